What follows belongs to an exercise in optimizing a design on an open flow for small area; a production flow would make more cautious choices.
Function was checked by simulation only, so behaviour that the tests miss may differ from the original.
Order is by start time. A run may have started before the one above it ended, and the first run may already hold edits.
Not every run is shown, and edits may drop behaviour that the tests do not exercise.

===== design.v =====
`timescale 1ns / 1ps
module mul_2bit(clk,reset,A,B,result);
input clk,reset;
input [1:0] A,B;
output [3:0] result;
reg [3:0] result;
always@(posedge clk or negedge reset)
begin
  if(reset == 1'b0)
    result <= 4'b0;
  else
   begin
      result[3] <= A[1] & A[0] & B[1] & B[0];
      result[2] <= A[1] & (~A[0]) & B[1] | A[1] & B[1] & (~B[0]);
      result[1] <= A[1] & (~B[1]) & B[0] | A[1] & (~A[0]) & B[0] | (~A[1]) & A[0] & B[1] | A[0] & B[1] & (~B[0]);
      result[0] <= A[0] & B[0];
   end
end
endmodule
`timescale 1ns / 1ps
module mul_3bit(clk,reset,A,B,result);
input clk,reset;
input [2:0] A,B;
output [5:0] result;
reg [5:0] result;
always@(posedge clk or negedge reset) 
begin
  if(reset==0)
    result <= 6'b0;
  else
   begin
        case(A)
          3'b000: result <= 6'b0;
          3'b001: result <= B;
          3'b010: result <= {B,1'b0};
          3'b011: result <= {B,1'b0}+B;
          3'b100: result <= {B,2'b0};
          3'b101: result <= {B,2'b0}+B;
          3'b110: result <= {B,2'b0}+{B,1'b0}; 
          default:  result <= {B,3'b0} + (~B + 1);
        endcase
   end
end
endmodule
`timescale 1ns / 1ps
module mul(clk,reset,filterWeight2,filterWeight3,filterOut2,filterOut3,computeOut2,computeOut3);
input clk,reset;
input [179:0] filterWeight2;      
input [59:0] filterWeight3;      
input [215:0] filterOut2;         
input [71:0] filterOut3;         
output [143:0] computeOut2;         
output [71:0] computeOut3;         
genvar i;
generate
    for (i = 0; i < 36; i=i+1)
       mul_2bit mul_2bit1(clk,reset,filterOut2[i*6+:2],filterOut2[(i*6+3)+:2],computeOut2[i*4+:4]);
    for (i = 0; i < 12; i=i+1)
       mul_3bit mul_3bit1(clk,reset,filterOut3[i*6+:3],filterOut3[(i*6+3)+:3],computeOut3[i*6+:6]);
endgenerate
endmodule
`timescale 1ns / 1ps
module shifter4bit(clk,reset,a,shift_bits,shiftOut);
input clk,reset;
input [3:0] a;
input [4:0] shift_bits;
output [23:0] shiftOut;
reg [23:0] shiftOut;
always@(posedge clk or negedge reset)
begin
    if(reset==1'b0)
    begin
        shiftOut<=24'b0;
    end
    else
    begin
        case(shift_bits)
            5'b00000:  shiftOut<={20'b0,a};
            5'b00001:  shiftOut<={19'b0,a,1'b0};
            5'b00010:  shiftOut<={18'b0,a,2'b0};
            5'b00011:  shiftOut<={17'b0,a,3'b0};
            5'b00100:  shiftOut<={16'b0,a,4'b0};
            5'b00101:  shiftOut<={15'b0,a,5'b0};
            5'b00110:  shiftOut<={14'b0,a,6'b0};
            5'b00111:  shiftOut<={13'b0,a,7'b0};
            5'b01000:  shiftOut<={12'b0,a,8'b0};
            5'b01001:  shiftOut<={11'b0,a,9'b0};
            5'b01010:  shiftOut<={10'b0,a,10'b0};
            5'b01011:  shiftOut<={9'b0,a,11'b0};
            5'b01100:  shiftOut<={8'b0,a,12'b0};
            5'b01101:  shiftOut<={7'b0,a,13'b0};
            5'b01110:  shiftOut<={6'b0,a,14'b0};
            5'b01111:  shiftOut<={5'b0,a,15'b0};
            5'b10000:  shiftOut<={4'b0,a,16'b0};
            5'b10001:  shiftOut<={3'b0,a,17'b0};
            5'b10010:  shiftOut<={2'b0,a,18'b0};
            5'b10011:  shiftOut<={1'b0,a,19'b0};
            5'b10100:  shiftOut<={a,20'b0};
            default:   shiftOut<=24'b0;
        endcase
    end
end
endmodule
`timescale 1ns / 1ps
module shifter6bit(clk,reset,a,shift_bits,shiftOut);
input clk,reset;
input [5:0] a;
input [4:0] shift_bits;
output [23:0] shiftOut;
reg [23:0] shiftOut;
always@(posedge clk or negedge reset)
begin
    if(reset==1'b0)
    begin
        shiftOut<=24'b0;
    end
    else
    begin
        case(shift_bits)
            5'b00000:  shiftOut<={20'b0,a};
            5'b00001:  shiftOut<={17'b0,a,1'b0};
            5'b00010:  shiftOut<={16'b0,a,2'b0};
            5'b00011:  shiftOut<={15'b0,a,3'b0};
            5'b00100:  shiftOut<={14'b0,a,4'b0};
            5'b00101:  shiftOut<={13'b0,a,5'b0};
            5'b00110:  shiftOut<={12'b0,a,6'b0};
            5'b00111:  shiftOut<={11'b0,a,7'b0};
            5'b01000:  shiftOut<={10'b0,a,8'b0};
            5'b01001:  shiftOut<={9'b0,a,9'b0};
            5'b01010:  shiftOut<={8'b0,a,10'b0};
            5'b01011:  shiftOut<={7'b0,a,11'b0};
            5'b01100:  shiftOut<={6'b0,a,12'b0};
            5'b01101:  shiftOut<={5'b0,a,13'b0};
            5'b01110:  shiftOut<={4'b0,a,14'b0};
            5'b01111:  shiftOut<={3'b0,a,15'b0};
            5'b10000:  shiftOut<={2'b0,a,16'b0};
            5'b10001:  shiftOut<={1'b0,a,17'b0};
            5'b10010:  shiftOut<={a,18'b0};
            default:   shiftOut<=24'b0;
        endcase
    end
end
endmodule
`timescale 1ns / 1ps
module concat(clk,reset,computeOut2,computeOut3,filterWeight2,filterWeight3,concatOut,nonconcatOut);
input clk,reset;
input [143:0] computeOut2;         
input [71:0] computeOut3;         
input [179:0] filterWeight2;      
input [59:0] filterWeight3;      
output [383:0] concatOut;
output [383:0] nonconcatOut;
reg [383:0] concatOut;
reg [383:0] nonconcatOut;    
wire [863:0] shiftOut2;      
wire [287:0] shiftOut3;      
genvar i;
generate
    for (i = 0 ; i < 36; i=i+1)
       shifter4bit shifter4bit1(clk,reset,computeOut2[i*4+:4],filterWeight2[i*5+:5],shiftOut2[i*24+:24]);
    for (i = 0; i < 12; i=i+1)
       shifter6bit shifter6bit1(clk,reset,computeOut3[i*6+:6],filterWeight3[i*5+:5],shiftOut3[i*24+:24]);
endgenerate
always@(*)
begin
  if(reset==1'b0)
  begin
    concatOut<=384'b0;
    nonconcatOut<=384'b0;
  end
  else
  begin
    nonconcatOut[23:0]<=shiftOut2[23:0];
    nonconcatOut[47:24]<=shiftOut2[47:24];
    concatOut[23:0]<=shiftOut2[71:48] | shiftOut3[23:0];
    concatOut[47:24]<=shiftOut2[95:72] | shiftOut3[47:24];
    concatOut[71:48]<=shiftOut2[143:120] | shiftOut2[119:96];
    concatOut[95:72]<=shiftOut2[167:144] | shiftOut3[71:48];
    concatOut[119:96]<=shiftOut2[191:168] | shiftOut3[95:72];
    nonconcatOut[71:48]<=shiftOut2[215:192];
    nonconcatOut[95:72]<=shiftOut2[239:216];
    nonconcatOut[119:96]<=shiftOut2[263:240];
    nonconcatOut[143:120]<=shiftOut2[287:264];
    concatOut[143:120]<=shiftOut2[311:288] | shiftOut3[119:96];
    concatOut[167:144]<=shiftOut2[335:312] | shiftOut3[143:120];
    concatOut[191:168]<=shiftOut2[383:360] | shiftOut2[359:336];
    concatOut[215:192]<=shiftOut2[407:384] | shiftOut3[167:144];
    concatOut[239:216]<=shiftOut2[431:408] | shiftOut3[191:168];
    nonconcatOut[167:144]<=shiftOut2[455:432];
    nonconcatOut[191:168]<=shiftOut2[479:456];
    nonconcatOut[215:192]<=shiftOut2[503:480];
    nonconcatOut[239:216]<=shiftOut2[527:504];
    concatOut[263:240]<=shiftOut2[551:528] | shiftOut3[215:192];
    concatOut[287:264]<=shiftOut2[575:552] | shiftOut3[239:216];
    concatOut[311:288]<=shiftOut2[623:600] | shiftOut2[599:576];
    concatOut[335:312]<=shiftOut2[647:624] | shiftOut3[263:240];
    concatOut[359:336]<=shiftOut2[671:648] | shiftOut3[287:264];
    nonconcatOut[263:240]<=shiftOut2[695:672];
    nonconcatOut[287:264]<=shiftOut2[719:696];
    nonconcatOut[311:288]<=shiftOut2[743:720];
    nonconcatOut[335:312]<=shiftOut2[767:744];
    concatOut[383:360]<=shiftOut2[815:792] | shiftOut2[791:768];
    nonconcatOut[359:336]<=shiftOut2[839:816];
    nonconcatOut[383:360]<=shiftOut2[863:840];
  end
end
endmodule
`timescale 1ns / 1ps
module add(clk,reset,concatOut,nonconcatOut,addOut);
input clk,reset;
input [383:0] concatOut;          
input [383:0] nonconcatOut;       
output [29:0] addOut;
reg [29:0] addOut;
always@(posedge clk or negedge reset)
begin
   if(reset==1'b0)
      addOut<=30'b0;
   else
   begin
      addOut<=concatOut[383:360]+concatOut[359:336]+concatOut[335:312]+concatOut[311:288]+concatOut[287:264]+concatOut[263:240]+concatOut[239:216]+concatOut[215:192]+concatOut[191:168]+concatOut[167:144]+concatOut[143:120]+concatOut[119:96]+concatOut[95:72]+concatOut[71:48]+concatOut[47:24] + concatOut[23:0]+nonconcatOut[383:360]+nonconcatOut[359:336]+nonconcatOut[335:312]+nonconcatOut[311:288]+nonconcatOut[287:264]+nonconcatOut[263:240]+nonconcatOut[239:216]+nonconcatOut[215:192]+nonconcatOut[191:168]+nonconcatOut[167:144]+nonconcatOut[143:120]+nonconcatOut[119:96]+nonconcatOut[95:72]+nonconcatOut[71:48]+nonconcatOut[47:24]+nonconcatOut[23:0];
   end
end
endmodule
`timescale 1ns / 1ps
module maxpooling(clk,reset,operands,maxOut);
input clk,reset;
input [107:0] operands;        
output [11:0] maxOut;
reg [11:0] maxOut;
reg [11:0] maxreg;
reg [3:0] i;
always@(*)
begin 
   maxreg = 12'b0;
   for (i=0; i<9; i=i+1)
   begin
       if(operands[i*12+:12] > maxreg) 
          maxreg = operands[i*12+:12]; 
   end
   if(reset==1'b0)
      maxOut = 12'b0;
   else
      maxOut = maxreg;
end 
endmodule
`timescale 1ns / 1ps
module avg_sum(clk,reset,operands,sumreg);
input clk,reset;
input [107:0] operands;        
output [15:0] sumreg;
reg [15:0] sumreg;
always@(*)
begin
    if(reset==1'b0)
      sumreg<=16'b0;
   else
      sumreg<=(({4'b0,operands[11:0]}+operands[23:12])+(operands[35:24]+operands[47:36]))+((operands[59:48]+operands[71:60])+(operands[83:72]+operands[95:84]))+operands[107:96];
end
endmodule
`timescale 1ns / 1ps
module avgpooling(clk,reset,operands,avgOut);
input clk,reset;
input [107:0] operands;        
output [11:0] avgOut;
reg [11:0] avgOut;
wire [15:0] sumreg;
reg [3:0] i;
avg_sum avg_sum1(clk,reset,operands,sumreg);
always@(*)
begin 
   if(reset==1'b0)
      avgOut<=12'b0;
   else
      avgOut<=sumreg/9;
end 
endmodule
`timescale 1ns / 1ps
module sgap_conv(clk,reset,ops,filterWeight2,filterWeight3,filterOut2,filterOut3,operands,data,sum);
input clk,reset;
input [1:0] ops;
input [179:0] filterWeight2;      
input [59:0] filterWeight3;       
input [215:0] filterOut2;         
input [71:0] filterOut3;          
input [107:0] operands;           
input [63:0] data;      
output [29:0] sum;
reg [29:0] sum;
wire [143:0] computeOut2;         
wire [71:0] computeOut3;         
wire [383:0] concatOut;          
wire [383:0] nonconcatOut;       
wire [29:0] addOut;
wire [11:0] maxOut;
wire [11:0] avgOut;
mul mul1(clk,reset,filterWeight2,filterWeight3,filterOut2,filterOut3,computeOut2,computeOut3);
concat concat1(clk,reset,computeOut2,computeOut3,filterWeight2,filterWeight3,concatOut,nonconcatOut);
add  add1(clk,reset,concatOut,nonconcatOut,addOut);
maxpooling maxpooling1(clk,reset,operands,maxOut);
avgpooling avgpooling1(clk,reset,operands,avgOut);
always@(*)
begin
   case(ops)
      2'b00:  sum<=addOut;
      2'b01:  sum<=maxOut;
      2'b10:  sum<=avgOut;
      default:  sum<=data;
   endcase
end
endmodule

===== run.sh =====
#!/bin/bash
# synth_recipe.tcl (not shown) runs the flow's synth.tcl, then flattens the netlist and writes it again
# the make line also repeats each setting of config.mk as NAME=value (left out here)
make -C /OpenROAD-flow-scripts/flow DESIGN_CONFIG=/design/flow/config.mk WORK_HOME=/design/flow/orfs CLKGATE_MAP_FILE= SYNTH_SCRIPT=/design/flow/synth_recipe.tcl finish

===== config.mk =====
export PLATFORM = sky130hd
export DESIGN_NAME = sgap_conv
export DESIGN_NICKNAME = sgap_conv
export VERILOG_FILES = /design/flow/design.v
export SDC_FILE = /design/flow/constraint.sdc
export NUM_CORES = 4
export LEC_CHECK = 0
export CAP_MARGIN = 20
export CORE_MARGIN = 2
export CORE_UTILIZATION = 40
export SLEW_MARGIN = 20

===== constraint.sdc =====
create_clock -name core_clock -period 35.0 [get_ports {clk}]
set_input_delay 7.0000 -clock core_clock [delete_from_list [all_inputs] [get_ports {clk}]]
set_output_delay 7.0000 -clock core_clock [all_outputs]
set_load 0.01 [all_outputs]

==> results of run 1 <==
[layout by cell type, fill, tap and decap left out, types with 37 or more instances in the layout]
cell type                         netlist  layout
sky130_fd_sc_hd__a221o_1               56      56
sky130_fd_sc_hd__fa_1                 786     786
sky130_fd_sc_hd__nand2b_1             179     179
sky130_fd_sc_hd__clkbuf_16              0     167
sky130_fd_sc_hd__nor3b_1               48      47
sky130_fd_sc_hd__inv_1                887     887
sky130_fd_sc_hd__nor4_1                68      68
sky130_fd_sc_hd__mux2_2                73      73
sky130_fd_sc_hd__o22ai_1              146     146
sky130_fd_sc_hd__or2_2                 62      62
sky130_fd_sc_hd__o21ai_0              767     767
sky130_fd_sc_hd__and3_1                77      77
sky130_fd_sc_hd__a22o_1                80      80
sky130_fd_sc_hd__xnor2_1               92      92
sky130_fd_sc_hd__a211oi_1              38      37
sky130_fd_sc_hd__a31oi_1               74      74
sky130_fd_sc_hd__or3_1                 42      42
sky130_fd_sc_hd__a21oi_1              422     422
sky130_fd_sc_hd__xor2_1                69      69
sky130_fd_sc_hd__and2_1               214     213
sky130_fd_sc_hd__nor2_1              1004    1003
sky130_fd_sc_hd__nor3_1               250     250
sky130_fd_sc_hd__nand3b_1              51      51
sky130_fd_sc_hd__nand3_1              199     199
sky130_fd_sc_hd__a32oi_1               50      50
sky130_fd_sc_hd__nand2_1             1246    1246
sky130_fd_sc_hd__a21o_1                65      65
sky130_fd_sc_hd__a22oi_1              273     273
sky130_fd_sc_hd__ha_1                 286     286
sky130_fd_sc_hd__buf_4                  1      37
sky130_fd_sc_hd__o31ai_1               50      50
sky130_fd_sc_hd__nor2b_1              193     193
sky130_fd_sc_hd__clkdlybuf4s50_1        0     625
sky130_fd_sc_hd__dfrtp_1             1398    1398
sky130_fd_sc_hd__mux2i_1              181     181
[per-stage QoR]
stage                     utilization, %  cells  instance area (um^2)
after detailed placement           43.70  13852                106300
final                              46.22  14186                112400
after floorplan                        -  10552                 97770
after global placement             43.70  13852                106300
after CTS                          46.19  14160                112300
after global routing               46.21  14176                112400
[state kept, by name (all words and copies together) (netlist names)]
| register | cells |
|---|---|
| concat1.genblk1.shifter4bit1.shiftOut | 864 |
| concat1.genblk2.shifter6bit1.shiftOut | 288 |
| mul1.genblk1.mul_2bit1.result | 144 |
| mul1.genblk2.mul_3bit1.result | 72 |
| add1.addOut | 30 |
[worst max-delay path by stage]
stage	slack (ns)	to	cells after the start
CTS	3.38	sum[0]	94
global route	1.61	sum[0]	92
floorplan	6.27	sum[0]	94
finish	3.36	sum[0]	94
detailed placement	3.41	sum[0]	94
global placement	3.47	sum[0]	94
[final cells by class]
cell class	count	area, um^2	share of cell area [%]
clock inverters	96	1419	1.262
flip-flops and latches	1398	34980	31.12
clock buffers	212	4638	4.126
repair buffers	670	6678	5.940
inverters	892	3348	2.978
diodes	26	65.06	0.05788
multi-input cells	7690	57270	50.95
well taps	3202	4006	3.564
[worst register-to-register path: cells and delay by family (launching register included)]
family	cells	cell delay, ns
compound gates	27	4.99
simple gates	6	0.92
fa+ha+maj	10	5.17
flops	1	0.36
buf+inv	2	0.12
[logic make-up (layout without fill, tap and decap cells)]
| kind of cell | count (synthesis) | count (layout) | synth area share, % |
|---|---|---|---|
| flops | 1398 | 1398 | 35.78 |
| other cells | 0 | 26 | 0 |
| compound gates | 2418 | 2418 | 16.15 |
| buf+inv | 1464 | 1870 | 5.655 |
| mux | 261 | 261 | 2.846 |
| fa+ha+maj | 1078 | 1078 | 19.82 |
| xor+xnor | 164 | 164 | 1.510 |
| simple gates | 3769 | 3769 | 18.23 |
[layer usage]
| layer | GRT usage (%) | up-vias | wire, um |
|---|---|---|---|
| met2 | 42.33 | 3077 | 154200 |
| met4 | 9.855 | 40 | 13850 |
| met5 | 0 | - | 255 |
| met3 | 5.287 | 554 | 25220 |
| met1 | 36.84 | 39269 | 143400 |
| li1 | - | 36589 | - |
==> metrics list, run 1 <==
* Run status: complete, no violations
* Sequential element share of the synthesized area: 35.78%
* Max cap viols: 0
- Clock tree synthesis found a total of 1398 sinks.
* Top cell type's share of synthesized area: a little over a third
- Post-CTS repair changed the size of 0 cells.
- Worst EP arrival: 24.64 ns
- The critical path is of the input port to output port type.
* Insertion delay to the later sink of the worst-skew pair: 0.86 ns
- CTS placed an instance of sky130_fd_sc_hd__clkbuf_16 at the clock tree root.
* Number of buffers and inverters on the critical path: 11
- Drt pass-1 iters: 6
- In this design, the critical path's most frequently occurring cell is sky130_fd_sc_hd__a21oi_1.
* Setup repair after global routing missed its margin: false
- Critical Path Start Type: input port
- The worst register-to-register path begins at concat1.genblk2[11].shifter6bit1.shiftOut[1].
* Number of antenna-violating nets in the routed design: 0
- Worst slack at placement: 3.412 ns
- After clock tree synthesis, the clock-pin slew on the worst setup and hold paths is 0.06 ns.
- Across every metal layer, demand over resource in global routing totals 26.90%.
* Final clock period utilization by the worst path: 90.39%
* Hold Crit Depth: 2
* Number of setup buffers added after CTS: 0
* Mapped Nets: around 12000
* Pin count of the biggest net entering global routing: 179
- Count of flip-flops with a built-in enable after synthesis: 0
- Die X: around 500 um
- Via count: a little under 80000
* Top flip-flop cell by instance count after synthesis: sky130_fd_sc_hd__dfrtp_1
- Derived from the worst setup path, the maximum achievable clock frequency is around 32 MHz.
- Site Rows: 181
- Maximum buffer depth of the clock tree: 3
- Average cell area after synthesis: approximately 9 um^2
- Endpoints failing hold: 0
- Starting density of the core: between 40% and 50%
* Data required time at the worst endpoint: 28.00 ns
- Setup slack on the worst reg-to-reg path comes out at ~23 ns.
- Dominant delay contributor by cell family on the critical path: compound AO/OA/AOI/OAI gates
* Post-synth cell types: 124
- Post-synthesis sequential element count: 1398
- Setup violations remaining at the end of the flow were counted as 0.
- Setup total negative slack on the finished layout was measured at 0 ns.
- Relative max-transition margin: 30.53%
* DRC violation count after routing: 0
- From synthesis to final layout, the design area changed by 14.98%.
* Core ar.: 243200 um^2
- Most instantiated library cell after synthesis: sky130_fd_sc_hd__dfrtp_1
- Height of the die: ~500 um
- Total detailed-routing wirelength: 336.8 mm
- Launch point of the worst hold path: mul1.genblk1[14].mul_2bit1.result[1]
- Routability-driven placement finished with a final weighted congestion of 1.003.
- CP Launch Point: operands[5]
- Dividing the detail-routed via count by the number of cells gives between 5 and 6.
* Setup slack of the critical path after layout: approximately 3.4 ns
- The die covers 248400 um^2.
- Final Critical Period: about 32 ns
* Slew Viols, Final: 0
* Net count of the finished layout: 12594
* Worst r2r path cells: 45
* Worst-path maximum fanout: 24
* Number of warning messages in the yosys log: 10
* Hold buffers post-CTS: 0
- Gr ovfl total: 0
* Worst clock skew: 0.04761 ns
- H-tree Lvls: 4
- Fill cells: 23162
- STA classifies the critical path endpoint as an output port.
* Longest individual stage delay on the worst path: between 0.7 and 0.8 ns
- For the pin with the worst max-slew slack, the measured transition is 1.031 ns.
* Terminus of the critical flop-to-flop path: add1.addOut[29]
* Slowest cell on the critical path: sky130_fd_sc_hd__a22oi_1
* Class of the tightest hold or removal check: flip-flop to flip-flop
- After synthesis, the most frequently instantiated cells are 1398 x sky130_fd_sc_hd__dfrtp_1, 1246 x sky130_fd_sc_hd__nand2_1, 1004 x sky130_fd_sc_hd__nor2_1, 887 x sky130_fd_sc_hd__inv_1, 786 x sky130_fd_sc_hd__fa_1.
* Hold slack final: 0.5464 ns
- Clock tree from TritonCTS: done
- Counting flops with an async set or reset pin after synthesis yields a share of 100.0%.
* Number of antenna violations at the first check in global routing: 59
* Number of global-route vias before repair: 79070
- After the first detailed-routing iteration, the DRC count stood at approximately 8600.
- # IOs: 734
- The post-route netlist has 5.156% of its cells at a drive strength greater than 1.
* Worst hold path endpoint: concat1.genblk1[14].shifter4bit1.shiftOut[21]
- Synthesis produced a netlist whose cell count is 10552.
- Dividing the detail-routed wire length by the instance count gives 23.74 um.
* Count of input and output buffers: 627
- First-pass GRT wire length: 506.1 mm
- The biggest area contributor in the post-synthesis netlist is sky130_fd_sc_hd__dfrtp_1.
- After synthesis, the cell types taking the most area are sky130_fd_sc_hd__dfrtp_1 36%, sky130_fd_sc_hd__fa_1 16%, sky130_fd_sc_hd__nand2_1 4.8%.
- Detailed placer's ending HPWL: 272.2 mm
- CTS buffer count: 166
* Mapped cell area: around 100000 um^2
Power of run 1 is left out: the tool's default activity adds up to more than one toggle a clock period on the data nets, which glitch-free logic cannot reach.
==> inputs of run 2 (changes only) <==
==> design.v (replaced) <==
`timescale 1ns / 1ps
module sgap_conv(clk,reset,ops,filterWeight2,filterWeight3,filterOut2,filterOut3,operands,data,sum);
input clk,reset;
input [1:0] ops;
input [179:0] filterWeight2;
input [59:0] filterWeight3;
input [215:0] filterOut2;
input [71:0] filterOut3;
input [107:0] operands;
input [63:0] data;
output reg [29:0] sum;
reg [143:0] p2;
reg [71:0] p3;
reg [28:0] acc;
reg [28:0] r;
integer i;
always @(posedge clk or negedge reset)
  if (!reset) begin
    p2 <= 0; p3 <= 0;
  end else begin
    for (i = 0; i < 36; i = i + 1)
      p2[i*4+:4] <= filterOut2[i*6+:2] * filterOut2[i*6+3+:2];
    for (i = 0; i < 12; i = i + 1)
      p3[i*6+:6] <= filterOut3[i*6+:3] * filterOut3[i*6+3+:3];
  end
reg [23:0] s2 [0:35];
reg [23:0] s3 [0:11];
reg [28:0] tot;
always @(*) begin
  for (i = 0; i < 36; i = i + 1)
    s2[i] = (filterWeight2[i*5+:5] <= 20) ? ({20'b0, p2[i*4+:4]} << filterWeight2[i*5+:5]) : 24'b0;
  for (i = 0; i < 12; i = i + 1)
    s3[i] = (filterWeight3[i*5+:5] <= 18) ? ({18'b0, p3[i*6+:6]} << filterWeight3[i*5+:5]) : 24'b0;
  tot = s2[0] + s2[1] + s2[8] + s2[9] + s2[10] + s2[11] + s2[18] + s2[19]
      + s2[20] + s2[21] + s2[28] + s2[29] + s2[30] + s2[31] + s2[34] + s2[35]
      + (s2[2] | s3[0]) + (s2[3] | s3[1]) + (s2[5] | s2[4]) + (s2[6] | s3[2])
      + (s2[7] | s3[3]) + (s2[12] | s3[4]) + (s2[13] | s3[5]) + (s2[15] | s2[14])
      + (s2[16] | s3[6]) + (s2[17] | s3[7]) + (s2[22] | s3[8]) + (s2[23] | s3[9])
      + (s2[25] | s2[24]) + (s2[26] | s3[10]) + (s2[27] | s3[11]) + (s2[33] | s2[32]);
end
always @(posedge clk or negedge reset)
  if (!reset) begin
    acc <= 0; r <= 0;
  end else begin
    acc <= tot; r <= acc;
  end
reg [11:0] mx;
reg [15:0] asum;
always @(*) begin
  mx = 12'b0;
  asum = 16'b0;
  for (i = 0; i < 9; i = i + 1) begin
    if (operands[i*12+:12] > mx) mx = operands[i*12+:12];
    asum = asum + operands[i*12+:12];
  end
end
wire [11:0] avg = asum / 9;
always @(*)
  case (ops)
    2'b00: sum = {1'b0, r};
    2'b01: sum = reset ? {18'b0, mx} : 30'b0;
    2'b10: sum = reset ? {18'b0, avg} : 30'b0;
    default: sum = data[29:0];
  endcase
endmodule
==> metrics list, run 2 <==
- Number of gates resized after CTS: 0 (unchanged)
- The insertion delay of the later-clocked pin in the worst-skew pair came to 0.64 ns (-0.22 ns).
- Gate count after technology mapping: 6852 (-35%)
- The wire length of the first global-routing pass was 320.1 mm (-37%).
* Launch point of the worst hold path: acc[14]
- All-layer global routing usage: 28.77% (+1.9 points)
- Total clock sinks: 274 (-80%)
- Class of the tightest hold or removal check: flip-flop to flip-flop
- Height of the die: 382.2 um (-23%)
- Post-synth cell types: 113 (-8.9%)
- Root buf cell: sky130_fd_sc_hd__clkbuf_16
- The clock transition time at the flip-flop clock pins of the worst setup and hold paths was 0.05 ns (about the same).
- Basic-gate share of the synthesized area counting and, or, nand and nor cells: 19.36% (+1.1 points)
- The clock buffer count from CTS is 38 (-77%).
* Sequential element share of the synthesized area: 11.98% (-24 points)
* Avg Vias per Cell: 5.636 (+0.53%)
- By count the netlist is led by 943 x sky130_fd_sc_hd__inv_1, 820 x sky130_fd_sc_hd__fa_1, 721 x sky130_fd_sc_hd__nand2_1, 480 x sky130_fd_sc_hd__nor2_1, 358 x sky130_fd_sc_hd__a21oi_1.
- Final routed wire length divided by cell count: 23.11 um (-2.7%)
- The total routed wire length on the met1 layer was 89.90 mm (-37%).
- The horizontal extent of the die is 382.2 um (-23%).
* Path type of the worst setup path: input port to output port
* Worst-path maximum fanout: 24 (unchanged)
- Post-synth top area cell: sky130_fd_sc_hd__fa_1
- The most used flip-flop cell after synthesis is sky130_fd_sc_hd__dfrtp_1.
* Number of antenna-violating nets in the routed design: 0 (unchanged)
- The highest clock rate is 30.41 MHz (-3.8%).
- The core area came to 141800 um^2 (-42%).
- The largest registers in the layout are p2: 144 flops, p3: 72 flops.
* # IOs: 734 (unchanged)
- Slew Viols, Final: 0 (unchanged)
- Area growth syn-to-layout: 15.90%
- Worst flop-to-flop path startpoint: p2[91]
- H-tree Lvls: 2 (-2)
- Most frequent standard cell in the layout excluding fill and tap cells: sky130_fd_sc_hd__inv_1
* Number of setup buffers added after CTS: 0 (unchanged)
* RD Place Congestion: 1.032 (+2.9%)
- Fraction of registers with async set or reset after synthesis: 100.0% (unchanged)
- The slew at the pin closest to its max-slew limit was 1.001 ns (-0.02997 ns).
- CP Launch Point: operands[1]
- Slowest cell on the critical path: sky130_fd_sc_hd__nor2_1
- Wire length on met2: 97.79 mm (-37%)
- The multiplexer share of the synthesized area came to 6.144% (+3.3 points).
- Count of flip-flops with a built-in enable after synthesis: 0 (unchanged)
- Number of global-route vias before repair: 51912 (-34%)
- Critical Path Start Type: input port
* Worst EP arrival: 25.88 ns (+1.24 ns)
- The max capacitance violation total was 0 (unchanged).
* Mapped cell area: 57230 um^2 (-41%)
* Site Rows: 138 (-24%)
* Post-synthesis sequential element count: 274 (-80%)
- Starting DRC count in detailed routing: 4839 (-44%)
- The top cell types in the final layout, fill and taps aside, are 943 x sky130_fd_sc_hd__inv_1, 820 x sky130_fd_sc_hd__fa_1, 721 x sky130_fd_sc_hd__nand2_1.
* Xor and xnor area share after synthesis: 1.176% (-0.33 points)
- Run status: complete, no violations
* Maximum buffer depth of the clock tree: 3 (unchanged)
- Drt pass-1 iters: 8 (+2)
* Complex-gate fraction of the synthesized area: 17.87% (+1.7 points)
- The required time of the critical path is 28.00 ns (about the same).
* Starting density of the core: 40.37% (+0.17 points)
* Number of antenna violations at the first check in global routing: 19 (-68%)
* Final Critical Period: 32.88 ns (+1.244 ns)
* Pin count of the biggest net entering global routing: 67 (-63%)
- Gr ovfl total: 0 (unchanged)
* Final clock period utilization by the worst path: 93.95% (+3.6 points)
- The setup-violating endpoint count in the final report came to 0 (unchanged).
- Fraction of final layout cells with drive strength greater than 1: 3.965% (-1.2 points)
- The number of warning messages in the yosys log is 3 (-7).
- Relative max-transition margin: 32.55% (+2.0 points)
* Top cell type's share of synthesized area: 28.69% (-7.1 points)
* Post-route setup TNS: 0 ns (unchanged)
- DRC violation count after routing: 0 (unchanged)
- Detailed placer's ending HPWL: 185.6 mm (-32%)
- Hold buffers post-CTS: 0 (unchanged)
- Detailed route wirelength on metal3: 16.07 mm (-36%)
* Share of synthesized cell area in full adder, half adder and majority cells: 35.37% (+16 points)
- The floorplan die area came to 146100 um^2 (-41%).
- The maximum cell stage delay along the critical path was 0.74 ns (+0.02 ns).
* Mapped Nets: 8677 (-30%)
- Clock tree from TritonCTS: done
- Combinational family with the most area after synthesis: adder cells
- Count of input and output buffers: 627 (unchanged)
* Critical Path Most Common Cell: sky130_fd_sc_hd__a21oi_1
* Endpoints failing hold: 0 (unchanged)
* Total detailed-routing wirelength: 212.3 mm (-37%)
- The net total in the final layout came to 9085 (-28%).
- The number of flip-flops under the largest register name is 144 (-83%).
* Setup repair after global routing missed its margin: false
- Most instantiated library cell after synthesis: sky130_fd_sc_hd__inv_1
- Highest routed metal layer: met5
- The worst setup path is captured at an output port.
- The setup skew after layout is 0.05090 ns (+0.003290 ns).
- The total number of vias is 51771 (-35%).
- Top register by number of flip-flops: p2
- The average cell area after synthesis is 8.352 um^2 (-9.9%).
- Largest cells by area after synthesis: sky130_fd_sc_hd__fa_1 29%, sky130_fd_sc_hd__dfrtp_1 12%, sky130_fd_sc_hd__ha_1 6.6%
## run 2: path summary, 6_finish.rpt
kind / endpoint / slack [ns] / cells past startpoint
min in group asynchronous: acc[6] / 6.31 / 1
max in group asynchronous: p2[44] / 26.42 / 4
worst max register to register: acc[28] / 23.77 / 44
worst min-delay path: r[14] / 0.35 / 0
worst min register to register: r[14] / 0.35 / 0
worst max-delay path: sum[0] / 2.12 / 92
## run 2: critical path, delay by kind of cell
kind	cells	cell delay, ns
compound gates	40	8.25
buf+inv	12	3.16
fa+ha+maj	8	2.34
simple gates	27	3.89
mux	5	1.17
## run 2: logic make-up (layout without fill, tap and decap cells)
family	Yosys count	count (layout)
other	0	7
AO/OA/AOI/OAI	1548	1548
buffers and inverters	1227	1664
AND/OR/NAND/NOR	2263	2263
flip-flops	274	274
adder cells (fa/ha/maj)	1127	1127
multiplexers	337	337
XOR/XNOR	76	76
## run 2: routing by layer
metal,GRT usage [%],vias to the layer above
met1,38.10,25395
li1,-,24051
met4,9.981,20
met2,46.83,1984
met5,0,-
met3,5.637,321
## run 2: final cells by class
| cell class | instances | area, um^2 |
|---|---|---|
| Tap cell | 1890 | 2365 |
| Fill cell | 13942 | 75430 |
| Inverter | 947 | 3555 |
| Multi-Input combinational cell | 5351 | 45760 |
| Sequential cell | 274 | 6857 |
| Timing Repair Buffer | 648 | 6451 |
| Clock buffer | 46 | 1031 |
| Clock inverter | 23 | 289.0 |
| Antenna cell | 7 | 17.52 |
## run 2: metrics by stage
stage               hold WS, ns  std cells  utilization, %  cell area (um^2)  setup slack (ns)
floorplan                0.3312       6852               -             57230             5.437
global placement         0.3334       9109           45.83             64970             2.392
detailed placement       0.3379       9109           45.83             64970             2.357
CTS                      0.3534       9178           46.76             66290             2.282
global route             0.3607       9184           46.78             66320            0.3960
finish                   0.3520       9186           46.79             66330             2.119
Power of run 2 is left out for the same reason.
## Run 3: large edit since run 2, in outline
design.v: 65 -> 4013 lines; modules unchanged: 0
  sgap_conv: edited, 64 -> 4006 lines, shown in part
  fa_cell: new, 3 lines
  ha_cell: new, 3 lines
==> module sgap_conv, changes in run 3, first 45 of 4025 lines <==
@@ -8,52 +8,3994 @@
 input [107:0] operands;
 input [63:0] data;
 output reg [29:0] sum;
-reg [143:0] p2;
+reg [107:0] c2;
 reg [71:0] p3;
+reg v1;
 reg [28:0] acc;
 reg [28:0] r;
 integer i;
-always @(posedge clk or negedge reset)
-  if (!reset) begin
-    p2 <= 0; p3 <= 0;
-  end else begin
-    for (i = 0; i < 36; i = i + 1)
-      p2[i*4+:4] <= filterOut2[i*6+:2] * filterOut2[i*6+3+:2];
-    for (i = 0; i < 12; i = i + 1)
-      p3[i*6+:6] <= filterOut3[i*6+:3] * filterOut3[i*6+3+:3];
-  end
-reg [23:0] s2 [0:35];
-reg [23:0] s3 [0:11];
-reg [28:0] tot;
-always @(*) begin
+always @(posedge clk) begin
   for (i = 0; i < 36; i = i + 1)
-    s2[i] = (filterWeight2[i*5+:5] <= 20) ? ({20'b0, p2[i*4+:4]} << filterWeight2[i*5+:5]) : 24'b0;
+    c2[i*3+:3] <= {filterOut2[i*6+1] & filterOut2[i*6+4],
+                   (filterOut2[i*6+1] & filterOut2[i*6+3]) ^ (filterOut2[i*6] & filterOut2[i*6+4]),
+                   filterOut2[i*6] & filterOut2[i*6+3]};
   for (i = 0; i < 12; i = i + 1)
-    s3[i] = (filterWeight3[i*5+:5] <= 18) ? ({18'b0, p3[i*6+:6]} << filterWeight3[i*5+:5]) : 24'b0;
-  tot = s2[0] + s2[1] + s2[8] + s2[9] + s2[10] + s2[11] + s2[18] + s2[19]
-      + s2[20] + s2[21] + s2[28] + s2[29] + s2[30] + s2[31] + s2[34] + s2[35]
-      + (s2[2] | s3[0]) + (s2[3] | s3[1]) + (s2[5] | s2[4]) + (s2[6] | s3[2])
-      + (s2[7] | s3[3]) + (s2[12] | s3[4]) + (s2[13] | s3[5]) + (s2[15] | s2[14])
-      + (s2[16] | s3[6]) + (s2[17] | s3[7]) + (s2[22] | s3[8]) + (s2[23] | s3[9])
-      + (s2[25] | s2[24]) + (s2[26] | s3[10]) + (s2[27] | s3[11]) + (s2[33] | s2[32]);
+    p3[i*6+:6] <= filterOut3[i*6+:3] * filterOut3[i*6+3+:3];
 end
 always @(posedge clk or negedge reset)
+  if (!reset) v1 <= 1'b0;
+  else v1 <= 1'b1;
+wire [143:0] p2;
+genvar g;
==> module fa_cell as of run 3 <==
module fa_cell(input a, input b, input c, output s, output co);
assign {co, s} = a + b + c;
endmodule
==> module ha_cell as of run 3 <==
module ha_cell(input a, input b, output s, output co);
assign {co, s} = a + b;
endmodule
--- a/config.mk
+++ b/config.mk
@@ -5,7 +5,9 @@
 export SDC_FILE = /design/flow/constraint.sdc
 export NUM_CORES = 4
 export LEC_CHECK = 0
+export ABC_AREA = 1
 export CAP_MARGIN = 20
 export CORE_MARGIN = 2
 export CORE_UTILIZATION = 40
 export SLEW_MARGIN = 20
+export SYNTH_HIERARCHICAL = 1
==> metrics list, run 3 <==
- The count of buffers inserted at the top-level ports is 627 (unchanged).
- The total number of vias was 44977 (-13%).
- First-pass GRT wire length: 287.0 mm (-10%)
- Launch point of the worst hold path: acc[5]
- Detailed placer's ending HPWL: 175.6 mm (-5.4%)
- Fraction of registers with async set or reset after synthesis: 24.69% (-75 points)
- On the critical path, the stage with the largest delay is an instance of sky130_fd_sc_hd__fa_1.
- Tightest Pin Transition: 1.052 ns (+0.05131 ns)
- The setup-violating endpoint count in the final report is 0 (unchanged).
* Most instantiated library cell after synthesis: sky130_fd_sc_hd__nand2_1
- The average cell area after synthesis was 7.801 um^2 (-6.6%).
- Post-synth top cells: 1518 x sky130_fd_sc_hd__nand2_1, 915 x sky130_fd_sc_hd__inv_1, 855 x sky130_fd_sc_hd__fa_1, 391 x sky130_fd_sc_hd__nor2_1, 382 x sky130_fd_sc_hd__o22ai_1
* Fill cells: 11159 (-20%)
* Die X: 341.1 um (-11%)
* Critical Path Start Type: input port
- Worst EP arrival: 23.54 ns (-2.34 ns)
- The maximum cell stage delay along the critical path is 0.59 ns (-0.15 ns).
* Starting DRC count in detailed routing: 4460 (-7.8%)
- Total detailed-routing wirelength: 198.3 mm (-6.6%)
- H-tree Lvls: 1 (-1)
* Gate count after technology mapping: 5828 (-15%)
* Mapped cell area: 45460 um^2 (-21%)
* Number of setup buffers added after CTS: 0 (unchanged)
* Count of flip-flops with a built-in enable after synthesis: 0 (unchanged)
- CP endpoint kind: output port
- The number of standard-cell rows in the floorplan is 123 (-11%).
* Top cell type's share of synthesized area: 37.65% (+9.0 points)
- The number of warning messages in the yosys log was 7 (+4).
* Dominant delay contributor by cell family on the critical path: adder cells
* Final clock period utilization by the worst path: 87.25% (-6.7 points)
* Top register by number of flip-flops: c2
- Drt pass-1 iters: 6 (-2)
- Among the stages of the critical path, the cell type that occurs most often is sky130_fd_sc_hd__nand2_2.
- Relative max-transition margin: 29.19% (-3.4 points)
- CP Launch Point: operands[96]
- Leading cell types in the layout, fill and taps excluded: 1518 x sky130_fd_sc_hd__nand2_1, 915 x sky130_fd_sc_hd__inv_1, 855 x sky130_fd_sc_hd__fa_1
- Final Critical Period: 30.54 ns (-2.344 ns)
- Path type of the worst setup path: input port to output port
* Max frequency: 32.75 MHz (+7.7%)
- Sequential element share of the synthesized area: 11.17% (-0.81 points)
- Number of antenna-violating nets in the routed design: 0 (unchanged)
* Number of buffers and inverters on the critical path: 13 (+1)
- In the synthesized netlist the dominant register cell turns out to be sky130_fd_sc_hd__dfxtp_1.
- The number of buffers between clock root and the deepest sink is 3 (unchanged).
- Max FFs per register: 108 (-25%)
- After synthesis, the cell types taking the most area are sky130_fd_sc_hd__fa_1 38%, sky130_fd_sc_hd__nand2_1 13%, sky130_fd_sc_hd__dfxtp_1 7.9%.
- The global placer's final weighted congestion came to 1.059 (+2.5%).
- The clock transition time at the flip-flop clock pins of the worst setup and hold paths is 0.07 ns (+0.02 ns).
- The setup skew after layout was 0.02981 ns (-0.02109 ns).
* Root buf cell: sky130_fd_sc_hd__clkbuf_16
- Post-route setup TNS: 0 ns (unchanged)
- Relative to the synthesized area, the layout overhead comes to 20.77%.
- Hold buffers post-CTS: 0 (unchanged)
- Setup repair after global routing missed its margin: false
* Run status: complete, no violations
- The post-synthesis register bit count came to 239 (-13%).
- Data required time at the worst endpoint: 28.00 ns (about the same)
- The fraction of final layout cells with drive strength greater than 1 is 3.433% (-0.53 points).
- Slew Viols, Final: 0 (unchanged)
* Insertion delay to the later sink of the worst-skew pair: 0.64 ns (about the same)
- Total clock sinks: 239 (-13%)
* Registers with the most flip-flops: c2: 108 flops, p3: 72 flops
- Worst flop-to-flop path startpoint: c2[81]
- Number of antenna violations at the first check in global routing: 11 (-8)
* Core ar.: 112700 um^2 (-21%)
* CTS buffer count: 31 (-18%)
- The library cell used most frequently in the layout, excluding fill and tap cells, is sky130_fd_sc_hd__nand2_1.
* Hold slack final: 0.3309 ns (-0.02114 ns)
* Die Footprint: 116400 um^2 (-20%)
- The per-cell via count in the routed design came to 5.600 (-0.63%).
- The global-route congestion overflow total was 0 (unchanged).
- All-layer global routing usage: 33.54% (+4.8 points)
- Starting density of the core: 40.36% (about the same)
- The final count of hold timing violations came to 0 (unchanged).
- Final routed wire length divided by cell count: 24.69 um (+6.8%)
* Pin count of the biggest net entering global routing: 62 (-7.5%)
- Number of global-route vias before repair: 44064 (-15%)
- # IOs: 734 (unchanged)
* Mapped Nets: 7490 (-14%)
- The tightest min-delay check is of the flip-flop to flip-flop type.
- The chip height came to 341.1 um (-11%).
* Worst-path maximum fanout: 5 (-79%)
- The distinct cell type count of the synthesized netlist is 51 (-55%).
- The number of remaining DRC errors is 0 (unchanged).
- Net count of the finished layout: 8163 (-10%)
- TritonCTS built the clock tree.
- Post-synth top area cell: sky130_fd_sc_hd__fa_1
- Number of gates resized after CTS: 0 (unchanged)
* Max cap viols: 0 (unchanged)
run 3: cell count changes after synthesis, moves of 198 or more:
cell,delta
sky130_fd_sc_hd__mux2i_1,-217
sky130_fd_sc_hd__a21oi_1,-265
sky130_fd_sc_hd__ha_1,-198
sky130_fd_sc_hd__clkbuf_1,-204
sky130_fd_sc_hd__dfrtp_1,-215
sky130_fd_sc_hd__nand3_1,+200
sky130_fd_sc_hd__and2_1,-288
sky130_fd_sc_hd__nand2_1,+797
run 3: area by class of cell:
type,instances,area (um^2),share of cell area (%)
diodes,6,15.01,0.02735
clock buffers,39,825.8,1.504
clock inverters,18,197.7,0.3600
inverters,923,3465,6.310
multi-input cells,4622,36750,66.93
flip-flops and latches,239,5080,9.252
well taps,1500,1877,3.418
repair buffers,684,6699,12.20
run 3: worst register-to-register path, delay by kind of cell (launching register included):
kind	cells	cell delay (ns)
DFF	1	0.35
and+or+nand+nor	3	0.46
adders and majority gates	35	15.55
AOI/OAI and AO/OA	1	0.45
buffers and inverters	2	0.17
run 3: per-module statistics from Yosys (local to each module, per instance):
module | cell area (um^2) | cells inside | copies in the design
sgap_conv | 28560 | 4976 | 1
fa_cell | 20.02 | 1 | 831
ha_cell | 12.51 | 1 | 21
run 3: routing by layer:
layer	vias to the layer above	track usage [%]	share of wire [%]
li1	20758	-	-
met1	21889	44.20	41
met2	1980	52.92	45
met3	340	7.548	9.0
met4	10	14.67	5.2
met5	-	0	0.033
run 3: path summary, 6_finish.rpt:
path / endpoint / slack [ns] / cells after the start
worst min-delay path: r[5] / 0.33 / 0
worst max-delay path: sum[0] / 4.46 / 101
max in group asynchronous: r[15] / 27.97 / 2
min in group asynchronous: acc[4] / 6.53 / 2
worst min register to register: r[5] / 0.33 / 0
worst max register to register: acc[27] / 17.94 / 41
run 3: per-stage QoR:
step	utilization (%)	std cells	area, um^2	worst slack, ns
after floorplan	-	5828	45460	6.714
after global placement	47.82	7968	53870	4.756
after detailed placement	47.82	7968	53870	4.409
after CTS	48.73	8025	54890	4.448
after global routing	48.74	8031	54910	3.280
final	48.74	8031	54910	4.464
run 3: cell families after synthesis:
group,share of synthesized area (%)
mux,0.2642
simple gates,23.22
xor+xnor,1.137
compound gates,15.71
fa+ha+maj,40.48
other cells,0.008249
buf+inv,8.001
flops,11.17
Power of run 3 is left out for the same reason.
==> inputs of run 4 (changes only) <==
--- a/config.mk
+++ b/config.mk
@@ -8,6 +8,8 @@
 export ABC_AREA = 1
 export CAP_MARGIN = 20
 export CORE_MARGIN = 2
-export CORE_UTILIZATION = 40
+export CORE_UTILIZATION = 60
+export CTS_BUF_LIST = sky130_fd_sc_hd__clkbuf_8
+export PLACE_DENSITY = 0.72
 export SLEW_MARGIN = 20
 export SYNTH_HIERARCHICAL = 1
==> metrics list, run 4 <==
- The number of flip-flops under the largest register name is 108 (unchanged).
- STA classifies the critical path startpoint as an input port.
* Total detailed-routing wirelength: 184.9 mm (-6.7%)
- The setup-violating endpoint count in the final report came to 0 (unchanged).
* Number of warning messages in the yosys log: 7 (unchanged)
- The relative max-transition margin is 27.36% (-1.8 points).
- The quantity of hold-fixing buffers added after cts was 0 (unchanged).
- Final Critical Period: 30.81 ns (+0.2718 ns)
- Dominant delay contributor by cell family on the critical path: adder cells
* Leading cell types in the layout, fill and taps excluded: 1518 x sky130_fd_sc_hd__nand2_1, 922 x sky130_fd_sc_hd__inv_1, 855 x sky130_fd_sc_hd__fa_1
- The effective utilization at floorplan is 60.86% (+21 points).
- The flow ran to the end and the layout has no timing, DRC or antenna violations.
- The worst hold path belongs to the class flip-flop to flip-flop.
* Setup repair after global routing missed its margin: false
* Number of setup buffers added after CTS: 0 (unchanged)
- The count of pins on the block boundary came to 734 (unchanged).
- Gr ovfl total: 0 (unchanged)
- RD Place Congestion: 1.218 (+15%)
- The wire length of the first global-routing pass was 274.0 mm (-4.5%).
- The final non-filler cell total came to 7527 (-6.3%).
- The cell total after placement was 7410 (-7.0%).
- The via count of the first global-routing pass was 46673 (+5.9%).
- By instance count, the leading cell after synthesis is sky130_fd_sc_hd__nand2_1.
* Worst EP arrival: 23.81 ns (+0.27 ns)
- Maximum buffer depth of the clock tree: 3 (unchanged)
- The root buffer cell chosen for the clock tree is sky130_fd_sc_hd__clkbuf_8.
* Post-synth top cells: 1518 x sky130_fd_sc_hd__nand2_1, 915 x sky130_fd_sc_hd__inv_1, 855 x sky130_fd_sc_hd__fa_1, 391 x sky130_fd_sc_hd__nor2_1, 382 x sky130_fd_sc_hd__o22ai_1
* Post-route setup TNS: 0 ns (unchanged)
- Drt pass-1 iters: 11 (+5)
- Data required time at the worst endpoint: 28.00 ns (about the same)
* Longest individual stage delay on the worst path: 0.57 ns (-0.02 ns)
* Worst-path maximum fanout: 5 (unchanged)
* Post-synth cell types: 51 (unchanged)
- Largest cells by area after synthesis: sky130_fd_sc_hd__fa_1 38%, sky130_fd_sc_hd__nand2_1 13%, sky130_fd_sc_hd__dfxtp_1 7.9%
- Endpoints failing hold: 0 (unchanged)
* Mapped cell area: 45460 um^2 (unchanged)
* DRC violation count after routing: 0 (unchanged)
* Detailed placer's ending HPWL: 159.7 mm (-9.1%)
- CTS buffer count: 45 (+45%)
- Clock tree from TritonCTS: done
- The all-layer global routing usage is 47.19% (+14 points).
- Total clock sinks: 239 (unchanged)
- The share of flip-flops with an asynchronous set or reset was 24.69% (unchanged).
- The worst setup path is of the input port to output port kind.
- Area growth syn-to-layout: 18.87%
- The number of standard-cell rows in the floorplan was 100 (-19%).
* Registers with the most flip-flops: c2: 108 flops, p3: 72 flops
- The horizontal extent of the die was 279.3 um (-18%).
- The insertion delay of the later-clocked pin in the worst-skew pair was 0.65 ns (about the same).
* Mapped Nets: 7490 (unchanged)
* Setup slack of the critical path after layout: 4.192 ns (-0.2717 ns)
* Slew Viols, Final: 0 (unchanged)
- The number of antenna violations at the first check in global routing was 39 (+28).
- The number of nets still failing antenna checks after routing is 0 (unchanged).
- The floorplan die area came to 77990 um^2 (-33%).
* Max frequency: 32.46 MHz (-0.88%)
* Worst clock skew: 0.03898 ns (+0.009172 ns)
* Number of gates resized after CTS: 0 (unchanged)
- The slew at the pin closest to its max-slew limit is 1.078 ns (+0.02582 ns).
- Top cell type's share of synthesized area: 37.65% (unchanged)
* Starting DRC count in detailed routing: 6323 (+42%)
* Fraction of final layout cells with drive strength greater than 1: 3.328% (-0.10 points)
- The sequential-to-total area share from yosys stat was 11.17% (unchanged).
* Worst slack at placement: 4.236 ns (-0.1727 ns)
- Top flip-flop cell by instance count after synthesis: sky130_fd_sc_hd__dfxtp_1
- The average cell area after synthesis is 7.801 um^2 (unchanged).
* Net count of the finished layout: 8150 (-0.16%)
- Finished Core Util: 72.35% (+24 points)
- Pin count of the biggest net entering global routing: 62 (unchanged)
- The number of buffers and inverters on the critical path came to 13 (unchanged).
- Fill cells: 5859 (-47%)
- Core ar.: 74700 um^2 (-34%)
- The post-synthesis register bit count is 239 (unchanged).
- The total number of vias was 47903 (+6.5%).
- The per-cell via count in the routed design was 6.364 (+14%).
- CP endpoint kind: output port
- Post-synth top area cell: sky130_fd_sc_hd__fa_1
- The post-detailed-route wirelength per cell was 24.57 um (-0.48%).
- Leaving out fill and tap cells, the most frequent cell in the layout is sky130_fd_sc_hd__nand2_1.
* Critical Path Most Common Cell: sky130_fd_sc_hd__nand2_2
- Slowest cell on the critical path: sky130_fd_sc_hd__fa_1
- Height of the die: 279.3 um (-18%)
- The part of the cycle the worst path needs was 88.02% (+0.78 points).
- Count of input and output buffers: 627 (unchanged)
* Max cap viols: 0 (unchanged)
- Top register by number of flip-flops: c2
- Clock transition time at the flip-flop clock pins of the worst setup and hold paths: 0.06 ns (about the same)
* H-tree Lvls: 2 (+1)
- Count of flip-flops with a built-in enable after synthesis: 0 (unchanged)
- Gate count after technology mapping: 5828 (unchanged)
run 4: changes by cell type in the layout (fill, tap and decap cells not counted), sizes merged:
| cell | delta |
|---|---|
| diode | +32 |
| buf | -27 |
| clkbuf | +16 |
| inv | +6 |
| bufinv | -1 |
| clkinv | +1 |
run 4: stage by stage:
| step | instance area (um^2) | hold WS, ns |
|---|---|---|
| floorplan | 45460 | 0.3312 |
| global placement | 53000 | 0.3341 |
| detailed placement | 53000 | 0.3347 |
| CTS | 53940 | 0.3517 |
| global route | 54010 | 0.3526 |
| finish | 54040 | 0.3476 |
run 4: area by class of cell:
type | count | area (um^2) | area share [%]
clock inverter | 24 | 182.7 | 0.3380
timing repair buffer | 657 | 6496 | 12.02
inverter | 923 | 3465 | 6.411
tap | 969 | 1212 | 2.244
sequential | 239 | 5080 | 9.400
multi-input combinational | 4622 | 36750 | 68.01
clock buffer | 55 | 757.0 | 1.401
antenna | 38 | 95.09 | 0.1760
run 4: final timing paths:
kind                              start      end  slack (ns)  cells after the start
min in group asynchronous         reset     r[0]        6.52                      2
max in group asynchronous         reset  acc[18]       27.99                      2
setup / recovery           operands[96]   sum[0]        4.19                    101
setup reg to reg                 c2[69]  acc[27]       17.84                     41
hold reg to reg                 acc[11]    r[11]        0.35                      0
hold / removal                  acc[11]    r[11]        0.35                      0
run 4: Yosys stat by module (local to each module, per instance):
module | cells inside | flops+latches | times used
fa_cell | 1 | 0 | 831
ha_cell | 1 | 0 | 21
sgap_conv | 4976 | 239 | 1
run 4: layer usage:
| metal | wire length (um) | track usage (%) |
|---|---|---|
| met1 | 61300 | 54.61 |
| met2 | 78170 | 70.27 |
| met3 | 29250 | 21.76 |
| met4 | 15970 | 31.17 |
| met5 | 257 | 0.8130 |
run 4: kinds of logic (layout without fill, tap and decap cells):
kind of cell	count (synthesis)	after routing	share of synthesized area [%]
AO/OA/AOI/OAI	1071	1071	15.71
XOR/XNOR	59	59	1.137
adder cells (fa/ha/maj)	958	958	40.48
buffers and inverters	967	1659	8.001
flip-flops	239	239	11.17
multiplexers	12	12	0.2642
other	1	39	0.008249
AND/OR/NAND/NOR	2521	2521	23.22
Power of run 4 is left out for the same reason.
==> inputs of run 5 (changes only) <==
==> flow/run.sh (new file) <==
#!/bin/bash
set -euo pipefail
W=$(pwd)
sed 's#^  log_cmd abc {\*}$abc_args#  set abc_args [lreplace $abc_args 0 1 -script '"$W"'/flow/area.abc]\n  log_cmd abc {*}$abc_args#' \
  "$FLOW_HOME/scripts/synth.tcl" > "$W/own_synth_body.tcl"
grep -q "flow/area.abc" "$W/own_synth_body.tcl"
sed 's#source $::env(SCRIPTS_DIR)/synth.tcl#source '"$W"'/own_synth_body.tcl#' synth_recipe.tcl > "$W/own_synth.tcl"
grep -q own_synth_body "$W/own_synth.tcl"
sed 's#SYNTH_SCRIPT=[^ ]*synth_recipe.tcl#SYNTH_SCRIPT='"$W"'/own_synth.tcl '"'"'BUFFER_PORTS_ARGS=-buffer_cell sky130_fd_sc_hd__buf_1'"'"'#' \
  standard.sh > "$W/own_standard.sh"
grep -q own_synth.tcl "$W/own_standard.sh"
bash "$W/own_standard.sh" finish > "$W/flow.log" 2>&1
==> flow/area.abc (new file) <==
strash
dch -f
amap -F 1000
==> standard.sh (new file) <==
#!/bin/bash
# synth_recipe.tcl (not shown) runs the flow's synth.tcl, then flattens the netlist and writes it again
# the make line also repeats each setting of config.mk as NAME=value (left out here)
make -C /OpenROAD-flow-scripts/flow DESIGN_CONFIG=/design/flow/config.mk WORK_HOME=/design/flow/orfs CLKGATE_MAP_FILE= SYNTH_SCRIPT=/design/flow/synth_recipe.tcl "${@:-finish}"
--- a/config.mk
+++ b/config.mk
@@ -8,8 +8,6 @@
 export ABC_AREA = 1
 export CAP_MARGIN = 20
 export CORE_MARGIN = 2
-export CORE_UTILIZATION = 60
-export CTS_BUF_LIST = sky130_fd_sc_hd__clkbuf_8
-export PLACE_DENSITY = 0.72
+export CORE_UTILIZATION = 40
 export SLEW_MARGIN = 20
 export SYNTH_HIERARCHICAL = 1
removed: run.sh
==> metrics list, run 5 <==
- The logic depth of the worst path, buffers included is 90 (-11%).
* Via count: 43278 (-9.7%)
- Max cap viols: 0 (unchanged)
- Among the stages of the critical path, the cell type that occurs most often is sky130_fd_sc_hd__fa_1.
- The count of clock tree sinks is 239 (unchanged).
- Registers with the most flip-flops: c2: 108 flops, p3: 72 flops
* Site Rows: 120 (+20%)
- The chip height is 331.8 um (+19%).
- Drt pass-1 iters: 14 (+3)
- Grouping stages by cell kind, the critical path spends the most delay in adder cells.
- Summed over all instances, the cell type with the most area after synthesis is sky130_fd_sc_hd__fa_1.
* Hold buffers post-CTS: 0 (unchanged)
- Detailed placer's ending HPWL: 161.6 mm (+1.2%)
* Clock tree from TritonCTS: done
- The multiplexer share of the synthesized area is 0% (-0.26 points).
* Top cell type's share of synthesized area: 39.82% (+2.2 points)
- The maximum cell stage delay along the critical path came to 0.59 ns (+0.02 ns).
- The count of pins on the block boundary was 734 (unchanged).
- Slew Viols, Final: 0 (unchanged)
* Fraction of registers with async set or reset after synthesis: 24.69% (unchanged)
- Slowest cell on the critical path: sky130_fd_sc_hd__fa_1
* Area growth syn-to-layout: 13.96%
- In the layout the commonest cells are 871 x sky130_fd_sc_hd__clkinv_1, 855 x sky130_fd_sc_hd__fa_1, 626 x sky130_fd_sc_hd__buf_1.
* Starting density of the core: 40.26% (-21 points)
- Post-synthesis sequential element count: 239 (unchanged)
* Count of input and output buffers: 627 (unchanged)
- The insertion delay of the later-clocked pin in the worst-skew pair was 0.65 ns (about the same).
- The global placer's final weighted congestion is 1.068 (-12%).
- Leaving out fill and tap cells, the most frequent cell in the layout is sky130_fd_sc_hd__clkinv_1.
- Worst r2r path cells: 40 (-2.4%)
- The number of design-rule violations left by the first detailed-router iteration is 6045 (-4.4%).
* Setup violation total in the final timing report: 0 (unchanged)
- The fraction of final layout cells with drive strength greater than 1 is 3.088% (-0.24 points).
- Clock transition time at the flip-flop clock pins of the worst setup and hold paths: 0.08 ns (+0.02 ns)
- The share of the synthesized area in compound gates (AO/OA/AOI/OAI) is 25.48% (+9.8 points).
- Number of global-route vias before repair: 42174 (-9.6%)
- Area of the multi-input gates: 34730 um^2 (-5.5%)
- The number of flip-flops under the largest register name is 108 (unchanged).
- The relative max-transition margin came to 26.55% (-0.81 points).
- The highest clock rate is 29.44 MHz (-9.3%).
- By count the netlist is led by 879 x sky130_fd_sc_hd__clkinv_1, 855 x sky130_fd_sc_hd__fa_1, 543 x sky130_fd_sc_hd__nor2_1, 387 x sky130_fd_sc_hd__o22ai_1, 362 x sky130_fd_sc_hd__o21ai_0.
* Basic-gate share of the synthesized area counting and, or, nand and nor cells: 12.18% (-11 points)
- Gr ovfl total: 0 (unchanged)
- CTS buffer count: 31 (-31%)
* Run status: complete, no violations
* Mapped Nets: 6492 (-13%)
* DRC violation count after routing: 0 (unchanged)
- The highest fanout seen on the critical path was 5 (unchanged).
- The synthesized area came to 42980 um^2 (-5.5%).
- The final count of hold timing violations came to 0 (unchanged).
- Post-synth cell types: 39 (-24%)
- The xor/xnor cell area share of the yosys netlist was 0.02038% (-1.1 points).
- Root buf cell: sky130_fd_sc_hd__clkbuf_16
* Top flip-flop cell by instance count after synthesis: sky130_fd_sc_hd__dfxtp_1
- Most instantiated library cell after synthesis: sky130_fd_sc_hd__clkinv_1
- By area the synthesized netlist is led by sky130_fd_sc_hd__fa_1 40%, sky130_fd_sc_hd__dfxtp_1 8.4%, sky130_fd_sc_hd__clkinv_1 7.7%.
- First-pass GRT wire length: 267.6 mm (-2.3%)
- Share of synthesized cell area in full adder, half adder and majority cells: 42.82% (+2.3 points)
- The net total in the final layout was 7240 (-11%).
- The number of nets still failing antenna checks after routing was 0 (unchanged).
- Class of the tightest hold or removal check: flip-flop to flip-flop
- The slew at the pin closest to its max-slew limit is 1.093 ns (+0.01508 ns).
* Post-route setup TNS: 0 ns (unchanged)
- Critical Path Start Type: input port
* Path type of the worst setup path: input port to output port
- The all-layer global routing usage is 32.59% (-15 points).
- The per-cell via count in the routed design is 6.155 (-3.3%).
* Combinational family with the most area after synthesis: adder cells
- The post-synthesis instance total came to 4830 (-17%).
- Number of antenna violations at the first check in global routing: 26 (-33%)
- Core ar.: 106800 um^2 (+43%)
- The part of the cycle the worst path needs was 97.06% (+9.0 points).
- The arrival time of the worst setup path came to 26.97 ns (+3.16 ns).
- Hold Crit Depth: 0 (unchanged)
- Fill cells: 10603 (+81%)
- Finished Core Util: 45.88% (-26 points)
- Worst clock skew: 0.04754 ns (+0.008551 ns)
- The sequential standard cell area was 5080 um^2 (unchanged).
* Average cell area after synthesis: 8.899 um^2 (+14%)
- Final routed wire length divided by cell count: 26.16 um (+6.5%)
* Count of flip-flops with a built-in enable after synthesis: 0 (unchanged)
- The floorplan die area is 110100 um^2 (+41%).
* Sequential element share of the synthesized area: 11.82% (+0.64 points)
* Number of buffers and inverters on the critical path: 24 (+11)
- The number of buffers between clock root and the deepest sink came to 3 (unchanged).
- The number of warning messages in the yosys log was 7 (unchanged).
- Final Critical Period: 33.97 ns (+3.164 ns)
- CP endpoint kind: output port
- Top register by number of flip-flops: c2
- The horizontal extent of the die was 331.8 um (+19%).
- Total detailed-routing wirelength: 184.0 mm (-0.54%)
* H-tree Lvls: 1 (-1)
* Data required time at the worst endpoint: 28.00 ns (about the same)
* Pin count of the biggest net entering global routing: 62 (unchanged)
run 5: cell count changes after synthesis, moves of 44 or more:
cell                        delta
sky130_fd_sc_hd__clkinv_1    +879
sky130_fd_sc_hd__a222oi_1    +245
sky130_fd_sc_hd__inv_1       -915
sky130_fd_sc_hd__nor2_1      +152
sky130_fd_sc_hd__a221o_1      -52
sky130_fd_sc_hd__nand2_1    -1338
sky130_fd_sc_hd__o21a_1       +67
sky130_fd_sc_hd__o2111ai_1    -99
sky130_fd_sc_hd__nor3_1       +66
sky130_fd_sc_hd__o21ai_0     +154
sky130_fd_sc_hd__o32ai_1      +44
sky130_fd_sc_hd__nand3_1     -105
run 5: metrics by stage:
stage          hold slack, ns  instance area [um^2]  instances  setup WS [ns]
3_5_place_dp           0.3347                 47670       6936        -0.8438
5_1_grt                0.3533                 48980       7031        -0.3078
3_3_place_gp           0.3317                 47670       6936        -0.2894
4_1_cts                0.3452                 48750       6997        0.09478
2_1_floorplan          0.3312                 42980       4830         0.5710
6_report               0.3406                 48980       7031          1.028
run 5: cell families after synthesis:
family,Yosys count
adder cells (fa/ha/maj),958
other,1
AND/OR/NAND/NOR,1206
XOR/XNOR,1
AO/OA/AOI/OAI,1546
buffers and inverters,879
flip-flops,239
run 5: final cells by class:
| class | count | area share (%) |
|---|---|---|
| antenna | 26 | 0.1328 |
| clock buffer | 37 | 1.711 |
| clock inverter | 20 | 0.3908 |
| inverter | 879 | 6.743 |
| multi-input combinational | 3712 | 70.91 |
| sequential | 239 | 10.37 |
| tap | 1403 | 3.584 |
| timing repair buffer | 715 | 6.156 |
run 5: worst paths after layout:
check / startpoint / endpoint / slack (ns)
worst max-delay path: operands[96] / sum[0] / 1.03
worst max register to register: c2[66] / acc[27] / 17.48
worst min register to register: acc[23] / r[23] / 0.34
max in group asynchronous: reset / acc[25] / 27.97
min in group asynchronous: reset / r[0] / 6.53
worst min-delay path: acc[23] / r[23] / 0.34
run 5: timing repair:
action / CTS / global route
hold endpoints to repair: 0 / 0
buffers inserted: 4 / 8
endpoints found under the setup margin: 2 / 3
pin swaps: 3 / 9
gates resized for setup: 3 / 30
run 5: per-module statistics from Yosys, one instance, submodules excluded:
module / cells / flip-flops and latches / copies in the design
fa_cell: 1 / 0 / 831
ha_cell: 1 / 0 / 21
sgap_conv: 3978 / 239 / 1
run 5: layer usage:
metal  vias to the layer above  track usage (%)  share of wire (%)
met5                         -                0                  0
met4                         0            16.09                5.9
met3                       430            6.983                9.4
met2                      2447            52.54                 46
met1                     21183            41.59                 39
li1                      19218                -                  -
Power of run 5 is left out for the same reason.
==> inputs of run 6 (changes only) <==
--- a/design.v
+++ b/design.v
@@ -3941,52 +3941,9 @@
 wire pa_171;
 wire pa_172;
 ha_cell pa_ha86 (pa_144, pa_118, pa_171, pa_172);
-wire pa_173;
-wire pa_174;
-ha_cell pa_ha87 (operands[0], pa_145, pa_173, pa_174);
-wire pa_175;
-wire pa_176;
-fa_cell pa_fa88 (pa_147, pa_146, pa_174, pa_175, pa_176);
-wire pa_177;
-wire pa_178;
-fa_cell pa_fa89 (pa_149, pa_148, pa_176, pa_177, pa_178);
-wire pa_179;
-wire pa_180;
-fa_cell pa_fa90 (pa_151, pa_150, pa_178, pa_179, pa_180);
-wire pa_181;
-wire pa_182;
-fa_cell pa_fa91 (pa_153, pa_152, pa_180, pa_181, pa_182);
-wire pa_183;
-wire pa_184;
-fa_cell pa_fa92 (pa_155, pa_154, pa_182, pa_183, pa_184);
-wire pa_185;
-wire pa_186;
-fa_cell pa_fa93 (pa_157, pa_156, pa_184, pa_185, pa_186);
-wire pa_187;
-wire pa_188;
-fa_cell pa_fa94 (pa_159, pa_158, pa_186, pa_187, pa_188);
-wire pa_189;
-wire pa_190;
-fa_cell pa_fa95 (pa_161, pa_160, pa_188, pa_189, pa_190);
-wire pa_191;
-wire pa_192;
-fa_cell pa_fa96 (pa_163, pa_162, pa_190, pa_191, pa_192);
-wire pa_193;
-wire pa_194;
-fa_cell pa_fa97 (pa_165, pa_164, pa_192, pa_193, pa_194);
-wire pa_195;
-wire pa_196;
-fa_cell pa_fa98 (pa_167, pa_166, pa_194, pa_195, pa_196);
-wire pa_197;
-wire pa_198;
-fa_cell pa_fa99 (pa_169, pa_168, pa_196, pa_197, pa_198);
-wire pa_199;
-wire pa_200;
-fa_cell pa_fa100 (pa_171, pa_170, pa_198, pa_199, pa_200);
-wire pa_201;
-wire pa_202;
-ha_cell pa_ha101 (pa_172, pa_200, pa_201, pa_202);
-wire [15:0] asum = {pa_202,pa_201,pa_199,pa_197,pa_195,pa_193,pa_191,pa_189,pa_187,pa_185,pa_183,pa_181,pa_179,pa_177,pa_175,pa_173};
+wire [15:0] asum_a = {1'b0,pa_172,pa_171,pa_169,pa_167,pa_165,pa_163,pa_161,pa_159,pa_157,pa_155,pa_153,pa_151,pa_149,pa_147,operands[0]};
+wire [15:0] asum_b = {1'b0,1'b0,pa_170,pa_168,pa_166,pa_164,pa_162,pa_160,pa_158,pa_156,pa_154,pa_152,pa_150,pa_148,pa_146,pa_145};
+wire [15:0] asum = asum_a + asum_b;
 reg [11:0] avg;
 reg [4:0] rem;
 always @(*) begin
==> metrics list, run 6 <==
- Among the stages of the critical path, the cell type that occurs most often is sky130_fd_sc_hd__clkinv_1.
- Post-synth top cells: 887 x sky130_fd_sc_hd__clkinv_1, 843 x sky130_fd_sc_hd__fa_1, 549 x sky130_fd_sc_hd__nor2_1, 387 x sky130_fd_sc_hd__o22ai_1, 363 x sky130_fd_sc_hd__o21ai_0
- The final count of hold timing violations is 0 (unchanged).
- The per-cell via count in the routed design is 6.143 (-0.20%).
* Slew Viols, Final: 0 (unchanged)
- The chip height is 332.7 um (+0.27%).
* Worst-path maximum fanout: 6 (+1)
* Path type of the worst setup path: input port to output port
* DRC violation count after routing: 0 (unchanged)
- Class of the tightest hold or removal check: flip-flop to flip-flop
- The number of warning messages in the yosys log came to 7 (unchanged).
- The fraction of final layout cells with drive strength greater than 1 came to 2.410% (-0.68 points).
- The arrival time of the worst setup path is 26.04 ns (-0.93 ns).
* All-layer global routing usage: 33.03% (+0.43 points)
* Root buf cell: sky130_fd_sc_hd__clkbuf_16
- Final routed wire length divided by cell count: 26.37 um (+0.80%)
- CP endpoint kind: output port
* Total clock sinks: 239 (unchanged)
* Total detailed-routing wirelength: 186.3 mm (+1.3%)
- The post-detailed-placement cell area came to 47820 um^2 (+0.32%).
- Die X: 332.7 um (+0.27%)
- By area the synthesized netlist is led by sky130_fd_sc_hd__fa_1 39%, sky130_fd_sc_hd__dfxtp_1 8.3%, sky130_fd_sc_hd__clkinv_1 7.7%.
* Number of global-route vias before repair: 42311 (+0.32%)
* Max frequency: 30.27 MHz (+2.8%)
* Final clock period utilization by the worst path: 94.39% (-2.7 points)
- Detailed placer's ending HPWL: 164.2 mm (+1.6%)
* Run status: complete, no violations
* Clock tree from TritonCTS: done
- The count of pins on the block boundary is 734 (unchanged).
- Drt pass-1 iters: 15 (+1)
- Among all stages on the critical path, the largest delay is contributed by sky130_fd_sc_hd__fa_1.
- Mapped Nets: 6543 (+0.79%)
- Number of antenna violations at the first check in global routing: 27 (+3.8%)
* Fin area: 49130 um^2 (+0.30%)
- Final Critical Period: 33.04 ns (-0.9347 ns)
- Core ar.: 107100 um^2 (+0.28%)
- The number of design-rule violations left by the first detailed-router iteration is 5796 (-4.1%).
- Count of flip-flops with a built-in enable after synthesis: 0 (unchanged)
* Critical Path Start Type: input port
- Max FFs per register: 108 (unchanged)
- Top register by number of flip-flops: c2
- The total number of vias was 43394 (+0.27%).
- The effective utilization at floorplan came to 40.37% (+0.11 points).
- The post-placement worst setup slack came to 0.1796 ns (+1.023 ns).
- The relative max-transition margin is 26.45% (-0.10 points).
* Max cap viols: 0 (unchanged)
* Top cell type's share of synthesized area: 39.05% (-0.77 points)
- Mapped cell area: 43220 um^2 (+0.55%)
* First-pass GRT wire length: 270.4 mm (+1.0%)
- The setup-violating endpoint count in the final report came to 0 (unchanged).
* Worst clock skew: 0.03079 ns (-0.01675 ns)
- The global placer's final weighted congestion came to 1.052 (-1.4%).
- In the layout the commonest cells are 886 x sky130_fd_sc_hd__clkinv_1, 843 x sky130_fd_sc_hd__fa_1, 626 x sky130_fd_sc_hd__buf_1.
- Number of antenna-violating nets in the routed design: 0 (unchanged)
- The net total in the final layout came to 7282 (+0.58%).
- The final setup slack of the worst path is 1.962 ns (+0.9347 ns).
- The required time of the critical path was 28.00 ns (about the same).
* CTS buffer count: 34 (+9.7%)
- Count of input and output buffers: 627 (unchanged)
- The maximum cell stage delay along the critical path came to 0.55 ns (-0.04 ns).
- From synthesis to final layout, the design area changed by 13.67%.
- The number of buffers and inverters on the critical path was 21 (-13%).
* Hold buffers post-CTS: 0 (unchanged)
- Finished Core Util: 45.89% (about the same)
- H-tree Lvls: 2 (+1)
- The sequential-to-total area share from yosys stat is 11.75% (-0.065 points).
- Average cell area after synthesis: 8.855 um^2 (-0.50%)
* Post-synthesis sequential element count: 239 (unchanged)
- Pin count of the biggest net entering global routing: 62 (unchanged)
- Top flip-flop cell by instance count after synthesis: sky130_fd_sc_hd__dfxtp_1
* Gr ovfl total: 0 (unchanged)
- The largest registers in the layout are c2: 108 flops, p3: 72 flops.
* Most frequent standard cell in the layout excluding fill and tap cells: sky130_fd_sc_hd__clkinv_1
- Post-synth cell types: 41 (+5.1%)
- Insertion delay to the later sink of the worst-skew pair: 0.59 ns (-0.06 ns)
- Die Footprint: 110700 um^2 (+0.54%)
* Fraction of registers with async set or reset after synthesis: 24.69% (unchanged)
* Maximum buffer depth of the clock tree: 3 (unchanged)
* Tightest Pin Transition: 1.103 ns (+0.009963 ns)
- Site Rows: 120 (unchanged)
* Dominant delay contributor by cell family on the critical path: compound AO/OA/AOI/OAI gates
- In the post-synthesis netlist, the cell with the most instances is sky130_fd_sc_hd__clkinv_1.
- The post-synthesis instance total is 4881 (+1.1%).
- Of all cell types, the one taking the most synthesized area is sky130_fd_sc_hd__fa_1.
* Clock transition time at the flip-flop clock pins of the worst setup and hold paths: 0.06 ns (-0.02 ns)
[run 6: cell count changes in the layout (fill, tap and decap cells not counted), sizes merged, moves of 7 or more]
cell    before  now
a222oi     245  267
nand4        9    1
fa         855  843
a22oi      105   81
ha         103  115
o21a        67   88
clkinv     881  891
nand3      171  186
diode       26   19
buf        714  702
a21oi       94  103
[run 6: final timing paths]
kind,start,end,slack [ns],cells past startpoint
worst max register to register,c2[69],acc[27],17.63,40
min in group asynchronous,reset,r[0],6.57,2
worst min register to register,acc[5],r[5],0.34,0
worst max-delay path,operands[96],sum[0],1.96,85
max in group asynchronous,reset,acc[22],27.93,2
worst min-delay path,acc[5],r[5],0.34,0
[run 6: modules after synthesis, one instance, submodules excluded]
module,flops+latches,area (um^2),cells,copies in the design
fa_cell,0,20.02,1,818
sgap_conv,239,26610,4044,1
ha_cell,0,12.51,1,19
[run 6: cells by family (layout without fill, tap and decap cells)]
logic type               after synthesis  count (layout)  synth area share (%)
other                                  1              20              0.008676
AO/OA/AOI/OAI                       1570            1570                 25.85
buffers and inverters                887            1648                 7.703
adder cells (fa/ha/maj)              958             958                 42.38
flip-flops                           239             239                 11.75
AND/OR/NAND/NOR                     1226            1226                 12.30
[run 6: repair_timing]
item | CTS | global route
gates resized for setup | 0 | 8
endpoints found under the setup margin | 0 | 3
buffers inserted | 0 | 11
[run 6: layout make-up]
cell class / count / area (um^2)
antenna: 19 / 47.55
multi-input combinational: 3755 / 34840
timing repair buffer: 703 / 2925
clock buffer: 41 / 908.4
sequential: 239 / 5080
inverter: 887 / 3329
fill: 10712 / 57920
clock inverter: 17 / 247.7
tap: 1403 / 1755
[run 6: layer usage]
| metal | global-route usage (%) | up-vias | wire length (um) |
|---|---|---|---|
| met5 | 0 | - | 81 |
| met4 | 14.91 | 14 | 9876 |
| met3 | 8.075 | 401 | 19330 |
| met2 | 53.19 | 2344 | 86090 |
| met1 | 42.00 | 21252 | 70920 |
| li1 | - | 19383 | - |
[run 6: metrics by stage]
step / hold slack (ns) / instances / setup TNS [ns]
6_report: 0.3417 / 7064 / 0
5_1_grt: 0.3458 / 7062 / -0.01428
4_1_cts: 0.3450 / 7034 / 0
3_5_place_dp: 0.3365 / 6976 / 0
3_3_place_gp: 0.3334 / 6976 / 0
2_1_floorplan: 0.3312 / 4881 / 0
Power of run 6 is left out for the same reason.
==> inputs of run 7 (changes only) <==
--- a/config.mk
+++ b/config.mk
@@ -9,5 +9,8 @@
 export CAP_MARGIN = 20
 export CORE_MARGIN = 2
 export CORE_UTILIZATION = 40
+export CTS_BUF_LIST = sky130_fd_sc_hd__clkbuf_8
+export CTS_CLUSTER_DIAMETER = 100
+export CTS_CLUSTER_SIZE = 20
 export SLEW_MARGIN = 20
 export SYNTH_HIERARCHICAL = 1
==> metrics list, run 7 <==
- Clock transition time at the flip-flop clock pins of the worst setup and hold paths: 0.10 ns (+0.04 ns)
* # IOs: 734 (unchanged)
- Post-synth top area cell: sky130_fd_sc_hd__fa_1
- The global placer's final weighted congestion came to 1.052 (unchanged).
- The count of clock tree sinks came to 239 (unchanged).
- The final design utilization came to 45.27% (-0.62 points).
- Max FFs per register: 108 (unchanged)
- The clock buffer count from CTS is 22 (-35%).
- The arrival time of the worst setup path is 25.97 ns (-0.07 ns).
* Max cap viols: 0 (unchanged)
* Most frequent standard cell in the layout excluding fill and tap cells: sky130_fd_sc_hd__clkinv_1
* Registers with the most flip-flops: c2: 108 flops, p3: 72 flops
- Root buf cell: sky130_fd_sc_hd__clkbuf_8
- Drt pass-1 iters: 13 (-2)
* Fraction of registers with async set or reset after synthesis: 24.69% (unchanged)
- The post-detailed-route wirelength per cell came to 26.39 um (about the same).
* DRC violation count after routing: 0 (unchanged)
- Broken down by cell family, the worst path's largest delay share belongs to compound AO/OA/AOI/OAI gates.
- Final clock period utilization by the worst path: 94.19% (-0.21 points)
- Class of the tightest hold or removal check: flip-flop to flip-flop
* Slew Viols, Final: 0 (unchanged)
- The flow ran to the end and the layout has no timing, DRC or antenna violations.
- The synthesized area was 43220 um^2 (unchanged).
- The average cell area after synthesis is 8.855 um^2 (unchanged).
* Most instantiated library cell after synthesis: sky130_fd_sc_hd__clkinv_1
- The fraction of final layout cells with drive strength greater than 1 came to 2.152% (-0.26 points).
- Number of antenna-violating nets in the routed design: 0 (unchanged)
- The quantity of hold-fixing buffers added after cts was 0 (unchanged).
- Sequential element share of the synthesized area: 11.75% (unchanged)
* Register-to-register setup slack: 17.55 ns (-0.08 ns)
* Path type of the worst setup path: input port to output port
- Maximum buffer depth of the clock tree: 3 (unchanged)
- The insertion delay of the later-clocked pin in the worst-skew pair is 0.70 ns (+0.11 ns).
- The number of antenna violations at the first check in global routing came to 28 (+3.7%).
* Number of global-route vias before repair: 42152 (-0.38%)
- The HPWL after detailed placement came to 164.2 mm (unchanged).
- Critical path depth: 85 (unchanged)
- The required time of the critical path is 28.00 ns (about the same).
- Core ar.: 107100 um^2 (unchanged)
* Number of buffers and inverters on the critical path: 21 (unchanged)
- The highest clock rate was 30.33 MHz (+0.22%).
* Area growth syn-to-layout: 12.14%
- All-layer global routing usage: 32.88% (-0.15 points)
- The distinct cell type count of the synthesized netlist is 41 (unchanged).
- The net total in the final layout was 7270 (-0.16%).
- Among the stages of the critical path, the cell type that occurs most often is sky130_fd_sc_hd__clkinv_1.
* Worst r2r path cells: 40 (unchanged)
- The largest individual stage delay along the critical path comes from the cell sky130_fd_sc_hd__fa_1.
* Post-synth top cells: 887 x sky130_fd_sc_hd__clkinv_1, 843 x sky130_fd_sc_hd__fa_1, 549 x sky130_fd_sc_hd__nor2_1, 387 x sky130_fd_sc_hd__o22ai_1, 363 x sky130_fd_sc_hd__o21ai_0
- The post-synthesis net count came to 6543 (unchanged).
- The top-area cell type share of the netlist area was 39.05% (unchanged).
- CP endpoint kind: output port
* H-tree Lvls: 1 (-1)
- Clock tree from TritonCTS: done
- Post-synthesis sequential element count: 239 (unchanged)
* Endpoints failing hold: 0 (unchanged)
- Largest cells by area after synthesis: sky130_fd_sc_hd__fa_1 39%, sky130_fd_sc_hd__dfxtp_1 8.3%, sky130_fd_sc_hd__clkinv_1 7.7%
- The worst hold path begins at acc[2].
* Count of input and output buffers: 627 (unchanged)
- Starting DRC count in detailed routing: 5555 (-4.2%)
- Top register by number of flip-flops: c2
- Site Rows: 120 (unchanged)
- Leaving out fill and tap cells, the most frequent cells in the layout are 886 x sky130_fd_sc_hd__clkinv_1, 843 x sky130_fd_sc_hd__fa_1, 626 x sky130_fd_sc_hd__buf_1.
- The setup-violating endpoint count in the final report came to 0 (unchanged).
- Longest individual stage delay on the worst path: 0.57 ns (+0.02 ns)
- The global-route congestion overflow total came to 0 (unchanged).
- Tightest Pin Transition: 1.113 ns (+0.009996 ns)
- The total number of vias is 43379 (-0.035%).
- The post-synthesis instance total came to 4881 (unchanged).
- Worst-path maximum fanout: 6 (unchanged)
* Worst clock skew: 0.03584 ns (+0.005048 ns)
* Top flip-flop cell by instance count after synthesis: sky130_fd_sc_hd__dfxtp_1
* Terminus of the critical flop-to-flop path: acc[27]
* Critical Path Start Type: input port
* Pin count of the biggest net entering global routing: 62 (unchanged)
- Die Footprint: 110700 um^2 (unchanged)
- Avg Vias per Cell: 6.157 (+0.24%)
- Number of warning messages in the yosys log: 7 (unchanged)
- Relative max-transition margin: 25.78% (-0.67 points)
- Final Critical Period: 32.97 ns (-0.07202 ns)
* Die X: 332.7 um (unchanged)
- Total detailed-routing wirelength: 185.9 mm (-0.20%)
- The chip height came to 332.7 um (unchanged).
* Starting density of the core: 40.37% (unchanged)
- Worst flop-to-flop path startpoint: c2[69]
- The count of cells along the worst hold path was 0 (unchanged).
* Worst hold path endpoint: r[2]
- The wire length of the first global-routing pass is 269.9 mm (-0.17%).
- The count of flip-flops with a built-in enable after synthesis is 0 (unchanged).
==> run 7: cell types whose count changed in the layout (fill, tap and decap cells not counted), sizes merged <==
cell / delta
bufinv: -5
inv: +7
clkinv: -2
clkbuf: -18
clkinvlp: -1
==> run 7: cells by family (layout without fill, tap and decap cells) <==
| family | after synthesis | count (layout) | synth area share, % |
|---|---|---|---|
| compound gates | 1570 | 1570 | 25.85 |
| fa+ha+maj | 958 | 958 | 42.38 |
| buf+inv | 887 | 1629 | 7.703 |
| flops | 239 | 239 | 11.75 |
| other cells | 1 | 20 | 0.008676 |
| simple gates | 1226 | 1226 | 12.30 |
==> run 7: modules after synthesis (local to each module, per instance) <==
module / cell area [um^2] / times used / cells inside / flip-flops and latches
sgap_conv: 26610 / 1 / 4044 / 239
fa_cell: 20.02 / 818 / 1 / 0
ha_cell: 12.51 / 19 / 1 / 0
==> run 7: what timing repair did <==
item | in CTS | in global routing
setup endpoints to repair | 0 | 3
resized for setup | 0 | 8
buffers inserted | 0 | 11
==> run 7: how the worst max path moves through the flow <==
| stage | from | to | slack (ns) |
|---|---|---|---|
| 2_1_floorplan | operands[96] | sum[0] | 3.05 |
| 3_3_place_gp | operands[96] | sum[0] | 0.50 |
| 3_5_place_dp | operands[96] | sum[0] | 0.18 |
| 4_1_cts | operands[96] | sum[0] | 0.04 |
| 5_1_grt | operands[96] | sum[0] | -0.01 |
| 6_report | operands[96] | sum[0] | 2.03 |
==> run 7: cell type report <==
type / instances / area [um^2]
multi-input cells: 3755 / 34840
well taps: 1403 / 1755
clock buffers: 23 / 316.6
repair buffers: 703 / 2925
flip-flops and latches: 239 / 5080
inverters: 887 / 3329
diodes: 19 / 47.55
clock inverters: 16 / 175.2
fillers: 10775 / 58590
==> run 7: per-stage QoR <==
step	instances	hold WS [ns]	setup WS, ns	TNS (ns)	area (um^2)
3_5_place_dp	6976	0.3365	0.1796	0	47820
2_1_floorplan	4881	0.3312	3.047	0	43220
5_1_grt	7044	0.3612	-0.01428	-0.01428	48460
4_1_cts	7015	0.3497	0.03510	0	48310
3_3_place_gp	6976	0.3334	0.5021	0	47820
6_report	7045	0.3471	2.034	0	48470
==> run 7: worst reg2reg max path: cells and delay by family, from the launching register on <==
kind,cells,cell delay [ns]
adders and majority gates,35,15.62
and+or+nand+nor,2,0.74
DFF,1,0.39
AOI/OAI and AO/OA,1,0.33
buffers and inverters,2,0.30
==> run 7: metal layers <==
layer | routed length (um) | up-vias | track usage [%] | share of wire [%]
met2 | 86190 | 2317 | 53.12 | 46
met3 | 18730 | 370 | 7.824 | 10
met1 | 71390 | 21340 | 42.13 | 38
met4 | 9539 | 12 | 14.01 | 5.1
met5 | 80 | - | 0 | 0.043
li1 | - | 19340 | - | -
Power of run 7 is left out for the same reason.
==> inputs of run 8 (changes only) <==
--- a/config.mk
+++ b/config.mk
@@ -12,5 +12,6 @@
 export CTS_BUF_LIST = sky130_fd_sc_hd__clkbuf_8
 export CTS_CLUSTER_DIAMETER = 100
 export CTS_CLUSTER_SIZE = 20
+export GPL_TIMING_DRIVEN = 0
 export SLEW_MARGIN = 20
 export SYNTH_HIERARCHICAL = 1
==> metrics list, run 8 <==
- The flow ran to the end and the layout has no timing, DRC or antenna violations.
- The sequential-to-total area share from yosys stat is 11.75% (unchanged).
- The average cell area after synthesis came to 8.855 um^2 (unchanged).
- Fraction of registers with async set or reset after synthesis: 24.69% (unchanged)
- The number of nets still failing antenna checks after routing came to 0 (unchanged).
- The count of pins on the block boundary was 734 (unchanged).
- The max capacitance violation total was 0 (unchanged).
- Endpoints failing hold: 0 (unchanged)
- Yosys attributes the largest share of cell area to sky130_fd_sc_hd__fa_1 39%, sky130_fd_sc_hd__dfxtp_1 8.3%, sky130_fd_sc_hd__clkinv_1 7.7%.
- CTS buffer count: 21 (-4.5%)
* Critical Path Start Type: input port
* Die Footprint: 110700 um^2 (unchanged)
* Via count: 43247 (-0.30%)
- Mapped Nets: 6543 (unchanged)
* Class of the tightest hold or removal check: flip-flop to flip-flop
* Site Rows: 120 (unchanged)
- Leading cell types in the layout, fill and taps excluded: 886 x sky130_fd_sc_hd__clkinv_1, 843 x sky130_fd_sc_hd__fa_1, 624 x sky130_fd_sc_hd__buf_1
- Top cell type's share of synthesized area: 39.05% (unchanged)
- Path type of the worst setup path: input port to output port
- Final clock period utilization by the worst path: 95.21% (+1.0 points)
- Post-synth top area cell: sky130_fd_sc_hd__fa_1
- The post-synthesis register bit count is 239 (unchanged).
* Max frequency: 30.01 MHz (-1.1%)
- Top register by number of flip-flops: c2
- The core area is 107100 um^2 (unchanged).
* Max FFs per register: 108 (unchanged)
- The relative max-transition margin is 21.75% (-4.0 points).
* Net count of the finished layout: 7207 (-0.87%)
* Gate count after technology mapping: 4881 (unchanged)
- H-tree Lvls: 1 (unchanged)
* Final routed wire length divided by cell count: 26.89 um (+1.9%)
- First-pass GRT wire length: 271.7 mm (+0.66%)
- The routed wire length came to 187.5 mm (+0.86%).
- Among all cell types in the netlist, the one instantiated most often is sky130_fd_sc_hd__clkinv_1.
* Gr ovfl total: 0 (unchanged)
- In the final layout, the registers with the most flip-flops are c2: 108 flops, p3: 72 flops.
- The count of clock tree sinks came to 239 (unchanged).
* Maximum buffer depth of the clock tree: 3 (unchanged)
- Most frequent standard cell in the layout excluding fill and tap cells: sky130_fd_sc_hd__clkinv_1
* Setup violation total in the final timing report: 0 (unchanged)
* Finished Core Util: 44.80% (-0.48 points)
* Root buf cell: sky130_fd_sc_hd__clkbuf_8
* CP endpoint kind: output port
- The chip height came to 332.7 um (unchanged).
* Hold buffers post-CTS: 0 (unchanged)
- The maximum cell stage delay along the critical path was 0.57 ns (about the same).
- The most numerous cell type found on the critical path is sky130_fd_sc_hd__clkinv_1.
* Count of input and output buffers: 627 (unchanged)
- Hold slack final: 0.3490 ns (+0.001872 ns)
- The effective utilization at floorplan came to 40.37% (unchanged).
- Clock transition time at the flip-flop clock pins of the worst setup and hold paths: 0.12 ns (+0.02 ns)
- Worst EP arrival: 26.32 ns (+0.35 ns)
- The slew at the pin closest to its max-slew limit was 1.165 ns (+0.05145 ns).
* Mapped cell area: 43220 um^2 (unchanged)
- Data required time at the worst endpoint: 28.00 ns (about the same)
* Die X: 332.7 um (unchanged)
- The sequential standard cell area was 5080 um^2 (unchanged).
* Number of global-route vias before repair: 42064 (-0.21%)
- Top flip-flop cell by instance count after synthesis: sky130_fd_sc_hd__dfxtp_1
* Worst clock skew: 0.05539 ns (+0.01955 ns)
* Clock tree from TritonCTS: done
* Number of warning messages in the yosys log: 7 (unchanged)
- The final critical-path required period came to 33.32 ns (+0.3591 ns).
- The highest fanout seen on the critical path came to 6 (unchanged).
- The number of buffers and inverters on the critical path is 23 (+9.5%).
- The detailed-routing iteration count for the pre-antenna-repair pass was 13 (unchanged).
* Slew Viols, Final: 0 (unchanged)
- The number of antenna violations at the first check in global routing was 18 (-36%).
* Pin count of the biggest net entering global routing: 36 (-42%)
* Dominant delay contributor by cell family on the critical path: compound AO/OA/AOI/OAI gates
- The fill cell total of the finished layout came to 10755 (-0.19%).
- Post-synth top cells: 887 x sky130_fd_sc_hd__clkinv_1, 843 x sky130_fd_sc_hd__fa_1, 549 x sky130_fd_sc_hd__nor2_1, 387 x sky130_fd_sc_hd__o22ai_1, 363 x sky130_fd_sc_hd__o21ai_0
* DRC violation count after routing: 0 (unchanged)
- The number of design-rule violations left by the first detailed-router iteration came to 5950 (+7.1%).
- Slowest cell on the critical path: sky130_fd_sc_hd__fa_1
- Relative to the synthesized area, the layout overhead comes to 10.96%.
- The area taken by multi-input logic gates is 34840 um^2 (about the same).
- Detailed placer's ending HPWL: 165.5 mm (+0.79%)
* Count of flip-flops with a built-in enable after synthesis: 0 (unchanged)
- The register-to-register setup slack came to 17.56 ns (about the same).
* Avg Vias per Cell: 6.202 (+0.73%)
- Insertion delay to the later sink of the worst-skew pair: 0.70 ns (about the same)
- The fraction of final layout cells with drive strength greater than 1 was 1.008% (-1.1 points).
- The distinct cell type count of the synthesized netlist is 41 (unchanged).
- The all-layer global routing usage came to 33.23% (+0.35 points).
- The global placer's final weighted congestion came to 1.065 (+1.2%).
[run 8: changes by cell type in the layout (fill, tap and decap cells not counted), moves of 2 or more]
| cell | delta |
|---|---|
| sky130_fd_sc_hd__buf_4 | -64 |
| sky130_fd_sc_hd__clkinv_2 | -2 |
| sky130_fd_sc_hd__buf_1 | -2 |
| sky130_fd_sc_hd__inv_12 | -2 |
| sky130_fd_sc_hd__diode_2 | -6 |
| sky130_fd_sc_hd__clkbuf_8 | -2 |
| sky130_fd_sc_hd__clkbuf_2 | +2 |
| sky130_fd_sc_hd__clkinv_8 | +2 |
[run 8: worst paths after layout]
| path | cells after the start | start | to |
|---|---|---|---|
| max reg2reg | 40 | c2[69] | acc[27] |
| max | 85 | operands[96] | sum[0] |
| min | 0 | acc[28] | r[28] |
| min in group asynchronous | 1 | reset | r[7] |
| max in group asynchronous | 2 | reset | acc[27] |
| min reg2reg | 0 | acc[28] | r[28] |
[run 8: through the flow]
step           instance area [um^2]  setup TNS, ns  setup WS [ns]  instances
2_1_floorplan                 43220              0          3.047       4881
3_3_place_gp                  47330              0         0.1892       6911
3_5_place_dp                  47360        -0.1898        -0.1898       6912
4_1_cts                       47820              0         0.1850       6949
5_1_grt                       47950        -0.1135        -0.1135       6970
6_report                      47960              0          1.675       6973
[run 8: repair_timing]
item / in CTS / in global routing
endpoints found under the setup margin: 1 / 3
pin swaps: 1 / 7
setup buffers: 2 / 10
gates cloned: 0 / 0
resized for setup: 1 / 5
[run 8: Yosys stat by module (local to each module, per instance)]
module	cells	flops+latches	times used
sgap_conv	4044	239	1
fa_cell	1	0	818
ha_cell	1	0	19
[run 8: layout make-up]
type / instances / share of cell area (%)
antenna: 13 / 0.06784
timing repair buffer: 641 / 5.155
clock buffer: 21 / 0.6027
tap: 1403 / 3.661
multi-input combinational: 3755 / 72.65
sequential: 239 / 10.59
inverter: 887 / 6.943
clock inverter: 14 / 0.3287
[run 8: kinds of logic (layout without fill, tap and decap cells)]
logic type                 Yosys count  after routing  share of synthesized area, %
DFF                                239            239                         11.75
adders and majority gates          958            958                         42.38
buffers and inverters              887           1563                         7.703
other                                1             14                      0.008676
AOI/OAI and AO/OA                 1570           1570                         25.85
and+or+nand+nor                   1226           1226                         12.30
[run 8: worst reg2reg max path: cells and delay by family (launching register included)]
family                   cells  cell delay [ns]
adder cells (fa/ha/maj)     35            15.46
buffers and inverters        2             0.32
flip-flops                   1             0.39
AND/OR/NAND/NOR              2             0.83
AO/OA/AOI/OAI                1             0.29
[run 8: layer usage]
metal  up-vias  share of wire (%)  GRT usage [%]
met5         -             0.0048              0
met4         2                5.1          14.27
met3       341                9.7          7.031
met2      2388                 46          53.88
met1     21290                 39          42.92
li1      19226                  -              -
Power of run 8 is left out for the same reason.
==> inputs of run 9 (changes only) <==
--- a/flow/run.sh
+++ b/flow/run.sh
@@ -6,7 +6,7 @@
 grep -q "flow/area.abc" "$W/own_synth_body.tcl"
 sed 's#source $::env(SCRIPTS_DIR)/synth.tcl#source '"$W"'/own_synth_body.tcl#' synth_recipe.tcl > "$W/own_synth.tcl"
 grep -q own_synth_body "$W/own_synth.tcl"
-sed 's#SYNTH_SCRIPT=[^ ]*synth_recipe.tcl#SYNTH_SCRIPT='"$W"'/own_synth.tcl '"'"'BUFFER_PORTS_ARGS=-buffer_cell sky130_fd_sc_hd__buf_1'"'"'#' \
+sed 's#SYNTH_SCRIPT=[^ ]*synth_recipe.tcl#SYNTH_SCRIPT='"$W"'/own_synth.tcl '"'"'BUFFER_PORTS_ARGS=-buffer_cell sky130_fd_sc_hd__buf_1'"'"' '"'"'CTS_ARGS=-sink_clustering_enable -repair_clock_nets -sink_clustering_size 16 -sink_clustering_max_diameter 100 -buf_list sky130_fd_sc_hd__clkbuf_8 -dont_use_dummy_load'"'"'#' \
   standard.sh > "$W/own_standard.sh"
 grep -q own_synth.tcl "$W/own_standard.sh"
 bash "$W/own_standard.sh" finish > "$W/flow.log" 2>&1
--- a/config.mk
+++ b/config.mk
@@ -11,7 +11,6 @@
 export CORE_UTILIZATION = 40
 export CTS_BUF_LIST = sky130_fd_sc_hd__clkbuf_8
 export CTS_CLUSTER_DIAMETER = 100
-export CTS_CLUSTER_SIZE = 20
-export GPL_TIMING_DRIVEN = 0
+export CTS_CLUSTER_SIZE = 16
 export SLEW_MARGIN = 20
 export SYNTH_HIERARCHICAL = 1
==> metrics list, run 9 <==
- In the synthesized netlist, the cells that appear most often are 887 x sky130_fd_sc_hd__clkinv_1, 843 x sky130_fd_sc_hd__fa_1, 549 x sky130_fd_sc_hd__nor2_1, 387 x sky130_fd_sc_hd__o22ai_1, 363 x sky130_fd_sc_hd__o21ai_0.
- By area, the combinational part of the netlist is dominated by adder cells.
- Fraction of final layout cells with drive strength greater than 1: 1.890% (+0.88 points)
- The via count of the first global-routing pass is 42082 (+0.043%).
- Area growth syn-to-layout: 11.74%
* CP Launch Point: operands[96]
- The final cell area excluding filler cells was 48290 um^2 (+0.70%).
- The largest individual stage delay along the critical path comes from the cell sky130_fd_sc_hd__fa_1.
- Endpoints failing hold: 0 (unchanged)
* Max FFs per register: 108 (unchanged)
* Run status: complete, no violations
- Total detailed-routing wirelength: 186.0 mm (-0.84%)
- Leaving out fill and tap cells, the most frequent cell in the layout is sky130_fd_sc_hd__clkinv_1.
- Register-to-register setup slack: 17.55 ns (about the same)
- Core ar.: 107100 um^2 (unchanged)
- In this run the critical register-to-register path is captured at acc[27].
* Via count: 43456 (+0.48%)
- The distinct cell type count of the synthesized netlist is 41 (unchanged).
- The relative max-transition margin is 27.71% (+6.0 points).
- The insertion delay of the later-clocked pin in the worst-skew pair is 0.72 ns (+0.02 ns).
* Final clock period utilization by the worst path: 94.37% (-0.85 points)
- Leading cell types in the layout, fill and taps excluded: 886 x sky130_fd_sc_hd__clkinv_1, 843 x sky130_fd_sc_hd__fa_1, 626 x sky130_fd_sc_hd__buf_1
* Max frequency: 30.28 MHz (+0.90%)
- The synthesized area came to 43220 um^2 (unchanged).
- In the synthesized netlist the dominant register cell turns out to be sky130_fd_sc_hd__dfxtp_1.
- Fill cells: 10784 (+0.27%)
* Detailed placer's ending HPWL: 164.2 mm (-0.78%)
* Clock transition time at the flip-flop clock pins of the worst setup and hold paths: 0.10 ns (-0.02 ns)
- The chip height was 332.7 um (unchanged).
- Finished Core Util: 45.11% (+0.31 points)
- The arrival time of the worst setup path came to 26.03 ns (-0.29 ns).
- The count of buffers inserted at the top-level ports was 627 (unchanged).
- The floorplan die area is 110700 um^2 (unchanged).
- The largest registers in the layout are c2: 108 flops, p3: 72 flops.
- The number of remaining DRC errors is 0 (unchanged).
- Worst clock skew: 0.07837 ns (+0.02298 ns)
- The wire length of the first global-routing pass is 269.9 mm (-0.65%).
- Gr ovfl total: 0 (unchanged)
- Number of warning messages in the yosys log: 7 (unchanged)
- TritonCTS built the clock tree.
- The net total in the final layout is 7271 (+0.89%).
* Top register by number of flip-flops: c2
* Complex-gate fraction of the synthesized area: 25.85% (unchanged)
* Worst hold path endpoint: r[22]
- Count of flip-flops with a built-in enable after synthesis: 0 (unchanged)
- Non-filler instance count after layout: 7030 (+0.82%)
* Top cell type's share of synthesized area: 39.05% (unchanged)
- Starting DRC count in detailed routing: 5933 (-0.29%)
* Number of antenna-violating nets in the routed design: 0 (unchanged)
* Critical Path Start Type: input port
- The horizontal extent of the die was 332.7 um (unchanged).
- The post-detailed-route wirelength per cell came to 26.45 um (-1.6%).
- The synthesized-area fraction occupied by and/or/nand/nor cells came to 12.30% (unchanged).
* Max cap viols: 0 (unchanged)
- Path type of the worst setup path: input port to output port
- Avg Vias per Cell: 6.182 (-0.33%)
* Total clock sinks: 239 (unchanged)
* H-tree Lvls: 1 (unchanged)
- CP endpoint kind: output port
- The slew at the pin closest to its max-slew limit is 1.084 ns (-0.08038 ns).
* Number of antenna violations at the first check in global routing: 29 (+11)
- Root buf cell: sky130_fd_sc_hd__clkbuf_8
* Post-synth top area cell: sky130_fd_sc_hd__fa_1
* Slew Viols, Final: 0 (unchanged)
- Starting density of the core: 40.37% (unchanged)
* Share of synthesized cell area in full adder, half adder and majority cells: 42.38% (unchanged)
- The startpoint identified for the worst register-to-register timing path is c2[78].
- The setup-violating endpoint count in the final report came to 0 (unchanged).
- Hold slack final: 0.3106 ns (-0.03841 ns)
- Hold buffers post-CTS: 0 (unchanged)
- RD Place Congestion: 1.052 (-1.2%)
- The post-synthesis net count is 6543 (unchanged).
* Critical Path Most Common Cell: sky130_fd_sc_hd__clkinv_1
* Cell area after placement: 47820 um^2 (+0.97%)
- The largest net degree at the start of global routing is 62 (+72%).
- The multiplexer share of the synthesized area is 0% (unchanged).
- The final critical-path required period was 33.03 ns (-0.2970 ns).
* # IOs: 734 (unchanged)
- The all-layer global routing usage is 32.88% (-0.34 points).
- The required time of the critical path was 28.00 ns (about the same).
- Class of the tightest hold or removal check: flip-flop to flip-flop
- The share of flip-flops with an asynchronous set or reset came to 24.69% (unchanged).
* Launch point of the worst hold path: acc[22]
- Site Rows: 120 (unchanged)
- Maximum buffer depth of the clock tree: 3 (unchanged)
- Gate count after technology mapping: 4881 (unchanged)
- The xor/xnor cell area share of the yosys netlist was 0% (unchanged).
* Hold Crit Depth: 0 (unchanged)
* Post-placement cell count: 6976 (+0.93%)
- The highest fanout seen on the critical path is 6 (unchanged).
- Most instantiated library cell after synthesis: sky130_fd_sc_hd__clkinv_1
- Longest individual stage delay on the worst path: 0.55 ns (-0.02 ns)
- Average cell area after synthesis: 8.855 um^2 (unchanged)
* Drt pass-1 iters: 13 (unchanged)
- The depth of the worst register-to-register path was 40 (unchanged).
* Sequential element share of the synthesized area: 11.75% (unchanged)
- Largest cells by area after synthesis: sky130_fd_sc_hd__fa_1 39%, sky130_fd_sc_hd__dfxtp_1 8.3%, sky130_fd_sc_hd__clkinv_1 7.7%
- Post-synthesis sequential element count: 239 (unchanged)
* CTS buffer count: 23 (+9.5%)
[run 9: cell counts after synthesis]
Identical to the previous run, type by type.
[run 9: how the worst max path moves through the flow]
stage          cells past startpoint     end
2_1_floorplan                     80  sum[0]
3_3_place_gp                      82  sum[0]
3_5_place_dp                      82  sum[0]
4_1_cts                           82  sum[0]
5_1_grt                           85  sum[0]
6_report                          85  sum[0]
[run 9: area by class of cell]
type                       count  area, um^2  area share, %
sequential                   239        5080          10.52
multi-input combinational   3755       34840          72.14
inverter                     887        3329          6.894
tap                         1403        1755          3.635
timing repair buffer         703        2925          6.057
antenna                       20       50.05         0.1036
clock buffer                  23       316.6         0.6555
[run 9: modules after synthesis (local to each module, per instance)]
| module | cell area (um^2) | flops+latches | times used | cells |
|---|---|---|---|---|
| fa_cell | 20.02 | 0 | 818 | 1 |
| ha_cell | 12.51 | 0 | 19 | 1 |
| sgap_conv | 26610 | 239 | 1 | 4044 |
[run 9: stage by stage]
stage | setup slack (ns) | TNS, ns
6_report | 1.972 | 0
5_1_grt | -0.01428 | -0.01428
4_1_cts | 0.03510 | 0
3_5_place_dp | 0.1796 | 0
3_3_place_gp | 0.5021 | 0
2_1_floorplan | 3.047 | 0
[run 9: cell families after synthesis]
family,count (synthesis)
compound gates,1570
flops,239
buf+inv,887
simple gates,1226
other cells,1
fa+ha+maj,958
[run 9: worst max-delay path, delay by kind of cell]
kind	cells	cell delay, ns
adders and majority gates	11	3.71
buffers and inverters	21	3.59
and+or+nand+nor	20	2.91
AOI/OAI and AO/OA	33	8.84
[run 9: timing repair]
action	in CTS	in global routing
buffers inserted	0	11
endpoints found under the setup margin	0	3
gates resized for setup	0	8
[run 9: routing by layer]
metal	GRT usage, %	part of all wire [%]	vias up
met2	53.24	46	2312
li1	-	-	19337
met1	42.04	38	21423
met3	7.853	10	372
met5	0	0.042	-
met4	13.95	5.2	12
Power of run 9 is left out for the same reason.
==> inputs of run 10 (changes only) <==
--- a/design.v
+++ b/design.v
@@ -15,13 +15,461 @@
 reg [28:0] acc;
 reg [28:0] r;
 integer i;
+wire [107:0] c2e;
+genvar ge;
+generate for (ge = 0; ge < 36; ge = ge + 1) begin : enc
+  g_and2 e0 (filterOut2[ge*6], filterOut2[ge*6+3], c2e[ge*3]);
+  g_xa e1 (filterOut2[ge*6+1], filterOut2[ge*6+3], filterOut2[ge*6], filterOut2[ge*6+4], c2e[ge*3+1]);
+  g_and2 e2 (filterOut2[ge*6+1], filterOut2[ge*6+4], c2e[ge*3+2]);
+end endgenerate
+wire [71:0] p3e;
+wire pp0_00;
+g_and2 a0_00 (filterOut3[0], filterOut3[3], pp0_00);
+wire pp0_01;
+g_and2 a0_01 (filterOut3[0], filterOut3[4], pp0_01);
+wire pp0_02;
+g_and2 a0_02 (filterOut3[0], filterOut3[5], pp0_02);
+wire pp0_10;
+g_and2 a0_10 (filterOut3[1], filterOut3[3], pp0_10);
+wire pp0_11;
+g_and2 a0_11 (filterOut3[1], filterOut3[4], pp0_11);
+wire pp0_12;
+g_and2 a0_12 (filterOut3[1], filterOut3[5], pp0_12);
+wire pp0_20;
+g_and2 a0_20 (filterOut3[2], filterOut3[3], pp0_20);
+wire pp0_21;
+g_and2 a0_21 (filterOut3[2], filterOut3[4], pp0_21);
+wire pp0_22;
+g_and2 a0_22 (filterOut3[2], filterOut3[5], pp0_22);
+wire m0_1;
+wire m0_2;
+ha_cell m0_ha1 (pp0_20, pp0_11, m0_1, m0_2);
+wire m0_3;
+wire m0_4;
+ha_cell m0_ha2 (pp0_21, pp0_12, m0_3, m0_4);
+wire m0_5;
+wire m0_6;
+ha_cell m0_ha3 (pp0_01, pp0_10, m0_5, m0_6);
+wire m0_7;
+wire m0_8;
+fa_cell m0_fa4 (pp0_02, m0_1, m0_6, m0_7, m0_8);
+wire m0_9;
+wire m0_10;
+fa_cell m0_fa5 (m0_3, m0_2, m0_8, m0_9, m0_10);
+wire m0_11;
+wire m0_12;
+fa_cell m0_fa6 (pp0_22, m0_4, m0_10, m0_11, m0_12);
+assign p3e[0+:6] = {m0_12,m0_11,m0_9,m0_7,m0_5,pp0_00};
+wire pp1_00;
+g_and2 a1_00 (filterOut3[6], filterOut3[9], pp1_00);
+wire pp1_01;
+g_and2 a1_01 (filterOut3[6], filterOut3[10], pp1_01);
+wire pp1_02;
+g_and2 a1_02 (filterOut3[6], filterOut3[11], pp1_02);
+wire pp1_10;
+g_and2 a1_10 (filterOut3[7], filterOut3[9], pp1_10);
+wire pp1_11;
+g_and2 a1_11 (filterOut3[7], filterOut3[10], pp1_11);
+wire pp1_12;
+g_and2 a1_12 (filterOut3[7], filterOut3[11], pp1_12);
+wire pp1_20;
+g_and2 a1_20 (filterOut3[8], filterOut3[9], pp1_20);
+wire pp1_21;
+g_and2 a1_21 (filterOut3[8], filterOut3[10], pp1_21);
+wire pp1_22;
+g_and2 a1_22 (filterOut3[8], filterOut3[11], pp1_22);
+wire m1_1;
+wire m1_2;
+ha_cell m1_ha1 (pp1_20, pp1_11, m1_1, m1_2);
+wire m1_3;
+wire m1_4;
+ha_cell m1_ha2 (pp1_21, pp1_12, m1_3, m1_4);
+wire m1_5;
+wire m1_6;
+ha_cell m1_ha3 (pp1_01, pp1_10, m1_5, m1_6);
+wire m1_7;
+wire m1_8;
+fa_cell m1_fa4 (pp1_02, m1_1, m1_6, m1_7, m1_8);
+wire m1_9;
+wire m1_10;
+fa_cell m1_fa5 (m1_3, m1_2, m1_8, m1_9, m1_10);
+wire m1_11;
+wire m1_12;
+fa_cell m1_fa6 (pp1_22, m1_4, m1_10, m1_11, m1_12);
+assign p3e[6+:6] = {m1_12,m1_11,m1_9,m1_7,m1_5,pp1_00};
+wire pp2_00;
+g_and2 a2_00 (filterOut3[12], filterOut3[15], pp2_00);
+wire pp2_01;
+g_and2 a2_01 (filterOut3[12], filterOut3[16], pp2_01);
+wire pp2_02;
+g_and2 a2_02 (filterOut3[12], filterOut3[17], pp2_02);
+wire pp2_10;
+g_and2 a2_10 (filterOut3[13], filterOut3[15], pp2_10);
+wire pp2_11;
+g_and2 a2_11 (filterOut3[13], filterOut3[16], pp2_11);
+wire pp2_12;
+g_and2 a2_12 (filterOut3[13], filterOut3[17], pp2_12);
+wire pp2_20;
+g_and2 a2_20 (filterOut3[14], filterOut3[15], pp2_20);
+wire pp2_21;
+g_and2 a2_21 (filterOut3[14], filterOut3[16], pp2_21);
+wire pp2_22;
+g_and2 a2_22 (filterOut3[14], filterOut3[17], pp2_22);
+wire m2_1;
+wire m2_2;
+ha_cell m2_ha1 (pp2_20, pp2_11, m2_1, m2_2);
+wire m2_3;
+wire m2_4;
+ha_cell m2_ha2 (pp2_21, pp2_12, m2_3, m2_4);
+wire m2_5;
+wire m2_6;
+ha_cell m2_ha3 (pp2_01, pp2_10, m2_5, m2_6);
+wire m2_7;
+wire m2_8;
+fa_cell m2_fa4 (pp2_02, m2_1, m2_6, m2_7, m2_8);
+wire m2_9;
+wire m2_10;
+fa_cell m2_fa5 (m2_3, m2_2, m2_8, m2_9, m2_10);
+wire m2_11;
+wire m2_12;
+fa_cell m2_fa6 (pp2_22, m2_4, m2_10, m2_11, m2_12);
+assign p3e[12+:6] = {m2_12,m2_11,m2_9,m2_7,m2_5,pp2_00};
+wire pp3_00;
+g_and2 a3_00 (filterOut3[18], filterOut3[21], pp3_00);
+wire pp3_01;
+g_and2 a3_01 (filterOut3[18], filterOut3[22], pp3_01);
+wire pp3_02;
+g_and2 a3_02 (filterOut3[18], filterOut3[23], pp3_02);
+wire pp3_10;
+g_and2 a3_10 (filterOut3[19], filterOut3[21], pp3_10);
+wire pp3_11;
+g_and2 a3_11 (filterOut3[19], filterOut3[22], pp3_11);
+wire pp3_12;
+g_and2 a3_12 (filterOut3[19], filterOut3[23], pp3_12);
+wire pp3_20;
+g_and2 a3_20 (filterOut3[20], filterOut3[21], pp3_20);
+wire pp3_21;
+g_and2 a3_21 (filterOut3[20], filterOut3[22], pp3_21);
+wire pp3_22;
+g_and2 a3_22 (filterOut3[20], filterOut3[23], pp3_22);
+wire m3_1;
+wire m3_2;
+ha_cell m3_ha1 (pp3_20, pp3_11, m3_1, m3_2);
+wire m3_3;
+wire m3_4;
+ha_cell m3_ha2 (pp3_21, pp3_12, m3_3, m3_4);
+wire m3_5;
+wire m3_6;
+ha_cell m3_ha3 (pp3_01, pp3_10, m3_5, m3_6);
+wire m3_7;
+wire m3_8;
+fa_cell m3_fa4 (pp3_02, m3_1, m3_6, m3_7, m3_8);
+wire m3_9;
+wire m3_10;
+fa_cell m3_fa5 (m3_3, m3_2, m3_8, m3_9, m3_10);
+wire m3_11;
+wire m3_12;
+fa_cell m3_fa6 (pp3_22, m3_4, m3_10, m3_11, m3_12);
+assign p3e[18+:6] = {m3_12,m3_11,m3_9,m3_7,m3_5,pp3_00};
+wire pp4_00;
+g_and2 a4_00 (filterOut3[24], filterOut3[27], pp4_00);
+wire pp4_01;
+g_and2 a4_01 (filterOut3[24], filterOut3[28], pp4_01);
+wire pp4_02;
+g_and2 a4_02 (filterOut3[24], filterOut3[29], pp4_02);
+wire pp4_10;
+g_and2 a4_10 (filterOut3[25], filterOut3[27], pp4_10);
+wire pp4_11;
+g_and2 a4_11 (filterOut3[25], filterOut3[28], pp4_11);
+wire pp4_12;
+g_and2 a4_12 (filterOut3[25], filterOut3[29], pp4_12);
+wire pp4_20;
+g_and2 a4_20 (filterOut3[26], filterOut3[27], pp4_20);
+wire pp4_21;
+g_and2 a4_21 (filterOut3[26], filterOut3[28], pp4_21);
+wire pp4_22;
+g_and2 a4_22 (filterOut3[26], filterOut3[29], pp4_22);
+wire m4_1;
+wire m4_2;
+ha_cell m4_ha1 (pp4_20, pp4_11, m4_1, m4_2);
+wire m4_3;
+wire m4_4;
+ha_cell m4_ha2 (pp4_21, pp4_12, m4_3, m4_4);
+wire m4_5;
+wire m4_6;
+ha_cell m4_ha3 (pp4_01, pp4_10, m4_5, m4_6);
+wire m4_7;
+wire m4_8;
+fa_cell m4_fa4 (pp4_02, m4_1, m4_6, m4_7, m4_8);
+wire m4_9;
+wire m4_10;
+fa_cell m4_fa5 (m4_3, m4_2, m4_8, m4_9, m4_10);
+wire m4_11;
+wire m4_12;
+fa_cell m4_fa6 (pp4_22, m4_4, m4_10, m4_11, m4_12);
+assign p3e[24+:6] = {m4_12,m4_11,m4_9,m4_7,m4_5,pp4_00};
+wire pp5_00;
+g_and2 a5_00 (filterOut3[30], filterOut3[33], pp5_00);
+wire pp5_01;
+g_and2 a5_01 (filterOut3[30], filterOut3[34], pp5_01);
+wire pp5_02;
+g_and2 a5_02 (filterOut3[30], filterOut3[35], pp5_02);
+wire pp5_10;
+g_and2 a5_10 (filterOut3[31], filterOut3[33], pp5_10);
+wire pp5_11;
+g_and2 a5_11 (filterOut3[31], filterOut3[34], pp5_11);
+wire pp5_12;
+g_and2 a5_12 (filterOut3[31], filterOut3[35], pp5_12);
+wire pp5_20;
+g_and2 a5_20 (filterOut3[32], filterOut3[33], pp5_20);
+wire pp5_21;
+g_and2 a5_21 (filterOut3[32], filterOut3[34], pp5_21);
+wire pp5_22;
+g_and2 a5_22 (filterOut3[32], filterOut3[35], pp5_22);
+wire m5_1;
+wire m5_2;
+ha_cell m5_ha1 (pp5_20, pp5_11, m5_1, m5_2);
+wire m5_3;
+wire m5_4;
+ha_cell m5_ha2 (pp5_21, pp5_12, m5_3, m5_4);
+wire m5_5;
+wire m5_6;
+ha_cell m5_ha3 (pp5_01, pp5_10, m5_5, m5_6);
+wire m5_7;
+wire m5_8;
+fa_cell m5_fa4 (pp5_02, m5_1, m5_6, m5_7, m5_8);
+wire m5_9;
+wire m5_10;
+fa_cell m5_fa5 (m5_3, m5_2, m5_8, m5_9, m5_10);
+wire m5_11;
+wire m5_12;
+fa_cell m5_fa6 (pp5_22, m5_4, m5_10, m5_11, m5_12);
+assign p3e[30+:6] = {m5_12,m5_11,m5_9,m5_7,m5_5,pp5_00};
+wire pp6_00;
+g_and2 a6_00 (filterOut3[36], filterOut3[39], pp6_00);
+wire pp6_01;
+g_and2 a6_01 (filterOut3[36], filterOut3[40], pp6_01);
+wire pp6_02;
+g_and2 a6_02 (filterOut3[36], filterOut3[41], pp6_02);
+wire pp6_10;
+g_and2 a6_10 (filterOut3[37], filterOut3[39], pp6_10);
+wire pp6_11;
+g_and2 a6_11 (filterOut3[37], filterOut3[40], pp6_11);
+wire pp6_12;
+g_and2 a6_12 (filterOut3[37], filterOut3[41], pp6_12);
+wire pp6_20;
+g_and2 a6_20 (filterOut3[38], filterOut3[39], pp6_20);
+wire pp6_21;
+g_and2 a6_21 (filterOut3[38], filterOut3[40], pp6_21);
+wire pp6_22;
+g_and2 a6_22 (filterOut3[38], filterOut3[41], pp6_22);
+wire m6_1;
+wire m6_2;
+ha_cell m6_ha1 (pp6_20, pp6_11, m6_1, m6_2);
+wire m6_3;
+wire m6_4;
+ha_cell m6_ha2 (pp6_21, pp6_12, m6_3, m6_4);
+wire m6_5;
+wire m6_6;
+ha_cell m6_ha3 (pp6_01, pp6_10, m6_5, m6_6);
+wire m6_7;
+wire m6_8;
+fa_cell m6_fa4 (pp6_02, m6_1, m6_6, m6_7, m6_8);
+wire m6_9;
+wire m6_10;
+fa_cell m6_fa5 (m6_3, m6_2, m6_8, m6_9, m6_10);
+wire m6_11;
+wire m6_12;
+fa_cell m6_fa6 (pp6_22, m6_4, m6_10, m6_11, m6_12);
+assign p3e[36+:6] = {m6_12,m6_11,m6_9,m6_7,m6_5,pp6_00};
+wire pp7_00;
+g_and2 a7_00 (filterOut3[42], filterOut3[45], pp7_00);
+wire pp7_01;
+g_and2 a7_01 (filterOut3[42], filterOut3[46], pp7_01);
+wire pp7_02;
+g_and2 a7_02 (filterOut3[42], filterOut3[47], pp7_02);
+wire pp7_10;
+g_and2 a7_10 (filterOut3[43], filterOut3[45], pp7_10);
+wire pp7_11;
+g_and2 a7_11 (filterOut3[43], filterOut3[46], pp7_11);
+wire pp7_12;
+g_and2 a7_12 (filterOut3[43], filterOut3[47], pp7_12);
+wire pp7_20;
+g_and2 a7_20 (filterOut3[44], filterOut3[45], pp7_20);
+wire pp7_21;
+g_and2 a7_21 (filterOut3[44], filterOut3[46], pp7_21);
+wire pp7_22;
+g_and2 a7_22 (filterOut3[44], filterOut3[47], pp7_22);
+wire m7_1;
+wire m7_2;
+ha_cell m7_ha1 (pp7_20, pp7_11, m7_1, m7_2);
+wire m7_3;
+wire m7_4;
+ha_cell m7_ha2 (pp7_21, pp7_12, m7_3, m7_4);
+wire m7_5;
+wire m7_6;
+ha_cell m7_ha3 (pp7_01, pp7_10, m7_5, m7_6);
+wire m7_7;
+wire m7_8;
+fa_cell m7_fa4 (pp7_02, m7_1, m7_6, m7_7, m7_8);
+wire m7_9;
+wire m7_10;
+fa_cell m7_fa5 (m7_3, m7_2, m7_8, m7_9, m7_10);
+wire m7_11;
+wire m7_12;
+fa_cell m7_fa6 (pp7_22, m7_4, m7_10, m7_11, m7_12);
+assign p3e[42+:6] = {m7_12,m7_11,m7_9,m7_7,m7_5,pp7_00};
+wire pp8_00;
+g_and2 a8_00 (filterOut3[48], filterOut3[51], pp8_00);
+wire pp8_01;
+g_and2 a8_01 (filterOut3[48], filterOut3[52], pp8_01);
+wire pp8_02;
+g_and2 a8_02 (filterOut3[48], filterOut3[53], pp8_02);
+wire pp8_10;
+g_and2 a8_10 (filterOut3[49], filterOut3[51], pp8_10);
+wire pp8_11;
+g_and2 a8_11 (filterOut3[49], filterOut3[52], pp8_11);
+wire pp8_12;
+g_and2 a8_12 (filterOut3[49], filterOut3[53], pp8_12);
+wire pp8_20;
+g_and2 a8_20 (filterOut3[50], filterOut3[51], pp8_20);
+wire pp8_21;
+g_and2 a8_21 (filterOut3[50], filterOut3[52], pp8_21);
+wire pp8_22;
+g_and2 a8_22 (filterOut3[50], filterOut3[53], pp8_22);
+wire m8_1;
+wire m8_2;
+ha_cell m8_ha1 (pp8_20, pp8_11, m8_1, m8_2);
+wire m8_3;
+wire m8_4;
+ha_cell m8_ha2 (pp8_21, pp8_12, m8_3, m8_4);
+wire m8_5;
+wire m8_6;
+ha_cell m8_ha3 (pp8_01, pp8_10, m8_5, m8_6);
+wire m8_7;
+wire m8_8;
+fa_cell m8_fa4 (pp8_02, m8_1, m8_6, m8_7, m8_8);
+wire m8_9;
+wire m8_10;
+fa_cell m8_fa5 (m8_3, m8_2, m8_8, m8_9, m8_10);
+wire m8_11;
+wire m8_12;
+fa_cell m8_fa6 (pp8_22, m8_4, m8_10, m8_11, m8_12);
+assign p3e[48+:6] = {m8_12,m8_11,m8_9,m8_7,m8_5,pp8_00};
+wire pp9_00;
+g_and2 a9_00 (filterOut3[54], filterOut3[57], pp9_00);
+wire pp9_01;
+g_and2 a9_01 (filterOut3[54], filterOut3[58], pp9_01);
+wire pp9_02;
+g_and2 a9_02 (filterOut3[54], filterOut3[59], pp9_02);
+wire pp9_10;
+g_and2 a9_10 (filterOut3[55], filterOut3[57], pp9_10);
+wire pp9_11;
+g_and2 a9_11 (filterOut3[55], filterOut3[58], pp9_11);
+wire pp9_12;
+g_and2 a9_12 (filterOut3[55], filterOut3[59], pp9_12);
+wire pp9_20;
+g_and2 a9_20 (filterOut3[56], filterOut3[57], pp9_20);
+wire pp9_21;
+g_and2 a9_21 (filterOut3[56], filterOut3[58], pp9_21);
+wire pp9_22;
+g_and2 a9_22 (filterOut3[56], filterOut3[59], pp9_22);
+wire m9_1;
+wire m9_2;
+ha_cell m9_ha1 (pp9_20, pp9_11, m9_1, m9_2);
+wire m9_3;
+wire m9_4;
+ha_cell m9_ha2 (pp9_21, pp9_12, m9_3, m9_4);
+wire m9_5;
+wire m9_6;
+ha_cell m9_ha3 (pp9_01, pp9_10, m9_5, m9_6);
+wire m9_7;
+wire m9_8;
+fa_cell m9_fa4 (pp9_02, m9_1, m9_6, m9_7, m9_8);
+wire m9_9;
+wire m9_10;
+fa_cell m9_fa5 (m9_3, m9_2, m9_8, m9_9, m9_10);
+wire m9_11;
+wire m9_12;
+fa_cell m9_fa6 (pp9_22, m9_4, m9_10, m9_11, m9_12);
+assign p3e[54+:6] = {m9_12,m9_11,m9_9,m9_7,m9_5,pp9_00};
+wire pp10_00;
+g_and2 a10_00 (filterOut3[60], filterOut3[63], pp10_00);
+wire pp10_01;
+g_and2 a10_01 (filterOut3[60], filterOut3[64], pp10_01);
+wire pp10_02;
+g_and2 a10_02 (filterOut3[60], filterOut3[65], pp10_02);
+wire pp10_10;
+g_and2 a10_10 (filterOut3[61], filterOut3[63], pp10_10);
+wire pp10_11;
+g_and2 a10_11 (filterOut3[61], filterOut3[64], pp10_11);
+wire pp10_12;
+g_and2 a10_12 (filterOut3[61], filterOut3[65], pp10_12);
+wire pp10_20;
+g_and2 a10_20 (filterOut3[62], filterOut3[63], pp10_20);
+wire pp10_21;
+g_and2 a10_21 (filterOut3[62], filterOut3[64], pp10_21);
+wire pp10_22;
+g_and2 a10_22 (filterOut3[62], filterOut3[65], pp10_22);
+wire m10_1;
+wire m10_2;
+ha_cell m10_ha1 (pp10_20, pp10_11, m10_1, m10_2);
+wire m10_3;
+wire m10_4;
+ha_cell m10_ha2 (pp10_21, pp10_12, m10_3, m10_4);
+wire m10_5;
+wire m10_6;
+ha_cell m10_ha3 (pp10_01, pp10_10, m10_5, m10_6);
+wire m10_7;
+wire m10_8;
+fa_cell m10_fa4 (pp10_02, m10_1, m10_6, m10_7, m10_8);
+wire m10_9;
+wire m10_10;
+fa_cell m10_fa5 (m10_3, m10_2, m10_8, m10_9, m10_10);
+wire m10_11;
+wire m10_12;
+fa_cell m10_fa6 (pp10_22, m10_4, m10_10, m10_11, m10_12);
+assign p3e[60+:6] = {m10_12,m10_11,m10_9,m10_7,m10_5,pp10_00};
+wire pp11_00;
+g_and2 a11_00 (filterOut3[66], filterOut3[69], pp11_00);
+wire pp11_01;
+g_and2 a11_01 (filterOut3[66], filterOut3[70], pp11_01);
+wire pp11_02;
+g_and2 a11_02 (filterOut3[66], filterOut3[71], pp11_02);
+wire pp11_10;
+g_and2 a11_10 (filterOut3[67], filterOut3[69], pp11_10);
+wire pp11_11;
+g_and2 a11_11 (filterOut3[67], filterOut3[70], pp11_11);
+wire pp11_12;
+g_and2 a11_12 (filterOut3[67], filterOut3[71], pp11_12);
+wire pp11_20;
+g_and2 a11_20 (filterOut3[68], filterOut3[69], pp11_20);
+wire pp11_21;
+g_and2 a11_21 (filterOut3[68], filterOut3[70], pp11_21);
+wire pp11_22;
+g_and2 a11_22 (filterOut3[68], filterOut3[71], pp11_22);
+wire m11_1;
+wire m11_2;
+ha_cell m11_ha1 (pp11_20, pp11_11, m11_1, m11_2);
+wire m11_3;
+wire m11_4;
+ha_cell m11_ha2 (pp11_21, pp11_12, m11_3, m11_4);
+wire m11_5;
+wire m11_6;
+ha_cell m11_ha3 (pp11_01, pp11_10, m11_5, m11_6);
+wire m11_7;
+wire m11_8;
+fa_cell m11_fa4 (pp11_02, m11_1, m11_6, m11_7, m11_8);
+wire m11_9;
+wire m11_10;
+fa_cell m11_fa5 (m11_3, m11_2, m11_8, m11_9, m11_10);
+wire m11_11;
+wire m11_12;
+fa_cell m11_fa6 (pp11_22, m11_4, m11_10, m11_11, m11_12);
+assign p3e[66+:6] = {m11_12,m11_11,m11_9,m11_7,m11_5,pp11_00};
 always @(posedge clk) begin
-  for (i = 0; i < 36; i = i + 1)
-    c2[i*3+:3] <= {filterOut2[i*6+1] & filterOut2[i*6+4],
-                   (filterOut2[i*6+1] & filterOut2[i*6+3]) ^ (filterOut2[i*6] & filterOut2[i*6+4]),
-                   filterOut2[i*6] & filterOut2[i*6+3]};
-  for (i = 0; i < 12; i = i + 1)
-    p3[i*6+:6] <= filterOut3[i*6+:3] * filterOut3[i*6+3+:3];
+  c2 <= c2e;
+  p3 <= p3e;
 end
 always @(posedge clk or negedge reset)
   if (!reset) v1 <= 1'b0;
@@ -3968,3 +4416,9 @@
 module ha_cell(input a, input b, output s, output co);
 assign {co, s} = a + b;
 endmodule
+module g_and2(input a, input b, output y);
+assign y = a & b;
+endmodule
+module g_xa(input a, input b, input c, input d, output y);
+assign y = (a & b) ^ (c & d);
+endmodule
--- a/config.mk
+++ b/config.mk
@@ -12,5 +12,6 @@
 export CTS_BUF_LIST = sky130_fd_sc_hd__clkbuf_8
 export CTS_CLUSTER_DIAMETER = 100
 export CTS_CLUSTER_SIZE = 16
+export GPL_TIMING_DRIVEN = 0
 export SLEW_MARGIN = 20
 export SYNTH_HIERARCHICAL = 1
==> metrics list, run 10 <==
- Cell area after placement: 46600 um^2 (-2.5%)
- Xor and xnor area share after synthesis: 0% (unchanged)
- The total number of vias came to 41690 (-4.1%).
- The chip height was 329.8 um (-0.89%).
- The highest fanout seen on the critical path is 8 (+2).
- Die Footprint: 108700 um^2 (-1.8%)
- Post-route setup TNS: 0 ns (unchanged)
- The all-layer global routing usage came to 32.08% (-0.81 points).
- The multiplexer share of the synthesized area is 0% (unchanged).
- Final Critical Period: 32.93 ns (-0.09646 ns)
- The biggest area contributor in the post-synthesis netlist is sky130_fd_sc_hd__fa_1.
* RD Place Congestion: 1.084 (+3.0%)
- The arithmetic-cell share of the synthesized area counting full adders, half adders and majority gates was 43.01% (+0.63 points).
- The highest clock rate is 30.37 MHz (+0.29%).
- The synthesized area is 42450 um^2 (-1.8%).
- Slew Viols, Final: 0 (unchanged)
- The clock buffer count from CTS was 24 (+4.3%).
* Average cell area after synthesis: 9.352 um^2 (+5.6%)
- Maximum buffer depth of the clock tree: 3 (unchanged)
* Number of antenna violations at the first check in global routing: 25 (-14%)
* Count of input and output buffers: 627 (unchanged)
- Mapped Nets: 6189 (-5.4%)
- The horizontal extent of the die came to 329.8 um (-0.89%).
- More flip-flops sit in one register than any other, and that register is c2.
* Most frequent standard cell in the layout excluding fill and tap cells: sky130_fd_sc_hd__fa_1
* Total detailed-routing wirelength: 179.3 mm (-3.6%)
- The slew at the pin closest to its max-slew limit is 1.142 ns (+0.05738 ns).
* Leading cell types in the layout, fill and taps excluded: 855 x sky130_fd_sc_hd__fa_1, 626 x sky130_fd_sc_hd__buf_1, 600 x sky130_fd_sc_hd__clkinv_1
- The depth of the worst register-to-register path is 40 (unchanged).
* Registers with the most flip-flops: c2: 108 flops, p3: 72 flops
* Top flip-flop cell by instance count after synthesis: sky130_fd_sc_hd__dfxtp_1
* Most instantiated library cell after synthesis: sky130_fd_sc_hd__fa_1
* Post-synth top cells: 855 x sky130_fd_sc_hd__fa_1, 600 x sky130_fd_sc_hd__clkinv_1, 395 x sky130_fd_sc_hd__o22ai_1, 354 x sky130_fd_sc_hd__o21ai_0, 320 x sky130_fd_sc_hd__nor2_1
- The required time of the critical path was 28.00 ns (about the same).
- The maximum cell stage delay along the critical path came to 0.58 ns (+0.03 ns).
- The synthesized-area fraction occupied by and/or/nand/nor cells came to 13.92% (+1.6 points).
- Post-placement cell count: 6559 (-6.0%)
- Hold slack final: 0.3511 ns (+0.04054 ns)
- STA classifies the critical path startpoint as an input port.
- The effective utilization at floorplan is 40.32% (-0.049 points).
* Site Rows: 119 (-0.83%)
* Hold Crit Depth: 0 (unchanged)
- The number of remaining DRC errors came to 0 (unchanged).
* Complex-gate fraction of the synthesized area: 25.80% (-0.057 points)
* Number of warning messages in the yosys log: 7 (unchanged)
- Run status: complete, no violations
- The max capacitance violation total is 0 (unchanged).
- The count of flip-flops with a built-in enable after synthesis came to 0 (unchanged).
- Total clock sinks: 239 (unchanged)
* Hold buffers post-CTS: 0 (unchanged)
- After synthesis, the cell types taking the most area are sky130_fd_sc_hd__fa_1 40%, sky130_fd_sc_hd__dfxtp_1 8.5%, sky130_fd_sc_hd__a222oi_1 6.1%.
- The area taken by multi-input logic gates is 35140 um^2 (+0.88%).
* Gate count after technology mapping: 4539 (-7.0%)
* Critical Path Most Common Cell: sky130_fd_sc_hd__clkinv_1
* Class of the tightest hold or removal check: flip-flop to flip-flop
* Sequential cell area in the final layout: 5080 um^2 (unchanged)
* Post-synth cell types: 43 (+4.9%)
- Top cell type's share of synthesized area: 40.32% (+1.3 points)
- Root buf cell: sky130_fd_sc_hd__clkbuf_8
- Sequential element share of the synthesized area: 11.97% (+0.21 points)
* Clock tree from TritonCTS: done
* First-pass GRT wire length: 256.0 mm (-5.1%)
- Post-synthesis sequential element count: 239 (unchanged)
- The area growth from synthesis to layout is 10.81%.
* Fraction of registers with async set or reset after synthesis: 24.69% (unchanged)
- The insertion delay of the later-clocked pin in the worst-skew pair came to 0.70 ns (-0.02 ns).
- The global-route congestion overflow total came to 0 (unchanged).
* Worst clock skew: 0.08443 ns (+0.006054 ns)
- Final routed wire length divided by cell count: 27.12 um (+2.5%)
- CP endpoint kind: output port
- Slowest cell on the critical path: sky130_fd_sc_hd__fa_1
- The largest net degree at the start of global routing came to 30 (-52%).
- The deepest level of the CTS H-tree is 1 (unchanged).
- The relative max-transition margin was 23.88% (-3.8 points).
- The via count of the first global-routing pass came to 40407 (-4.0%).
- The count of pins on the block boundary is 734 (unchanged).
- The core area was 105300 um^2 (-1.7%).
- The final non-filler cell total came to 6611 (-6.0%).
* Number of antenna-violating nets in the routed design: 0 (unchanged)
- The setup-violating endpoint count in the final report came to 0 (unchanged).
- Path type of the worst setup path: input port to output port
- The fill cell total of the finished layout is 10344 (-4.1%).
- Detailed placer's ending HPWL: 157.5 mm (-4.1%)
* Fin area: 47040 um^2 (-2.6%)
- The net total in the final layout came to 6848 (-5.8%).
- Avg Vias per Cell: 6.306 (+2.0%)
* Drt pass-1 iters: 15 (+2)
* Final clock period utilization by the worst path: 94.09% (-0.28 points)
- The clock transition time at the flip-flop clock pins of the worst setup and hold paths is 0.08 ns (-0.02 ns).
- The final count of hold timing violations came to 0 (unchanged).
- The arrival time of the worst setup path came to 25.93 ns (-0.10 ns).
- Starting DRC count in detailed routing: 5788 (-2.4%)
- The fraction of final layout cells with drive strength greater than 1 was 0.6928% (-1.2 points).
- After synthesis, the largest family of logic cells by area is adder cells.
- Max FFs per register: 108 (unchanged)
-- run 10: changes by cell type after synthesis, moves of 21 or more --
cell                       before  now
sky130_fd_sc_hd__a21oi_1      103   82
sky130_fd_sc_hd__and2_0         0  252
sky130_fd_sc_hd__clkinv_1     887  600
sky130_fd_sc_hd__ha_1         115   91
sky130_fd_sc_hd__nand2_1      184  160
sky130_fd_sc_hd__nor2_1       549  320
-- run 10: timing repair --
action                     CTS  global route
setup endpoints to repair    0             2
gates resized for setup      0             5
setup buffers                0             4
-- run 10: cell type report --
class	count	area share [%]
diodes	24	0.1277
well taps	1391	3.700
flip-flops and latches	239	10.80
clock buffers	24	0.7022
inverters	600	4.788
repair buffers	633	5.171
multi-input cells	3700	74.71
-- run 10: path summary, 6_finish.rpt --
path                         startpoint  endpoint  slack [ns]
max in group asynchronous         reset     r[27]       28.18
setup reg to reg                 c2[78]   acc[27]       17.44
hold / removal                   acc[2]      r[2]        0.35
hold reg to reg                  acc[2]      r[2]        0.35
min in group asynchronous         reset    acc[6]        6.19
setup / recovery           operands[26]    sum[0]        2.07
-- run 10: logic make-up (layout without fill, tap and decap cells) --
group,after synthesis,count (layout)
other,1,25
buffers and inverters,600,1257
adder cells (fa/ha/maj),946,946
AO/OA/AOI/OAI,1535,1535
AND/OR/NAND/NOR,1218,1218
flip-flops,239,239
-- run 10: per-module statistics from Yosys, one instance, submodules excluded --
module / area, um^2 / cells inside / flops+latches
fa_cell: 20.02 / 1 / 0
g_and2: 6.256 / 1 / 0
g_xa: 21.27 / 4 / 0
ha_cell: 12.51 / 1 / 0
sgap_conv: 22770 / 3306 / 239
-- run 10: through the flow --
stage	utilization [%]	setup WS [ns]
final	44.69	2.069
after global routing	44.68	-0.04087
after CTS	44.59	1.163
after detailed placement	44.27	1.318
after global placement	44.21	1.632
after floorplan	-	4.523
-- run 10: metal layers --
layer | routed length, um | global-route usage (%)
met5 | 32 | 0
met4 | 11940 | 17.87
met3 | 18720 | 8.600
met2 | 81840 | 50.83
met1 | 66740 | 39.74
-- run 10: worst max-delay path, delay by kind of cell --
family,cells,cell delay [ns]
AND/OR/NAND/NOR,19,2.40
adder cells (fa/ha/maj),14,4.25
AO/OA/AOI/OAI,36,9.27
buffers and inverters,17,3.00
Power of run 10 is left out for the same reason.
==> inputs of run 11 (changes only) <==
==> flow/area.abc (replaced) <==
strash
dch -f
amap
strash
dch -f
amap
==> metrics list, run 11 <==
* Via count: 40993 (-1.7%)
- Fraction of registers with async set or reset after synthesis: 24.69% (unchanged)
- The count of pins on the block boundary came to 734 (unchanged).
- Total detailed-routing wirelength: 186.9 mm (+4.3%)
* Worst EP arrival: 25.73 ns (-0.20 ns)
- The count of flip-flops with a built-in enable after synthesis was 0 (unchanged).
* Worst-path maximum fanout: 6 (-2)
* Setup repair after global routing missed its margin: false
- DRC violation count after routing: 0 (unchanged)
- First-pass GRT wire length: 267.0 mm (+4.3%)
- Largest cells by area after synthesis: sky130_fd_sc_hd__fa_1 41%, sky130_fd_sc_hd__dfxtp_1 8.6%, sky130_fd_sc_hd__o22ai_1 7.4%
* Share of synthesized cell area in full adder, half adder and majority cells: 43.36% (+0.36 points)
- Top cell type's share of synthesized area: 40.66% (+0.34 points)
- Worst clock skew: 0.04403 ns (-0.04039 ns)
- The number of warning messages in the yosys log is 7 (unchanged).
* Critical Path Start Type: input port
- The flow ran to the end and the layout has no timing, DRC or antenna violations.
- Pin count of the biggest net entering global routing: 33 (+10%)
* Sequential element share of the synthesized area: 12.07% (+0.10 points)
* Xor and xnor area share after synthesis: 0% (unchanged)
* Top register by number of flip-flops: c2
- Final routed wire length divided by cell count: 28.94 um (+6.7%)
* Clock tree from TritonCTS: done
- In this run the worst hold path is classified as flip-flop to flip-flop.
* Top flip-flop cell by instance count after synthesis: sky130_fd_sc_hd__dfxtp_1
* All-layer global routing usage: 33.96% (+1.9 points)
- The count of buffers inserted at the top-level ports was 627 (unchanged).
- The multiplexer share of the synthesized area was 0% (unchanged).
- Number of setup buffers added after CTS: 0 (unchanged)
* Critical Path Most Common Cell: sky130_fd_sc_hd__nor2_1
- The synthesized-area fraction occupied by and/or/nand/nor cells was 15.84% (+1.9 points).
- The maximum cell stage delay along the critical path came to 0.60 ns (+0.02 ns).
- Mapped cell area: 42100 um^2 (-0.83%)
* Gr ovfl total: 0 (unchanged)
* Post-synthesis sequential element count: 239 (unchanged)
- The net total in the final layout is 6711 (-2.0%).
- The deepest level of the CTS H-tree is 1 (unchanged).
* Max FFs per register: 108 (unchanged)
* Total clock sinks: 239 (unchanged)
* Registers with the most flip-flops: c2: 108 flops, p3: 72 flops
- The clock buffer count from CTS was 19 (-21%).
- The relative max-transition margin was 28.59% (+4.7 points).
- The final design utilization came to 44.52% (-0.17 points).
- The detailed-routing iteration count for the pre-antenna-repair pass was 6 (-9).
- Number of antenna violations at the first check in global routing: 19 (-24%)
- Die Footprint: 107900 um^2 (-0.82%)
- Most instantiated library cell after synthesis: sky130_fd_sc_hd__fa_1
* Max cap viols: 0 (unchanged)
- The post-detailed-placement cell area came to 46280 um^2 (-0.69%).
- Setup violation total in the final timing report: 0 (unchanged)
- The effective utilization at floorplan was 40.16% (-0.16 points).
- Die X: 328.4 um (-0.41%)
* Leading cell types in the layout, fill and taps excluded: 855 x sky130_fd_sc_hd__fa_1, 626 x sky130_fd_sc_hd__buf_1, 504 x sky130_fd_sc_hd__nor2_1
- The commonest cells after synthesis are 855 x sky130_fd_sc_hd__fa_1, 505 x sky130_fd_sc_hd__nor2_1, 496 x sky130_fd_sc_hd__o22ai_1, 323 x sky130_fd_sc_hd__clkinv_1, 320 x sky130_fd_sc_hd__nand3_1.
- Gate count after technology mapping: 4406 (-2.9%)
- Core ar.: 104800 um^2 (-0.42%)
* Complex-gate fraction of the synthesized area: 25.84% (+0.040 points)
* Path type of the worst setup path: input port to output port
- Slew Viols, Final: 0 (unchanged)
- Hold slack final: 0.3352 ns (-0.01593 ns)
- Among all stages on the critical path, the largest delay is contributed by sky130_fd_sc_hd__fa_1.
- Maximum buffer depth of the clock tree: 3 (unchanged)
* Final clock period utilization by the worst path: 93.51% (-0.58 points)
* Post-synth cell types: 46 (+7.0%)
* Mapped Nets: 6056 (-2.1%)
- The clock transition time at the flip-flop clock pins of the worst setup and hold paths came to 0.11 ns (+0.03 ns).
- The library cell used most frequently in the layout, excluding fill and tap cells, is sky130_fd_sc_hd__fa_1.
* Post-synth top area cell: sky130_fd_sc_hd__fa_1
* Endpoints failing hold: 0 (unchanged)
* Tightest Pin Transition: 1.065 ns (-0.07705 ns)
- The quantity of hold-fixing buffers added after cts came to 0 (unchanged).
- The final cell area excluding filler cells was 46660 um^2 (-0.80%).
- The fraction of final layout cells with drive strength greater than 1 is 0.7511% (+0.058 points).
- The layout overhead on the synthesized area is 10.85% (about the same).
- Site Rows: 119 (unchanged)
- The global placer's final weighted congestion is 1.059 (-2.2%).
- The highest clock rate was 30.55 MHz (+0.62%).
* CP endpoint kind: output port
- Combinational family with the most area after synthesis: adder cells
- The via count of the first global-routing pass came to 40028 (-0.94%).
- The average cell area after synthesis came to 9.554 um^2 (+2.2%).
- The required time of the critical path came to 28.00 ns (about the same).
* Insertion delay to the later sink of the worst-skew pair: 0.67 ns (-0.03 ns)
- The per-cell via count in the routed design was 6.346 (+0.63%).
- The chip height was 328.4 um (-0.41%).
- Post-route setup TNS: 0 ns (unchanged)
- The number of nets still failing antenna checks after routing was 0 (unchanged).
- Starting DRC count in detailed routing: 4117 (-29%)
* Root buf cell: sky130_fd_sc_hd__clkbuf_8
* Final Critical Period: 32.73 ns (-0.2028 ns)
* Detailed placer's ending HPWL: 165.1 mm (+4.8%)
run 11: final timing paths:
check / from / endpoint / slack (ns) / depth (start not counted)
min in group asynchronous: reset / r[1] / 6.32 / 2
hold / removal: acc[10] / r[10] / 0.34 / 0
hold reg to reg: acc[10] / r[10] / 0.34 / 0
max in group asynchronous: reset / r[16] / 28.27 / 3
setup reg to reg: c2[96] / acc[27] / 18.12 / 40
setup / recovery: operands[26] / sum[0] / 2.27 / 91
run 11: through the flow:
step	std cells	setup WS, ns
finish	6460	2.272
global route	6456	0.004158
CTS	6447	1.590
detailed placement	6428	1.635
global placement	6424	2.036
floorplan	4406	5.464
run 11: what timing repair did:
item,CTS,global route
endpoints found under the hold margin,0,0
setup endpoints to repair,0,2
resized for setup,0,6
run 11: kinds of logic after synthesis:
family                   after synthesis
flip-flops                           239
other                                  1
AO/OA/AOI/OAI                       1496
AND/OR/NAND/NOR                     1401
buffers and inverters                323
adder cells (fa/ha/maj)              946
run 11: worst max-delay path, delay by kind of cell:
family / cells / cell delay [ns]
buffers and inverters: 15 / 2.64
and+or+nand+nor: 32 / 3.99
adders and majority gates: 7 / 2.82
AOI/OAI and AO/OA: 37 / 9.26
run 11: metal layers:
layer / vias to the layer above / global-route usage [%] / wire length, um
met2: 2174 / 54.62 / 85600
li1: 17989 / - / -
met3: 349 / 8.696 / 19570
met5: - / 0 / 130
met1: 20463 / 43.80 / 72960
met4: 18 / 13.41 / 8681
run 11: cell type report:
class	count	area, um^2
Fill cell	10320	58160
Multi-Input combinational cell	3844	35870
Sequential cell	239	5080
Timing Repair Buffer	634	2477
Tap cell	1391	1740
Inverter	323	1212
Clock buffer	19	261.5
Antenna cell	10	25.02
run 11: Yosys stat by module, one instance, submodules excluded:
module,cells inside,times used,area (um^2)
sgap_conv,3173,1,22600
g_xa,4,36,16.27
g_and2,1,180,6.256
fa_cell,1,854,20.02
ha_cell,1,55,12.51
Power of run 11 is left out for the same reason.
==> inputs of run 12 (changes only) <==
--- a/design.v
+++ b/design.v
@@ -4112,12 +4112,14 @@
 wire t_1502;
 fa_cell t_fa751 (t_1392, t_1446, t_1500, t_1501, t_1502);
 wire [28:0] tot = {t_1502,t_1501,t_1499,t_1497,t_1495,t_1493,t_1491,t_1489,t_1487,t_1485,t_1483,t_1481,t_1479,t_1477,t_1475,t_1473,t_1471,t_1469,t_1467,t_1465,t_1463,t_1461,t_1459,t_1457,t_1455,t_1453,t_1451,t_1449,t_1447};
+reg v2;
 always @(posedge clk or negedge reset)
-  if (!reset) begin
-    acc <= 0; r <= 0;
-  end else begin
-    acc <= tot & {29{v1}}; r <= acc;
-  end
+  if (!reset) v2 <= 1'b0;
+  else v2 <= v1;
+always @(posedge clk) begin
+  acc <= tot & {29{v1}};
+  r <= acc;
+end
 reg [11:0] mx;
 reg [8:0] act;
 integer b, k;
@@ -4404,7 +4406,7 @@
 end
 always @(*)
   case (ops)
-    2'b00: sum = {1'b0, r};
+    2'b00: sum = v2 ? {1'b0, r} : 30'b0;
     2'b01: sum = reset ? {18'b0, mx} : 30'b0;
     2'b10: sum = reset ? {18'b0, avg} : 30'b0;
     default: sum = data[29:0];
==> metrics list, run 12 <==
* Worst-path maximum fanout: 7 (+1)
- The final design utilization came to 44.65% (+0.13 points).
* Sequential element share of the synthesized area: 11.51% (-0.56 points)
- The average cell area after synthesis is 9.480 um^2 (-0.77%).
* Clock transition time at the flip-flop clock pins of the worst setup and hold paths: 0.09 ns (-0.02 ns)
* Largest cells by area after synthesis: sky130_fd_sc_hd__fa_1 41%, sky130_fd_sc_hd__dfxtp_1 11%, sky130_fd_sc_hd__o22ai_1 7.3%
- Registers with the most flip-flops: c2: 108 flops, p3: 72 flops
- Worst r2r path cells: 40 (unchanged)
* Number of antenna violations at the first check in global routing: 23 (+4)
- The effective utilization at floorplan is 40.37% (+0.21 points).
- Among all stages on the critical path, the largest delay is contributed by sky130_fd_sc_hd__fa_1.
- Max cap viols: 0 (unchanged)
- Net count of the finished layout: 6716 (+0.075%)
- Tightest Pin Transition: 1.133 ns (+0.06869 ns)
- Relative to the synthesized area, the layout overhead comes to 10.58%.
- Fraction of final layout cells with drive strength greater than 1: 0.5529% (-0.20 points)
* Total detailed-routing wirelength: 184.5 mm (-1.3%)
- Mapped cell area: 41850 um^2 (-0.59%)
- The post-synthesis register bit count is 240 (+0.42%).
- The chip height came to 327.4 um (-0.29%).
- Clock tree from TritonCTS: done
- The count of clock tree sinks was 240 (+0.42%).
* Pin count of the biggest net entering global routing: 33 (unchanged)
* Top cell type's share of synthesized area: 40.90% (+0.24 points)
* Number of setup buffers added after CTS: 0 (unchanged)
- Class of the tightest hold or removal check: flip-flop to flip-flop
- The setup skew after layout was 0.08380 ns (+0.03977 ns).
- The smallest hold slack was 0.3032 ns (-0.03198 ns).
* First-pass GRT wire length: 265.5 mm (-0.57%)
- The most numerous cell type found on the critical path is sky130_fd_sc_hd__nor2_1.
- The relative max-transition margin came to 24.09% (-4.5 points).
- The count of pins on the block boundary is 734 (unchanged).
* Via count: 41089 (+0.23%)
- The final setup slack of the worst path was 2.525 ns (+0.2539 ns).
- The floorplan die area is 107200 um^2 (-0.59%).
- The post-synthesis instance total came to 4414 (+0.18%).
* Detailed placer's ending HPWL: 162.6 mm (-1.5%)
- The post-detailed-route wirelength per cell is 28.58 um (-1.2%).
- The count of cells along the worst hold path is 0 (unchanged).
* Max FFs per register: 108 (unchanged)
* Number of global-route vias before repair: 39979 (-0.12%)
- The count of buffers inserted at the top-level ports was 627 (unchanged).
- Fill cells: 10237 (-0.80%)
* Leading cell types in the layout, fill and taps excluded: 855 x sky130_fd_sc_hd__fa_1, 625 x sky130_fd_sc_hd__buf_1, 512 x sky130_fd_sc_hd__nor2_1
* RD Place Congestion: 1.096 (+3.4%)
- Among cell families on the critical path, the largest total delay comes from compound AO/OA/AOI/OAI gates.
* Top register by number of flip-flops: c2
- The worst setup path is captured at an output port.
- DRC violation count after routing: 0 (unchanged)
- Clock tree synthesis selected as its root buffer the cell sky130_fd_sc_hd__clkbuf_8.
* All-layer global routing usage: 33.75% (-0.21 points)
* Path type of the worst setup path: input port to output port
- Data required time at the worst endpoint: 28.00 ns (about the same)
- The per-cell via count in the routed design is 6.363 (+0.28%).
- The library cell used most frequently in the layout, excluding fill and tap cells, is sky130_fd_sc_hd__fa_1.
* Insertion delay to the later sink of the worst-skew pair: 0.68 ns (about the same)
* Fraction of registers with async set or reset after synthesis: 0.8333% (-24 points)
- The deepest level of the CTS H-tree was 1 (unchanged).
- Number of gates resized after CTS: 0 (unchanged)
- Worst slack at placement: 2.830 ns (+1.195 ns)
* Maximum buffer depth of the clock tree: 3 (unchanged)
* Post-synth cell types: 41 (-11%)
- The total negative slack for setup checks came to 0 ns (unchanged).
- Final Critical Period: 32.47 ns (-0.2539 ns)
- Starting DRC count in detailed routing: 4269 (+3.7%)
- Drt pass-1 iters: 6 (unchanged)
- The global-route congestion overflow total was 0 (unchanged).
- The number of pins with negative max-slew slack in the final report is 0 (unchanged).
- Ranked by instance count, the synthesized netlist is headed by 855 x sky130_fd_sc_hd__fa_1, 512 x sky130_fd_sc_hd__nor2_1, 486 x sky130_fd_sc_hd__o22ai_1, 319 x sky130_fd_sc_hd__clkinv_1, 318 x sky130_fd_sc_hd__nand3_1.
- Die X: 327.4 um (-0.29%)
- The maximum cell stage delay along the critical path is 0.59 ns (about the same).
* Number of antenna-violating nets in the routed design: 0 (unchanged)
- The number of warning messages in the yosys log is 7 (unchanged).
- Setup repair after global routing missed its margin: false
- CTS buffer count: 21 (+2)
- Most instantiated library cell after synthesis: sky130_fd_sc_hd__fa_1
* Count of flip-flops with a built-in enable after synthesis: 0 (unchanged)
* Top flip-flop cell by instance count after synthesis: sky130_fd_sc_hd__dfxtp_1
- The run finished with no timing, DRC or antenna violations.
- The worst setup path is launched from an input port.
- The number of standard-cell rows in the floorplan is 118 (-0.84%).
- The part of the cycle the worst path needs is 92.78% (-0.73 points).
- Max frequency: 30.79 MHz (+0.78%)
- The quantity of hold-fixing buffers added after cts came to 0 (unchanged).
- The arrival time of the worst setup path is 25.47 ns (-0.26 ns).
- Mapped Nets: 6064 (+0.13%)
- Setup violation total in the final timing report: 0 (unchanged)
* Number of buffers and inverters on the critical path: 15 (unchanged)
* Post-synth top area cell: sky130_fd_sc_hd__fa_1
- The core area is 103600 um^2 (-1.1%).
- The logic depth of the worst path, buffers included was 88 (-3.3%).
* Endpoints failing hold: 0 (unchanged)
-- run 12: changes by cell type after synthesis, sizes merged, moves of 4 or more --
cell and delta:
a31oi -4, clkinv -4, nor2 +7, or3 +9
a21oi +6, o22ai -10, o21ai +6, a32oi +5
dfrtp -57, dfxtp +58
-- run 12: metrics by stage --
step                      instances  area, um^2
after floorplan                4414       41850
after global placement         6421       45930
after detailed placement       6422       45950
after CTS                      6443       46240
after global routing           6452       46260
final                          6457       46280
-- run 12: final timing paths --
| kind | slack, ns | startpoint | end |
|---|---|---|---|
| max | 2.53 | operands[96] | sum[0] |
| min | 0.30 | acc[20] | r[20] |
| max reg2reg | 18.11 | c2[96] | acc[27] |
| min reg2reg | 0.30 | acc[20] | r[20] |
| max in group asynchronous | 28.63 | reset | v2 |
| min in group asynchronous | 6.12 | reset | v1 |
-- run 12: kinds of logic after synthesis --
group	Yosys count	synth area share, %
buffers and inverters	319	2.861
other	1	0.008961
adders and majority gates	946	43.62
DFF	240	11.51
and+or+nand+nor	1417	16.13
AOI/OAI and AO/OA	1491	25.87
-- run 12: per-module statistics from Yosys (local to each module, per instance) --
module | area, um^2 | cells | copies in the design
sgap_conv | 22350 | 3181 | 1
fa_cell | 20.02 | 1 | 854
g_xa | 16.27 | 4 | 36
ha_cell | 12.51 | 1 | 55
g_and2 | 6.256 | 1 | 180
-- run 12: layout make-up --
cell class | count | area, um^2 | area share (%)
multi-input cells | 3855 | 35850 | 77.46
diodes | 13 | 32.53 | 0.07030
repair buffers | 629 | 2369 | 5.118
inverters | 319 | 1197 | 2.588
clock buffers | 21 | 289.0 | 0.6246
flip-flops and latches | 240 | 4815 | 10.40
well taps | 1380 | 1727 | 3.731
-- run 12: metal layers --
metal	GRT usage, %	share of wire, %	wire length [um]
met5	0	0.062	115
met4	11.84	4.2	7703
met3	9.222	11	20570
met2	53.70	45	83430
met1	44.20	39	72700
Power of run 12 is left out for the same reason.
==> inputs of run 13 (changes only) <==
--- a/design.v
+++ b/design.v
@@ -4112,12 +4112,15 @@
 wire t_1502;
 fa_cell t_fa751 (t_1392, t_1446, t_1500, t_1501, t_1502);
 wire [28:0] tot = {t_1502,t_1501,t_1499,t_1497,t_1495,t_1493,t_1491,t_1489,t_1487,t_1485,t_1483,t_1481,t_1479,t_1477,t_1475,t_1473,t_1471,t_1469,t_1467,t_1465,t_1463,t_1461,t_1459,t_1457,t_1455,t_1453,t_1451,t_1449,t_1447};
-reg v2;
+reg v2, v3;
 always @(posedge clk or negedge reset)
-  if (!reset) v2 <= 1'b0;
-  else v2 <= v1;
+  if (!reset) begin
+    v2 <= 1'b0; v3 <= 1'b0;
+  end else begin
+    v2 <= v1; v3 <= v2;
+  end
 always @(posedge clk) begin
-  acc <= tot & {29{v1}};
+  acc <= tot;
   r <= acc;
 end
 reg [11:0] mx;
@@ -4406,7 +4409,7 @@
 end
 always @(*)
   case (ops)
-    2'b00: sum = v2 ? {1'b0, r} : 30'b0;
+    2'b00: sum = v3 ? {1'b0, r} : 30'b0;
     2'b01: sum = reset ? {18'b0, mx} : 30'b0;
     2'b10: sum = reset ? {18'b0, avg} : 30'b0;
     default: sum = data[29:0];
==> metrics list, run 13 <==
- The horizontal extent of the die was 326.8 um (-0.21%).
- The HPWL after detailed placement came to 163.0 mm (+0.30%).
* Setup violation total in the final timing report: 0 (unchanged)
* Terminus of the critical flop-to-flop path: acc[27]
- By area the synthesized netlist is led by sky130_fd_sc_hd__fa_1 41%, sky130_fd_sc_hd__dfxtp_1 11%, sky130_fd_sc_hd__o22ai_1 7.4%.
* Height of the die: 326.8 um (-0.21%)
- Count of input and output buffers: 627 (unchanged)
* Post-synth top cells: 855 x sky130_fd_sc_hd__fa_1, 506 x sky130_fd_sc_hd__nor2_1, 495 x sky130_fd_sc_hd__o22ai_1, 323 x sky130_fd_sc_hd__clkinv_1, 323 x sky130_fd_sc_hd__nand3_1
- The startpoint identified for the worst hold timing path is acc[16].
* Data required time at the worst endpoint: 28.00 ns (about the same)
- The clock buffer count from CTS is 20 (-4.8%).
* Number of gates resized after CTS: 0 (unchanged)
* Tightest Pin Transition: 1.087 ns (-0.04640 ns)
* Longest individual stage delay on the worst path: 0.60 ns (about the same)
- DRC violation count after routing: 0 (unchanged)
- The final non-filler cell total was 6429 (-0.43%).
- Insertion delay to the later sink of the worst-skew pair: 0.70 ns (+0.02 ns)
- Mapped Nets: 6036 (-0.46%)
- The number of flip-flops under the largest register name came to 108 (unchanged).
* Number of antenna-violating nets in the routed design: 0 (unchanged)
- The detailed-routing iteration count for the pre-antenna-repair pass is 8 (+2).
- The met2 routing resource usage after global routing was 55.13% (+1.4 points).
- The net total in the final layout was 6689 (-0.40%).
* Leading cell types in the layout, fill and taps excluded: 855 x sky130_fd_sc_hd__fa_1, 625 x sky130_fd_sc_hd__buf_1, 506 x sky130_fd_sc_hd__nor2_1
- Grt met3 use: 8.671% (-0.55 points)
* Area growth syn-to-layout: 10.74%
* Path type of the worst setup path: input port to output port
* Die Footprint: 106800 um^2 (-0.42%)
- CP endpoint kind: output port
- Fraction of final layout cells with drive strength greater than 1: 0.5956% (+0.043 points)
* Sequential element share of the synthesized area: 11.61% (+0.11 points)
* # IOs: 734 (unchanged)
- Worst EP arrival: 25.97 ns (+0.50 ns)
- Top register by number of flip-flops: c2
- Hold Crit Depth: 0 (unchanged)
* Clock transition time at the flip-flop clock pins of the worst setup and hold paths: 0.11 ns (+0.02 ns)
- Fraction of registers with async set or reset after synthesis: 1.245% (+0.41 points)
- Worst flop-to-flop path startpoint: c2[96]
- The tree is rooted in a sky130_fd_sc_hd__clkbuf_8.
- The number of standard-cell rows in the floorplan is 118 (unchanged).
- The relative max-transition margin was 27.10% (+3.0 points).
- Run status: complete, no violations
* Count of flip-flops with a built-in enable after synthesis: 0 (unchanged)
* Final clock period utilization by the worst path: 94.19% (+1.4 points)
* Slowest cell on the critical path: sky130_fd_sc_hd__fa_1
- The routed wire length came to 185.6 mm (+0.60%).
- Starting DRC count in detailed routing: 5000 (+17%)
* Global routing's busiest layer: met2
- Maximum buffer depth of the clock tree: 3 (unchanged)
- Top flip-flop cell by instance count after synthesis: sky130_fd_sc_hd__dfxtp_1
- Mapped cell area: 41670 um^2 (-0.42%)
* Post-synth top area cell: sky130_fd_sc_hd__fa_1
- The top-area cell type share of the netlist area is 41.08% (+0.17 points).
- Critical Path Start Type: input port
* Number of warning messages in the yosys log: 7 (unchanged)
- Worst-path maximum fanout: 7 (unchanged)
* Clock tree from TritonCTS: done
- Avg Vias per Cell: 6.423 (+0.94%)
- The max capacitance violation total was 0 (unchanged).
- Most instantiated library cell after synthesis: sky130_fd_sc_hd__fa_1
- The global-route met1 utilization is 44.60% (+0.39 points).
* Via count: 41294 (+0.50%)
- The global placer's final weighted congestion came to 1.058 (-3.5%).
- Gate count after technology mapping: 4386 (-0.63%)
- The register-to-register setup slack is 18.71 ns (+0.60 ns).
* Post-route setup TNS: 0 ns (unchanged)
* Post-placement cell count: 6397 (-0.39%)
- The deepest level of the CTS H-tree came to 1 (unchanged).
- The highest clock rate came to 30.33 MHz (-1.5%).
- The path class of the tightest hold or removal check is flip-flop to flip-flop.
- Gr ovfl total: 0 (unchanged)
* Number of antenna violations at the first check in global routing: 16 (-30%)
- The path with the worst hold slack has its endpoint at r[16].
- Core ar.: 103500 um^2 (-0.14%)
- The quantity of hold-fixing buffers added after cts came to 0 (unchanged).
- Registers with the most flip-flops: c2: 108 flops, p3: 72 flops
- Post-synthesis sequential element count: 241 (+0.42%)
- The post-detailed-route wirelength per cell is 28.87 um (+1.0%).
- Endpoints failing hold: 0 (unchanged)
- Average cell area after synthesis: 9.501 um^2 (+0.21%)
- The setup skew after layout came to 0.07336 ns (-0.01044 ns).
* Number of setup buffers added after CTS: 0 (unchanged)
- The count of clock tree sinks was 241 (+0.42%).
- First-pass GRT wire length: 267.0 mm (+0.57%)
* Final Critical Period: 32.97 ns (+0.4912 ns)
- All-layer global routing usage: 34.08% (+0.33 points)
- Setup repair after global routing missed its margin: false
* Critical Path Most Common Cell: sky130_fd_sc_hd__o22ai_1
* Starting density of the core: 40.26% (-0.11 points)
- Leaving out fill and tap cells, the most frequent cell in the layout is sky130_fd_sc_hd__fa_1.
- The distinct cell type count of the synthesized netlist came to 45 (+9.8%).
* Pin count of the biggest net entering global routing: 28 (-15%)
- The via count of the first global-routing pass came to 39914 (-0.16%).
- Worst r2r path cells: 40 (unchanged)
- Slew Viols, Final: 0 (unchanged)
[run 13: cell count changes after synthesis, moves of 3 or more]
| cell | change |
|---|---|
| sky130_fd_sc_hd__o221ai_1 | -3 |
| sky130_fd_sc_hd__nor2_1 | -6 |
| sky130_fd_sc_hd__or3_1 | -6 |
| sky130_fd_sc_hd__nand3_1 | +5 |
| sky130_fd_sc_hd__nor2b_1 | -29 |
| sky130_fd_sc_hd__o21ai_0 | -4 |
| sky130_fd_sc_hd__a31oi_1 | +5 |
| sky130_fd_sc_hd__clkinv_1 | +4 |
| sky130_fd_sc_hd__o22ai_1 | +9 |
| sky130_fd_sc_hd__a32oi_1 | -6 |
[run 13: stage by stage]
stage	util, %	cell area [um^2]	worst slack [ns]	hold WS [ns]
2_1_floorplan	-	41670	5.970	0.3096
3_3_place_gp	44.20	45750	2.731	0.3118
3_5_place_dp	44.28	45830	2.273	0.3121
4_1_cts	44.55	46110	2.221	0.2687
5_1_grt	44.57	46120	0.1775	0.2685
6_report	44.59	46150	2.034	0.2760
[run 13: final cells by class]
type	count	area, um^2
fillers	10201	57350
multi-input cells	3822	35630
flip-flops and latches	241	4840
repair buffers	631	2429
well taps	1380	1727
inverters	323	1212
clock buffers	20	275.3
diodes	12	30.03
[run 13: worst max-delay path, delay by kind of cell]
| kind | cells | cell delay (ns) |
|---|---|---|
| AO/OA/AOI/OAI | 39 | 9.83 |
| adder cells (fa/ha/maj) | 9 | 3.25 |
| buffers and inverters | 16 | 2.95 |
| AND/OR/NAND/NOR | 25 | 2.94 |
[run 13: kinds of logic after synthesis]
family | Yosys count | synth area share, %
other | 1 | 0.008999
and+or+nand+nor | 1380 | 15.66
buffers and inverters | 323 | 2.910
AOI/OAI and AO/OA | 1495 | 25.99
adders and majority gates | 946 | 43.81
DFF | 241 | 11.61
[run 13: layer usage]
metal	vias up	routed length, um
li1	17923	-
met2	2422	85400
met5	-	72
met1	20568	73090
met4	12	7502
met3	369	19560
[run 13: worst max-delay path by stage]
stage / from / end / slack (ns) / cells after the start
finish: operands[14] / sum[0] / 2.03 / 89
global route: operands[14] / sum[0] / 0.18 / 91
CTS: operands[2] / sum[0] / 2.22 / 89
detailed placement: operands[2] / sum[0] / 2.27 / 89
global placement: operands[14] / sum[0] / 2.73 / 91
floorplan: operands[26] / sum[0] / 5.97 / 89
[run 13: per-module statistics from Yosys, one instance, submodules excluded]
module / cell area (um^2) / copies in the design / cells inside
g_and2: 6.256 / 180 / 1
fa_cell: 20.02 / 854 / 1
ha_cell: 12.51 / 55 / 1
sgap_conv: 22170 / 1 / 3153
g_xa: 16.27 / 36 / 4
Power of run 13 is left out for the same reason.

==> static timing again, ports no longer ideal <==
In the flow no input, the clock included, has a driving cell. The finished layouts below were timed again as built, in two steps.
Step 1 (the two cells are an assumption about what drives the block):
set clk [get_ports {clk}]
set_driving_cell -lib_cell sky130_fd_sc_hd__clkbuf_16 $clk
set_driving_cell -lib_cell sky130_fd_sc_hd__buf_2 [delete_from_list [all_inputs] $clk]
Step 2 moves the port delays by t, midway between the first and last clock arrival at a register: inputs arrive t later, outputs are due t later. That takes back most of the time a late clock gives input paths.
Three values: no drivers, after step 1, after step 2; two values: the first two.
run	t, ns	slack for setup (ns)	worst register clock-pin slew, ns
run 1	0.929	3.363 / 3.319 / 3.319	0.07 / 0.07
run 2	0.690	2.119 / 2.088 / 2.088	0.07 / 0.07
run 3	0.703	4.463 / 4.439 / 4.439	0.07 / 0.07
run 4	0.705	4.192 / 4.163 / 4.163	0.06 / 0.06
run 5	0.702	1.028 / 1.005 / 1.005	0.08 / 0.08
run 6	0.657	1.962 / 1.939 / 1.939	0.06 / 0.06
run 7	0.757	2.034 / 2.011 / 2.011	0.12 / 0.12
run 8	0.750	1.675 / 1.652 / 1.652	0.12 / 0.12
run 9	0.754	1.972 / 1.949 / 1.949	0.11 / 0.11
run 10	0.743	2.069 / 2.046 / 2.046	0.10 / 0.10
run 11	0.718	2.272 / 2.235 / 2.235	0.11 / 0.11
run 12	0.722	2.525 / 2.434 / 2.434	0.11 / 0.11
run 13	0.733	2.034 / 1.999 / 1.999	0.11 / 0.11
After both steps every run listed still meets setup and hold. For run 12, which loses most, drivers alone change the setup slack by -0.091 ns; drivers and shift together by -0.091 ns.
